This design comes from an exercise in tuning for small area and a short achievable clock period on the open sky130 flow, not from production work. Only simulation tests tie the RTL to the original design; equivalence was not proved. The runs stand in the order in which they began. Some may have run side by side, so a run need not build on the results above it, and the first need not be the original design. The series may have gaps, and a smaller design here may also do less where the tests do not look. Power is estimated from default activity; no workload was simulated.

<file path="flow/design.v">
module ysyx_22050598_sirv_gnrl_dfflr #(
  parameter DW = 32
) (
  input               lden, 
  input      [DW-1:0] dnxt,
  output     [DW-1:0] qout,
  input               clk,
  input               rst_n
);
reg [DW-1:0] qout_r;
always @(posedge clk) begin
  if (rst_n == 1'b0)
    qout_r <= {DW{1'b0}};
  else if (lden == 1'b1)
    qout_r <= dnxt;
end
assign qout = qout_r;
endmodule
module ysyx_22050598_sirv_gnrl_dffl #(
  parameter DW = 32
) (
  input               lden,
  input      [DW-1:0] dnxt,
  output     [DW-1:0] qout,
  input               clk
);
reg [DW-1:0] qout_r;
always @(posedge clk) begin
  if (lden == 1'b1)
    qout_r <= dnxt;
end
assign qout = qout_r;
endmodule
module ysyx_22050598_sirv_gnrl_dfflr_with_resetval #(
  parameter DW = 64, 
  parameter RESET_VAL = 0
  ) (
  input               lden, 
  input      [DW-1:0] dnxt,
  output     [DW-1:0] qout,
  input               clk,
  input               rst_n
);
  reg [DW-1:0] qout_r;
  always @(posedge clk) begin:DFFLR_WITH_RESETVAL
    if (rst_n == 1'b0) 
    qout_r <= RESET_VAL;
    else if (lden == 1'b1) 
    qout_r <= dnxt;
  end
  assign qout = qout_r;
endmodule
module S011HD1P_X32Y2D128_BW #(
    parameter AW = 6
) (
    output [127:0]       Q     ,
    input                CLK   ,
    input                CEN   ,
    input                WEN   ,
    input  [127:0]       BWEN  ,
    input  [AW-1:0]      A     ,
    input  [127:0]       D     
);
wire cen  = ~CEN;
wire wen  = ~WEN;
wire [127:0] bwen = ~BWEN;
reg [127:0] ram [(1<<AW)-1:0];
always @(posedge CLK) begin
    if(cen & wen) begin
        ram[A] <= (D & bwen) | (ram[A] & BWEN);
    end
end
   assign Q = {128{(cen & ~wen)}} & ram[A] ;
endmodule
module ysyx_22050598_EX_LS (
    input           clk                     ,
    input           rst                     ,
    input           ex_ls_stall             ,
    input   [63:0]  ex_ls_alu_rd_ls_data    ,
    input           ex_ls_alu_rd_data_en    ,
    input           ex_ls_load_en           ,
    input           ex_ls_store_en          ,
    input   [63:0]  ex_ls_store_data        ,
    input   [1:0]   ex_ls_ls_data_bus       ,
    input   [4:0]   ex_ls_write_rd_idx      ,
    input           ex_ls_load_unsigned     ,
    output [63:0]   ex_ls_alu_rd_ls_data_o  ,
    output [63:0]   ex_ls_store_data_o      ,
    output          ex_ls_alu_rd_data_en_o  ,
    output          ex_ls_load_en_o         , 
    output          ex_ls_store_en_o        ,  
    output [1:0]    ex_ls_ls_data_type_o    ,
    output [4:0]    ex_ls_rd_idx_o          ,
    output          ex_ls_load_unsigned_o   ,
    input           ex_ls_inst_is_ebreak    ,
    output          ex_ls_inst_is_ebreak_o  
);
    wire [63:0] ex_ls_alu_rd_ls_data_r  ;
    wire [63:0] ex_ls_store_data_r      ;
    wire        ex_ls_alu_rd_data_en_r  ;
    wire        ex_ls_load_en_r         ;
    wire        ex_ls_store_en_r        ;
    wire [1:0]  ex_ls_ls_data_bus_r     ;
    wire [4:0]  ex_ls_write_rd_idx_r    ;
    wire        ex_ls_inst_is_ebreak_r  ;
    wire        ex_ls_load_unsigned_r   ;
    wire ex_ls_en = ~ex_ls_stall;
    wire ex_ls_store_data_en = ex_ls_en & ex_ls_store_en;
    ysyx_22050598_sirv_gnrl_dffl  #(64) ex_ls_alu_rd_ls_data_dfflr(ex_ls_en           , ex_ls_alu_rd_ls_data, ex_ls_alu_rd_ls_data_r, clk);
    ysyx_22050598_sirv_gnrl_dfflr #(1)  ex_ls_rd_data_en_dfflr    (ex_ls_en           , ex_ls_alu_rd_data_en, ex_ls_alu_rd_data_en_r, clk, rst);
    ysyx_22050598_sirv_gnrl_dfflr #(1)  ex_ls_load_en_dfflr       (ex_ls_en           , ex_ls_load_en       , ex_ls_load_en_r       , clk, rst);
    ysyx_22050598_sirv_gnrl_dfflr #(1)  ex_ls_store_en_dfflr      (ex_ls_en           , ex_ls_store_en      , ex_ls_store_en_r      , clk, rst);
    ysyx_22050598_sirv_gnrl_dfflr #(2)  ex_ls_ls_data_bus_dfflr   (ex_ls_en           , ex_ls_ls_data_bus   , ex_ls_ls_data_bus_r   , clk, rst);
    ysyx_22050598_sirv_gnrl_dfflr #(5)  ex_ls_write_rd_idx_dfflr  (ex_ls_en           , ex_ls_write_rd_idx  , ex_ls_write_rd_idx_r  , clk, rst);
    ysyx_22050598_sirv_gnrl_dffl  #(64) ex_ls_store_data_dfflr    (ex_ls_store_data_en, ex_ls_store_data    , ex_ls_store_data_r    , clk);
    ysyx_22050598_sirv_gnrl_dfflr #(1)  ex_ls_load_unsigned_dfflr (ex_ls_en           , ex_ls_load_unsigned , ex_ls_load_unsigned_r , clk, rst);
    ysyx_22050598_sirv_gnrl_dfflr #(1)  ex_ls_inst_is_ebreak_dfflr(ex_ls_en           , ex_ls_inst_is_ebreak, ex_ls_inst_is_ebreak_r, clk, rst);
    assign ex_ls_alu_rd_data_en_o  = ex_ls_alu_rd_data_en_r ;
    assign ex_ls_load_en_o         = ex_ls_load_en_r        ;
    assign ex_ls_store_en_o        = ex_ls_store_en_r       ;
    assign ex_ls_ls_data_type_o    = ex_ls_ls_data_bus_r    ;
    assign ex_ls_rd_idx_o          = ex_ls_write_rd_idx_r   ;
    assign ex_ls_alu_rd_ls_data_o  = ex_ls_alu_rd_ls_data_r ;
    assign ex_ls_store_data_o      = ex_ls_store_data_r     ;
    assign ex_ls_load_unsigned_o   = ex_ls_load_unsigned_r  ;
    assign ex_ls_inst_is_ebreak_o  = ex_ls_inst_is_ebreak_r ;
endmodule
module ysyx_22050598_ID_EX (
    input            clk                      ,   
    input            rst                      ,
    input            id_ex_flush              ,
    input            id_ex_stall              ,
    input   [9:0]    id_ex_op_type            ,
    input   [63:0]   alu_op_a                 ,
    input   [63:0]   alu_op_b                 ,
    input   [63:0]   id_ex_pc                 ,
    input   [63:0]   id_ex_bs_zimm_data       ,
    input   [4:0]    id_write_rd_idx          ,
    input            id_ex_w_reg_en           ,
    input            id_ex_inst_is_ebreak     ,
    input            id_ex_inst_is_ecall      ,
    input            id_ex_inst_is_fencei     ,
    input            id_ex_inst_is_jalr       ,
    input            id_ex_inst_is_jal        ,
    input            id_ex_inst_is_store      ,
    input            id_ex_inst_is_set        ,
    input            id_ex_inst_is_srax       ,
    input            id_ex_inst_5_shamt       ,
    input            id_ex_inst_is_mret       ,
    input            id_inst_is_csri          ,
    input   [1:0]    id_ex_ls_data_bus        ,
    input            id_ex_inst_divrem_bus    ,
    input   [4:0]    id_ex_inst_mul_bus       ,
    input   [5:0]    id_ex_csr_bus            ,
    input   [5:0]    id_ex_branch_bus         ,
    input   [1:0]    id_ex_unsigned_bus       ,
    input            id_ex_ls_req             ,
    input            id_ex_inst_is_rv64       ,
    input            id_ex_inst_is_illegal    ,
    output  [9:0]    id_ex_op_type_o          ,
    output  [63:0]   alu_op_a_o               ,
    output  [63:0]   alu_op_b_o               ,
    output  [63:0]   id_ex_pc_o               ,
    output  [63:0]   id_ex_bs_zimm_data_o     ,
    output  [4:0]    id_write_rd_idx_o        ,
    output           id_ex_w_reg_en_o         ,
    output           id_ex_inst_is_ebreak_o   ,
    output           id_ex_inst_is_ecall_o    ,
    output           id_ex_inst_is_fencei_o   ,
    output           id_ex_inst_is_jalr_o     ,
    output           id_ex_inst_is_jal_o      ,
    output           id_ex_inst_is_store_o    ,
    output           id_ex_inst_is_set_o      ,
    output           id_ex_inst_is_srax_o     ,
    output           id_ex_inst_5_shamt_o     ,
    output           id_ex_inst_is_mret_o     ,
    output  [1:0]    id_ex_ls_data_bus_o      ,
    output           id_ex_inst_divrem_bus_o  ,
    output  [4:0]    id_ex_inst_mul_bus_o     ,
    output  [5:0]    id_ex_csr_bus_o          ,
    output  [5:0]    id_ex_branch_bus_o       ,
    output  [1:0]    id_ex_unsigned_bus_o     ,
    output           id_ex_ls_req_o           ,
    output           id_ex_inst_is_rv64_o     ,
    output           id_ex_inst_is_illegal_o 
);
    wire [9:0]  id_ex_inst_bus = {
                                  id_ex_inst_is_fencei  ,
                                  id_ex_inst_is_ebreak  , 
                                  id_ex_inst_is_ecall   , 
                                  id_ex_inst_is_jalr    , 
                                  id_ex_inst_is_jal     ,     
                                  id_ex_inst_is_store   , 
                                  id_ex_inst_is_set     , 
                                  id_ex_inst_is_srax    ,
                                  id_ex_inst_5_shamt    , 
                                  id_ex_inst_is_mret
                                 };
    wire [9:0]  temp_id_ex_inst_bus         = id_ex_flush ? 10'b0          : id_ex_inst_bus         ;
    wire [9:0]  temp_id_ex_op_type          = id_ex_flush ? 10'b1000000000 : id_ex_op_type          ;
    wire [63:0] temp_alu_op_a               = alu_op_a               ;
    wire [63:0] temp_alu_op_b               = alu_op_b               ;  
    wire [63:0] temp_id_ex_pc               = id_ex_pc               ;
    wire [63:0] temp_id_ex_bs_zimm_data     = id_ex_bs_zimm_data     ;
    wire [4:0]  temp_id_write_rd_idx        = id_ex_flush ? 5'b0           : id_write_rd_idx        ;
    wire        temp_id_ex_w_reg_en         = id_ex_flush ? 1'b0           : id_ex_w_reg_en         ;
    wire [1:0]  temp_id_ex_ls_data_bus      = id_ex_flush ? 2'b0           : id_ex_ls_data_bus      ;
    wire        temp_id_ex_inst_divrem_bus  = id_ex_flush ? 1'b0           : id_ex_inst_divrem_bus  ;
    wire [4:0]  temp_id_ex_inst_mul_bus     = id_ex_flush ? 5'b0           : id_ex_inst_mul_bus     ;
    wire [5:0]  temp_id_ex_csr_bus          = id_ex_flush ? 6'b0           : id_ex_csr_bus          ;
    wire [5:0]  temp_id_ex_branch_bus       = id_ex_flush ? 6'b0           : id_ex_branch_bus       ;
    wire [1:0]  temp_id_ex_unsigned_bus     = id_ex_flush ? 2'b0           : id_ex_unsigned_bus     ;
    wire        temp_id_ex_ls_req           = id_ex_flush ? 1'b0           : id_ex_ls_req           ;
    wire        temp_id_ex_inst_is_rv64     = id_ex_flush ? 1'b0           : id_ex_inst_is_rv64     ;
    wire        temp_id_ex_inst_is_illegal  = id_ex_flush ? 1'b0           : id_ex_inst_is_illegal  ;
    wire [9:0]  id_ex_inst_bus_r        ;
    wire [9:0]  id_ex_op_type_r         ;
    wire [63:0] alu_op_a_r              ;
    wire [63:0] alu_op_b_r              ;
    wire [63:0] id_ex_pc_r              ;
    wire [63:0] id_ex_bs_zimm_data_r    ;
    wire [4:0]  id_write_rd_idx_r       ;
    wire        id_ex_w_reg_en_r        ;
    wire [1:0]  id_ex_ls_data_bus_r     ;
    wire        id_ex_inst_divrem_bus_r ;
    wire [4:0]  id_ex_inst_mul_bus_r    ;
    wire [5:0]  id_ex_csr_bus_r         ;
    wire [5:0]  id_ex_branch_bus_r      ;
    wire [1:0]  id_ex_unsigned_bus_r    ;
    wire        id_ex_ls_req_r          ;
    wire        id_ex_inst_is_rv64_r    ;
    wire        id_ex_inst_is_illegal_r ;
    wire id_ex_en                   = ~id_ex_stall;
    wire id_ex_inst_btype           = |id_ex_branch_bus;
    wire id_ex_pc_en                = id_ex_en ;
    wire id_ex_den                  = id_ex_en ;
    ysyx_22050598_sirv_gnrl_dfflr #(10)  id_ex_inst_bus_dfflr         (id_ex_en     , temp_id_ex_inst_bus         , id_ex_inst_bus_r        , clk, rst);
    ysyx_22050598_sirv_gnrl_dfflr #(10) id_ex_op_type_dfflr           (id_ex_en     , temp_id_ex_op_type          , id_ex_op_type_r         , clk, rst);
    ysyx_22050598_sirv_gnrl_dffl  #(64) alu_op_a_dfflr                (id_ex_en     , temp_alu_op_a               , alu_op_a_r              , clk);
    ysyx_22050598_sirv_gnrl_dffl  #(64) alu_op_b_dfflr                (id_ex_en     , temp_alu_op_b               , alu_op_b_r              , clk);
    ysyx_22050598_sirv_gnrl_dffl  #(64) id_ex_pc_dfflr                (id_ex_pc_en  , temp_id_ex_pc               , id_ex_pc_r              , clk);
    ysyx_22050598_sirv_gnrl_dffl  #(64) id_ex_bs_zimm_data_dfflr      (id_ex_den    , temp_id_ex_bs_zimm_data     , id_ex_bs_zimm_data_r    , clk);
    ysyx_22050598_sirv_gnrl_dfflr #(5)  id_write_rd_idx_dfflr         (id_ex_en     , temp_id_write_rd_idx        , id_write_rd_idx_r       , clk, rst);
    ysyx_22050598_sirv_gnrl_dfflr #(1)  id_ex_w_reg_en_dfflr          (id_ex_en     , temp_id_ex_w_reg_en         , id_ex_w_reg_en_r        , clk, rst);
    ysyx_22050598_sirv_gnrl_dfflr #(2)  id_ex_ls_data_bus_dfflr       (id_ex_en     , temp_id_ex_ls_data_bus      , id_ex_ls_data_bus_r     , clk, rst);
    ysyx_22050598_sirv_gnrl_dfflr #(1)  id_ex_inst_divrem_bus_dfflr   (id_ex_en     , temp_id_ex_inst_divrem_bus  , id_ex_inst_divrem_bus_r , clk, rst);
    ysyx_22050598_sirv_gnrl_dfflr #(5)  id_ex_inst_mul_bus_dfflr      (id_ex_en     , temp_id_ex_inst_mul_bus     , id_ex_inst_mul_bus_r    , clk, rst);
    ysyx_22050598_sirv_gnrl_dfflr #(6)  id_ex_csr_bus_dfflr           (id_ex_en     , temp_id_ex_csr_bus          , id_ex_csr_bus_r         , clk, rst);
    ysyx_22050598_sirv_gnrl_dfflr #(6)  id_ex_branch_bus_dfflr        (id_ex_en     , temp_id_ex_branch_bus       , id_ex_branch_bus_r      , clk, rst);
    ysyx_22050598_sirv_gnrl_dfflr #(2)  id_ex_unsigned_bus_dfflr      (id_ex_en     , temp_id_ex_unsigned_bus     , id_ex_unsigned_bus_r    , clk, rst);
    ysyx_22050598_sirv_gnrl_dfflr #(1)  id_ex_ls_req_dfflr            (id_ex_en     , temp_id_ex_ls_req           , id_ex_ls_req_r          , clk, rst);
    ysyx_22050598_sirv_gnrl_dfflr #(1)  id_ex_inst_is_rv64_dfflr      (id_ex_en     , temp_id_ex_inst_is_rv64     , id_ex_inst_is_rv64_r    , clk, rst);
    ysyx_22050598_sirv_gnrl_dfflr #(1)  id_ex_inst_is_illegal_dfflr   (id_ex_en     , temp_id_ex_inst_is_illegal  , id_ex_inst_is_illegal_r , clk, rst);
    assign id_ex_op_type_o         = id_ex_op_type_r         ;
    assign alu_op_a_o              = alu_op_a_r              ;
    assign alu_op_b_o              = alu_op_b_r              ;
    assign id_ex_pc_o              = id_ex_pc_r              ;
    assign id_ex_bs_zimm_data_o    = id_ex_bs_zimm_data_r    ;
    assign id_write_rd_idx_o       = id_write_rd_idx_r       ;
    assign id_ex_w_reg_en_o        = id_ex_w_reg_en_r        ;
    assign id_ex_inst_is_fencei_o  = id_ex_inst_bus_r[9]     ;
    assign id_ex_inst_is_ebreak_o  = id_ex_inst_bus_r[8]     ;
    assign id_ex_inst_is_ecall_o   = id_ex_inst_bus_r[7]     ;
    assign id_ex_inst_is_jalr_o    = id_ex_inst_bus_r[6]     ;
    assign id_ex_inst_is_jal_o     = id_ex_inst_bus_r[5]     ;
    assign id_ex_inst_is_store_o   = id_ex_inst_bus_r[4]     ;
    assign id_ex_inst_is_set_o     = id_ex_inst_bus_r[3]     ;
    assign id_ex_inst_is_srax_o    = id_ex_inst_bus_r[2]     ;
    assign id_ex_inst_5_shamt_o    = id_ex_inst_bus_r[1]     ;
    assign id_ex_inst_is_mret_o    = id_ex_inst_bus_r[0]     ;
    assign id_ex_ls_data_bus_o     = id_ex_ls_data_bus_r     ;
    assign id_ex_inst_divrem_bus_o = id_ex_inst_divrem_bus_r ;
    assign id_ex_inst_mul_bus_o    = id_ex_inst_mul_bus_r    ;
    assign id_ex_csr_bus_o         = id_ex_csr_bus_r         ;
    assign id_ex_branch_bus_o      = id_ex_branch_bus_r      ;
    assign id_ex_unsigned_bus_o    = id_ex_unsigned_bus_r    ;
    assign id_ex_ls_req_o          = id_ex_ls_req_r          ;
    assign id_ex_inst_is_rv64_o    = id_ex_inst_is_rv64_r    ;
    assign id_ex_inst_is_illegal_o = id_ex_inst_is_illegal_r ;
endmodule
module ysyx_22050598_IF_ID(
    input           clk             ,
    input           rst             ,
    input [31:0]    if_inst         ,
    input [63:0]    if_pc_i         ,
    input           if_flush        ,
    input           if_stall        ,
    output [63:0]   if_pc_o         ,
    output [31:0]   if_inst_o       
);
    wire [31:0] temp_inst;
    wire [63:0] temp_pc  ;
    wire temp_flush;
    wire [63:0] pc_r;
    wire [31:0] inst_r;
    assign temp_inst = if_flush ? 32'h00000013 : if_inst; 
    assign temp_pc   = if_flush ? 64'h0        : if_pc_i;
    wire if_en = ~if_stall;
    ysyx_22050598_sirv_gnrl_dffl  #(64) pc_dfflr   (if_en, temp_pc    , pc_r   , clk);
    ysyx_22050598_sirv_gnrl_dfflr #(32) inst_dfflr (if_en, temp_inst  , inst_r , clk, rst);
    assign if_pc_o    = pc_r;
    assign if_inst_o  = inst_r;
endmodule
module ysyx_22050598_LS_WB (
    input         clk                   ,
    input         rst                   ,
    input         ls_wb_stall           ,
    input  [63:0] ls_wb_rd_data         ,
    input         ls_wb_rd_en           ,
    input  [4:0]  ls_wb_rd_idx          ,
    input         ls_wb_inst_is_ebreak  ,
    output [63:0] ls_wb_rd_data_o       ,
    output        ls_wb_rd_en_o         ,
    output [4:0]  ls_wb_rd_idx_o        ,
    output        ls_wb_inst_is_ebreak_o 
);
    wire ls_wb_en = ~ls_wb_stall ;
    wire  [63:0] ls_wb_rd_data_r   ;
    wire         ls_wb_rd_en_r     ;
    wire  [4:0]  ls_wb_rd_idx_r    ;
    wire         ls_wb_inst_is_ebreak_r ;
    ysyx_22050598_sirv_gnrl_dffl  #(64) ls_wb_rd_data_dfflr (ls_wb_en ,ls_wb_rd_data ,ls_wb_rd_data_r , clk);
    ysyx_22050598_sirv_gnrl_dfflr #(1)  ls_wb_rd_en_dfflr   (ls_wb_en ,ls_wb_rd_en   ,ls_wb_rd_en_r   , clk, rst);
    ysyx_22050598_sirv_gnrl_dfflr #(5)  ls_wb_rd_idx_dfflr  (ls_wb_en ,ls_wb_rd_idx  ,ls_wb_rd_idx_r  , clk, rst);
    ysyx_22050598_sirv_gnrl_dfflr #(1)  ls_wb_ebreak_dfflr  (ls_wb_en ,ls_wb_inst_is_ebreak ,ls_wb_inst_is_ebreak_r , clk, rst);
    assign ls_wb_rd_data_o =  ls_wb_rd_data_r ;
    assign ls_wb_rd_en_o   =  ls_wb_rd_en_r   ;
    assign ls_wb_rd_idx_o  =  ls_wb_rd_idx_r  ;
    assign ls_wb_inst_is_ebreak_o  =  ls_wb_inst_is_ebreak_r  ;
endmodule
module ysyx_22050598_cache (
    input            clk                    ,
    input            rst                    ,
    input            cpu_read_req           ,
    input            cpu_write_req          ,
    input  [63:0]    cpu_addr_a             , 
    input  [7:0]     cpu_wmask              ,
    input  [63:0]    cpu_write_data         ,
    output           cpu_data_ok            ,
    output [63:0]    cpu_read_data          ,
    output [63:0]    mem_req_addr           ,
    output [127:0]   mem_w_data             ,
    output           mem_req_r              ,
    output           mem_req_w              ,
    input  [127:0]   mem_r_data             ,
    input            mem_req_ready          ,
    input            unalign_st             , 
    input            adv                    , 
    input  [31:0]    adv_addr                
);
    localparam TW = 26;
    reg  [4:0] state_r;
    wire s_cmp  = state_r[0];
    wire s_wmem = state_r[1];
    wire s_fill = state_r[2];
    wire s_wline= state_r[3];
    wire s_rline= state_r[4];
    wire [31:0]   cpu_addr = unalign_st ? addr_b : addr_a;
    wire [1:0]    set_i = cpu_addr[5:4];
    wire cpu_req = cpu_read_req | cpu_write_req;
    wire [TW-1:0] tag_r   [0:15];
    wire [15:0]   valid_r ;
    wire [15:0]   dirty_r ;
    wire [127:0]  data_r  [0:15];
    function [3:0] lookup(input [31:0] x);
        integer k;
        begin
            for (k = 0; k < 4; k = k + 1)
                lookup[k] = valid_r[k*4 + x[5:4]] & (tag_r[k*4 + x[5:4]] == x[31:6]);
        end
    endfunction
    wire [31:0] addr_a = {cpu_addr_a[31:3], 3'b0};
    wire [28:0] addr_b_hi;
    ysyx_22050598_pfx_add #(29) u_addr_b (.a(cpu_addr_a[31:3]), .b(29'd0), .cin(1'b1), .s(addr_b_hi), .cout());
    wire [31:0] addr_b = {addr_b_hi, 3'b0};
    reg  [3:0] hit_a_r, hit_b_r;
    always @(posedge clk) begin
        if (rst == 1'b0) begin
            hit_a_r <= 4'b0;
            hit_b_r <= 4'b0;
        end else begin
            if (adv) hit_a_r <= lookup(adv_addr);
            else if (s_fill & (~unalign_st | ~cpu_addr_a[3])) hit_a_r <= way_r;
            hit_b_r <= lookup(addr_b);
        end
    end
    wire [3:0] hit_w = unalign_st ? hit_b_r : hit_a_r;
    wire [TW-1:0] way_tag [0:3];
    wire [127:0]  way_data[0:3];
    genvar w;
    generate
        for (w = 0; w < 4; w = w + 1) begin : g_way
            assign way_tag[w]  = tag_r[w*4 + set_i];
            assign way_data[w] = data_r[w*4 + set_i];
        end
    endgenerate
    wire hit = |hit_w;
    wire [1:0] lru_way;
    wire [3:0] chose = 4'b0001 << lru_way;
    wire line_dirty  = dirty_r[{lru_way, set_i}];
    wire [3:0] way_sel = hit ? hit_w : chose;
    wire [1:0] hit_idx = {hit_w[3] | hit_w[2], hit_w[3] | hit_w[1]};
    reg  [3:0]  way_r ;
    always @(posedge clk) begin
        if (s_cmp & cpu_req) way_r <= way_sel;
    end
    wire        off_r   = cpu_addr[3];
    wire [31:0] addr_r  = cpu_addr;
    wire [63:0] wdata_r = cpu_write_data;
    always @(posedge clk) begin
        if (rst == 1'b0) state_r <= 5'b00001;
        else begin
            if (s_cmp & cpu_req)
                state_r <= hit ? (cpu_read_req ? 5'b00001 : 5'b01000) : (line_dirty ? 5'b00010 : 5'b00100);
            if (s_wmem & mem_req_ready) state_r <= 5'b00100;
            if (s_fill & mem_req_ready) state_r <= cpu_read_req ? 5'b10000 : cpu_write_req ? 5'b01000 : 5'b00100;
            if (s_wline | s_rline) state_r <= 5'b00001;
        end
    end
    ysyx_22050598_cache_lru #(4) u_cache_lru (
        .clk            (clk                        ),
        .rst            (rst                        ),
        .wen            (s_cmp & cpu_req            ),
        .set_index      (set_i                      ),
        .way_index_i    (hit ? hit_idx : lru_way    ),
        .way_index_o    (lru_way                    )
    );
    wire [15:0] wmask_line = off_r ? {cpu_wmask, 8'b0} : {8'b0, cpu_wmask};
    wire [127:0] wline_data = {2{wdata_r}};
    genvar i, b;
    generate
        for (i = 0; i < 16; i = i + 1) begin : g_line
            wire sel = way_r[i/4] & (set_i == (i % 4));
            reg          v_q, d_q;
            reg [TW-1:0] t_q;
            reg [127:0]  l_q;
            always @(posedge clk) begin
                if (rst == 1'b0) begin
                    v_q <= 1'b0;
                    d_q <= 1'b0;
                end else begin
                    if (sel & s_fill) v_q <= 1'b1;
                    if (sel & (s_fill | s_wline)) d_q <= s_wline;
                end
                if (sel & s_fill) t_q <= addr_r[31:6];
            end
            for (b = 0; b < 16; b = b + 1) begin : g_byte
                always @(posedge clk) begin
                    if (sel & ((s_fill & mem_req_ready) | (s_wline & wmask_line[b])))
                        l_q[b*8 +: 8] <= s_wline ? wline_data[b*8 +: 8] : mem_r_data[b*8 +: 8];
                end
            end
            assign valid_r[i] = v_q;
            assign dirty_r[i] = d_q;
            assign tag_r[i]   = t_q;
            assign data_r[i]  = l_q;
        end
    endgenerate
    wire [127:0] hit_line = ({128{hit_w[0]}} & way_data[0]) |
                            ({128{hit_w[1]}} & way_data[1]) |
                            ({128{hit_w[2]}} & way_data[2]) |
                            ({128{hit_w[3]}} & way_data[3]) ;
    assign cpu_read_data = cpu_addr[3] ? hit_line[127:64] : hit_line[63:0];
    assign cpu_data_ok   = (hit & cpu_read_req & s_cmp) | s_wline | s_rline;
    wire [127:0] vic_line = ({128{way_r[0]}} & way_data[0]) |
                            ({128{way_r[1]}} & way_data[1]) |
                            ({128{way_r[2]}} & way_data[2]) |
                            ({128{way_r[3]}} & way_data[3]) ;
    wire [TW-1:0] vic_tag = ({TW{way_r[0]}} & way_tag[0]) |
                            ({TW{way_r[1]}} & way_tag[1]) |
                            ({TW{way_r[2]}} & way_tag[2]) |
                            ({TW{way_r[3]}} & way_tag[3]) ;
    assign mem_w_data   = vic_line;
    assign mem_req_addr = {32'b0, s_wmem ? {vic_tag, addr_r[5:0]} : addr_r};
    assign mem_req_r    = s_fill;
    assign mem_req_w    = s_wmem;
endmodule
module ysyx_22050598_cache_lru #(
    parameter DP = 64
) (
    input           clk         ,
    input           rst         ,
    input           wen         ,
    input   [$clog2(DP)-1:0]   set_index   ,
    input   [1:0]   way_index_i ,
    output  [1:0]   way_index_o
);
    wire [1:0] cache_lru_file [DP-1:0];
    wire [DP-1:0] cache_wen;
    genvar i;
    generate 
      for (i=0; i<DP; i=i+1) begin:cache_lru_ram
            assign cache_wen[i] = wen & (set_index == i) ;
            ysyx_22050598_set_cache_lru set_cache_ram (clk, rst, cache_wen[i], way_index_i, cache_lru_file[i]);
      end
    endgenerate 
    assign way_index_o = cache_lru_file[set_index];
endmodule
module ysyx_22050598_cache_tag_vaild #(
    parameter DW = 55,
    parameter DP = 64
) (
    input               clk                 ,
    input               rst                 ,
    input               wen                 ,
    input   [$clog2(DP)-1:0]       set_index           ,
    input   [DW-1:0]    tag_vaild_data_i    ,
    output  [DW-1:0]    tag_vaild_data_o
);
    wire [DW-1:0] cache_tag_vaild_file [DP-1:0];
    wire [DP-1:0] cache_wen;
    genvar i;
    generate 
      for (i=0; i<DP; i=i+1) begin:cache_tag_vaild_ram
            assign cache_wen[i] = wen & (set_index == i) ;
            ysyx_22050598_sirv_gnrl_dfflr #(DW) tag_vaild_ram (cache_wen[i], tag_vaild_data_i, cache_tag_vaild_file[i], clk, rst);
      end
    endgenerate 
    assign tag_vaild_data_o = cache_tag_vaild_file[set_index];
endmodule
module ysyx_22050598_core(
        input           clk                 ,
        input           rst                 ,
        output [63:0]   ifu_mem_addr        ,
        output          ifu_mem_valid       ,
        input  [127:0]  ifu_mem_data        ,
        input           ifu_mem_ready       ,
        output [63:0]   lsu_mem_addr        ,
        output [127:0]  lsu_mem_wdata       ,
        output          lsu_mem_r_req       ,
        output          lsu_mem_w_req       ,
        output          lsu_is_device       ,
        output [7:0]    lsu_wmask           ,
        input  [127:0]  lsu_mem_rdata       ,
        input           lsu_mem_ready
    );
    wire [63:0] ebreak_a0              ;
    wire [63:0] if_bpu_pc_op           ;
    wire        if_prdt_taken          ;
    wire [31:0] if_id_inst             ;
    wire [63:0] if_id_pc               ;
    wire [31:0] if_inst                ;
    wire [63:0] if_pc_i                ;
    wire [63:0] id_pc                  ;
    wire [31:0] id_inst                ;
    wire [9:0]  id_ex_op_type          ;
    wire [2:0]  id_op_a_sel            ; 
    wire [1:0]  id_op_b_sel            ; 
    wire [63:0] id_imm                 ;
    wire [4:0]  id_read_rs1_idx        ;
    wire [4:0]  id_read_rs2_idx        ;
    wire        id_ex_w_reg_en         ;
    wire [4:0]  id_write_rd_idx        ;
    wire        id_ex_inst_is_ebreak   ;
    wire        id_ex_inst_is_ecall    ;
    wire        id_ex_inst_is_fencei   ;
    wire        id_ex_inst_is_jalr     ;
    wire        id_ex_inst_is_jal      ;
    wire        id_ex_inst_is_store    ; 
    wire        id_ex_inst_is_set      ; 
    wire        id_ex_inst_is_srax     ; 
    wire        id_ex_inst_5_shamt     ;
    wire        id_ex_inst_is_mret     ;
    wire        id_ex_inst_is_csri     ;
    wire [1:0]  id_ex_ls_data_bus      ; 
    wire        id_ex_inst_divrem_bus  ; 
    wire [4:0]  id_ex_inst_mul_bus     ; 
    wire [5:0]  id_ex_csr_bus          ;
    wire [5:0]  id_ex_branch_bus       ;
    wire [1:0]  id_ex_unsigned_bus     ;
    wire        id_ex_ls_req           ; 
    wire        id_ex_inst_is_rv64     ;
    wire        id_inst_is_illegal     ;
    wire [63:0] id_read_rs1_data       ;
    wire [63:0] id_read_rs2_data       ;
    wire [63:0] id_ex_alu_op_a         ;
    wire [63:0] id_ex_alu_op_b         ;
    wire [63:0] id_ex_bs_zimm_data     ;
    wire        forward_load_stall     ;
    wire [9:0]  ex_op_type             ;
    wire [63:0] ex_alu_op_a            ;
    wire [63:0] ex_alu_op_b            ;
    wire [63:0] ex_pc                  ;
    wire [63:0] ex_bs_zimm_data        ;
    wire [4:0]  ex_write_rd_idx        ;
    wire        ex_w_reg_en            ;
    wire        ex_inst_is_ebreak      ;
    wire        ex_inst_is_ecall       ;
    wire        ex_inst_is_fencei      ;
    wire        ex_inst_is_jalr        ;
    wire        ex_inst_is_jal         ;
    wire        ex_inst_is_store       ;
    wire        ex_inst_is_set         ;
    wire        ex_inst_is_srax        ;
    wire        ex_inst_5_shamt        ;
    wire        ex_inst_is_mret        ;
    wire [1:0]  ex_ls_data_bus         ;
    wire        ex_inst_divrem_bus     ;
    wire [4:0]  ex_inst_mul_bus        ;
    wire [5:0]  ex_csr_bus             ;
    wire [5:0]  ex_branch_bus          ;
    wire [1:0]  ex_unsigned_bus        ;
    wire        ex_ls_req              ;
    wire        ex_inst_is_rv64        ;
    wire        ex_inst_is_illegal     ;
    wire [63:0] ex_ls_alu_rd_ls_data ; 
    wire        ex_ls_alu_rd_data_en ;
    wire [63:0] ex_ls_alu_pc         ;
    wire        ex_ls_alu_pc_en      ;
    wire        ex_ls_load_en        ;
    wire        ex_ls_store_en       ;
    wire [63:0] ex_ls_store_data     ;
    wire        muldiv_ready         ;
    wire        muldivout_valid      ;
    wire        ex_alu_flush         ;
    wire [31:0] ex_ls_addr           ;
    wire        csr_flush            ;
    wire [63:0] ex_csr_rd_pc_data    ;
    wire [63:0] ex_rd_data           ;
    wire        ex_pc_data_ena       ;
    wire [63:0] ex_pc_data           ;
    wire [63:0]   ls_alu_rd_ls_data  ;
    wire [63:0]   ls_store_data      ;
    wire          ls_alu_rd_data_en  ;
    wire          ls_load_en         ;
    wire          ls_store_en        ;
    wire [1:0]    ls_ls_data_type    ;
    wire [4:0]    ls_rd_idx          ;
    wire          ls_inst_is_ebreak  ;
    wire          ls_load_unsigned   ;
    wire          ls_unalign_stall   ;
    wire [63:0]   ls_wb_load_data    ;
    wire [63:0]   ls_rd_data         ;
    wire [63:0]   wb_rd_data         ;
    wire          wb_rd_en           ;
    wire [4:0]    wb_rd_idx          ;
    wire          wb_inst_is_ebreak  ;
    wire [2:0]    pipeline_flush     ;
    wire [4:0]    pipeline_stall     ;
    wire          ifu_stall          ;
    ysyx_22050598_ifu_bpu ysyx_22050598_ifu_bpu(
                        .if_inst                 (if_id_inst            ),
                        .bpu_pc_add_op           (if_bpu_pc_op          ),
                        .prdt_taken              (if_prdt_taken         )
                          );
    ysyx_22050598_ifu u_ysyx_22050598_ifu(
                        .clk                     (clk                   ),
                        .rst                     (rst                   ),
                        .pc_stall                (pipeline_stall[0]     ),
                        .flush_pc_en             (pipeline_flush[0]     ),
                        .flush_pc                (ex_pc_data            ),
                        .prdt_pc_en              (if_prdt_taken         ),
                        .prdt_pc_add_op          (if_bpu_pc_op          ),
                        .ifu_stall               (ifu_stall             ),
                        .pc_now                  (if_id_pc              ),
                        .id_inst                 (if_id_inst            ),
                        .ifu_mem_addr            (ifu_mem_addr          ),
                        .ifu_mem_valid           (ifu_mem_valid         ),
                        .ifu_mem_data            (ifu_mem_data          ),
                        .ifu_mem_ready           (ifu_mem_ready         )
                      );
    ysyx_22050598_IF_ID u_ysyx_22050598_IF_ID(
                        .clk                     (clk                   ),
                        .rst                     (rst                   ),
                        .if_inst                 (if_id_inst            ),
                        .if_pc_i                 (if_id_pc              ),
                        .if_flush                (pipeline_flush[1]     ),
                        .if_stall                (pipeline_stall[1]     ),
                        .if_pc_o                 (id_pc                 ),
                        .if_inst_o               (id_inst               )
                        );
    ysyx_22050598_idu_decode u_ysyx_22050598_idu_decode (
                        .id_inst_i               (id_inst               ),
                        .id_op_type_o            (id_ex_op_type         ),
                        .id_op_a_sel_o           (id_op_a_sel           ),
                        .id_op_b_sel_o           (id_op_b_sel           ),
                        .id_imm_o                (id_imm                ),
                        .id_read_rs1_idx_o       (id_read_rs1_idx       ),
                        .id_read_rs2_idx_o       (id_read_rs2_idx       ),
                        .id_w_reg_en_o           (id_ex_w_reg_en        ),
                        .id_write_rd_idx_o       (id_write_rd_idx       ),
                        .id_inst_is_ebreak_o     (id_ex_inst_is_ebreak  ),
                        .id_inst_is_ecall_o      (id_ex_inst_is_ecall   ),
                        .id_inst_is_fencei_o     (id_ex_inst_is_fencei  ),
                        .id_inst_is_jalr_o       (id_ex_inst_is_jalr    ),
                        .id_inst_is_jal_o        (id_ex_inst_is_jal     ),
                        .id_inst_is_store_o      (id_ex_inst_is_store   ),
                        .id_inst_is_set_o        (id_ex_inst_is_set     ),
                        .id_inst_is_srax_o       (id_ex_inst_is_srax    ),
                        .id_inst_5_shamt_o       (id_ex_inst_5_shamt    ),
                        .id_inst_is_mret_o       (id_ex_inst_is_mret    ),
                        .id_inst_is_csri_o       (id_ex_inst_is_csri    ),
                        .id_ls_data_bus_o        (id_ex_ls_data_bus     ),
                        .id_inst_divrem_bus_o    (id_ex_inst_divrem_bus ),
                        .id_inst_mul_bus_o       (id_ex_inst_mul_bus    ),
                        .id_csr_bus_o            (id_ex_csr_bus         ),
                        .id_branch_bus_o         (id_ex_branch_bus      ),
                        .id_unsigned_bus_o       (id_ex_unsigned_bus    ),
                        .id_ls_req_o             (id_ex_ls_req          ),
                        .id_inst_is_rv64_o       (id_ex_inst_is_rv64    ),
                        .id_inst_is_illegal_o    (id_inst_is_illegal    )
                             );
    ysyx_22050598_regfile u_ysyx_22050598_regfile (
                        .ebreak_a0               (ebreak_a0             ),
                        .clk                     (clk                   ),
                        .rst                     (rst                   ),
                        .read_rs1_idx            (id_read_rs1_idx       ),
                        .read_rs2_idx            (id_read_rs2_idx       ),
                        .read_rs1_data           (id_read_rs1_data      ),
                        .read_rs2_data           (id_read_rs2_data      ),
                        .write_en                (wb_rd_en              ),
                        .write_rd_idx            (wb_rd_idx             ),
                        .write_rd_data           (wb_rd_data            )
                          );
    ysyx_22050598_idu_forward ysyx_22050598_idu_forward (
                        .id_rs1_idx              (id_read_rs1_idx       ),
                        .id_rs2_idx              (id_read_rs2_idx       ),
                        .alu_op_a_sel            (id_op_a_sel           ),
                        .alu_op_b_sel            (id_op_b_sel           ),
                        .id_rd_idx               (id_write_rd_idx       ),
                        .rs1_data                (id_read_rs1_data      ),
                        .rs2_data                (id_read_rs2_data      ),
                        .id_imm                  (id_imm                ),
                        .pc_data                 (id_pc                 ),
                        .id_inst_is_csri         (id_ex_inst_is_csri    ),
                        .id_branch_bus           (id_ex_branch_bus      ),
                        .id_inst_is_store        (id_ex_inst_is_store   ),
                        .ex_rd_idx               (ex_write_rd_idx       ),
                        .ex_rd_en                (ex_ls_alu_rd_data_en  ),
                        .ex_load_en              (ex_ls_load_en         ),
                        .ex_alu_data             (ex_rd_data            ),
                        .mem_rd_idx              (ls_rd_idx             ),
                        .mem_rd_en               (ls_alu_rd_data_en     ),
                        .mem_data                (ls_rd_data            ),
                        .wb_rd_idx               (wb_rd_idx             ),
                        .wb_rd_en                (wb_rd_en              ),
                        .wb_data                 (wb_rd_data            ),
                        .forward_load_stall      (forward_load_stall    ),
                        .alu_op_a                (id_ex_alu_op_a        ),
                        .alu_op_b                (id_ex_alu_op_b        ),
                        .ex_bs_zimm_data         (id_ex_bs_zimm_data    )
                              );
    ysyx_22050598_ID_EX u_ysyx_22050598_ID_EX (
                        .clk                     (clk                   ),
                        .rst                     (rst                   ),
                        .id_ex_flush             (pipeline_flush[2]     ),
                        .id_ex_stall             (pipeline_stall[2]     ),
                        .id_ex_op_type           (id_ex_op_type         ),
                        .alu_op_a                (id_ex_alu_op_a        ),
                        .alu_op_b                (id_ex_alu_op_b        ),
                        .id_ex_pc                (id_pc                 ),
                        .id_ex_bs_zimm_data      (id_ex_bs_zimm_data    ),
                        .id_write_rd_idx         (id_write_rd_idx       ),
                        .id_ex_w_reg_en          (id_ex_w_reg_en        ),
                        .id_ex_inst_is_ebreak    (id_ex_inst_is_ebreak  ),
                        .id_ex_inst_is_ecall     (id_ex_inst_is_ecall   ),
                        .id_ex_inst_is_fencei    (id_ex_inst_is_fencei  ),
                        .id_ex_inst_is_jalr      (id_ex_inst_is_jalr    ),
                        .id_ex_inst_is_jal       (id_ex_inst_is_jal     ),
                        .id_ex_inst_is_store     (id_ex_inst_is_store   ),
                        .id_ex_inst_is_set       (id_ex_inst_is_set     ),
                        .id_ex_inst_is_srax      (id_ex_inst_is_srax    ),
                        .id_ex_inst_5_shamt      (id_ex_inst_5_shamt    ),
                        .id_ex_inst_is_mret      (id_ex_inst_is_mret    ),
                        .id_inst_is_csri         (id_ex_inst_is_csri    ),
                        .id_ex_ls_data_bus       (id_ex_ls_data_bus     ),
                        .id_ex_inst_divrem_bus   (id_ex_inst_divrem_bus ),
                        .id_ex_inst_mul_bus      (id_ex_inst_mul_bus    ),
                        .id_ex_csr_bus           (id_ex_csr_bus         ),
                        .id_ex_branch_bus        (id_ex_branch_bus      ),
                        .id_ex_unsigned_bus      (id_ex_unsigned_bus    ),
                        .id_ex_ls_req            (id_ex_ls_req          ),
                        .id_ex_inst_is_rv64      (id_ex_inst_is_rv64    ),
                        .id_ex_inst_is_illegal   (id_inst_is_illegal    ),
                        .id_ex_op_type_o         (ex_op_type            ),
                        .alu_op_a_o              (ex_alu_op_a           ),
                        .alu_op_b_o              (ex_alu_op_b           ),
                        .id_ex_pc_o              (ex_pc                 ),
                        .id_ex_bs_zimm_data_o    (ex_bs_zimm_data       ),
                        .id_write_rd_idx_o       (ex_write_rd_idx       ),
                        .id_ex_w_reg_en_o        (ex_w_reg_en           ),
                        .id_ex_inst_is_ebreak_o  (ex_inst_is_ebreak     ),
                        .id_ex_inst_is_ecall_o   (ex_inst_is_ecall      ),
                        .id_ex_inst_is_fencei_o  (ex_inst_is_fencei     ),
                        .id_ex_inst_is_jalr_o    (ex_inst_is_jalr       ),
                        .id_ex_inst_is_jal_o     (ex_inst_is_jal        ),
                        .id_ex_inst_is_store_o   (ex_inst_is_store      ),
                        .id_ex_inst_is_set_o     (ex_inst_is_set        ),
                        .id_ex_inst_is_srax_o    (ex_inst_is_srax       ),
                        .id_ex_inst_5_shamt_o    (ex_inst_5_shamt       ),
                        .id_ex_inst_is_mret_o    (ex_inst_is_mret       ),
                        .id_ex_ls_data_bus_o     (ex_ls_data_bus        ),
                        .id_ex_inst_divrem_bus_o (ex_inst_divrem_bus    ),
                        .id_ex_inst_mul_bus_o    (ex_inst_mul_bus       ),
                        .id_ex_csr_bus_o         (ex_csr_bus            ),
                        .id_ex_branch_bus_o      (ex_branch_bus         ),
                        .id_ex_unsigned_bus_o    (ex_unsigned_bus       ),
                        .id_ex_ls_req_o          (ex_ls_req             ),
                        .id_ex_inst_is_rv64_o    (ex_inst_is_rv64       ),
                        .id_ex_inst_is_illegal_o (ex_inst_is_illegal    )
                        );
    ysyx_22050598_exu_alu u_ysyx_22050598_exu_alu (
                        .clk                     (clk                   ),
                        .rst                     (rst                   ),
                        .ex_muldiv_hold          (ifu_stall | ls_unalign_stall),
                        .ex_alu_op_type          (ex_op_type            ),
                        .ex_alu_op_a             (ex_alu_op_a           ),
                        .ex_alu_op_b             (ex_alu_op_b           ),
                        .ex_pc                   (ex_pc                 ),
                        .ex_bs_zimm_data         (ex_bs_zimm_data       ),
                        .ex_write_reg_en         (ex_w_reg_en           ),
                        .ex_inst_is_jalr         (ex_inst_is_jalr       ),
                        .ex_inst_is_jal          (ex_inst_is_jal        ),
                        .ex_inst_is_store        (ex_inst_is_store      ),
                        .ex_inst_is_set          (ex_inst_is_set        ),
                        .ex_inst_is_srax         (ex_inst_is_srax       ),
                        .ex_inst_5_shamt         (ex_inst_5_shamt       ),
                        .ex_inst_divrem_bus      (ex_inst_divrem_bus    ),
                        .ex_inst_mul_bus         (ex_inst_mul_bus       ),
                        .ex_branch_bus           (ex_branch_bus         ),
                        .ex_unsigned_bus         (ex_unsigned_bus[1]    ),
                        .ex_ls_req               (ex_ls_req             ),
                        .ex_inst_is_rv64         (ex_inst_is_rv64       ),
                        .id_pc                   (id_pc                 ),
                        .ex_alu_flush_o          (ex_alu_flush          ),
                        .ex_alu_rd_ls_data       (ex_ls_alu_rd_ls_data  ),
                        .ex_ls_addr_o            (ex_ls_addr            ),
                        .ex_alu_rd_data_en       (ex_ls_alu_rd_data_en  ),
                        .ex_alu_pc_o             (ex_ls_alu_pc          ),
                        .ex_alu_pc_en_o          (ex_ls_alu_pc_en       ),
                        .ex_load_en_o            (ex_ls_load_en         ),
                        .ex_store_en_o           (ex_ls_store_en        ),
                        .ex_store_data_o         (ex_ls_store_data      ),
                        .muldiv_ready            (muldiv_ready          ),
                        .muldivout_valid         (muldivout_valid       )
                          );
    ysyx_22050598_exu_csr u_ysyx_22050598_exu_csr (
                        .clk                     (clk                   ),
                        .rst                     (rst                   ),
                        .csr_commit              (~pipeline_stall[2]    ),
                        .ex_csr_bus_i            (ex_csr_bus            ),
                        .csr_imm_i               (ex_alu_op_b           ),
                        .csr_reg_i               (ex_alu_op_a           ),
                        .csr_zimm_i              (ex_bs_zimm_data       ),
                        .csr_ecall_pc            (ex_pc                 ),
                        .ex_inst_is_mret_i       (ex_inst_is_mret       ),
                        .ex_inst_is_ecall_i      (ex_inst_is_ecall      ),
                        .id_pc                   (id_pc                 ),
                        .csr_flush_o             (csr_flush             ),
                        .csr_rd_pc_data          (ex_csr_rd_pc_data     )
                          );
    ysyx_22050598_exu_rd_pc_mux u_ysyx_22050598_exu_rd_pc_mux (
                        .csr_rd_pc_data          (ex_csr_rd_pc_data     ),
                        .alu_rd_data             (ex_ls_alu_rd_ls_data  ),
                        .alu_pc_data             (ex_ls_alu_pc          ),
                        .csr_rd_en               (|ex_csr_bus           ),
                        .alu_pc_en               (ex_ls_alu_pc_en       ),
                        .csr_mret                (ex_inst_is_mret       ),
                        .csr_ecall               (ex_inst_is_ecall      ),
                        .ex_pc_data_ena_o        (ex_pc_data_ena        ),
                        .ex_rd_data_o            (ex_rd_data            ),
                        .ex_pc_data_o            (ex_pc_data            )
                                );
    ysyx_22050598_EX_LS u_ysyx_22050598_EX_LS (
                        .clk                     (clk                   ),
                        .rst                     (rst                   ),
                        .ex_ls_stall             (pipeline_stall[3]     ),
                        .ex_ls_alu_rd_ls_data    (ex_rd_data            ),
                        .ex_ls_alu_rd_data_en    (ex_ls_alu_rd_data_en  ),
                        .ex_ls_load_en           (ex_ls_load_en         ),
                        .ex_ls_store_en          (ex_ls_store_en        ),
                        .ex_ls_store_data        (ex_ls_store_data      ),
                        .ex_ls_ls_data_bus       (ex_ls_data_bus        ),
                        .ex_ls_write_rd_idx      (ex_write_rd_idx       ),
                        .ex_ls_load_unsigned     (ex_unsigned_bus[0]    ),
                        .ex_ls_alu_rd_ls_data_o  (ls_alu_rd_ls_data     ),
                        .ex_ls_store_data_o      (ls_store_data         ),
                        .ex_ls_alu_rd_data_en_o  (ls_alu_rd_data_en     ),
                        .ex_ls_load_en_o         (ls_load_en            ),
                        .ex_ls_store_en_o        (ls_store_en           ),
                        .ex_ls_ls_data_type_o    (ls_ls_data_type       ),
                        .ex_ls_rd_idx_o          (ls_rd_idx             ),
                        .ex_ls_load_unsigned_o   (ls_load_unsigned      ),
                        .ex_ls_inst_is_ebreak    (ex_inst_is_ebreak     ),
                        .ex_ls_inst_is_ebreak_o  (ls_inst_is_ebreak     )
                        );
    ysyx_22050598_lsu u_ysyx_22050598_lsu (
                        .clk                     (clk                   ),
                        .rst                     (rst                   ),
                        .ls_store_data           (ls_store_data         ),
                        .ls_loc                  (ls_alu_rd_ls_data     ),
                        .load_en                 (ls_load_en            ),
                        .store_en                (ls_store_en           ),
                        .ls_type                 (ls_ls_data_type       ),
                        .load_unsigned           (ls_load_unsigned      ),
                        .lsu_stall               (pipeline_stall[3]     ),
                        .lsu_adv                 (~pipeline_stall[3]    ),
                        .lsu_adv_addr            (ex_ls_addr            ),
                        .unalign_stall           (ls_unalign_stall      ),
                        .load_data_o             (ls_wb_load_data       ),
                        .lsu_mem_addr            (lsu_mem_addr          ),
                        .lsu_mem_wdata           (lsu_mem_wdata         ),
                        .lsu_mem_r_req           (lsu_mem_r_req         ),
                        .lsu_mem_w_req           (lsu_mem_w_req         ),
                        .lsu_wmask               (lsu_wmask             ),
                        .lsu_is_device           (lsu_is_device         ),
                        .lsu_mem_rdata           (lsu_mem_rdata         ),
                        .lsu_mem_ready           (lsu_mem_ready         )
                      );
    ysyx_22050598_lsu_rd_mux ysyx_22050598_lsu_rd_mux (
                        .ls_alu_rd_data          (ls_alu_rd_ls_data     ),
                        .ls_lsu_rd_data          (ls_wb_load_data       ),
                        .ls_load_en              (ls_load_en            ),
                        .ls_rd_data              (ls_rd_data            )
                             );
    ysyx_22050598_LS_WB ysyx_22050598_LS_WB (
                        .clk                     (clk                   ),
                        .rst                     (rst                   ),
                        .ls_wb_stall             (pipeline_stall[4]     ),
                        .ls_wb_rd_data           (ls_rd_data            ),
                        .ls_wb_rd_en             (ls_alu_rd_data_en     ),
                        .ls_wb_rd_idx            (ls_rd_idx             ),
                        .ls_wb_inst_is_ebreak    (ls_inst_is_ebreak     ),
                        .ls_wb_rd_data_o         (wb_rd_data            ),
                        .ls_wb_rd_en_o           (wb_rd_en              ),
                        .ls_wb_rd_idx_o          (wb_rd_idx             ),
                        .ls_wb_inst_is_ebreak_o  (wb_inst_is_ebreak     )
                        );
    ysyx_22050598_pipeline_ctrl ysyx_22050598_pipeline_ctrl (
                        .pc_flush_in             (ex_alu_flush | csr_flush),
                        .forward_load_stall      (forward_load_stall    ),
                        .muldiv_ready            (muldiv_ready          ),
                        .muldivout_valid         (muldivout_valid       ),
                        .exu_is_mul              (ex_op_type[7]         ),
                        .exu_is_div              (ex_op_type[6]         ),
                        .exu_is_rem              (ex_op_type[5]         ),
                        .ifu_stall               (ifu_stall             ),
                        .lsu_unalign_stall       (ls_unalign_stall      ),
                        .pipeline_flush          (pipeline_flush        ),
                        .pipeline_stall          (pipeline_stall        )
                                );
endmodule
module ysyx_22050598_cpu(
    	input            clk             ,
    	input            rst             ,
    	output           M_AXI_AWID      ,
	output [63:0]    M_AXI_AWADDR    ,
	output [7:0]     M_AXI_AWLEN     ,
	output [2:0]     M_AXI_AWSIZE    ,
	output [1:0]     M_AXI_AWBURST   ,
	output [3:0]     M_AXI_AWCACHE   ,
	output [2:0]     M_AXI_AWPROT    ,
	output [3:0]     M_AXI_AWQOS     ,
	output           M_AXI_AWVALID   ,
	input            M_AXI_AWREADY   ,
	output [63:0]    M_AXI_WDATA     ,
	output [7:0]     M_AXI_WSTRB     ,
	output           M_AXI_WLAST     ,
	output           M_AXI_WVALID    ,
	input            M_AXI_WREADY    ,
	input            M_AXI_BID       ,
	input  [1:0]     M_AXI_BRESP     ,
	input            M_AXI_BVALID    ,
	output           M_AXI_BREADY    ,
	output           M_AXI_ARID      ,
	output [63:0]    M_AXI_ARADDR    ,
	output [7:0]     M_AXI_ARLEN     ,
	output [2:0]     M_AXI_ARSIZE    ,
	output [1:0]     M_AXI_ARBURST   ,
	output [3:0]     M_AXI_ARCACHE   ,
	output [2:0]     M_AXI_ARPROT    ,
	output [3:0]     M_AXI_ARQOS     ,
	output           M_AXI_ARVALID   ,
	input            M_AXI_ARREADY   ,
	input            M_AXI_RID       ,
	input  [63:0]    M_AXI_RDATA     ,
	input  [1:0]     M_AXI_RRESP     ,
	input            M_AXI_RLAST     ,
	input            M_AXI_RVALID    ,
	output           M_AXI_RREADY
);
    wire [63:0]   ifu_mem_addr        ;
    wire          ifu_mem_valid       ;
    wire [127:0]  ifu_mem_data        ;
    wire          ifu_mem_ready       ;
    wire [63:0]   lsu_mem_addr        ;
    wire [127:0]  lsu_mem_wdata       ;
    wire          lsu_mem_r_req       ;
    wire          lsu_mem_w_req       ;
    wire [7:0]    lsu_wmask           ;
    wire [63:0]   core_ifu_mem_addr   ;
    wire          core_ifu_mem_valid  ;
    wire [127:0]  core_ifu_mem_data   ;
    wire          core_ifu_mem_ready  ;
    wire [63:0]   core_lsu_mem_addr   ;
    wire [127:0]  core_lsu_mem_wdata  ;
    wire          core_lsu_mem_r_req  ;
    wire          core_lsu_mem_w_req  ;
    wire          core_lsu_is_device  ;
    wire [7:0]    core_lsu_wmask      ;
    wire [127:0]  core_lsu_mem_rdata  ;
    wire          core_lsu_mem_ready  ;
ysyx_22050598_core u_ysyx_22050598_core(
    .clk                 (clk               ),
    .rst                 (rst               ),
    .ifu_mem_addr        (core_ifu_mem_addr ),
    .ifu_mem_valid       (core_ifu_mem_valid),
    .ifu_mem_data        (core_ifu_mem_data ),
    .ifu_mem_ready       (core_ifu_mem_ready),
    .lsu_mem_addr        (core_lsu_mem_addr ),
    .lsu_mem_wdata       (core_lsu_mem_wdata),
    .lsu_mem_r_req       (core_lsu_mem_r_req),
    .lsu_mem_w_req       (core_lsu_mem_w_req),
    .lsu_wmask           (core_lsu_wmask    ),
    .lsu_is_device       (core_lsu_is_device),
    .lsu_mem_rdata       (core_lsu_mem_rdata),
    .lsu_mem_ready       (core_lsu_mem_ready)
);
    assign ifu_mem_addr  = {core_ifu_mem_addr[63:4],4'b0000};
    assign ifu_mem_valid = core_ifu_mem_valid ;
    assign lsu_mem_addr  = ({64{~core_lsu_is_device}} & {core_lsu_mem_addr[63:4],4'b0000}) | 
                           ({64{ core_lsu_is_device}} & core_lsu_mem_addr)                 ;
    assign lsu_mem_wdata = core_lsu_mem_wdata ;
    assign lsu_mem_r_req = core_lsu_mem_r_req ;
    assign lsu_mem_w_req = core_lsu_mem_w_req ;
    assign lsu_wmask     = ({8{core_lsu_is_device}} & core_lsu_wmask) | 
                           {8{~core_lsu_is_device}}                   ;
	wire m_axi_waddr_ok = M_AXI_AWVALID & M_AXI_AWREADY	        ;
	wire m_axi_wdata_ok = M_AXI_WVALID  & M_AXI_WREADY		    ;
    wire m_axi_wresp_ok = M_AXI_BVALID  & M_AXI_BREADY          ;
	wire m_axi_raddr_ok = M_AXI_ARVALID & M_AXI_ARREADY		    ;
	wire m_axi_rdata_ok = M_AXI_RVALID  & M_AXI_RREADY		    ;
    wire lsu_mem_w_req_r                                        ;
    wire write_posedge      = ~lsu_mem_w_req_r & lsu_mem_w_req  ;
    wire m_axi_awvalid_r                                        ;
    wire m_axi_awvalid_in   =  write_posedge                    ;
    wire m_axi_awvalid_ena  =  write_posedge | m_axi_waddr_ok   ;
    ysyx_22050598_sirv_gnrl_dfflr #(1) m_axi_w_posedge_dfflr(1'b1, lsu_mem_w_req, lsu_mem_w_req_r, clk, rst);
    ysyx_22050598_sirv_gnrl_dfflr #(1) m_axi_awvalid_dfflr(m_axi_awvalid_ena, m_axi_awvalid_in, m_axi_awvalid_r, clk, rst);
    wire m_axi_cnt_r                                            ;
    wire m_axi_cnt_in  =  ~m_axi_cnt_r                          ;   
    wire m_axi_cnt_ena =  ~core_lsu_is_device & m_axi_wdata_ok  ;
    ysyx_22050598_sirv_gnrl_dfflr #(1) m_axi_cnt_dfflr(m_axi_cnt_ena, m_axi_cnt_in, m_axi_cnt_r, clk, rst);
    wire m_axi_wlast = (core_lsu_is_device & m_axi_wdata_ok) | (~core_lsu_is_device & m_axi_wdata_ok & m_axi_cnt_r);
    wire m_axi_wvalid_r                                         ;
	wire m_axi_wvalid_in  = m_axi_waddr_ok                      ;     
    wire m_axi_wvalid_ena = m_axi_waddr_ok | m_axi_wlast        ;
	ysyx_22050598_sirv_gnrl_dfflr#(1) m_axi_wvalid_dfflr(m_axi_wvalid_ena, m_axi_wvalid_in, m_axi_wvalid_r, clk, rst);
    localparam READ_IDLE    = 2'b00                                  ;
    localparam LSU_READ     = 2'b10                                  ;
    localparam IFU_READ     = 2'b11                                  ;
    wire [1:0] state_r                                               ;
    wire       sta_is_idle          = (~state_r[1])                  ;
    wire       sta_is_lsu_read      = ( state_r[1]) & (~state_r[0])  ;
    wire       sta_is_ifu_read      = ( state_r[1]) & ( state_r[0])  ;
    wire       read_done            = M_AXI_RLAST & m_axi_rdata_ok   ;
    wire       sta_is_idle_exit_ena = sta_is_idle & (lsu_mem_r_req | ifu_mem_valid) ;
    wire       sta_is_lsu_exit_ena  = sta_is_lsu_read  & read_done   ;
    wire       sta_is_ifu_exit_ena  = sta_is_ifu_read  & read_done   ;
    wire [1:0] sta_is_idle_nxt      = lsu_mem_r_req ? LSU_READ : IFU_READ ;
    wire [1:0] sta_is_lsu_read_nxt  = ifu_mem_valid ? IFU_READ : READ_IDLE ;
    wire [1:0] sta_is_ifu_read_nxt  = lsu_mem_r_req ? LSU_READ : READ_IDLE ;
    wire       state_ena = sta_is_idle_exit_ena | 
                           sta_is_lsu_exit_ena  | 
                           sta_is_ifu_exit_ena  ;
    wire [1:0] state_nxt = ({2{sta_is_idle_exit_ena}} & sta_is_idle_nxt     ) |
                           ({2{sta_is_lsu_exit_ena }} & sta_is_lsu_read_nxt ) |
                           ({2{sta_is_ifu_exit_ena }} & sta_is_ifu_read_nxt ) ;
    wire lsu_ena = sta_is_lsu_read ;
    ysyx_22050598_sirv_gnrl_dfflr #(2) m_axi_read_fsm_dfflr(state_ena, state_nxt, state_r, clk, rst);
    wire read_start         = state_ena & state_nxt[1]                          ;
    wire m_axi_arvalid_r                                                        ;
    wire m_axi_arvalid_in   =  read_start                                       ;
    wire m_axi_arvalid_ena  =  read_start | m_axi_raddr_ok                      ;
    ysyx_22050598_sirv_gnrl_dfflr #(1) m_axi_arvalid_dfflr(m_axi_arvalid_ena, m_axi_arvalid_in, m_axi_arvalid_r, clk, rst);
    wire lsu_device_read = lsu_ena & core_lsu_is_device ;
    wire [63:0] m_axi_read_data_r ;
    wire        m_axi_read_data_ena = m_axi_rdata_ok & ~lsu_device_read & ~M_AXI_RLAST;
    ysyx_22050598_sirv_gnrl_dffl  #(64) m_axi_read_data_dfflr(m_axi_read_data_ena, M_AXI_RDATA, m_axi_read_data_r, clk);
    reg  [63:0] araddr_r ;
    reg         arlen0_r ;
    reg  [63:0] awaddr_r ;
    reg         awlen0_r ;
    reg  [63:0] wdata_r  ;
    reg  [7:0]  wstrb_r  ;
    wire        w_cnt_nxt = m_axi_cnt_r ^ m_axi_cnt_ena ;
    always @(posedge clk) begin
        if (read_start) begin
            araddr_r <= state_nxt[0] ? ifu_mem_addr : lsu_mem_addr;
            arlen0_r <= state_nxt[0] | ~core_lsu_is_device;
        end
        if (write_posedge) begin
            awaddr_r <= lsu_mem_addr;
            awlen0_r <= ~core_lsu_is_device;
        end
        wdata_r <= w_cnt_nxt ? lsu_mem_wdata[127:64] : lsu_mem_wdata[63:0];
        wstrb_r <= lsu_wmask;
    end
    assign M_AXI_AWID    = 1'b1             				 	                            ;
    assign M_AXI_AWLEN   = {7'b0,awlen0_r}                                                  ; 
    assign M_AXI_AWSIZE  = 3'b011 				 	                ;
    assign M_AXI_AWBURST = 2'b01                               ;
    assign M_AXI_AWCACHE = 4'b0010   ;
    assign M_AXI_AWPROT  = 3'b000                      |
						   3'b000                            |
		   				   3'b000             	                ;
    assign M_AXI_AWQOS   = 4'b0                            				 	                ;
    assign M_AXI_AWADDR  = awaddr_r                                                         ;
    assign M_AXI_AWVALID = m_axi_awvalid_r                     				                ;
    assign M_AXI_WSTRB   = wstrb_r                                                          ;
    assign M_AXI_WDATA   = wdata_r                                                          ;
    assign M_AXI_WLAST   = core_lsu_is_device | m_axi_cnt_r                                 ;
    assign M_AXI_WVALID  = m_axi_wvalid_r                   				                ;
    assign M_AXI_BREADY  = 1'b1                             				                ; 
    assign M_AXI_ARID    = lsu_ena ? 1'b1 : 1'b0                              		        ;
    assign M_AXI_ARADDR  = araddr_r                                                         ;
    assign M_AXI_ARLEN   = {7'b0,arlen0_r}                                                  ;
    assign M_AXI_ARSIZE  = 3'b011                      				;
    assign M_AXI_ARBURST = 2'b01                               ;
    assign M_AXI_ARCACHE = 4'b0010   ;
    assign M_AXI_ARPROT  = 3'b000                      |
						   3'b000                            |
		   				   3'b000                              ;                             			
    assign M_AXI_ARQOS   = 4'b0                              				                ;
    assign M_AXI_ARVALID = m_axi_arvalid_r                  				                ;
    assign M_AXI_RREADY  = 1'b1                                                             ;     
    assign core_ifu_mem_data  = {M_AXI_RDATA, m_axi_read_data_r} ;
    assign core_ifu_mem_ready = sta_is_ifu_exit_ena              ;
    assign core_lsu_mem_rdata = ({128{~core_lsu_is_device}} & {M_AXI_RDATA, m_axi_read_data_r}) |
                                ({128{ core_lsu_is_device}} & {2{M_AXI_RDATA}})                 ;
    assign core_lsu_mem_ready = sta_is_lsu_exit_ena | m_axi_wresp_ok;             				
endmodule
module ysyx_22050598_exu_alu (
    input         clk                 ,
    input         rst                 ,
    input         ex_muldiv_hold      , 
    input [9:0]   ex_alu_op_type      , 
    input [63:0]  ex_alu_op_a         , 
    input [63:0]  ex_alu_op_b         , 
    input [63:0]  ex_pc               , 
    input [63:0]  ex_bs_zimm_data     , 
    input         ex_write_reg_en     , 
    input         ex_inst_is_jalr     , 
    input         ex_inst_is_jal      , 
    input         ex_inst_is_store    , 
    input         ex_inst_is_set      , 
    input         ex_inst_is_srax     , 
    input         ex_inst_5_shamt     , 
    input         ex_inst_divrem_bus  , 
    input [4:0]   ex_inst_mul_bus     , 
    input [5:0]   ex_branch_bus       , 
    input         ex_unsigned_bus     , 
    input         ex_ls_req           , 
    input         ex_inst_is_rv64     , 
    input [63:0]  id_pc               , 
    output [63:0] ex_alu_rd_ls_data   , 
    output [31:0] ex_ls_addr_o        , 
    output        ex_alu_rd_data_en   ,
    output [63:0] ex_alu_pc_o         ,
    output        ex_alu_pc_en_o      ,
    output        ex_alu_flush_o      , 
    output        ex_load_en_o        ,
    output        ex_store_en_o       ,
    output [63:0] ex_store_data_o     ,
    output        muldiv_ready        ,
    output        muldivout_valid
);
    wire [63:0] a = ex_alu_op_a;
    wire [63:0] b = ex_alu_op_b;
    wire is_sub  = ex_alu_op_type[8];
    wire [63:0] sum;
    wire        sum_cout;
    ysyx_22050598_pfx_add #(64) u_add (.a(a), .b(is_sub ? ~b : b), .cin(is_sub), .s(sum), .cout(sum_cout));
    assign ex_ls_addr_o = sum[31:0];
    wire [63:0] sum_result = ex_inst_is_rv64 ? {{32{sum[31]}}, sum[31:0]} : sum;
    wire lt = (ex_unsigned_bus | ~(a[63] ^ b[63])) ? ~sum_cout : a[63];
    wire eq = (a == b);
    wire mul_valid = ex_alu_op_type[7];
    wire div_valid = ex_alu_op_type[6] | ex_alu_op_type[5];
    wire muldivw = ex_inst_is_rv64;
    wire [1:0] mul_signed = ({2{ex_inst_mul_bus[4] | ex_inst_mul_bus[3] | ex_inst_mul_bus[0]}} & 2'b11) |
                            ({2{ex_inst_mul_bus[2]}} & 2'b10)                                           ;
    wire div_signed = ex_inst_divrem_bus;
    wire [63:0] result_hi ;
    wire [63:0] result_lo ;
    wire [63:0] quotient  ;
    wire [63:0] remainder ;
    ysyx_22050598_muldiv u_ysyx_22050598__muldiv(
    .clk             (clk             ),
    .rst             (rst             ),
    .mul_valid       (mul_valid       ),
    .div_valid       (div_valid       ),
    .muldiv_flush    (1'b0            ),
    .muldiv_hold     (ex_muldiv_hold  ),
    .muldivw         (muldivw         ),
    .mul_signed      (mul_signed      ),
    .div_signed      (div_signed      ),
    .muldiv_rs1      (a               ),
    .muldiv_rs2      (b               ),
    .muldiv_ready    (muldiv_ready    ),
    .out_valid       (muldivout_valid ),
    .result_hi       (result_hi       ),
    .result_lo       (result_lo       ),
    .quotient        (quotient        ),
    .remainder       (remainder       )
    );
    wire [63:0] mul_result = ({64{ex_inst_mul_bus[4]}} & result_lo) |
                             ({64{ex_inst_mul_bus[3] | ex_inst_mul_bus[2] | ex_inst_mul_bus[1]}} & result_hi) |
                             ({64{ex_inst_mul_bus[0]}} & {{32{result_lo[31]}},result_lo[31:0]})  ;
    wire [63:0] div_result = ex_inst_is_rv64 ? {{32{quotient[31] }},quotient[31:0] } : quotient  ;
    wire [63:0] mod_result = ex_inst_is_rv64 ? {{32{remainder[31]}},remainder[31:0]} : remainder ;
    wire        shl               = ex_alu_op_type[4];
    wire [63:0] sh_in_64          = shl ? reverse64(a)        : a       ;
    wire [31:0] sh_in_32          = shl ? reverse32(a[31:0])  : a[31:0] ;
    wire [64:0] shift_op_a_32     = {{33{(ex_inst_is_srax & sh_in_32[31])}}, sh_in_32} ;
    wire [64:0] shift_op_a_64     = {(ex_inst_is_srax & sh_in_64[63]), sh_in_64} ;
    wire [64:0] shift_op_a        = ex_inst_is_rv64 ? shift_op_a_32 : shift_op_a_64 ;
    wire [5:0]  shift_op_b        = ex_inst_5_shamt ? {1'b0, b[4:0]} : b[5:0] ;
    wire [64:0] sh_res            = ($signed(shift_op_a)) >>> shift_op_b ;
    wire [31:0] sh_res_32_rev     = reverse32(sh_res[31:0]);
    wire [63:0] sh_res_64_rev     = reverse64(sh_res[63:0]);
    wire [63:0] shift_result      = ex_inst_is_rv64 ? (shl ? {{32{sh_res_32_rev[31]}}, sh_res_32_rev} : {{32{sh_res[31]}}, sh_res[31:0]})
                                                    : (shl ? sh_res_64_rev : sh_res[63:0]);
    function [63:0] reverse64(input [63:0] in);
     integer i;
       for(i=0; i< 64; i=i+1) begin
        reverse64[i] = in[63-i];
       end
    endfunction
    function [31:0] reverse32(input [31:0] in);
     integer i;
       for(i=0; i< 32; i=i+1) begin
        reverse32[i] = in[31-i];
       end
    endfunction
    wire ex_inst_brach_en = |ex_branch_bus ;
    wire branch_en = (ex_branch_bus[5] &  eq) | (ex_branch_bus[4] & ~eq) |
                     (ex_branch_bus[3] &  lt) | (ex_branch_bus[2] & ~lt) |
                     (ex_branch_bus[1] &  lt) | (ex_branch_bus[0] & ~lt) ;
    wire [63:0] pc4;
    wire [63:0] br_tgt;
    ysyx_22050598_pfx_add #(64) u_pc4 (.a(ex_pc), .b(64'd4), .cin(1'b0), .s(pc4), .cout());
    ysyx_22050598_pfx_add #(64) u_tgt (.a(ex_pc), .b(ex_bs_zimm_data), .cin(1'b0), .s(br_tgt), .cout());
    function eq_sum(input [63:0] x, input [63:0] y, input [63:0] z, input cin);
        reg [63:0] need, gen;
        begin
            need = x ^ y ^ z;
            gen  = (x & y) | ((x ^ y) & ~z);
            eq_sum = (need == {gen[62:0], cin});
        end
    endfunction
    wire eq_tgt  = eq_sum(ex_pc, ex_bs_zimm_data, id_pc, 1'b0);
    wire eq_pc4  = eq_sum(ex_pc, 64'd4, id_pc, 1'b0);
    wire eq_jalr = eq_sum(a, b, {id_pc[63:1], a[0] ^ b[0]}, 1'b0) & ~id_pc[0];
    assign ex_alu_flush_o = (ex_inst_brach_en & (branch_en ? ~eq_tgt : ~eq_pc4)) |
                            (ex_inst_is_jalr & ~eq_jalr);
    assign ex_alu_pc_o    = ex_inst_brach_en ? (branch_en ? br_tgt : pc4) : {sum[63:1], 1'b0};
    assign ex_alu_pc_en_o = ex_inst_brach_en | ex_inst_is_jalr ;
    wire add_or_sub = ex_alu_op_type[8] | ex_alu_op_type[9];
    wire ex_inst_jump_en = ex_inst_is_jal | ex_inst_is_jalr;
    assign ex_alu_rd_ls_data = ({64{add_or_sub & ~ex_inst_is_set & ~ex_inst_jump_en}} & sum_result)
                             | ({64{ex_inst_is_set & ~ex_inst_jump_en}} & {63'b0, lt})
                             | ({64{ex_inst_jump_en  }} & pc4)
                             | ({64{ex_alu_op_type[7]}} & mul_result)
                             | ({64{ex_alu_op_type[6]}} & div_result)
                             | ({64{ex_alu_op_type[5]}} & mod_result)
                             | ({64{ex_alu_op_type[4] | ex_alu_op_type[3]}} & shift_result)
                             | ({64{ex_alu_op_type[2]}} & (a | b))
                             | ({64{ex_alu_op_type[1]}} & (a & b))
                             | ({64{ex_alu_op_type[0]}} & (a ^ b));
    assign ex_load_en_o       = ex_ls_req & (~ex_inst_is_store);
    assign ex_store_en_o      = ex_inst_is_store;
    assign ex_store_data_o    = ex_bs_zimm_data;
    assign ex_alu_rd_data_en  = ex_write_reg_en;
endmodule
module ysyx_22050598_exu_csr (
    input         clk                ,
    input         rst                ,
    input         csr_commit         , 
    input [5:0]   ex_csr_bus_i       ,
    input [63:0]  csr_imm_i          ,
    input [63:0]  csr_reg_i          ,
    input [63:0]  csr_zimm_i         ,
    input [63:0]  csr_ecall_pc       ,
    input         ex_inst_is_mret_i  ,
    input         ex_inst_is_ecall_i ,
    input  [63:0] id_pc              ,
    output        csr_flush_o        ,
    output [63:0] csr_rd_pc_data 
);
    wire [64-1:0] csr_mstatus_data ;
    wire [64-1:0] csr_mtvec_data   ;
    wire [64-1:0] csr_mepc_data    ;
    wire [64-1:0] csr_mcause_data  ;
    wire [64-1:0] csr_mstatus_data_r ;
    wire [64-1:0] csr_mtvec_data_r   ;
    wire [64-1:0] csr_mepc_data_r    ;
    wire [64-1:0] csr_mcause_data_r  ;
    wire mstatus_r_ena ;
    wire mtvec_r_ena   ;
    wire mepc_r_ena    ;
    wire mcause_r_ena  ;
    wire csr_ena = |ex_csr_bus_i; 
    wire [64-1:0] read_csr_data  ;
    wire [64-1:0] write_csr_data ;
    wire csr_imm_is_0x300 = ~(|(csr_imm_i[11:0] ^ 12'h300));
    wire csr_imm_is_0x305 = ~(|(csr_imm_i[11:0] ^ 12'h305));
    wire csr_imm_is_0x341 = ~(|(csr_imm_i[11:0] ^ 12'h341));
    wire csr_imm_is_0x342 = ~(|(csr_imm_i[11:0] ^ 12'h342));
    wire csr_mstatus_ena = (csr_imm_is_0x300 & csr_ena) ;
    wire csr_mtvec_ena   = (csr_imm_is_0x305 & csr_ena) ;
    wire csr_mepc_ena    = (csr_imm_is_0x341 & csr_ena) ;
    wire csr_mcause_ena  = (csr_imm_is_0x342 & csr_ena) ;
    wire write_csr_or = (ex_csr_bus_i[4] | ex_csr_bus_i[1]);
    wire [63:0] write_csr_or_data1 = read_csr_data & {64{write_csr_or}};
    wire [63:0] write_csr_or_data2 = ({64{ex_csr_bus_i[4]}} & csr_reg_i)  | 
                                     ({64{ex_csr_bus_i[1]}} & csr_zimm_i) ; 
    wire [63:0] write_csr_or_data = write_csr_or_data1 | write_csr_or_data2;
    wire write_csr_self = (ex_csr_bus_i[5] | ex_csr_bus_i[2]);
    wire [63:0] write_csr_self_data = ({64{ex_csr_bus_i[5]}} & csr_reg_i)  | 
                                      ({64{ex_csr_bus_i[2]}} & csr_zimm_i) ; 
    wire write_csr_and = (ex_csr_bus_i[3] | ex_csr_bus_i[0]);
    wire [63:0] write_csr_and_data1 = read_csr_data & {64{write_csr_and}};
    wire [63:0] write_csr_and_data2 = ({64{ex_csr_bus_i[3]}} & csr_reg_i)  | 
                                      ({64{ex_csr_bus_i[0]}} & csr_zimm_i) ; 
    wire [63:0] write_csr_and_data = write_csr_and_data1 & (~write_csr_and_data2);
    assign read_csr_data = ({64{csr_mstatus_ena}} & csr_mstatus_data_r) |
                           ({64{csr_mtvec_ena}}   & csr_mtvec_data_r  ) | 
                           ({64{csr_mepc_ena}}    & csr_mepc_data_r   ) |
                           ({64{csr_mcause_ena}}  & csr_mcause_data_r ) ;
    assign write_csr_data = ({64{write_csr_self}} & write_csr_self_data) | 
                            ({64{write_csr_or}}   & write_csr_or_data  ) | 
                            ({64{write_csr_and}}  & write_csr_and_data ) ;
    assign mstatus_r_ena    = csr_commit & csr_mstatus_ena  ; 
    assign mtvec_r_ena      = csr_commit & csr_mtvec_ena    ;
    assign mepc_r_ena       = csr_commit & (csr_mepc_ena    | ex_inst_is_ecall_i);
    assign mcause_r_ena     = csr_commit & (csr_mcause_ena  | ex_inst_is_ecall_i);
    assign csr_mstatus_data = (write_csr_data & {64{csr_mstatus_ena   }}) ; 
    assign csr_mtvec_data   = (write_csr_data & {64{csr_mtvec_ena     }}) ;
    assign csr_mepc_data    = (write_csr_data & {64{csr_mepc_ena      }}) | 
                              (csr_ecall_pc   & {64{ex_inst_is_ecall_i}}) ;
    assign csr_mcause_data  = (write_csr_data & {64{csr_mcause_ena }})    |  
                              (64'h0b         & {64{ex_inst_is_ecall_i }});
    wire [64-1:0] mstatus_q, mtvec_q, mepc_q, mcause_q;
    reg  [3:0] csr_valid_r;
    always @(posedge clk) begin
        if (rst == 1'b0) csr_valid_r <= 4'b0;
        else csr_valid_r <= csr_valid_r | {mcause_r_ena, mepc_r_ena, mtvec_r_ena, mstatus_r_ena};
    end
    ysyx_22050598_sirv_gnrl_dffl #(64) mstatus_dfflr(mstatus_r_ena, csr_mstatus_data, mstatus_q, clk);
    ysyx_22050598_sirv_gnrl_dffl #(64) mtvec_dfflr  (mtvec_r_ena  , csr_mtvec_data  , mtvec_q  , clk);
    ysyx_22050598_sirv_gnrl_dffl #(64) mepc_dfflr   (mepc_r_ena   , csr_mepc_data   , mepc_q   , clk);
    ysyx_22050598_sirv_gnrl_dffl #(64) mcause_dfflr (mcause_r_ena , csr_mcause_data , mcause_q , clk);
    assign csr_mstatus_data_r = csr_valid_r[0] ? mstatus_q : 64'h0000000a00001800;
    assign csr_mtvec_data_r   = mtvec_q  & {64{csr_valid_r[1]}};
    assign csr_mepc_data_r    = mepc_q   & {64{csr_valid_r[2]}};
    assign csr_mcause_data_r  = mcause_q & {64{csr_valid_r[3]}};
    assign csr_rd_pc_data = (read_csr_data    & {64{csr_ena}})            |
                            (csr_mtvec_data_r & {64{ex_inst_is_ecall_i}}) |
                            (csr_mepc_data_r  & {64{ex_inst_is_mret_i}})  ;
    assign csr_flush_o = (ex_inst_is_ecall_i & (csr_mtvec_data_r != id_pc)) |
                         (ex_inst_is_mret_i  & (csr_mepc_data_r  != id_pc)) ;
endmodule
module ysyx_22050598_exu_rd_pc_mux (
    input [63:0]   csr_rd_pc_data   ,
    input [63:0]   alu_rd_data      ,
    input [63:0]   alu_pc_data      ,
    input          csr_rd_en        ,
    input          alu_pc_en        ,
    input          csr_mret         ,
    input          csr_ecall        ,
    output         ex_pc_data_ena_o ,
    output [63:0]  ex_rd_data_o     ,
    output [63:0]  ex_pc_data_o 
);
    wire csr_pc_en = csr_ecall | csr_mret;
    assign ex_pc_data_ena_o = alu_pc_en | csr_pc_en ;
    assign ex_rd_data_o = csr_rd_en ? csr_rd_pc_data : alu_rd_data;
    assign ex_pc_data_o = csr_pc_en ? csr_rd_pc_data : alu_pc_data;
endmodule
module ysyx_22050598_pfx_add #(
    parameter W = 64
) (
    input  [W-1:0] a   ,
    input  [W-1:0] b   ,
    input          cin ,
    output [W-1:0] s   ,
    output         cout
);
    localparam L = $clog2(W);
    wire [W-1:0] p0 = a ^ b;
    wire [W-1:0] g0 = a & b;
    wire [W-1:0] gl [0:L];
    wire [W-1:0] pl [0:L];
    assign gl[0] = {g0[W-1:1], g0[0] | (p0[0] & cin)};
    assign pl[0] = p0;
    genvar l, i;
    generate
        for (l = 0; l < L; l = l + 1) begin : g_lvl
            for (i = 0; i < W; i = i + 1) begin : g_bit
                if (i >= (1 << l)) begin : g_op
                    assign gl[l+1][i] = gl[l][i] | (pl[l][i] & gl[l][i-(1<<l)]);
                    assign pl[l+1][i] = pl[l][i] & pl[l][i-(1<<l)];
                end else begin : g_pass
                    assign gl[l+1][i] = gl[l][i];
                    assign pl[l+1][i] = pl[l][i];
                end
            end
        end
    endgenerate
    assign s    = p0 ^ {gl[L][W-2:0], cin};
    assign cout = gl[L][W-1];
endmodule
module ysyx_22050598_idu_decode (
    input [31:0]  id_inst_i             ,
    output [9:0]  id_op_type_o          ,
    output [2:0]  id_op_a_sel_o         , 
    output [1:0]  id_op_b_sel_o         , 
    output [63:0] id_imm_o              ,
    output [4:0]  id_read_rs1_idx_o     ,
    output [4:0]  id_read_rs2_idx_o     ,
    output        id_w_reg_en_o         ,
    output [4:0]  id_write_rd_idx_o     ,
    output        id_inst_is_ebreak_o   ,
    output        id_inst_is_ecall_o    ,
    output        id_inst_is_fencei_o   ,
    output        id_inst_is_jalr_o     ,
    output        id_inst_is_jal_o      ,
    output        id_inst_is_store_o    , 
    output        id_inst_is_set_o      , 
    output        id_inst_is_srax_o     , 
    output        id_inst_5_shamt_o     ,
    output        id_inst_is_mret_o     ,
    output        id_inst_is_csri_o     ,
    output [1:0]  id_ls_data_bus_o      , 
    output        id_inst_divrem_bus_o  , 
    output [4:0]  id_inst_mul_bus_o     , 
    output [5:0]  id_csr_bus_o          ,
    output [5:0]  id_branch_bus_o       ,
    output [1:0]  id_unsigned_bus_o     ,
    output        id_ls_req_o           , 
    output        id_inst_is_rv64_o     ,
    output        id_inst_is_illegal_o 
);
    wire [2:0] func3  = id_inst_i[14:12];
    wire func3_000     = ~func3[2] & ~func3[1] & ~func3[0] ;
    wire func3_001     = ~func3[2] & ~func3[1] &  func3[0] ;
    wire func3_010     = ~func3[2] &  func3[1] & ~func3[0] ;
    wire func3_011     = ~func3[2] &  func3[1] &  func3[0] ;
    wire func3_100     =  func3[2] & ~func3[1] & ~func3[0] ;
    wire func3_101     =  func3[2] & ~func3[1] &  func3[0] ;
    wire func3_110     =  func3[2] &  func3[1] & ~func3[0] ;
    wire func3_111     =  func3[2] &  func3[1] &  func3[0] ;
    wire [6:0] func7  = id_inst_i[31:25];
    wire func7_0000000 = ~(|func7) ;
    wire func7_0100000 = ~func7[6] &  func7[5] & ~func7[4] & ~func7[3] & ~func7[2] & ~func7[1] & ~func7[0] ;
    wire func7_0000001 = ~func7[6] & ~func7[5] & ~func7[4] & ~func7[3] & ~func7[2] & ~func7[1] &  func7[0] ;
    wire func7_0000100 = ~func7[6] & ~func7[5] & ~func7[4] & ~func7[3] &  func7[2] & ~func7[1] & ~func7[0] ;
    wire func7_0001000 = ~func7[6] & ~func7[5] & ~func7[4] &  func7[3] & ~func7[2] & ~func7[1] & ~func7[0] ;
    wire func7_0010000 = ~func7[6] & ~func7[5] &  func7[4] & ~func7[3] & ~func7[2] & ~func7[1] & ~func7[0] ;
    wire func7_0011000 = ~func7[6] & ~func7[5] &  func7[4] &  func7[3] & ~func7[2] & ~func7[1] & ~func7[0] ;   
    wire func6_010000  = ~func7[6] &  func7[5] & ~func7[4] & ~func7[3] & ~func7[2] & ~func7[1] ;
    wire func6_000000  = ~(|func7[6:1]);
    wire [4:0] rs1_idx = id_inst_i[19:15];
    wire [4:0] rs2_idx = id_inst_i[24:20];
    wire [4:0] rd_idx  = id_inst_i[11:7];
    wire rs1_00000     = ~(|rs1_idx);
    wire rs2_00000     = ~(|rs2_idx);
    wire rs2_00001     = ~rs2_idx[4] & ~rs2_idx[3] & ~rs2_idx[2] & ~rs2_idx[1] &  rs2_idx[0] ;
    wire rs2_00010     = ~rs2_idx[4] & ~rs2_idx[3] & ~rs2_idx[2] &  rs2_idx[1] & ~rs2_idx[0] ;
    wire rd_00000      = ~(|rd_idx);
    wire [6:0] opcode  = id_inst_i[6:0];
    wire opcode_alui   = ~(|(opcode ^ 7'b00_100_11   ));
    wire opcode_alur   = ~(|(opcode ^ 7'b01_100_11   ));
    wire opcode_aluiw  = ~(|(opcode ^ 7'b00_110_11  ));
    wire opcode_alurw  = ~(|(opcode ^ 7'b01_110_11  ));
    wire opcode_auipc  = ~(|(opcode ^ 7'b00_101_11  ));
    wire opcode_branch = ~(|(opcode ^ 7'b11_000_11 ));
    wire opcode_jal    = ~(|(opcode ^ 7'b11_011_11    ));
    wire opcode_jalr   = ~(|(opcode ^ 7'b11_001_11   ));
    wire opcode_load   = ~(|(opcode ^ 7'b00_000_11   ));
    wire opcode_store  = ~(|(opcode ^ 7'b01_000_11  ));
    wire opcode_lui    = ~(|(opcode ^ 7'b01_101_11    ));
    wire opcode_system = ~(|(opcode ^ 7'b11_100_11 ));
    wire opcode_fence  = ~(|(opcode ^ 7'b00_011_11  ));
    wire inst_addi     = (opcode_alui & func3_000);
    wire inst_slti     = (opcode_alui & func3_010);
    wire inst_sltiu    = (opcode_alui & func3_011); 
    wire inst_xori     = (opcode_alui & func3_100);
    wire inst_ori      = (opcode_alui & func3_110);
    wire inst_andi     = (opcode_alui & func3_111);
    wire inst_slli     = (opcode_alui & func3_001 & func6_000000);
    wire inst_srli     = (opcode_alui & func3_101 & func6_000000);
    wire inst_srai     = (opcode_alui & func3_101 & func6_010000);
    wire inst_addiw    = (opcode_aluiw & func3_000);
    wire inst_slliw    = (opcode_aluiw & func3_001 & func6_000000);
    wire inst_srliw    = (opcode_aluiw & func3_101 & func6_000000);
    wire inst_sraiw    = (opcode_aluiw & func3_101 & func6_010000);
    wire inst_add      = (opcode_alur & func3_000 & func7_0000000);
    wire inst_sub      = (opcode_alur & func3_000 & func7_0100000);
    wire inst_sll      = (opcode_alur & func3_001 & func7_0000000);
    wire inst_slt      = (opcode_alur & func3_010 & func7_0000000);
    wire inst_sltu     = (opcode_alur & func3_011 & func7_0000000); 
    wire inst_xor      = (opcode_alur & func3_100 & func7_0000000);
    wire inst_srl      = (opcode_alur & func3_101 & func7_0000000);
    wire inst_sra      = (opcode_alur & func3_101 & func7_0100000);
    wire inst_or       = (opcode_alur & func3_110 & func7_0000000);
    wire inst_and      = (opcode_alur & func3_111 & func7_0000000);
    wire inst_div      = (opcode_alur & func3_100 & func7_0000001);
    wire inst_divu     = (opcode_alur & func3_101 & func7_0000001); 
    wire inst_mul      = (opcode_alur & func3_000 & func7_0000001);
    wire inst_mulh     = (opcode_alur & func3_001 & func7_0000001);
    wire inst_mulhsu   = (opcode_alur & func3_010 & func7_0000001); 
    wire inst_mulhu    = (opcode_alur & func3_011 & func7_0000001); 
    wire inst_rem      = (opcode_alur & func3_110 & func7_0000001);
    wire inst_remu     = (opcode_alur & func3_111 & func7_0000001); 
    wire inst_addw     = (opcode_alurw & func3_000 & func7_0000000);
    wire inst_subw     = (opcode_alurw & func3_000 & func7_0100000);
    wire inst_sllw     = (opcode_alurw & func3_001 & func7_0000000);
    wire inst_srlw     = (opcode_alurw & func3_101 & func7_0000000);
    wire inst_sraw     = (opcode_alurw & func3_101 & func7_0100000);
    wire inst_mulw     = (opcode_alurw & func3_000 & func7_0000001);
    wire inst_divw     = (opcode_alurw & func3_100 & func7_0000001);
    wire inst_divuw    = (opcode_alurw & func3_101 & func7_0000001); 
    wire inst_remw     = (opcode_alurw & func3_110 & func7_0000001);
    wire inst_remuw    = (opcode_alurw & func3_111 & func7_0000001); 
    wire inst_beq      = (opcode_branch & func3_000);
    wire inst_bne      = (opcode_branch & func3_001);
    wire inst_blt      = (opcode_branch & func3_100);
    wire inst_bge      = (opcode_branch & func3_101);
    wire inst_bltu     = (opcode_branch & func3_110); 
    wire inst_bgeu     = (opcode_branch & func3_111); 
    wire inst_jal      = opcode_jal ;
    wire inst_jalr     = opcode_jalr & func3_000; 
    wire inst_lui      = opcode_lui  ;
    wire inst_auipc    = opcode_auipc;
    wire inst_lb       = (opcode_load & func3_000);
    wire inst_lbu      = (opcode_load & func3_100); 
    wire inst_ld       = (opcode_load & func3_011);
    wire inst_lh       = (opcode_load & func3_001);
    wire inst_lhu      = (opcode_load & func3_101); 
    wire inst_lw       = (opcode_load & func3_010);
    wire inst_lwu      = (opcode_load & func3_110); 
    wire inst_sb       = (opcode_store & func3_000);
    wire inst_sh       = (opcode_store & func3_001);
    wire inst_sw       = (opcode_store & func3_010);
    wire inst_sd       = (opcode_store & func3_011);
    wire inst_ebreak   = (opcode_system & func3_000 & func7_0000000 & rs1_00000 & rs2_00001 & rd_00000);
    wire inst_ecall    = (opcode_system & func3_000 & func7_0000000 & rs1_00000 & rs2_00000 & rd_00000);
    wire inst_mret     = (opcode_system & func3_000 & func7_0011000 & rs1_00000 & rs2_00010 & rd_00000);
    wire inst_fencei   = (opcode_fence  & func3_001 & func7_0000000 & rs1_00000 & rs2_00000 & rd_00000);
    wire inst_csrrw    = (opcode_system & func3_001);
    wire inst_csrrs    = (opcode_system & func3_010);
    wire inst_csrrc    = (opcode_system & func3_011);
    wire inst_csrrwi   = (opcode_system & func3_101);
    wire inst_csrrsi   = (opcode_system & func3_110);
    wire inst_csrrci   = (opcode_system & func3_111);
    wire csr_need_rs1 = inst_csrrw  | inst_csrrs  | inst_csrrc ;
    wire inst_is_csri = inst_csrrwi | inst_csrrsi | inst_csrrci;
    wire inst_is_csr  = csr_need_rs1 | inst_is_csri;
    wire [9:0] inst_opcode; 
    wire inst_set_en = inst_slt | inst_slti | inst_sltiu | inst_sltu;
    assign inst_opcode[9] = inst_add    | inst_addi | inst_addiw | inst_addw  
                          | inst_auipc  | inst_jalr | inst_jal   | opcode_store
                          | opcode_load | inst_lui  ;
    assign inst_opcode[8] = inst_sub | inst_subw | inst_set_en | opcode_branch;
    assign inst_opcode[7] = inst_mul | inst_mulh | inst_mulhsu | inst_mulhu | inst_mulw ;
    assign inst_opcode[6] = inst_div | inst_divu | inst_divuw | inst_divw ;
    assign inst_opcode[5] = inst_rem | inst_remu | inst_remuw | inst_remw ;
    assign inst_opcode[4] = inst_sll | inst_slli | inst_slliw | inst_sllw ;
    assign inst_opcode[3] = inst_sra | inst_srai | inst_sraiw | inst_sraw 
                          | inst_srl | inst_srli | inst_srliw | inst_srlw ; 
    assign inst_opcode[2] = inst_or  | inst_ori  ;
    assign inst_opcode[1] = inst_and | inst_andi ; 
    assign inst_opcode[0] = inst_xor | inst_xori ;
    wire cmp_unsigned     = inst_sltu | inst_sltiu | inst_bltu | inst_bgeu  ;
    wire load_unsigned    =  inst_lbu | inst_lhu   | inst_lwu               ; 
    wire [5:0] inst_type; 
    assign inst_type[5] = opcode_alur | opcode_alurw;
    assign inst_type[4] = opcode_alui | opcode_aluiw | opcode_jalr | opcode_load | inst_is_csr;
    assign inst_type[3] = opcode_store ;
    assign inst_type[2] = opcode_branch ;
    assign inst_type[1] = opcode_lui | opcode_auipc;
    assign inst_type[0] = opcode_jal ;
    wire [63:0] Iimm = {{53{id_inst_i[31]}}, id_inst_i[30:20]};
    wire [63:0] Simm = {{53{id_inst_i[31]}}, id_inst_i[30:25], id_inst_i[11:7]};
    wire [63:0] Bimm = {{52{id_inst_i[31]}}, id_inst_i[7], id_inst_i[30:25], id_inst_i[11:8], 1'b0};
    wire [63:0] Uimm = {{32{id_inst_i[31]}}, id_inst_i[31:12], 12'b0};
    wire [63:0] Jimm = {{44{id_inst_i[31]}}, id_inst_i[19:12], id_inst_i[20], id_inst_i[30:21], 1'b0};   
    wire [63:0] imm = ({64{inst_type[4]}} & Iimm)
                    | ({64{inst_type[3]}} & Simm)
                    | ({64{inst_type[2]}} & Bimm)
                    | ({64{inst_type[1]}} & Uimm)
                    | ({64{inst_type[0]}} & Jimm);
    wire [2:0] alu_operand_sel_a; 
    wire [1:0] alu_operand_sel_b; 
    assign alu_operand_sel_a[2] = inst_type[5]  | inst_type[4]  | inst_type[3] | inst_type[2];  
    assign alu_operand_sel_a[1] = opcode_jal | opcode_auipc  ;  
    assign alu_operand_sel_a[0] = opcode_lui ;  
    assign alu_operand_sel_b[1] = inst_type[5] | inst_type[2] ; 
    assign alu_operand_sel_b[0] = inst_type[4] | inst_type[3] | inst_type[1] | inst_type[0];
    wire [1:0] ls_type =  
                         ({2{(inst_lh | inst_lhu | inst_sh)}} & 2'b01)
                       | ({2{(inst_lw | inst_lwu | inst_sw)}} & 2'b10)
                       | ({2{(inst_ld | inst_sd)}} & 2'b11);
    assign id_op_type_o    = inst_opcode;
    assign id_op_a_sel_o   = alu_operand_sel_a;
    assign id_op_b_sel_o   = alu_operand_sel_b;
    assign id_imm_o = imm;
    assign id_read_rs1_idx_o = rs1_idx;
    assign id_read_rs2_idx_o = rs2_idx;
    assign id_w_reg_en_o     = inst_type[5] | inst_type[4] | inst_type[1] | inst_type[0] ; 
    assign id_write_rd_idx_o = rd_idx;
    assign id_inst_is_ebreak_o = inst_ebreak;
    assign id_inst_is_ecall_o  = inst_ecall;
    assign id_inst_is_fencei_o = inst_fencei;
    assign id_inst_is_mret_o   = inst_mret;
    assign id_inst_is_jalr_o   = inst_jalr ;
    assign id_inst_is_jal_o    = opcode_jal;
    assign id_inst_is_store_o  = opcode_store;
    assign id_inst_is_srax_o   = inst_sra | inst_srai | inst_sraiw | inst_sraw;
    assign id_inst_5_shamt_o   = inst_sraw| inst_srlw | inst_sllw  ;
    assign id_inst_is_set_o    = inst_set_en;
    assign id_inst_is_csri_o   = inst_is_csri;
    assign id_csr_bus_o         = {inst_csrrw , inst_csrrs , inst_csrrc  , inst_csrrwi ,inst_csrrsi , inst_csrrci};
    assign id_branch_bus_o      = {inst_beq   , inst_bne   , inst_blt    , inst_bge    , inst_bltu  , inst_bgeu};
    assign id_inst_mul_bus_o    = {inst_mul   , inst_mulh  , inst_mulhsu , inst_mulhu  , inst_mulw};
    assign id_inst_divrem_bus_o = inst_rem  | inst_remw | inst_div | inst_divw;
    assign id_ls_data_bus_o     = ls_type ;
    assign id_unsigned_bus_o    = {cmp_unsigned, load_unsigned};
    assign id_ls_req_o          = opcode_load | opcode_store ;
    wire rv64_inst           = opcode_alurw | opcode_aluiw ; 
    assign id_inst_is_rv64_o = rv64_inst;
    wire sxxiw_shamt_legl = ~id_inst_i[25];  
    wire sxxiw_shamt_ilgl = (inst_slliw | inst_srliw | inst_sraiw) & (~sxxiw_shamt_legl);
    assign id_inst_is_illegal_o = sxxiw_shamt_ilgl;
 endmodule
module ysyx_22050598_idu_forward (
    input [4:0]      id_rs1_idx        ,
    input [4:0]      id_rs2_idx        ,
    input [2:0]      alu_op_a_sel      , 
    input [1:0]      alu_op_b_sel      , 
    input [4:0]      id_rd_idx         ,
    input [63:0]     rs1_data          ,
    input [63:0]     rs2_data          ,
    input [63:0]     id_imm            ,
    input [63:0]     pc_data           ,
    input [5:0]      id_branch_bus     ,
    input            id_inst_is_csri   ,
    input            id_inst_is_store  ,
    input [4:0]      ex_rd_idx         ,
    input            ex_rd_en          , 
    input            ex_load_en        ,
    input [63:0]     ex_alu_data       ,
    input [4:0]      mem_rd_idx        ,
    input            mem_rd_en         , 
    input [63:0]     mem_data          ,
    input [4:0]      wb_rd_idx         ,
    input            wb_rd_en          ,
    input [63:0]     wb_data           ,
    output           forward_load_stall,
    output [63:0]    alu_op_a          ,
    output [63:0]    alu_op_b          ,
    output [63:0]    ex_bs_zimm_data
   );
    wire rs1_used = alu_op_a_sel[2];
    wire rs2_used = alu_op_b_sel[1] | id_inst_is_store;
    wire ex_ok  = ex_rd_en & ~ex_load_en & (|ex_rd_idx);
    wire mem_ok = mem_rd_en & (|mem_rd_idx);
    wire wb_ok  = wb_rd_en  & (|wb_rd_idx);
    wire ex_hit1  = ex_ok  & (ex_rd_idx  == id_rs1_idx) & rs1_used;
    wire mem_hit1 = mem_ok & (mem_rd_idx == id_rs1_idx) & rs1_used;
    wire wb_hit1  = wb_ok  & (wb_rd_idx  == id_rs1_idx) & rs1_used;
    wire ex_hit2  = ex_ok  & (ex_rd_idx  == id_rs2_idx) & rs2_used;
    wire mem_hit2 = mem_ok & (mem_rd_idx == id_rs2_idx) & rs2_used;
    wire wb_hit2  = wb_ok  & (wb_rd_idx  == id_rs2_idx) & rs2_used;
    wire s1_ex  = ex_hit1;
    wire s1_mem = ~ex_hit1 & mem_hit1;
    wire s1_wb  = ~ex_hit1 & ~mem_hit1 & wb_hit1;
    wire s1_rf  = ~ex_hit1 & ~mem_hit1 & ~wb_hit1;
    wire s2_ex  = ex_hit2;
    wire s2_mem = ~ex_hit2 & mem_hit2;
    wire s2_wb  = ~ex_hit2 & ~mem_hit2 & wb_hit2;
    wire s2_rf  = ~ex_hit2 & ~mem_hit2 & ~wb_hit2;
    wire a_ex  = rs1_used & s1_ex;
    wire a_mem = rs1_used & s1_mem;
    wire a_wb  = rs1_used & s1_wb;
    wire a_rf  = rs1_used & s1_rf;
    wire a_pc  = alu_op_a_sel[1];
    assign alu_op_a = ({64{a_ex }} & ex_alu_data) |
                      ({64{a_mem}} & mem_data   ) |
                      ({64{a_wb }} & wb_data    ) |
                      ({64{a_rf }} & rs1_data   ) |
                      ({64{a_pc }} & pc_data    ) ;
    wire b_rs  = alu_op_b_sel[1];
    wire b_imm = alu_op_b_sel[0];
    assign alu_op_b = ({64{b_rs & s2_ex }} & ex_alu_data) |
                      ({64{b_rs & s2_mem}} & mem_data   ) |
                      ({64{b_rs & s2_wb }} & wb_data    ) |
                      ({64{b_rs & s2_rf }} & rs2_data   ) |
                      ({64{b_imm      }} & id_imm     ) ;
    wire z_br  = |id_branch_bus;
    wire z_st  = id_inst_is_store;
    assign ex_bs_zimm_data = ({64{z_br}} & id_imm) |
                             ({64{z_st & s2_ex }} & ex_alu_data) |
                             ({64{z_st & s2_mem}} & mem_data   ) |
                             ({64{z_st & s2_wb }} & wb_data    ) |
                             ({64{z_st & s2_rf }} & rs2_data   ) |
                             ({64{id_inst_is_csri}} & {59'd0, id_rs1_idx});
    wire ex_load_stall_rs1    = ex_load_en & (ex_rd_idx == (id_rs1_idx & {5{rs1_used}})) & (|ex_rd_idx);
    wire ex_load_stall_rs2    = ex_load_en & (ex_rd_idx == (id_rs2_idx & {5{rs2_used}})) & (|ex_rd_idx);
    assign forward_load_stall = ex_load_stall_rs1 | ex_load_stall_rs2 ;
endmodule
module ysyx_22050598_ifu(
input           clk               ,
input           rst               ,
input           pc_stall          ,
input           flush_pc_en       ,
input  [63:0]   flush_pc          ,
input           prdt_pc_en        ,
input  [63:0]   prdt_pc_add_op    ,
output          ifu_stall         ,
output [63:0]   pc_now            ,
output [31:0]   id_inst           ,
output [63:0]   ifu_mem_addr      ,
output          ifu_mem_valid     ,
input  [127:0]  ifu_mem_data      ,
input           ifu_mem_ready
);
    localparam TW = 26;
    reg  [31:0] pc_r;
    reg  [2:0] state_r;
    wire s_cmp  = state_r[0];
    wire s_fill = state_r[1];
    wire s_rline= state_r[2];
    wire [TW-1:0] tag_r   [0:15];
    wire [15:0]   valid_r ;
    wire [127:0]  data_r  [0:15];
    wire [3:0]  set_oh  = 4'b0001 << pc_r[5:4];
    wire [15:0] word_oh = 16'h0001 << pc_r[5:2];
    wire [15:0] tag_eq;
    wire [3:0]  hit_w;
    wire [31:0] inst_w [0:3];
    genvar i, w;
    generate
        for (i = 0; i < 16; i = i + 1) begin : g_cmp
            assign tag_eq[i] = valid_r[i] & (tag_r[i] == pc_r[31:6]);
        end
        for (w = 0; w < 4; w = w + 1) begin : g_way
            assign hit_w[w] = |(set_oh & tag_eq[w*4 +: 4]);
            wire [31:0] wd [0:15];
            wire [31:0] acc [0:16];
            assign acc[0] = 32'd0;
            for (i = 0; i < 16; i = i + 1) begin : g_word
                assign acc[i+1] = acc[i] | ({32{word_oh[i]}} & data_r[w*4 + i/4][(i%4)*32 +: 32]);
            end
            assign inst_w[w] = acc[16];
        end
    endgenerate
    wire hit = |hit_w;
    wire [31:0] inst = ({32{hit_w[0]}} & inst_w[0]) | ({32{hit_w[1]}} & inst_w[1]) |
                       ({32{hit_w[2]}} & inst_w[2]) | ({32{hit_w[3]}} & inst_w[3]) ;
    wire is_jal = (inst[6:0] == 7'b11_011_11);
    wire is_bxx = (inst[6:0] == 7'b11_000_11);
    wire [20:0] jimm = {inst[31], inst[19:12], inst[20], inst[30:21], 1'b0};
    wire [12:0] bimm = {inst[31], inst[7], inst[30:25], inst[11:8], 1'b0};
    wire [20:0] j_lo; wire j_c;
    wire [12:0] b_lo; wire b_c;
    ysyx_22050598_pfx_add #(21) u_jadd (.a(pc_r[20:0]), .b(jimm), .cin(1'b0), .s(j_lo), .cout(j_c));
    ysyx_22050598_pfx_add #(13) u_badd (.a(pc_r[12:0]), .b(bimm), .cin(1'b0), .s(b_lo), .cout(b_c));
    wire [10:0] j_hi_p, j_hi_m;
    wire [18:0] b_hi_p, b_hi_m;
    ysyx_22050598_pfx_add #(11) u_jhp (.a(pc_r[31:21]), .b(11'd0),    .cin(1'b1), .s(j_hi_p), .cout());
    ysyx_22050598_pfx_add #(11) u_jhm (.a(pc_r[31:21]), .b({11{1'b1}}), .cin(1'b0), .s(j_hi_m), .cout());
    ysyx_22050598_pfx_add #(19) u_bhp (.a(pc_r[31:13]), .b(19'd0),    .cin(1'b1), .s(b_hi_p), .cout());
    ysyx_22050598_pfx_add #(19) u_bhm (.a(pc_r[31:13]), .b({19{1'b1}}), .cin(1'b0), .s(b_hi_m), .cout());
    wire [10:0] j_hi = (j_c == jimm[20]) ? pc_r[31:21] : j_c ? j_hi_p : j_hi_m;
    wire [18:0] b_hi = (b_c == bimm[12]) ? pc_r[31:13] : b_c ? b_hi_p : b_hi_m;
    wire [31:0] pc_j = {j_hi, j_lo};
    wire [31:0] pc_b = {b_hi, b_lo};
    wire [29:0] pc_4_hi;
    ysyx_22050598_pfx_add #(30) u_pc4 (.a(pc_r[31:2]), .b(30'd0), .cin(1'b1), .s(pc_4_hi), .cout());
    wire [31:0] pc_4 = {pc_4_hi, pc_r[1:0]};
    wire [31:0] pc_pred = is_jal ? pc_j : (is_bxx & inst[31]) ? pc_b : pc_4;
    wire [31:0] pc_in   = flush_pc_en ? flush_pc[31:0] : pc_pred;
    always @(posedge clk) begin
        if (rst == 1'b0) pc_r <= 32'h80000000;
        else if (~pc_stall) pc_r <= pc_in;
    end
    wire [1:0] lru_way;
    wire [3:0] chose = 4'b0001 << lru_way;
    wire [1:0] hit_idx = {hit_w[3] | hit_w[2], hit_w[3] | hit_w[1]};
    reg  [3:0]  way_r ;
    always @(posedge clk) begin
        if (s_cmp) way_r <= hit ? hit_w : chose;
    end
    wire [31:0] addr_r = pc_r;
    always @(posedge clk) begin
        if (rst == 1'b0) state_r <= 3'b001;
        else begin
            if (s_cmp & ~hit) state_r <= 3'b010;
            if (s_fill & ifu_mem_ready) state_r <= 3'b100;
            if (s_rline) state_r <= 3'b001;
        end
    end
    ysyx_22050598_cache_lru #(4) u_cache_lru (
        .clk            (clk                        ),
        .rst            (rst                        ),
        .wen            (s_cmp                      ),
        .set_index      (pc_r[5:4]                  ),
        .way_index_i    (hit ? hit_idx : lru_way    ),
        .way_index_o    (lru_way                    )
    );
    generate
        for (i = 0; i < 16; i = i + 1) begin : g_line
            wire sel = way_r[i/4] & (addr_r[5:4] == (i % 4));
            reg          v_q;
            reg [TW-1:0] t_q;
            reg [127:0]  l_q;
            always @(posedge clk) begin
                if (rst == 1'b0) v_q <= 1'b0;
                else if (sel & s_fill) v_q <= 1'b1;
                if (sel & s_fill) t_q <= addr_r[31:6];
                if (sel & s_fill & ifu_mem_ready) l_q <= ifu_mem_data;
            end
            assign valid_r[i] = v_q;
            assign tag_r[i]   = t_q;
            assign data_r[i]  = l_q;
        end
    endgenerate
    assign ifu_mem_addr  = {32'b0, addr_r};
    assign ifu_mem_valid = s_fill;
    assign pc_now        = {32'b0, pc_r};
    assign ifu_stall     = ~((hit & s_cmp) | s_rline);
    assign id_inst       = inst;
endmodule
module ysyx_22050598_ifu_bpu(
    input  [31:0] if_inst           ,
    output [63:0] bpu_pc_add_op     ,
    output        prdt_taken                  
);
    wire inst_is_jal  = (if_inst[6:0] == 7'b11_011_11   );
    wire inst_is_bxx  = (if_inst[6:0] == 7'b11_000_11);
    wire [63:0] Bimm = {{52{if_inst[31]}}, if_inst[7]    , if_inst[30:25], if_inst[11:8] , 1'b0};
    wire [63:0] Jimm = {{44{if_inst[31]}}, if_inst[19:12], if_inst[20]   , if_inst[30:21], 1'b0};  
    assign bpu_pc_add_op  = ({64{inst_is_jal }} & Jimm) |
                            ({64{inst_is_bxx }} & Bimm) ; 
    assign prdt_taken   = inst_is_jal | (inst_is_bxx & Bimm[63]) ; 
endmodule
module ysyx_22050598_lsu (
    input           clk             ,
    input           rst             ,
    input [63:0]    ls_store_data   ,
    input [63:0]    ls_loc          ,
    input           load_en         ,
    input           store_en        ,
    input [1:0]     ls_type         ,
    input           load_unsigned   ,
    input           lsu_stall       ,
    input           lsu_adv         , 
    input  [31:0]   lsu_adv_addr    , 
    output          unalign_stall   ,
    output [63:0]   load_data_o     ,
    output [63:0]   lsu_mem_addr    ,
    output [127:0]  lsu_mem_wdata   ,
    output          lsu_mem_r_req   ,
    output          lsu_mem_w_req   ,
    output          lsu_is_device   ,
    output [7:0]    lsu_wmask       ,
    input  [127:0]  lsu_mem_rdata   ,
    input           lsu_mem_ready   
);
    wire addr_is_device = (ls_loc[31] & ~ls_loc[30] & ls_loc[29] & ~ls_loc[28]) ;
    wire cpu_data_ok ;
    wire unalign_state_r                               ; 
    wire state_is_lsu_idle         = ~unalign_state_r  ;
    wire state_is_lsu_unalign      =  unalign_state_r  ;
    wire lsu_unalign ;
    wire device_sta_is_done ;
    wire lsu_ena = (load_en | store_en) ;
    wire device_exit_ena = ( addr_is_device & lsu_mem_ready) | device_sta_is_done;
    wire normal_exit_ena = (~addr_is_device & cpu_data_ok  );
    wire exit_ena = (device_exit_ena | normal_exit_ena);
    wire state_is_idle_exit_ena    =  state_is_lsu_idle & lsu_unalign & lsu_ena & exit_ena ; 
    wire state_is_unalign_exit_ena =  state_is_lsu_unalign & exit_ena; 
    wire unalign_state_ena = state_is_idle_exit_ena | state_is_unalign_exit_ena ;
    wire unalign_state_nxt = state_is_lsu_idle;
    ysyx_22050598_sirv_gnrl_dfflr #(1) lsu_fsm_dfflr(unalign_state_ena, unalign_state_nxt, unalign_state_r, clk, rst);
    wire size_b  = (~ls_type[1]) & (~ls_type[0]) ;
    wire size_h  = (~ls_type[1]) & ( ls_type[0]) ;
    wire size_w  = ( ls_type[1]) & (~ls_type[0]) ;
    wire size_d  = ( ls_type[1]) & ( ls_type[0]) ;
    wire loc_000 = (~ls_loc[2]) & (~ls_loc[1]) & (~ls_loc[0]) ;
    wire loc_001 = (~ls_loc[2]) & (~ls_loc[1]) & ( ls_loc[0]) ;
    wire loc_010 = (~ls_loc[2]) & ( ls_loc[1]) & (~ls_loc[0]) ;
    wire loc_011 = (~ls_loc[2]) & ( ls_loc[1]) & ( ls_loc[0]) ;
    wire loc_100 = ( ls_loc[2]) & (~ls_loc[1]) & (~ls_loc[0]) ;
    wire loc_101 = ( ls_loc[2]) & (~ls_loc[1]) & ( ls_loc[0]) ;
    wire loc_110 = ( ls_loc[2]) & ( ls_loc[1]) & (~ls_loc[0]) ;
    wire loc_111 = ( ls_loc[2]) & ( ls_loc[1]) & ( ls_loc[0]) ;
    wire unalign_h_111 = (size_h & loc_111);
    wire unalign_w_101 = (size_w & loc_101);
    wire unalign_w_110 = (size_w & loc_110);
    wire unalign_w_111 = (size_w & loc_111);
    wire unalign_d_001 = (size_d & loc_001);
    wire unalign_d_010 = (size_d & loc_010);
    wire unalign_d_011 = (size_d & loc_011);
    wire unalign_d_100 = (size_d & loc_100);
    wire unalign_d_101 = (size_d & loc_101);
    wire unalign_d_110 = (size_d & loc_110);
    wire unalign_d_111 = (size_d & loc_111);
    assign lsu_unalign = unalign_h_111      |
                         unalign_w_101      |
                         unalign_w_110      |
                         unalign_w_111      |
                         (size_d & ~loc_000);
    wire [63:0] rdata;
    wire [63:0] device_load_data  = ({64{device_sta_is_done}} & device_load_data_r) | ({64{~device_sta_is_done}} & lsu_mem_rdata[63:0]);
    wire [63:0] align_rdata       = ({64{~lsu_unalign & ~addr_is_device}} & rdata) | ({64{addr_is_device}} & device_load_data);
    wire unalign_load_data_ena    = (lsu_unalign & state_is_lsu_idle & load_en);
    wire [63:0] unalign_rdata     = ({64{~addr_is_device}} & rdata) | ({64{addr_is_device}} & device_load_data);
    wire [7:0] align_load_data_b  = ({8{loc_000}} & align_rdata[7:0])    |
                                    ({8{loc_001}} & align_rdata[15:8])   |
                                    ({8{loc_010}} & align_rdata[23:16])  |
                                    ({8{loc_011}} & align_rdata[31:24])  |
                                    ({8{loc_100}} & align_rdata[39:32])  |
                                    ({8{loc_101}} & align_rdata[47:40])  |
                                    ({8{loc_110}} & align_rdata[55:48])  |
                                    ({8{loc_111}} & align_rdata[63:56])  ;
    wire [15:0] align_load_data_h = ({16{loc_000}} & align_rdata[15:0])  |
                                    ({16{loc_001}} & align_rdata[23:8])  |
                                    ({16{loc_010}} & align_rdata[31:16]) |
                                    ({16{loc_011}} & align_rdata[39:24]) |
                                    ({16{loc_100}} & align_rdata[47:32]) |
                                    ({16{loc_101}} & align_rdata[55:40]) |
                                    ({16{loc_110}} & align_rdata[63:48]) ;
    wire [31:0] align_load_data_w = ({32{loc_000}} & align_rdata[31:0])  |
                                    ({32{loc_001}} & align_rdata[39:8])  |
                                    ({32{loc_010}} & align_rdata[47:16]) |
                                    ({32{loc_011}} & align_rdata[55:24]) |
                                    ({32{loc_100}} & align_rdata[63:32]) ; 
    wire [63:0] align_load_data   = ({64{size_b}}  & {{56{align_load_data_b[7]  & ~load_unsigned}},align_load_data_b }) |
                                    ({64{size_h}}  & {{48{align_load_data_h[15] & ~load_unsigned}},align_load_data_h }) | 
                                    ({64{size_w}}  & {{32{align_load_data_w[31] & ~load_unsigned}},align_load_data_w }) |
                                    ({64{size_d}}  & align_rdata ) ;
    wire [55:0] idle_unalign_load_data_r ;
    wire [55:0] idle_unalign_load_data  = ({56{unalign_d_010}} & {8'b0 ,unalign_rdata[63:16]}) |
                                          ({56{unalign_d_011}} & {16'b0,unalign_rdata[63:24]}) |
                                          ({56{unalign_d_100}} & {24'b0,unalign_rdata[63:32]}) |
                                          ({56{unalign_w_101}} & {32'b0,unalign_rdata[63:40]}) |
                                          ({56{unalign_d_101}} & {32'b0,unalign_rdata[63:40]}) |
                                          ({56{unalign_w_110}} & {40'b0,unalign_rdata[63:48]}) |
                                          ({56{unalign_d_110}} & {40'b0,unalign_rdata[63:48]}) |
                                          ({56{unalign_h_111}} & {48'b0,unalign_rdata[63:56]}) |
                                          ({56{unalign_w_111}} & {48'b0,unalign_rdata[63:56]}) |
                                          ({56{unalign_d_111}} & {48'b0,unalign_rdata[63:56]}) |
                                          ({56{unalign_d_001}} & unalign_rdata[63:8]         ) ;
    wire [63:0] temp_unalign_load_data = ({64{unalign_h_111 & state_is_lsu_unalign}} & {48'b0,unalign_rdata[7:0] ,idle_unalign_load_data_r[7:0] }) |
                                         ({64{unalign_w_101 & state_is_lsu_unalign}} & {32'b0,unalign_rdata[7:0] ,idle_unalign_load_data_r[23:0]}) |
                                         ({64{unalign_w_110 & state_is_lsu_unalign}} & {32'b0,unalign_rdata[15:0],idle_unalign_load_data_r[15:0]}) |
                                         ({64{unalign_w_111 & state_is_lsu_unalign}} & {32'b0,unalign_rdata[23:0],idle_unalign_load_data_r[7:0] }) |
                                         ({64{unalign_d_001 & state_is_lsu_unalign}} & {unalign_rdata[7:0] ,idle_unalign_load_data_r[55:0]})       |
                                         ({64{unalign_d_010 & state_is_lsu_unalign}} & {unalign_rdata[15:0],idle_unalign_load_data_r[47:0]})       |
                                         ({64{unalign_d_011 & state_is_lsu_unalign}} & {unalign_rdata[23:0],idle_unalign_load_data_r[39:0]})       |
                                         ({64{unalign_d_100 & state_is_lsu_unalign}} & {unalign_rdata[31:0],idle_unalign_load_data_r[31:0]})       |
                                         ({64{unalign_d_101 & state_is_lsu_unalign}} & {unalign_rdata[39:0],idle_unalign_load_data_r[23:0]})       |
                                         ({64{unalign_d_110 & state_is_lsu_unalign}} & {unalign_rdata[47:0],idle_unalign_load_data_r[15:0]})       |
                                         ({64{unalign_d_111 & state_is_lsu_unalign}} & {unalign_rdata[55:0],idle_unalign_load_data_r[7:0]})        ;
    wire [63:0] unalign_load_data = ({64{size_h}}  & {{48{temp_unalign_load_data[15] & ~load_unsigned}},temp_unalign_load_data[15:0]}) | 
                                    ({64{size_w}}  & {{32{temp_unalign_load_data[31] & ~load_unsigned}},temp_unalign_load_data[31:0]}) |
                                    ({64{size_d}}  & temp_unalign_load_data ) ;                                 
    wire [63:0] load_data  = ({64{state_is_lsu_idle}} & align_load_data) | ({64{state_is_lsu_unalign}} & unalign_load_data );
    ysyx_22050598_sirv_gnrl_dffl  #(56) unalign_load_data_dfflr(unalign_load_data_ena, idle_unalign_load_data, idle_unalign_load_data_r, clk);
    wire [7:0]  wmask;
    wire [7:0] idle_wmask_b = ({8{loc_000}} & 8'b00000001)  |
                              ({8{loc_001}} & 8'b00000010)  |
                              ({8{loc_010}} & 8'b00000100)  |
                              ({8{loc_011}} & 8'b00001000)  |
                              ({8{loc_100}} & 8'b00010000)  |
                              ({8{loc_101}} & 8'b00100000)  |
                              ({8{loc_110}} & 8'b01000000)  |
                              ({8{loc_111}} & 8'b10000000)  ;
    wire [7:0] idle_wmask_h = ({8{loc_000}} & 8'b00000011) |
                              ({8{loc_001}} & 8'b00000110) |
                              ({8{loc_010}} & 8'b00001100) |
                              ({8{loc_011}} & 8'b00011000) |
                              ({8{loc_100}} & 8'b00110000) |
                              ({8{loc_101}} & 8'b01100000) |
                              ({8{loc_110}} & 8'b11000000) |
                              ({8{loc_111}} & 8'b10000000) ;  
    wire [7:0] idle_wmask_w = ({8{loc_000}} & 8'b00001111) |
                              ({8{loc_001}} & 8'b00011110) |
                              ({8{loc_010}} & 8'b00111100) |
                              ({8{loc_011}} & 8'b01111000) |
                              ({8{loc_100}} & 8'b11110000) |
                              ({8{loc_101}} & 8'b11100000) |
                              ({8{loc_110}} & 8'b11000000) |
                              ({8{loc_111}} & 8'b10000000) ;
    wire [7:0] idle_wmask_d = ({8{loc_000}} & 8'b11111111) |
                              ({8{loc_001}} & 8'b11111110) |
                              ({8{loc_010}} & 8'b11111100) |
                              ({8{loc_011}} & 8'b11111000) |
                              ({8{loc_100}} & 8'b11110000) |
                              ({8{loc_101}} & 8'b11100000) |
                              ({8{loc_110}} & 8'b11000000) |
                              ({8{loc_111}} & 8'b10000000) ;
    wire [7:0] idle_wmask = ({8{size_b}} & idle_wmask_b ) |
                            ({8{size_h}} & idle_wmask_h ) |
                            ({8{size_w}} & idle_wmask_w ) |
                            ({8{size_d}} & idle_wmask_d ) ;
    wire [7:0] unalign_wmask_h = ({8{unalign_h_111}} & 8'b00000001) ;  
    wire [7:0] unalign_wmask_w = ({8{unalign_w_101}} & 8'b00000001) |
                                 ({8{unalign_w_110}} & 8'b00000011) |
                                 ({8{unalign_w_111}} & 8'b00000111) ;
    wire [7:0] unalign_wmask_d = ({8{unalign_d_001}} & 8'b00000001) |
                                 ({8{unalign_d_010}} & 8'b00000011) |
                                 ({8{unalign_d_011}} & 8'b00000111) |
                                 ({8{unalign_d_100}} & 8'b00001111) |
                                 ({8{unalign_d_101}} & 8'b00011111) |
                                 ({8{unalign_d_110}} & 8'b00111111) |
                                 ({8{unalign_d_111}} & 8'b01111111) ;
    wire [7:0] unalign_wmask   = ({8{size_h}} & unalign_wmask_h ) |
                                 ({8{size_w}} & unalign_wmask_w ) |
                                 ({8{size_d}} & unalign_wmask_d ) ;
    assign wmask = ({8{state_is_lsu_idle}} & idle_wmask) | ({8{state_is_lsu_unalign}} & unalign_wmask) ;
    wire [63:0] normal_store_data = ls_store_data ; 
    wire [63:0] idle_data_b  = {8{normal_store_data[7:0]}} ;
    wire [63:0] idle_data_h  = ({64{loc_000}} & {4{normal_store_data[15:0]}})             | 
                               ({64{loc_010}} & {4{normal_store_data[15:0]}})             |
                               ({64{loc_100}} & {4{normal_store_data[15:0]}})             |
                               ({64{loc_110}} & {4{normal_store_data[15:0]}})             |
                               ({64{loc_001}} & {8'b0,{3{normal_store_data[15:0]}},8'b0}) |
                               ({64{loc_011}} & {8'b0,{3{normal_store_data[15:0]}},8'b0}) |
                               ({64{loc_101}} & {8'b0,{3{normal_store_data[15:0]}},8'b0}) |
                               ({64{loc_111}} & {normal_store_data[7:0],56'b0})           ;
    wire [63:0] idle_data_w  = ({64{loc_000}} & {2{normal_store_data[31:0]}})           |
                               ({64{loc_100}} & {2{normal_store_data[31:0]}})           |
                               ({64{loc_001}} & {24'b0,normal_store_data[31:0],8'b0 })  |
                               ({64{loc_010}} & {16'b0,normal_store_data[31:0],16'b0})  |
                               ({64{loc_011}} & {8'b0,normal_store_data[31:0],24'b0})   |
                               ({64{loc_101}} & {normal_store_data[23:0],40'b0})        |
                               ({64{loc_110}} & {normal_store_data[15:0],48'b0})        |
                               ({64{loc_111}} & {normal_store_data[7:0],56'b0})         ;
    wire [63:0] idle_data_d  = ({64{loc_000}} & normal_store_data)                |
                               ({64{loc_001}} & {normal_store_data[55:0],8'b0 })  |
                               ({64{loc_010}} & {normal_store_data[47:0],16'b0})  |
                               ({64{loc_011}} & {normal_store_data[39:0],24'b0})  |
                               ({64{loc_100}} & {normal_store_data[31:0],32'b0})  |
                               ({64{loc_101}} & {normal_store_data[23:0],40'b0})  |
                               ({64{loc_110}} & {normal_store_data[15:0],48'b0})  |
                               ({64{loc_111}} & {normal_store_data[7:0] ,56'b0})  ;
    wire [63:0] idle_data = ({64{size_b}} & idle_data_b ) |
                            ({64{size_h}} & idle_data_h ) |
                            ({64{size_w}} & idle_data_w ) |
                            ({64{size_d}} & idle_data_d ) ;
    wire [63:0] unalign_data_h  = {8{normal_store_data[15:8]}} ;  
    wire [63:0] unalign_data_w  = ({64{unalign_w_101}} & {56'b0,normal_store_data[31:24]}) |
                                  ({64{unalign_w_110}} & {48'b0,normal_store_data[31:16]}) |
                                  ({64{unalign_w_111}} & {40'b0,normal_store_data[31:8]})  ;
    wire [63:0] unalign_data_d  = ({64{unalign_d_001}} & {56'b0,normal_store_data[63:56]})  |
                                  ({64{unalign_d_010}} & {48'b0,normal_store_data[63:48]})  |
                                  ({64{unalign_d_011}} & {40'b0,normal_store_data[63:40]})  |
                                  ({64{unalign_d_100}} & {32'b0,normal_store_data[63:32]})  |
                                  ({64{unalign_d_101}} & {24'b0,normal_store_data[63:24]})  |
                                  ({64{unalign_d_110}} & {16'b0,normal_store_data[63:16]})  |
                                  ({64{unalign_d_111}} & {8'b0 ,normal_store_data[63:8] })  ;
    wire [63:0] unalign_data =  ({64{size_h}} & unalign_data_h ) |
                                ({64{size_w}} & unalign_data_w ) |
                                ({64{size_d}} & unalign_data_d ) ;
    wire [63:0] normal_wdata = ({64{state_is_lsu_idle}} & idle_data) | ({64{state_is_lsu_unalign}} & unalign_data);
    wire         cpu_read_req  = load_en  & ~addr_is_device ;
    wire         cpu_write_req = store_en & ~addr_is_device ; 
    wire [63:0]  cache_mem_addr                             ;
    wire [127:0] cache_mem_wdata                            ;
    wire         cache_mem_r                                ;
    wire         cache_mem_w                                ;
    ysyx_22050598_cache u_ysyx_22050598_dcache (
        .clk                    (clk            ),
        .rst                    (rst            ),
        .cpu_read_req           (cpu_read_req   ),
        .cpu_write_req          (cpu_write_req  ),
        .cpu_addr_a             (ls_loc         ),
        .unalign_st             (state_is_lsu_unalign),
        .adv                    (lsu_adv        ),
        .adv_addr               (lsu_adv_addr   ),
        .cpu_wmask              (wmask          ),
        .cpu_write_data         (normal_wdata   ),
        .cpu_data_ok            (cpu_data_ok    ),
        .cpu_read_data          (rdata          ),
        .mem_req_addr           (cache_mem_addr ),
        .mem_w_data             (cache_mem_wdata),
        .mem_req_r              (cache_mem_r    ), 
        .mem_req_w              (cache_mem_w    ),   
        .mem_r_data             (lsu_mem_rdata  ),
        .mem_req_ready          (lsu_mem_ready  )
    );
    localparam DEVICE_IDLE  = 2'b00 ;
    localparam DEVICE_WRITE = 2'b01 ;
    localparam DEVICE_READ  = 2'b10 ;
    localparam DEVICE_DONE  = 2'b11 ;
    wire [1:0] device_state_r ;
    wire       device_sta_is_idle  = ~device_state_r[1] & ~device_state_r[0];
    wire       device_sta_is_write = ~device_state_r[1] &  device_state_r[0];
    wire       device_sta_is_read  =  device_state_r[1] & ~device_state_r[0];
    assign     device_sta_is_done  =  device_state_r[1] &  device_state_r[0];
    wire   device_sta_is_idle_exit_ena   = device_sta_is_idle  & lsu_ena & addr_is_device  ; 
    wire   device_sta_is_write_exit_ena  = device_sta_is_write & lsu_mem_ready             ;
    wire   device_sta_is_read_exit_ena   = device_sta_is_read  & lsu_mem_ready             ;
    wire   device_sta_is_done_exit_ena   = device_sta_is_done  & ~lsu_stall                ;
    wire [1:0] device_sta_is_idle_nxt  = load_en    ? DEVICE_READ : DEVICE_WRITE           ; 
    wire [1:0] device_sta_is_write_nxt = lsu_stall  ? DEVICE_DONE : DEVICE_IDLE            ;
    wire [1:0] device_sta_is_read_nxt  = lsu_stall  ? DEVICE_DONE : DEVICE_IDLE            ;
    wire [1:0] device_sta_is_done_nxt  = DEVICE_IDLE                                       ;
    wire       device_ena = device_sta_is_idle_exit_ena  | 
                            device_sta_is_write_exit_ena | 
                            device_sta_is_read_exit_ena  |
                            device_sta_is_done_exit_ena  ;
    wire [1:0] device_nxt = ({2{device_sta_is_idle_exit_ena }} & device_sta_is_idle_nxt ) |
                            ({2{device_sta_is_write_exit_ena}} & device_sta_is_write_nxt) |
                            ({2{device_sta_is_read_exit_ena }} & device_sta_is_read_nxt ) |
                            ({2{device_sta_is_done_exit_ena }} & device_sta_is_done_nxt ) ;
    ysyx_22050598_sirv_gnrl_dfflr #(2) device_dfflr(device_ena, device_nxt, device_state_r, clk, rst); 
    wire        device_load_data_ena = device_sta_is_read_exit_ena ;
    wire [63:0] device_load_data_r ;
    ysyx_22050598_sirv_gnrl_dffl  #(64) device_load_data_dfflr(device_load_data_ena, lsu_mem_rdata[63:0], device_load_data_r, clk);               
    wire [63:0] device_wdata = ({64{size_b}} & {8{ls_store_data[7:0]}})  |
                               ({64{size_h}} & {4{ls_store_data[15:0]}}) |
                               ({64{size_w}} & {2{ls_store_data[31:0]}}) |
                               ({64{size_d}} & ls_store_data)            ;
    assign lsu_mem_addr     = ({64{~addr_is_device}}  & cache_mem_addr ) | ({64{addr_is_device & state_is_lsu_idle}} & {ls_loc[63:3],3'b0}) ;
    assign lsu_mem_wdata    = ({128{~addr_is_device}} & cache_mem_wdata) | ({128{addr_is_device}} & {2{device_wdata}}); 
    assign lsu_mem_r_req    = (cache_mem_r | device_sta_is_read );
    assign lsu_mem_w_req    = (cache_mem_w | device_sta_is_write); 
    assign lsu_is_device    = device_sta_is_read | device_sta_is_write ;
    assign lsu_wmask        = wmask ;
    assign unalign_stall = ( lsu_unalign & state_is_lsu_idle & lsu_ena            ) | 
                           (~lsu_unalign & state_is_lsu_idle & ~exit_ena & lsu_ena) | 
                           ( state_is_lsu_unalign & ~exit_ena                     ) ; 
    assign load_data_o   = load_data ;
    wire device_unalign = addr_is_device & lsu_unalign ;
endmodule
module ysyx_22050598_lsu_rd_mux (
    input  [63:0]  ls_alu_rd_data ,
    input  [63:0]  ls_lsu_rd_data ,
    input          ls_load_en     ,
    output [63:0]  ls_rd_data    
);
  assign ls_rd_data = ls_load_en ? ls_lsu_rd_data : ls_alu_rd_data ;
endmodule
module ysyx_22050598_muldiv(
    input           clk             ,
    input           rst             ,
    input           mul_valid       ,
    input           div_valid       ,
    input           muldiv_flush    ,
    input           muldiv_hold     ,
    input           muldivw         ,
    input  [1:0]    mul_signed      ,
    input           div_signed      ,
    input  [63:0]   muldiv_rs1      ,
    input  [63:0]   muldiv_rs2      ,
    output          muldiv_ready    ,
    output          out_valid       ,
    output [63:0]   result_hi       ,
    output [63:0]   result_lo       ,
    output [63:0]   quotient        ,
    output [63:0]   remainder
    );
    reg  [1:0] st_r ;
    reg  [5:0] cnt_r;
    wire st_idle = (st_r == 2'b00);
    wire st_mul  = (st_r == 2'b01);
    wire st_div  = (st_r == 2'b10);
    wire st_done = (st_r == 2'b11);
    wire mul_last = muldivw ? (cnt_r == 6'd16) : (cnt_r == 6'd32);
    wire div_last = muldivw ? (cnt_r == 6'd31) : (cnt_r == 6'd63);
    wire start_mul = st_idle & mul_valid;
    wire start_div = st_idle & div_valid;
    always @(posedge clk) begin
        if (rst == 1'b0) st_r <= 2'b00;
        else if (st_idle) st_r <= {div_valid, mul_valid};
        else if ((st_mul & mul_last) | (st_div & div_last)) st_r <= 2'b11;
        else if (st_done & ~muldiv_hold) st_r <= 2'b00;
    end
    always @(posedge clk) begin
        if (rst == 1'b0) cnt_r <= 6'd0;
        else if (st_idle) cnt_r <= 6'd0;
        else if (st_mul | st_div) cnt_r <= cnt_r + 6'd1;
    end
    reg  [67:0] acc_r ;    
    reg  [65:0] lo_r  ;    
    reg  [65:0] op_r  ;    
    reg         bprev_r;
    reg         q_neg_r;
    reg         r_neg_r;
    wire m1_sign = (mul_signed != 2'b00) & (muldivw ? muldiv_rs1[31] : muldiv_rs1[63]);
    wire m2_sign = (mul_signed == 2'b11) & (muldivw ? muldiv_rs2[31] : muldiv_rs2[63]);
    wire [65:0] m_init  = muldivw ? {{34{m1_sign}}, muldiv_rs1[31:0]} : {{2{m1_sign}}, muldiv_rs1};
    wire [65:0] l_init  = muldivw ? {{34{m2_sign}}, muldiv_rs2[31:0]} : {{2{m2_sign}}, muldiv_rs2};
    wire d1_sign = div_signed & (muldivw ? muldiv_rs1[31] : muldiv_rs1[63]);
    wire d2_sign = div_signed & (muldivw ? muldiv_rs2[31] : muldiv_rs2[63]);
    wire [63:0] d_a  = muldivw ? {{32{d1_sign}}, muldiv_rs1[31:0]} : muldiv_rs1;
    wire [63:0] d_b  = muldivw ? {{32{d2_sign}}, muldiv_rs2[31:0]} : muldiv_rs2;
    wire [63:0] abs_a;
    wire [63:0] abs_b;
    ysyx_22050598_pfx_add #(64) u_aneg (.a(d1_sign ? ~d_a : d_a), .b(64'd0), .cin(d1_sign), .s(abs_a), .cout());
    ysyx_22050598_pfx_add #(64) u_bneg (.a(d2_sign ? ~d_b : d_b), .b(64'd0), .cin(d2_sign), .s(abs_b), .cout());
    wire div_by_zero = muldivw ? ~(|muldiv_rs2[31:0]) : ~(|muldiv_rs2);
    wire [2:0]  bcode = {lo_r[1:0], bprev_r};
    wire        b_neg  = lo_r[1] & ~(lo_r[0] & bprev_r);
    wire        b_two  = (bcode == 3'b011) | (bcode == 3'b100);
    wire        b_zero = (bcode == 3'b000) | (bcode == 3'b111);
    wire [67:0] pp     = b_zero ? 68'd0 : b_two ? {op_r[65], op_r, 1'b0} : {{2{op_r[65]}}, op_r};
    wire [64:0] r_sh   = {acc_r[63:0], lo_r[63]};
    wire [67:0] add_a  = st_mul ? acc_r : {3'b0, r_sh};
    wire [67:0] add_b  = st_mul ? (b_neg ? ~pp : pp) : ~{4'b0, op_r[63:0]};
    wire        add_c  = st_mul ? b_neg : 1'b1;
    wire [67:0] sum;
    ysyx_22050598_pfx_add #(68) u_add (.a(add_a), .b(add_b), .cin(add_c), .s(sum), .cout());
    wire        d_ok   = ~sum[65];
    always @(posedge clk) begin
        if (start_mul) begin
            acc_r   <= 68'd0;
            lo_r    <= l_init;
            op_r    <= m_init;
            bprev_r <= 1'b0;
        end else if (start_div) begin
            acc_r   <= 68'd0;
            lo_r    <= {2'b0, muldivw ? {abs_a[31:0], 32'd0} : abs_a};
            op_r    <= {2'b0, abs_b};
            q_neg_r <= (d1_sign ^ d2_sign) & ~div_by_zero;
            r_neg_r <= d1_sign;
        end else if (st_mul) begin
            acc_r   <= {{2{sum[67]}}, sum[67:2]};
            lo_r    <= {sum[1:0], lo_r[65:2]};
            bprev_r <= lo_r[1];
        end else if (st_div) begin
            acc_r   <= {4'b0, d_ok ? sum[63:0] : r_sh[63:0]};
            lo_r    <= {2'b0, lo_r[62:0], d_ok};
        end
    end
    assign result_hi = {acc_r[61:0], lo_r[65:64]};
    assign result_lo = {lo_r[63:32], muldivw ? lo_r[63:32] : lo_r[31:0]};
    wire [63:0] q_abs = lo_r[63:0];
    wire [63:0] r_abs = acc_r[63:0];
    wire [63:0] q_sig;
    wire [63:0] r_sig;
    ysyx_22050598_pfx_add #(64) u_qneg (.a(q_neg_r ? ~q_abs : q_abs), .b(64'd0), .cin(q_neg_r), .s(q_sig), .cout());
    ysyx_22050598_pfx_add #(64) u_rneg (.a(r_neg_r ? ~r_abs : r_abs), .b(64'd0), .cin(r_neg_r), .s(r_sig), .cout());
    assign quotient  = q_sig;
    assign remainder = r_sig;
    assign muldiv_ready = st_idle;
    assign out_valid    = st_done;
endmodule
module ysyx_22050598_pipeline_ctrl (
    input         pc_flush_in       ,
    output [2:0]  pipeline_flush    ,
    input         muldiv_ready      ,
    input         muldivout_valid   ,
    input         exu_is_mul        ,
    input         exu_is_div        ,
    input         exu_is_rem        ,
    input         ifu_stall         ,
    input         lsu_unalign_stall ,
    input         forward_load_stall,
    output [4:0]  pipeline_stall    
);
    wire pc_flush_ena           = pc_flush_in ;
    wire inst_is_muldiv         = exu_is_mul | exu_is_div | exu_is_rem ;
    wire muldiv_stall           = (~muldivout_valid) & inst_is_muldiv;
    assign pipeline_flush   = ({3{forward_load_stall}} & 3'b100) |
                              ({3{pc_flush_ena      }} & 3'b111) ;
    assign pipeline_stall   = ({5{forward_load_stall}} & 5'b00011) |
                              ({5{muldiv_stall | lsu_unalign_stall | ifu_stall}} & 5'b11111) ;
endmodule
module ysyx_22050598_regfile (
    input                                     clk             ,
    input                                     rst             ,
    input  [5-1:0] read_rs1_idx    ,
    input  [5-1:0] read_rs2_idx    ,
    output [64-1:0]   read_rs1_data   ,
    output [64-1:0]   read_rs2_data   ,  
    input                                     write_en        ,
    input  [5-1:0] write_rd_idx    ,
    input  [64-1:0]   write_rd_data   ,
    output [63:0]                             ebreak_a0
);
    wire [64-1:0] rf_r [31:0];
    wire [31:0] rf_wen;
    genvar i;
    generate 
      for (i=0; i<32; i=i+1) begin:regfile
        if(i==0) begin  
            assign rf_wen[i] = 1'b0;
            assign rf_r[i] = 64'b0;
        end
        else begin
            assign rf_wen[i] = write_en & (write_rd_idx == i) ;
            ysyx_22050598_sirv_gnrl_dffl #(64) regfile_dfflr(rf_wen[i], write_rd_data, rf_r[i], clk);
        end
      end
    endgenerate
  reg [31:0] rf_valid_r;
  always @(posedge clk) begin
    if (rst == 1'b0) rf_valid_r <= 32'b0;
    else rf_valid_r <= rf_valid_r | rf_wen;
  end
  assign read_rs1_data = rf_r[read_rs1_idx] & {64{rf_valid_r[read_rs1_idx]}};
  assign read_rs2_data = rf_r[read_rs2_idx] & {64{rf_valid_r[read_rs2_idx]}};
  assign ebreak_a0     = rf_r[10];
endmodule
module ysyx_22050598_set_cache_lru (
    input           clk             ,
    input           rst             ,
    input           wen             ,
    input  [1:0]    way_index_i     ,
    output [1:0]    way_index_o
);
    wire [1:0] way0_way1_data;
    wire [1:0] way1_way2_data;
    wire [1:0] way2_way3_data;
    wire [1:0] way3_out_data ;
    wire not_way_0 = (|(way_index_i ^ way0_way1_data)) & wen       ;
    wire not_way_1 = (|(way_index_i ^ way1_way2_data)) & not_way_0 ;
    wire not_way_2 = (|(way_index_i ^ way2_way3_data)) & not_way_1 ;
    ysyx_22050598_sirv_gnrl_dfflr_with_resetval #(2,2'b00) u_cache_lru_reg_way0 (
    .lden         (wen            ), 
    .dnxt         (way_index_i    ),
    .qout         (way0_way1_data ),
    .clk          (clk            ),
    .rst_n        (rst            )
    );
    ysyx_22050598_sirv_gnrl_dfflr_with_resetval #(2,2'b01) u_cache_lru_reg_way1 (
    .lden         (not_way_0      ), 
    .dnxt         (way0_way1_data ),
    .qout         (way1_way2_data ),
    .clk          (clk            ),
    .rst_n        (rst            )
    );
    ysyx_22050598_sirv_gnrl_dfflr_with_resetval #(2,2'b10) u_cache_lru_reg_way2 (
    .lden         (not_way_1      ), 
    .dnxt         (way1_way2_data ),
    .qout         (way2_way3_data ),
    .clk          (clk            ),
    .rst_n        (rst            )
    );
    ysyx_22050598_sirv_gnrl_dfflr_with_resetval #(2,2'b11) u_cache_lru_reg_way3 (
    .lden         (not_way_2      ), 
    .dnxt         (way2_way3_data ),
    .qout         (way3_out_data  ),
    .clk          (clk            ),
    .rst_n        (rst            )
    );
    assign way_index_o = way3_out_data;
endmodule
</file>
<file path="flow/flow/run.sh">
#!/bin/bash
set -uo pipefail
here=$(pwd)
margin=$(tr -d ' \n' < flow/setup_margin.txt)
bash standard.sh synth > "$here/make_synth.log" 2>&1 || { echo "synthesis failed, see make_synth.log"; exit 1; }
bash standard.sh SETUP_SLACK_MARGIN="$margin" finish > "$here/make_layout.log" 2>&1 || { echo "layout failed, see make_layout.log"; exit 1; }
test -s out/final.def || { echo "no out/final.def"; exit 1; }
echo "flow done (setup slack margin $margin)"
</file>
<file path="flow/flow/setup_margin.txt">
10.5
</file>
<file path="flow/standard.sh">
#!/bin/bash
# synth_recipe.tcl (not shown) runs the flow's synth.tcl, then flattens the netlist and writes it again
# the make line also repeats each setting of config.mk as NAME=value (left out here)
make -C /OpenROAD-flow-scripts/flow DESIGN_CONFIG=/design/flow/config.mk WORK_HOME=/design/flow/orfs CLKGATE_MAP_FILE= SYNTH_SCRIPT=/design/flow/synth_recipe.tcl "${@:-finish}"
</file>
<file path="flow/config.mk">
export PLATFORM = sky130hd
export DESIGN_NAME = ysyx_22050598_cpu
export DESIGN_NICKNAME = ysyx_22050598_cpu
export VERILOG_FILES = /design/flow/design.v
export SDC_FILE = /design/flow/constraint.sdc
export NUM_CORES = 8
export LEC_CHECK = 0
export CAP_MARGIN = 40
export CORE_MARGIN = 2
export CORE_UTILIZATION = 35
export CTS_CLUSTER_DIAMETER = 100
export CTS_CLUSTER_SIZE = 20
export SETUP_SLACK_MARGIN = 0.5
export SLEW_MARGIN = 30
</file>
<file path="flow/constraint.sdc">
create_clock -name core_clock -period 16.0 [get_ports {clk}]
set_input_delay 3.2000 -clock core_clock [delete_from_list [all_inputs] [get_ports {clk}]]
set_output_delay 3.2000 -clock core_clock [all_outputs]
set_load 0.01 [all_outputs]
</file>
==> flow_summary.json, run 1 <==
{
  "cts_tree": "yes",
  "busiest_layer": "met2",
  "hold_class": "reg2reg",
  "drt_iter0_markers": 71809,
  "first_global_vias": 307546,
  "rrSetupSlack_ps": 9580,
  "crit_type": "reg2reg",
  "cts_buffers": 533,
  "area_growth_syn_to_layout_pct": 17.5,
  "worst_pin_slew_ps": 1180,
  "num_rows": 397,
  "core_area_sq_um": 1170000,
  "yosys_warnings": 28,
  "met1_usage_pct": 43.2,
  "clock_latency_ps": 1240,
  "crit_arrival_ps": 7460,
  "min_period_ps": 6420,
  "p_leak_nw": 155,
  "cts_root_buf": "clkbuf_16",
  "io_pins": 334,
  "synth_top_area_share_pct": 59.0,
  "use_met3_pct": 15.2,
  "relSlewSlack_pct": 20.8,
  "globalRoute.totalOverflow": 0,
  "syn_inst": 31133,
  "track_usage_pct": 36.1,
  "drv_cap": 0,
  "ys_types": 108,
  "r2r_cells": 25,
  "ctsHoldBuffers": 0,
  "drtAntennaViolNets": 0,
  "hold_viol": 0,
  "synthTopCellsByArea": "edfxtp_1, mux4_2, a22oi_1",
  "crit_required_ps": 17040,
  "fp.dieW_mm": 1.09,
  "cts_max_path_buffers": 5,
  "yosys.area.top_type": "edfxtp_1",
  "synth_seq_cells": 8514,
  "endpoint_kind": "flip-flop",
  "grt_first_pass_wirelength_mm": 2900,
  "ys_seq_area_share_pct": 61.2,
  "clock_skew_ps": 151,
  "vias": 340260,
  "firstDrtPassIters": 13,
  "min_period_over_period_pct": 40.1,
  "async_flop_share_pct": 0,
  "hpwl_mm": 1450,
  "drt_wl_total_mm": 2240,
  "antenna_found_initial": 318,
  "dieArea_sq_um": 1180000,
  "netlist_area_sq_um": 410000,
  "gp_congestion": 1.09,
  "wl_per_cell_um": 46.2,
  "fillers": 107228,
  "utilization_pct": 41.3,
  "rsz0062_at_grt": "true",
  "synth_edf_count": 8065,
  "clk_pin_slew_worst_paths_ps": 90,
  "final_layout_size_suffix_gt1_share_pct": 20.6,
  "start_util_pct": 35.1,
  "clock-sinks": 8514,
  "vdd_ir_drop_max_uv": 110,
  "p_per_area_nw_per_um2": 91.1,
  "grt_max_degree": 145,
  "ys.flop_type": "edfxtp_1",
  "setup_viol": 0,
  "cp_max_fo": 28,
  "status": "no timing/DRC/antenna violations",
  "vias_per_cell": 7.01,
  "syn_avg_cell_area_sq_um": 13.2,
  "max_freq_ghz": 0.156,
  "finalMaxSlewViolations": 0,
  "port_buffers": 272,
  "drcViolationCount": 0,
  "min_path_cells": 2,
  "final.setup.tns_ps": 0,
  "finalNetCount": 32886,
  "htree_levels": 6,
  "power.total_mw": 43.9,
  "met2_usage_pct": 49.7,
  "die_height_mm": 1.09,
  "start_kind": "flip-flop"
}
metal layers:
metal  part of all wire [%]  vias to the layer above
li1                       -                   127211
met1                     34                   171583
met2                     40                    33238
met3                     15                     8092
met4                     11                      136
met5                   0.11                        -
worst max-delay path, stage by stage, from the launching register on:
cell and delay (ps):
dfxtp_4 420, clkinvlp_4 130, ha_4 230, buf_4 150, clkinvlp_4 200, nor2_4 70
buf_12 160, bufbuf_16 450, a221o_1 390, a221oi_2 170, nand4_1 120, a221o_2 460
buf_16 200, ha_4 190, or3_4 340, o2111a_1 290, o21ai_2 170, a21oi_2 80
o211ai_1 430, nand2_4 140, buf_8 190, buf_4 150, mux2i_1 110, mux2_4 300
o2111a_1 240, a211o_1 260
cells in the mapped netlist (all sizes together), types with 56 or more instances:
cell / count
a211oi: 174
a21o: 184
a21oi: 1173
a221o: 253
a221oi: 757
a222oi: 366
a22o: 703
a22oi: 2033
a31oi: 198
and2: 84
and3: 193
and4: 75
buf: 643
clkbuf: 2000
dfxtp: 449
edfxtp: 8065
fa: 69
ha: 382
inv: 441
mux2: 488
mux2i: 582
mux4: 917
nand2: 1875
nand2b: 121
nand3: 914
nand4: 471
nor2: 2017
nor2b: 101
nor3: 296
nor4: 289
o2111ai: 85
o211ai: 288
o21a: 165
o21ai: 1330
o21bai: 56
o221ai: 240
o22a: 59
o22ai: 340
o31ai: 72
or3: 63
or4: 76
xnor2: 648
xor2: 834
area by class of cell:
type,instances,area (sq um),area share [%]
repair buffers,3266,36400,7.54
repair inverters,4,50.0,0.0104
clock buffers,675,14200,2.94
inverters,449,1840,0.382
well taps,15561,19500,4.04
flip-flops and latches,8514,251000,52.1
clock inverters,90,1310,0.271
diodes,370,926,0.192
multi-input cells,19589,157000,32.5
power by group:
part	switching, mW	internal [mW]
clock network	8.00	6.43
registers	0.395	24.4
logic	2.82	1.85
worst max path at each step:
stage / startpoint / endpoint / slack, ps / cells past startpoint
2_1_floorplan: M_AXI_RVALID / flip-flop / 8270 / 3
3_3_place_gp: flip-flop / flip-flop / 6860 / 27
6_report: flip-flop / flip-flop / 9580 / 25
3_5_place_dp: flip-flop / flip-flop / 6900 / 28
4_1_cts: flip-flop / flip-flop / 9720 / 31
5_1_grt: flip-flop / flip-flop / 9500 / 35
layout by cell type, fill, tap and decap left out, drive strengths merged, types with 340 or more instances in the layout:
cell type	Yosys	final
edfxtp	8065	8065
buf	643	2853
a22oi	2033	2033
nor2	2017	2019
nand2	1875	1877
o21ai	1330	1330
a21oi	1173	1173
mux4	917	917
nand3	914	914
xor2	834	834
a221oi	757	757
clkbuf	2000	742
a22o	703	703
xnor2	648	648
mux2i	582	582
mux2	488	491
inv	441	477
nand4	471	471
dfxtp	449	449
ha	382	382
diode	0	370
a222oi	366	366
o22ai	340	340
per-stage QoR:
stage	std cells	hold WS [ps]	area (sq um)	setup WS [ps]
after global placement	45891	435	438000	6860
after floorplan	31186	415	412000	8270
after detailed placement	46256	445	443000	6900
after global routing	48304	491	482000	9500
after CTS	47787	464	475000	9720
final	48518	464	482000	9580
cells by family after synthesis:
kind of cell / share of synthesized area, %
DFF: 61.2
adders and majority gates: 1.50
AOI/OAI and AO/OA: 15.6
buffers and inverters: 3.01
xor gates and xnor gates: 3.17
other: 0.00183
muxes: 7.80
and+or+nand+nor: 7.72
timing repair:
item | CTS | global route
pin swaps | 332 | 272
setup endpoints to repair | 4353 | 1437
gates resized for setup | 1522 | 575
cloned | 129 | 27
buffers inserted | 637 | 211
==> run 2, diff against run 1 <==
--- a/flow/design.v
+++ b/flow/design.v
@@ -1762,10 +1762,2 @@
                        ({32{hit_w[2]}} & inst_w[2]) | ({32{hit_w[3]}} & inst_w[3]) ;
-    wire is_jal = (inst[6:0] == 7'b11_011_11);
-    wire is_bxx = (inst[6:0] == 7'b11_000_11);
-    wire [20:0] jimm = {inst[31], inst[19:12], inst[20], inst[30:21], 1'b0};
-    wire [12:0] bimm = {inst[31], inst[7], inst[30:25], inst[11:8], 1'b0};
-    wire [20:0] j_lo; wire j_c;
-    wire [12:0] b_lo; wire b_c;
-    ysyx_22050598_pfx_add #(21) u_jadd (.a(pc_r[20:0]), .b(jimm), .cin(1'b0), .s(j_lo), .cout(j_c));
-    ysyx_22050598_pfx_add #(13) u_badd (.a(pc_r[12:0]), .b(bimm), .cin(1'b0), .s(b_lo), .cout(b_c));
     wire [10:0] j_hi_p, j_hi_m;
@@ -1776,6 +1768,2 @@
     ysyx_22050598_pfx_add #(19) u_bhm (.a(pc_r[31:13]), .b({19{1'b1}}), .cin(1'b0), .s(b_hi_m), .cout());
-    wire [10:0] j_hi = (j_c == jimm[20]) ? pc_r[31:21] : j_c ? j_hi_p : j_hi_m;
-    wire [18:0] b_hi = (b_c == bimm[12]) ? pc_r[31:13] : b_c ? b_hi_p : b_hi_m;
-    wire [31:0] pc_j = {j_hi, j_lo};
-    wire [31:0] pc_b = {b_hi, b_lo};
     wire [29:0] pc_4_hi;
@@ -1783,3 +1771,21 @@
     wire [31:0] pc_4 = {pc_4_hi, pc_r[1:0]};
-    wire [31:0] pc_pred = is_jal ? pc_j : (is_bxx & inst[31]) ? pc_b : pc_4;
+    wire [31:0] pred_w [0:3];
+    generate
+        for (w = 0; w < 4; w = w + 1) begin : g_pred
+            wire [31:0] iw = inst_w[w];
+            wire is_jal = (iw[6:0] == 7'b11_011_11);
+            wire is_bxx = (iw[6:0] == 7'b11_000_11);
+            wire [20:0] jimm = {iw[31], iw[19:12], iw[20], iw[30:21], 1'b0};
+            wire [12:0] bimm = {iw[31], iw[7], iw[30:25], iw[11:8], 1'b0};
+            wire [20:0] j_lo; wire j_c;
+            wire [12:0] b_lo; wire b_c;
+            ysyx_22050598_pfx_add #(21) u_jadd (.a(pc_r[20:0]), .b(jimm), .cin(1'b0), .s(j_lo), .cout(j_c));
+            ysyx_22050598_pfx_add #(13) u_badd (.a(pc_r[12:0]), .b(bimm), .cin(1'b0), .s(b_lo), .cout(b_c));
+            wire [10:0] j_hi = (j_c == jimm[20]) ? pc_r[31:21] : j_c ? j_hi_p : j_hi_m;
+            wire [18:0] b_hi = (b_c == bimm[12]) ? pc_r[31:13] : b_c ? b_hi_p : b_hi_m;
+            assign pred_w[w] = is_jal ? {j_hi, j_lo} : (is_bxx & iw[31]) ? {b_hi, b_lo} : pc_4;
+        end
+    endgenerate
+    wire [31:0] pc_pred = ({32{hit_w[0]}} & pred_w[0]) | ({32{hit_w[1]}} & pred_w[1]) |
+                          ({32{hit_w[2]}} & pred_w[2]) | ({32{hit_w[3]}} & pred_w[3]) ;
     wire [31:0] pc_in   = flush_pc_en ? flush_pc[31:0] : pc_pred;
@@ -1918,29 +1924,26 @@
     wire [63:0] device_load_data  = ({64{device_sta_is_done}} & device_load_data_r) | ({64{~device_sta_is_done}} & lsu_mem_rdata[63:0]);
-    wire [63:0] align_rdata       = ({64{~lsu_unalign & ~addr_is_device}} & rdata) | ({64{addr_is_device}} & device_load_data);
     wire unalign_load_data_ena    = (lsu_unalign & state_is_lsu_idle & load_en);
     wire [63:0] unalign_rdata     = ({64{~addr_is_device}} & rdata) | ({64{addr_is_device}} & device_load_data);
-    wire [7:0] align_load_data_b  = ({8{loc_000}} & align_rdata[7:0])    |
-                                    ({8{loc_001}} & align_rdata[15:8])   |
-                                    ({8{loc_010}} & align_rdata[23:16])  |
-                                    ({8{loc_011}} & align_rdata[31:24])  |
-                                    ({8{loc_100}} & align_rdata[39:32])  |
-                                    ({8{loc_101}} & align_rdata[47:40])  |
-                                    ({8{loc_110}} & align_rdata[55:48])  |
-                                    ({8{loc_111}} & align_rdata[63:56])  ;
-    wire [15:0] align_load_data_h = ({16{loc_000}} & align_rdata[15:0])  |
-                                    ({16{loc_001}} & align_rdata[23:8])  |
-                                    ({16{loc_010}} & align_rdata[31:16]) |
-                                    ({16{loc_011}} & align_rdata[39:24]) |
-                                    ({16{loc_100}} & align_rdata[47:32]) |
-                                    ({16{loc_101}} & align_rdata[55:40]) |
-                                    ({16{loc_110}} & align_rdata[63:48]) ;
-    wire [31:0] align_load_data_w = ({32{loc_000}} & align_rdata[31:0])  |
-                                    ({32{loc_001}} & align_rdata[39:8])  |
-                                    ({32{loc_010}} & align_rdata[47:16]) |
-                                    ({32{loc_011}} & align_rdata[55:24]) |
-                                    ({32{loc_100}} & align_rdata[63:32]) ; 
-    wire [63:0] align_load_data   = ({64{size_b}}  & {{56{align_load_data_b[7]  & ~load_unsigned}},align_load_data_b }) |
-                                    ({64{size_h}}  & {{48{align_load_data_h[15] & ~load_unsigned}},align_load_data_h }) | 
-                                    ({64{size_w}}  & {{32{align_load_data_w[31] & ~load_unsigned}},align_load_data_w }) |
-                                    ({64{size_d}}  & align_rdata ) ;
+    wire [7:0]  ld_loc  = {loc_111, loc_110, loc_101, loc_100, loc_011, loc_010, loc_001, loc_000};
+    wire [3:0]  ld_size = {size_d, size_w, size_h, size_b};
+    function [63:0] align_ld(input [63:0] x, input [7:0] lc, input [3:0] sz, input uns);
+        reg [7:0]  b;
+        reg [15:0] h;
+        reg [31:0] w;
+        begin
+            b = ({8{lc[0]}} & x[7:0])   | ({8{lc[1]}} & x[15:8])  | ({8{lc[2]}} & x[23:16]) | ({8{lc[3]}} & x[31:24]) |
+                ({8{lc[4]}} & x[39:32]) | ({8{lc[5]}} & x[47:40]) | ({8{lc[6]}} & x[55:48]) | ({8{lc[7]}} & x[63:56]);
+            h = ({16{lc[0]}} & x[15:0])  | ({16{lc[1]}} & x[23:8])  | ({16{lc[2]}} & x[31:16]) | ({16{lc[3]}} & x[39:24]) |
+                ({16{lc[4]}} & x[47:32]) | ({16{lc[5]}} & x[55:40]) | ({16{lc[6]}} & x[63:48]);
+            w = ({32{lc[0]}} & x[31:0])  | ({32{lc[1]}} & x[39:8])  | ({32{lc[2]}} & x[47:16]) | ({32{lc[3]}} & x[55:24]) |
+                ({32{lc[4]}} & x[63:32]);
+            align_ld = ({64{sz[0]}} & {{56{b[7]  & ~uns}}, b}) |
+                       ({64{sz[1]}} & {{48{h[15] & ~uns}}, h}) |
+                       ({64{sz[2]}} & {{32{w[31] & ~uns}}, w}) |
+                       ({64{sz[3]}} & x);
+        end
+    endfunction
+    wire [63:0] align_load_data = align_ld(rdata & {64{~lsu_unalign & ~addr_is_device}}, ld_loc, ld_size, load_unsigned) |
+                                  align_ld(lsu_mem_rdata[63:0] & {64{addr_is_device & ~device_sta_is_done}}, ld_loc, ld_size, load_unsigned) |
+                                  align_ld(device_load_data_r & {64{addr_is_device & device_sta_is_done}}, ld_loc, ld_size, load_unsigned);
     wire [55:0] idle_unalign_load_data_r ;
@@ -2192,3 +2195,2 @@
     reg  [65:0] op_r  ;    
-    reg         bprev_r;
     reg         q_neg_r;
@@ -2208,6 +2210,9 @@
     wire div_by_zero = muldivw ? ~(|muldiv_rs2[31:0]) : ~(|muldiv_rs2);
-    wire [2:0]  bcode = {lo_r[1:0], bprev_r};
-    wire        b_neg  = lo_r[1] & ~(lo_r[0] & bprev_r);
-    wire        b_two  = (bcode == 3'b011) | (bcode == 3'b100);
-    wire        b_zero = (bcode == 3'b000) | (bcode == 3'b111);
+    function [2:0] booth(input [2:0] c);    
+        booth = {c[2] & ~(c[1] & c[0]), (c == 3'b011) | (c == 3'b100), (c == 3'b000) | (c == 3'b111)};
+    endfunction
+    reg  [2:0]  bd_r;
+    wire        b_neg  = bd_r[2];
+    wire        b_two  = bd_r[1];
+    wire        b_zero = bd_r[0];
     wire [67:0] pp     = b_zero ? 68'd0 : b_two ? {op_r[65], op_r, 1'b0} : {{2{op_r[65]}}, op_r};
@@ -2222,2 +2227,3 @@
         if (start_mul) begin
+            bd_r    <= booth({l_init[1:0], 1'b0});
             acc_r   <= 68'd0;
@@ -2225,3 +2231,2 @@
             op_r    <= m_init;
-            bprev_r <= 1'b0;
         end else if (start_div) begin
@@ -2233,5 +2238,5 @@
         end else if (st_mul) begin
+            bd_r    <= booth(lo_r[3:1]);
             acc_r   <= {{2{sum[67]}}, sum[67:2]};
             lo_r    <= {sum[1:0], lo_r[65:2]};
-            bprev_r <= lo_r[1];
         end else if (st_div) begin
==> run 2 against run 1 <==
  * Cell count up 9.5%
  * Fmax rose by 6.7%
  * Synthesized area rose by 4.9%
  * First-iteration DRC count up 3.2%
  * Worst setup slack better by 400 ps
  * Utilization decreased by 0.35 points
  * Global-route usage rose by 2.3 points
  * Synthesized cell count grew 13%
  * Wire length grew 11%
  * Still clean
  * Clock-buffer cell count up 7
  * Non-clock buffer count grew 69
  * Clock skew grew 39 ps
==> flow_summary.json, run 2 <==
{
  "status": "no timing/DRC/antenna violations",
  "endpoint_kind": "flip-flop",
  "globalRoute.totalOverflow": 0,
  "start_kind": "flip-flop",
  "layout_common_cells": "edfxtp_1, nand2_1, buf_4",
  "clk_pin_slew_worst_paths_ps": 90,
  "die_height_mm": 1.11,
  "mostFrequentLayoutCell": "edfxtp_1",
  "ys_types": 126,
  "crit_chain": "inv_4 -> ha_4 -> buf_12 -> and2_4 -> buf_16 -> a22o_4 -> a2111oi_4 -> nand4_1 -> ha_4 -> nand4_1 -> buf_6 -> a211oi_4 -> o41ai_4 -> buf_12 -> and2_4 -> or2_1 -> buf_6 -> o2111a_1 -> a2111oi_4 -> o2111ai_1 -> or4_4 -> o211a_1 -> o21a_1",
  "antenna_found_initial": 319,
  "path_delay_family": "compound AO/OA/AOI/OAI gates",
  "area.sequential_sq_um": 251000,
  "grt_first_pass_wirelength_mm": 3220,
  "multi_input_area_sq_um": 175000,
  "yosys.area.top_type": "edfxtp_1",
  "crit_path_top_delay_cell": "or4_4",
  "vias": 369989,
  "gp_congestion": 1.04,
  "synth_edf_count": 8068,
  "final.setup.tns_ps": 0,
  "busiest_layer": "met2",
  "grt_max_degree": 103,
  "synth_seq_cells": 8516,
  "layout_setup_ws_ps": 9980,
  "cts_root_buf": "clkbuf_16",
  "syn_avg_cell_area_sq_um": 12.3,
  "port_buffers": 272,
  "setup_viol": 0,
  "worst_pin_slew_ps": 1270,
  "clock_skew_ps": 190,
  "synth_top_area_share_pct": 56.3,
  "crit_required_ps": 17040,
  "final_layout_size_suffix_gt1_share_pct": 18.3,
  "drtAntennaViolNets": 0,
  "wl_per_cell_um": 46.9,
  "io_pins": 334,
  "finalNetCount": 36718,
  "vdd_ir_drop_max_uv": 149,
  "drv_cap": 0,
  "cts_buffers": 548,
  "slowest_delay_ps": 540,
  "ys.flop_type": "edfxtp_1",
  "core_area_sq_um": 1230000,
  "relSlewSlack_pct": 15.5,
  "netlist_area_sq_um": 430000,
  "pre_cts_slack_ps": 6830,
  "min_period_over_period_pct": 37.6,
  "track_usage_pct": 38.4,
  "dieArea_sq_um": 1240000,
  "cp_max_fo": 7,
  "min_period_ps": 6020,
  "use_met3_pct": 14.4,
  "first_global_vias": 333184,
  "finalMaxSlewViolations": 0,
  "met1_usage_pct": 48.1,
  "start_util_pct": 35.1,
  "p_leak_nw": 166,
  "cts_max_path_buffers": 5,
  "critPathBufInv": 6,
  "hpwl_mm": 1690,
  "crit_type": "reg2reg",
  "rsz0062_at_grt": "true",
  "ys_seq_area_share_pct": 58.4,
  "clock-sinks": 8516,
  "drt_iter0_markers": 74103,
  "num_rows": 407,
  "p_per_area_nw_per_um2": 86.8,
  "drt_wl_total_mm": 2490,
  "crit_arrival_ps": 7050,
  "cts_tree": "yes",
  "fp.dieW_mm": 1.11,
  "yosysMostFrequentCell": "edfxtp_1",
  "htree_levels": 6,
  "async_flop_share_pct": 0,
  "synthTopCellsByArea": "edfxtp_1, a22oi_1, mux4_2",
  "fillers": 114214,
  "drcViolationCount": 0,
  "met2_usage_pct": 52.4,
  "synth_commonest_cells": "edfxtp_1, nand2_1, nor2_1",
  "hold_class": "reg2reg",
  "clock_latency_ps": 1290,
  "max_freq_ghz": 0.166,
  "area_growth_syn_to_layout_pct": 16.7,
  "yosys_warnings": 29,
  "hold_viol": 0,
  "vias_per_cell": 6.96,
  "syn_inst": 35040,
  "firstDrtPassIters": 13
}
==> run 2: changes by cell type in the layout (fill, tap and decap cells not counted), moves of 162 or more <==
cell	before	now
nor3_1	221	411
nor2_1	1770	1945
o21ai_0	1138	1513
a21oi_1	1057	1338
nand2_1	1786	2637
a22o_1	698	536
and2_1	71	269
mux2i_1	538	1104
mux4_2	917	639
==> run 2: cells by family after synthesis <==
| family | synth area share, % |
|---|---|
| AOI/OAI and AO/OA | 16.8 |
| xor gates and xnor gates | 3.26 |
| adders and majority gates | 1.68 |
| buffers and inverters | 3.22 |
| DFF | 58.4 |
| muxes | 7.30 |
| other | 0.00174 |
| and+or+nand+nor | 9.35 |
==> run 2: where the power goes <==
part / switching, mW / leakage, nW / internal, mW
registers: 0.437 / 76.8 / 24.5
clock network: 8.26 / 7.96 / 6.74
logic: 2.41 / 81.0 / 1.26
total: 11.1 / 166 / 32.5
==> run 2: per-stage QoR <==
step | std cells | util [%] | total power, mW | cell area (sq um) | hold WS [ps]
detailed placement | 51026 | 38.0 | 28.7 | 466000 | 450
global placement | 50597 | 37.4 | 28.6 | 459000 | 438
global route | 52872 | 40.9 | 44.4 | 502000 | 496
CTS | 52395 | 40.4 | 43.4 | 495000 | 471
finish | 53137 | 40.9 | 43.6 | 502000 | 468
floorplan | 35093 | - | 27.1 | 432000 | 418
==> run 2: metal layers <==
metal  wire length [um]  part of all wire (%)
met1             885000                    36
met2             985000                    40
met3             364000                    15
met4             257000                    10
met5                775                 0.031
==> run 2: area by class of cell <==
type	count	area share (%)
well taps	16360	4.08
repair inverters	2	0.00349
inverters	504	0.408
repair buffers	3335	7.03
diodes	410	0.204
clock buffers	682	2.88
flip-flops and latches	8516	50.1
multi-input cells	23199	34.9
clock inverters	129	0.400
==> run 2: final timing paths <==
path / from / endpoint / slack [ps] / cells after the start
max: flip-flop / flip-flop / 9980 / 23
min: flip-flop / flip-flop / 470 / 2
max reg2reg: flip-flop / flip-flop / 9980 / 23
min reg2reg: flip-flop / flip-flop / 470 / 2
==> run 2: repair_timing <==
item                                    in CTS  in global routing
gates resized for setup                   1464                564
endpoints found under the setup margin    3788                968
setup buffers                              480                175
gates cloned                                78                 20
endpoints found under the hold margin        0                  0
hold buffers                                 0                  0
pin swaps                                  258                225
==> run 2: tightest hold or removal path, stage by stage, from the launching register on <==
cell     delay [ps]
dfxtp_1         330
nor2_1           40
nor2_1           70
==> run 3, diff against run 2 <==
--- a/flow/design.v
+++ b/flow/design.v
@@ -1739,3 +1739,3 @@
     wire [3:0]  set_oh  = 4'b0001 << pc_r[5:4];
-    wire [15:0] word_oh = 16'h0001 << pc_r[5:2];
+    reg  [15:0] word_oh;
     wire [15:0] tag_eq;
@@ -1792,4 +1792,9 @@
     always @(posedge clk) begin
-        if (rst == 1'b0) pc_r <= 32'h80000000;
-        else if (~pc_stall) pc_r <= pc_in;
+        if (rst == 1'b0) begin
+            pc_r    <= 32'h80000000;
+            word_oh <= 16'h0001;
+        end else if (~pc_stall) begin
+            pc_r    <= pc_in;
+            word_oh <= 16'h0001 << pc_in[5:2];
+        end
     end
@@ -1923,3 +1928,3 @@
     wire [63:0] rdata;
-    wire [63:0] device_load_data  = ({64{device_sta_is_done}} & device_load_data_r) | ({64{~device_sta_is_done}} & lsu_mem_rdata[63:0]);
+    wire [63:0] device_load_data  = ({64{device_sta_is_done}} & device_load_data_r) | ({64{~device_sta_is_done}} & lsu_mem_rdata[127:64]);
     wire unalign_load_data_ena    = (lsu_unalign & state_is_lsu_idle & load_en);
@@ -1946,3 +1951,3 @@
     wire [63:0] align_load_data = align_ld(rdata & {64{~lsu_unalign & ~addr_is_device}}, ld_loc, ld_size, load_unsigned) |
-                                  align_ld(lsu_mem_rdata[63:0] & {64{addr_is_device & ~device_sta_is_done}}, ld_loc, ld_size, load_unsigned) |
+                                  align_ld(lsu_mem_rdata[127:64] & {64{addr_is_device & ~device_sta_is_done}}, ld_loc, ld_size, load_unsigned) |
                                   align_ld(device_load_data_r & {64{addr_is_device & device_sta_is_done}}, ld_loc, ld_size, load_unsigned);
@@ -2127,3 +2132,3 @@
     wire [63:0] device_load_data_r ;
-    ysyx_22050598_sirv_gnrl_dffl  #(64) device_load_data_dfflr(device_load_data_ena, lsu_mem_rdata[63:0], device_load_data_r, clk);               
+    ysyx_22050598_sirv_gnrl_dffl  #(64) device_load_data_dfflr(device_load_data_ena, lsu_mem_rdata[127:64], device_load_data_r, clk);               
     wire [63:0] device_wdata = ({64{size_b}} & {8{ls_store_data[7:0]}})  |
==> run 3 against run 2 <==
  * Clock power about the same
  * Worst setup slack better by 170 ps
  * Worst hold slack got worse by 1.1 ps
  * Clock skew is 8.2 ps higher
  * Critical path type unchanged
  * Largest cell class unchanged
  * Still clean
  * Die area is 0.92% lower
  * Sequential power is essentially flat
==> flow_summary.json, run 3 <==
{
  "antenna_found_initial": 345,
  "cts_max_path_buffers": 5,
  "p_sw_mw": 11.0,
  "rsz0062_at_grt": "true",
  "clock_skew_ps": 199,
  "crit_type": "reg2reg",
  "io_pins": 334,
  "syn_avg_cell_area_sq_um": 12.3,
  "cts_root_buf": "clkbuf_16",
  "p_per_area_nw_per_um2": 87.8,
  "syn_inst": 34607,
  "grt_max_degree": 134,
  "yosys_warnings": 29,
  "first_global_vias": 332300,
  "hp-start": "m_axi_read_data_dfflr.qout_r[46]",
  "gp_congestion": 1.11,
  "ys.flop_type": "edfxtp_1",
  "dieArea_sq_um": 1230000,
  "globalRoute.totalOverflow": 0,
  "clock-sinks": 8532,
  "crit_required_ps": 16920,
  "hold_viol": 0,
  "ys_types": 110,
  "core_area_sq_um": 1220000,
  "vias_per_cell": 7.11,
  "crit_arrival_ps": 6780,
  "internal_power_mw": 32.3,
  "grt_first_pass_wirelength_mm": 3200,
  "drv_cap": 0,
  "cts_buffers": 544,
  "track_usage_pct": 38.6,
  "area_growth_syn_to_layout_pct": 15.9,
  "netSwitchingFraction_pct": 25.5,
  "combPwrFrac_pct": 8.3,
  "async_flop_share_pct": 0,
  "drt_iter0_markers": 80607,
  "synthTopCellsByArea": "edfxtp_1, a22oi_1, mux4_2",
  "cp_max_fo": 37,
  "finalMaxSlewViolations": 0,
  "vias": 372580,
  "synth_commonest_cells": "edfxtp_1, nand2_1, nor2_1",
  "min_period_ps": 5850,
  "status": "no timing/DRC/antenna violations",
  "max_freq_ghz": 0.171,
  "synth_edf_count": 8068,
  "firstDrtPassIters": 22,
  "clk_pin_slew_worst_paths_ps": 100,
  "clkPwrFrac_pct": 34.3,
  "drcViolationCount": 0,
  "timing.hold.ws_ps": 467,
  "yosys.area.top_type": "edfxtp_1",
  "ys_seq_area_share_pct": 59.0,
  "yosysMostFrequentCell": "edfxtp_1",
  "clock_latency_ps": 1270,
  "netlist_area_sq_um": 426000,
  "mostFrequentLayoutCell": "edfxtp_1",
  "final_layout_size_suffix_gt1_share_pct": 17.3,
  "setup_viol": 0,
  "endpoint_kind": "flip-flop",
  "hpwl_mm": 1670,
  "cts_tree": "yes",
  "die_height_mm": 1.11,
  "relSlewSlack_pct": 21.9,
  "wl_per_cell_um": 47.5,
  "pwr-share-seq_pct": 57.4,
  "htree_levels": 6,
  "fp.dieW_mm": 1.11,
  "vdd_ir_drop_max_uv": 123,
  "start_kind": "flip-flop",
  "finalNetCount": 36061,
  "num_rows": 405,
  "synth_seq_cells": 8532,
  "hold_class": "reg2reg",
  "port_buffers": 272,
  "start_util_pct": 35.1,
  "layout_common_cells": "edfxtp_1, nand2_1, a22oi_1",
  "drtAntennaViolNets": 0,
  "drt_wl_total_mm": 2490,
  "min_period_over_period_pct": 36.6,
  "p_leak_nw": 162,
  "worst_pin_slew_ps": 1170,
  "synth_top_area_share_pct": 56.8,
  "final.setup.tns_ps": 0
}
==> run 3: cell count changes after synthesis, sizes merged, moves of 114 or more <==
cell	delta
clkbuf	+114
nor2	+185
xor2	-143
xnor2	+133
and2	-181
mux2i	-371
a22oi	+301
==> run 3: logic make-up (layout without fill, tap and decap cells) <==
kind of cell | Yosys count | in the layout | share of synthesized area (%)
mux | 1857 | 1859 | 6.47
simple gates | 8483 | 8485 | 9.33
other cells | 2 | 650 | 0.00176
xor+xnor | 1593 | 1593 | 3.27
compound gates | 10150 | 10150 | 17.0
fa+ha+maj | 529 | 529 | 1.68
flops | 8532 | 8532 | 59.0
buf+inv | 3461 | 4537 | 3.25
==> run 3: critical path: stages (launching register included) <==
cell	delay [ps]
edfxtp_1	340
buf_4	330
clkbuf_8	470
buf_4	500
nor2b_4	230
buf_4	310
nand2_1	150
buf_4	380
nor2_2	120
buf_4	270
or3_1	700
a22oi_1	290
o21ai_0	380
a2111oi_4	580
or2_4	290
inv_1	60
==> run 3: worst paths after layout <==
| kind | endpoint | slack, ps | depth (start not counted) |
|---|---|---|---|
| hold reg to reg | flip-flop | 470 | 0 |
| setup / recovery | flip-flop | 10150 | 15 |
| hold / removal | flip-flop | 470 | 0 |
| setup reg to reg | flip-flop | 10150 | 15 |
==> run 3: repair_timing <==
| action | CTS | global route |
|---|---|---|
| buffers inserted | 307 | 123 |
| hold buffers | 0 | 0 |
| resized for setup | 926 | 506 |
| endpoints found under the setup margin | 3423 | 794 |
| gates cloned | 73 | 25 |
| pin swaps | 115 | 120 |
==> run 3: cell type report <==
cell class	instances	area [sq um]
Inverter	550	2180
Timing Repair Buffer	3154	32900
Multi-Input combinational cell	22671	169000
Antenna cell	595	1490
Tap cell	16076	20100
Timing Repair inverter	1	8.76
Clock inverter	124	1930
Fill cell	113137	721000
Sequential cell	8532	252000
Clock buffer	708	14400
==> run 3: per-layer routing <==
layer / share of wire [%] / track usage, %
met5: 0.037 / 0.255
met4: 11 / 33.1
met1: 34 / 47.2
met2: 39 / 52.5
met3: 15 / 15.8
==> run 3: power by group through the flow <==
stage / clock [mW] / combinational [mW] / sequential (mW)
6_report: 14.9 / 3.60 / 24.9
5_1_grt: 15.5 / 3.69 / 24.9
4_1_cts: 14.8 / 3.38 / 24.9
3_5_place_dp: 0 / 3.27 / 25.4
3_3_place_gp: 0 / 3.18 / 25.4
2_1_floorplan: 0 / 1.89 / 25.1
==> run 3: stage by stage <==
| stage | cell area (sq um) | total power [mW] | instances | setup WS (ps) | util, % |
|---|---|---|---|---|---|
| floorplan | 427000 | 27.0 | 34660 | 8300 | - |
| global placement | 456000 | 28.6 | 49862 | 6840 | 37.5 |
| detailed placement | 462000 | 28.7 | 50320 | 7080 | 38.0 |
| CTS | 487000 | 43.1 | 51532 | 10260 | 40.1 |
| global route | 493000 | 44.1 | 52096 | 10270 | 40.6 |
| finish | 494000 | 43.4 | 52411 | 10150 | 40.7 |
==> run 4, diff against run 3 <==
--- a/flow/config.mk
+++ b/flow/config.mk
@@ -7,3 +7,3 @@
 export LEC_CHECK = 0
-export CAP_MARGIN = 40
+export CAP_MARGIN = 20
 export CORE_MARGIN = 2
@@ -13,2 +13,2 @@
 export SETUP_SLACK_MARGIN = 0.5
-export SLEW_MARGIN = 30
+export SLEW_MARGIN = 20
==> run 4 against run 3 <==
  * Fmax is 1.4% lower
  * Wire length hardly changed
  * Power hardly changed
  * First-iteration DRC count is 3.5% lower
  * Largest cell class unchanged
  * Largest power group unchanged
==> flow_summary.json, run 4 <==
{
  "clock-sinks": 8532,
  "fp.dieW_mm": 1.11,
  "synthXorXnorAreaFrac_pct": 3.27,
  "cp_max_fo": 23,
  "mostFrequentLayoutCell": "edfxtp_1",
  "cp.depth": 14,
  "hold_viol": 0,
  "cts_root_buf": "clkbuf_16",
  "crit_arrival_ps": 7040,
  "crit_type": "reg2reg",
  "synth_top_family_by_area": "compound AO/OA/AOI/OAI gates",
  "rrSetupSlack_ps": 10070,
  "path_delay_family": "buffers and inverters",
  "yosys.area_share.simple_pct": 9.33,
  "final.setup.tns_ps": 0,
  "area_growth_syn_to_layout_pct": 15.0,
  "status": "no timing/DRC/antenna violations",
  "globalRoute.totalOverflow": 0,
  "drt_iter0_markers": 77824,
  "vdd_ir_drop_max_uv": 101,
  "ys.flop_type": "edfxtp_1",
  "track_usage_pct": 38.6,
  "p_per_area_nw_per_um2": 88.5,
  "cts_max_path_buffers": 5,
  "die_height_mm": 1.11,
  "synthAdderAreaFrac_pct": 1.68,
  "synth_mux_area_share_pct": 6.47,
  "finalMaxSlewViolations": 0,
  "yosys_warnings": 29,
  "yosysMostFrequentCell": "edfxtp_1",
  "grt_first_pass_wirelength_mm": 3190,
  "drtAntennaViolNets": 0,
  "drv_cap": 0,
  "ys_types": 110,
  "clock_latency_ps": 1270,
  "vias_per_cell": 7.12,
  "clk_pin_slew_worst_paths_ps": 100,
  "finalNetCount": 35616,
  "cts_tree": "yes",
  "drt_wl_total_mm": 2490,
  "ctsHoldBuffers": 0,
  "crit_required_ps": 17100,
  "min_path_cells": 0,
  "synth_edf_count": 8068,
  "syn_avg_cell_area_sq_um": 12.3,
  "dpl_cell_area_sq_um": 456000,
  "start_util_pct": 35.1,
  "io_pins": 334,
  "area.sequential_sq_um": 252000,
  "wl_per_cell_um": 47.9,
  "crit_chain": "buf_4 -> or2_2 -> nor2_4 -> buf_4 -> buf_4 -> buf_4 -> a22oi_1 -> nand3_1 -> nor3_1 -> a211oi_2 -> a21oi_1 -> o21ai_0 -> mux2_2 -> a221o_1",
  "ys_seq_area_share_pct": 59.0,
  "synth_commonest_cells": "edfxtp_1, nand2_1, nor2_1",
  "min_period_ps": 5930,
  "netlist_area_sq_um": 426000,
  "p_leak_nw": 159,
  "critPathBufInv": 4,
  "hold_class": "reg2reg",
  "layout_common_cells": "edfxtp_1, nand2_1, a22oi_1",
  "worst_pin_slew_ps": 1380,
  "hpwl_mm": 1650,
  "yosys.area.top_type": "edfxtp_1",
  "first_global_vias": 330690,
  "fillers": 113218,
  "drcViolationCount": 0,
  "relSlewSlack_pct": 6.43,
  "final_layout_size_suffix_gt1_share_pct": 16.4,
  "synth_compound_area_share_pct": 17.0,
  "htree_levels": 6,
  "rsz0062_at_grt": "true",
  "vias": 370267,
  "synthTopCellsByArea": "edfxtp_1, a22oi_1, mux4_2",
  "crit_top_cell": "buf_4",
  "syn_inst": 34607,
  "fin_area_sq_um": 490000,
  "clock_skew_ps": 192,
  "start_kind": "flip-flop",
  "multi_input_area_sq_um": 170000,
  "synth_seq_cells": 8532,
  "hp-start": "m_axi_read_data_dfflr.qout_r[46]",
  "max_freq_ghz": 0.169,
  "cts_buffers": 543,
  "min_period_over_period_pct": 37.1,
  "antenna_found_initial": 367,
  "firstDrtPassIters": 17,
  "grt_max_degree": 134,
  "synth_top_area_share_pct": 56.8,
  "timing.hold.ws_ps": 464,
  "setup_viol": 0,
  "port_buffers": 272,
  "core_area_sq_um": 1220000,
  "async_flop_share_pct": 0,
  "num_rows": 405,
  "crit_path_top_delay_cell": "a211oi_2",
  "slowest_delay_ps": 1070,
  "endpoint_kind": "flip-flop",
  "dieArea_sq_um": 1230000,
  "r2r_cells": 14,
  "gp_congestion": 1.11
}
## run 4: what timing repair did
| item | 4_1_cts | 5_1_grt |
|---|---|---|
| setup endpoints to repair | 3974 | 1001 |
| pin swaps | 137 | 181 |
| gates cloned | 69 | 36 |
| gates resized for setup | 1171 | 576 |
| setup buffers | 339 | 189 |
## run 4: cell type report
class | instances | area share (%)
flip-flops and latches | 8532 | 51.4
multi-input cells | 22672 | 34.7
repair inverters | 1 | 0.00179
repair buffers | 2709 | 5.75
clock buffers | 688 | 2.90
inverters | 550 | 0.447
well taps | 16076 | 4.10
clock inverters | 123 | 0.385
diodes | 661 | 0.337
## run 4: routing by layer
layer | up-vias | wire length [um] | global-route usage, %
li1 | 138152 | - | -
met1 | 186323 | 852000 | 46.5
met2 | 36877 | 980000 | 52.1
met3 | 8769 | 387000 | 16.6
met4 | 146 | 272000 | 33.7
met5 | - | 2930 | 1.35
## run 4: worst max-delay path by stage
| stage | end | slack (ps) |
|---|---|---|
| floorplan | flip-flop | 8300 |
| global placement | flip-flop | 6840 |
| detailed placement | flip-flop | 6810 |
| CTS | M_AXI_WLAST | 10250 |
| global route | flip-flop | 10230 |
| finish | flip-flop | 10070 |
## run 4: cell families (layout without fill, tap and decap cells)
logic type | count (synthesis) | after routing
AOI/OAI and AO/OA | 10150 | 10151
DFF | 8532 | 8532
and+or+nand+nor | 8483 | 8485
buffers and inverters | 3461 | 4071
muxes | 1857 | 1859
xor gates and xnor gates | 1593 | 1593
adders and majority gates | 529 | 529
other | 2 | 716
## run 4: power breakdown
part           switching [mW]  total [mW]  internal [mW]  leakage, nW
logic                    2.43        3.64           1.21         74.7
clock network            8.27        14.8           6.56         7.73
registers               0.389        24.9           24.5         77.1
total                    11.1        43.4           32.3          159
## run 4: through the flow
| step | instances | setup slack (ps) | power, mW | utilization [%] |
|---|---|---|---|---|
| after floorplan | 34660 | 8300 | 27.0 | - |
| after global placement | 49862 | 6840 | 28.6 | 37.5 |
| after detailed placement | 49883 | 6810 | 28.6 | 37.5 |
| after CTS | 51102 | 10250 | 42.9 | 39.7 |
| after global routing | 51686 | 10230 | 44.1 | 40.3 |
| final | 52012 | 10070 | 43.4 | 40.3 |
## run 4: worst register-to-register path, stage by stage (launching register included)
cell,delay (ps)
dfxtp_1,300
buf_4,260
or2_2,690
nor2_4,300
buf_4,500
buf_4,620
buf_4,690
a22oi_1,220
nand3_1,120
nor3_1,60
a211oi_2,1070
a21oi_1,240
o21ai_0,370
mux2_2,220
a221o_1,150
==> run 5, diff against run 4 <==
--- a/flow/design.v
+++ b/flow/design.v
@@ -347,2 +347,3 @@
     input            unalign_st             , 
+    input            unalign_nxt            , 
     input            adv                    , 
@@ -358,3 +359,3 @@
     wire [31:0]   cpu_addr = unalign_st ? addr_b : addr_a;
-    wire [1:0]    set_i = cpu_addr[5:4];
+    wire [1:0]    set_i = set_r;    
     wire cpu_req = cpu_read_req | cpu_write_req;
@@ -375,3 +376,6 @@
     wire [31:0] addr_b = {addr_b_hi, 3'b0};
-    reg  [3:0] hit_a_r, hit_b_r;
+    reg  [3:0] hit_a_r, hit_w_r;
+    reg  [1:0] set_r;
+    wire [3:0] hit_a_nxt = adv ? lookup(adv_addr) :
+                           (s_fill & (~unalign_st | ~cpu_addr_a[3])) ? way_r : hit_a_r;
     always @(posedge clk) begin
@@ -379,10 +383,10 @@
             hit_a_r <= 4'b0;
-            hit_b_r <= 4'b0;
+            hit_w_r <= 4'b0;
         end else begin
-            if (adv) hit_a_r <= lookup(adv_addr);
-            else if (s_fill & (~unalign_st | ~cpu_addr_a[3])) hit_a_r <= way_r;
-            hit_b_r <= lookup(addr_b);
+            hit_a_r <= hit_a_nxt;
+            hit_w_r <= unalign_nxt ? lookup(addr_b) : hit_a_nxt;
         end
+        set_r <= adv ? adv_addr[5:4] : unalign_nxt ? addr_b[5:4] : addr_a[5:4];
     end
-    wire [3:0] hit_w = unalign_st ? hit_b_r : hit_a_r;
+    wire [3:0] hit_w = hit_w_r;
     wire [TW-1:0] way_tag [0:3];
@@ -1085,2 +1089,3 @@
     reg  [7:0]  wstrb_r  ;
+    reg         wlast_r  ;
     wire        w_cnt_nxt = m_axi_cnt_r ^ m_axi_cnt_ena ;
@@ -1097,2 +1102,3 @@
         wstrb_r <= lsu_wmask;
+        wlast_r <= core_lsu_is_device | w_cnt_nxt;
     end
@@ -1111,3 +1117,3 @@
     assign M_AXI_WDATA   = wdata_r                                                          ;
-    assign M_AXI_WLAST   = core_lsu_is_device | m_axi_cnt_r                                 ;
+    assign M_AXI_WLAST   = wlast_r                                                          ;
     assign M_AXI_WVALID  = m_axi_wvalid_r                   				                ;
@@ -2091,2 +2097,3 @@
         .unalign_st             (state_is_lsu_unalign),
+        .unalign_nxt            (unalign_state_ena ? unalign_state_nxt : unalign_state_r),
         .adv                    (lsu_adv        ),
--- a/flow/config.mk
+++ b/flow/config.mk
@@ -7,3 +7,3 @@
 export LEC_CHECK = 0
-export CAP_MARGIN = 20
+export CAP_MARGIN = 40
 export CORE_MARGIN = 2
@@ -13,2 +13,2 @@
 export SETUP_SLACK_MARGIN = 0.5
-export SLEW_MARGIN = 20
+export SLEW_MARGIN = 30
==> run 5 against run 4 <==
  * Highest routed layer unchanged
  * Sequential cell count rose by 3
  * Worst hold slack gained 7.4 ps
  * Still clean
  * Fmax is 2.5% higher
  * Largest cell class unchanged
  * Synthesized cell count decreased by 6.0%
  * Clock skew shrank 34 ps
  * Largest power group unchanged
  * First-iteration DRC count decreased by 8.4%
  * Worst setup slack better by 140 ps
==> flow_summary.json, run 5 <==
{
  "syn_inst": 32531,
  "setup_viol": 0,
  "max_freq_ghz": 0.173,
  "p_leak_nw": 155,
  "dpl_cell_area_sq_um": 454000,
  "num_rows": 402,
  "first_global_vias": 316110,
  "syn_avg_cell_area_sq_um": 12.9,
  "placed_cells": 48152,
  "ys_seq_area_share_pct": 60.0,
  "antenna_found_initial": 346,
  "vias_per_cell": 7.02,
  "port_buffers": 272,
  "start_util_pct": 35.0,
  "cp_max_fo": 8,
  "fin_area_sq_um": 484000,
  "finalMaxSlewViolations": 0,
  "drcViolationCount": 0,
  "clock_latency_ps": 1270,
  "synth_seq_cells": 8535,
  "layout_common_cells": "edfxtp_1, a22oi_1, nor2_1",
  "drv_cap": 0,
  "yosysMostFrequentCell": "edfxtp_1",
  "drt_wl_total_mm": 2390,
  "drtAntennaViolNets": 0,
  "layout.cells.non_filler": 49968,
  "final.setup.tns_ps": 0,
  "crit_type": "reg2reg",
  "ys.flop_type": "edfxtp_1",
  "globalRoute.totalOverflow": 0,
  "hold_viol": 0,
  "vdd_ir_drop_max_uv": 101,
  "start_kind": "flip-flop",
  "track_usage_pct": 37.7,
  "die_height_mm": 1.10,
  "htree_levels": 6,
  "layout_setup_ws_ps": 10210,
  "ys_types": 110,
  "core_area_sq_um": 1200000,
  "fp.dieW_mm": 1.10,
  "hold_class": "reg2reg",
  "r2r_cells": 17,
  "synth_commonest_cells": "edfxtp_1, nor2_1, clkbuf_1",
  "clock_skew_ps": 158,
  "status": "no timing/DRC/antenna violations",
  "crit_arrival_ps": 6800,
  "finalNetCount": 33967,
  "firstDrtPassIters": 12,
  "min_period_ps": 5790,
  "cts_buffers": 539,
  "netlist_area_sq_um": 419000,
  "p_per_area_nw_per_um2": 83.7,
  "synth_edf_count": 8068,
  "rrSetupSlack_ps": 10210,
  "gp_congestion": 1.07,
  "area_growth_syn_to_layout_pct": 15.4,
  "hpwl_mm": 1610,
  "cts_tree": "yes",
  "final_layout_size_suffix_gt1_share_pct": 17.6,
  "endpoint_kind": "flip-flop",
  "worst_pin_slew_ps": 1180,
  "yosys_warnings": 29,
  "min_path_cells": 2,
  "wl_per_cell_um": 47.9,
  "async_flop_share_pct": 0,
  "crit_required_ps": 17010,
  "clk_pin_slew_worst_paths_ps": 100,
  "cts_root_buf": "clkbuf_16",
  "io_pins": 334,
  "power.total_mw": 40.5,
  "relSlewSlack_pct": 19.7,
  "cts_max_path_buffers": 5,
  "grt_max_degree": 124,
  "drt_iter0_markers": 71257,
  "clock-sinks": 8535,
  "mostFrequentLayoutCell": "edfxtp_1",
  "yosys.area.top_type": "edfxtp_1",
  "synthTopCellsByArea": "edfxtp_1, mux4_2, a22oi_1",
  "ctsHoldBuffers": 0,
  "min_period_over_period_pct": 36.2,
  "rsz0062_at_grt": "true",
  "dieArea_sq_um": 1210000,
  "synth_top_area_share_pct": 57.8,
  "timing.hold.ws_ps": 471,
  "grt_first_pass_wirelength_mm": 3080,
  "utilization_pct": 40.4,
  "pre_cts_slack_ps": 6820,
  "vias": 350771
}
run 5: cell types whose count changed in the layout (fill, tap and decap cells not counted), sizes merged, moves of 165 or more:
cell / previous run / this run
mux4: 683 / 923
mux2: 381 / 204
and2: 112 / 277
a22o: 629 / 1046
a221oi: 730 / 1043
mux2i: 795 / 558
diode: 661 / 403
a222oi: 387 / 191
a22oi: 2283 / 2011
nor2: 2416 / 2105
buf: 2412 / 2675
nand2: 2608 / 1638
run 5: layout make-up:
class | count | area [sq um]
fillers | 111693 | 712000
flip-flops and latches | 8535 | 252000
multi-input cells | 20803 | 162000
repair buffers | 3005 | 31100
well taps | 15958 | 20000
clock buffers | 669 | 14100
inverters | 472 | 1850
clock inverters | 121 | 1790
diodes | 403 | 1010
repair inverters | 2 | 17.5
run 5: worst max-delay path by stage:
| stage | from | end | slack [ps] | cells past startpoint |
|---|---|---|---|---|
| after global routing | flip-flop | flip-flop | 10410 | 22 |
| after detailed placement | M_AXI_RVALID | flip-flop | 6820 | 19 |
| final | flip-flop | flip-flop | 10210 | 17 |
| after global placement | M_AXI_RVALID | flip-flop | 6630 | 18 |
| after floorplan | M_AXI_RVALID | flip-flop | 8300 | 3 |
| after CTS | m_axi_read_fsm_dfflr.qout_r[1] | M_AXI_ARID | 10490 | 2 |
run 5: worst max-delay path, stage by stage (launching register included):
cell and delay (ps):
edfxtp_1 360, buf_6 380, inv_1 230, ha_1 470
nor4_4 380, nand4_1 380, nor4_4 600, mux2i_2 390
buf_4 170, o31ai_2 70, buf_6 190, or4_1 510
a31oi_2 410, buf_6 260, mux2i_4 140, and2_1 250
a32oi_1 210, nor2_1 50
run 5: routing by layer:
metal,track usage [%],up-vias,wire length (um)
met5,0.445,-,2050
met4,33.0,148,263000
met3,14.7,7452,351000
met2,51.1,32332,943000
met1,46.5,178842,835000
li1,-,131997,-
run 5: cells by family (layout without fill, tap and decap cells):
family	count (synthesis)	after routing	share of synthesized area, %
and+or+nand+nor	7159	7161	8.17
AOI/OAI and AO/OA	9768	9769	16.8
DFF	8535	8535	60.0
adders and majority gates	533	533	1.72
other	2	458	0.00179
xor gates and xnor gates	1599	1600	3.34
buffers and inverters	3250	4269	3.07
muxes	1685	1685	6.84
run 5: what timing repair did:
| item | 4_1_cts | 5_1_grt |
|---|---|---|
| buffers inserted | 242 | 150 |
| pin swaps | 75 | 111 |
| resized for setup | 849 | 434 |
| gates cloned | 48 | 26 |
| endpoints found under the setup margin | 2027 | 643 |
run 5: report_power, final:
| part | switching (mW) | internal [mW] | total [mW] |
|---|---|---|---|
| registers | 0.109 | 24.3 | 24.5 |
| logic | 1.01 | 0.338 | 1.35 |
| clock network | 8.15 | 6.53 | 14.7 |
| total | 9.27 | 31.2 | 40.5 |
==> run 6, diff against run 5 <==
--- a/flow/design.v
+++ b/flow/design.v
@@ -805,2 +805,8 @@
                         );
+    wire [11:0] id_csr_num = id_inst[31:20];
+    wire [3:0]  id_csr_sel = {id_csr_num == 12'h342, id_csr_num == 12'h341, id_csr_num == 12'h305, id_csr_num == 12'h300};
+    reg  [3:0]  ex_csr_sel_r;
+    always @(posedge clk) begin
+        if (~pipeline_stall[2]) ex_csr_sel_r <= id_csr_sel;
+    end
     ysyx_22050598_exu_alu u_ysyx_22050598_exu_alu (
@@ -846,2 +852,3 @@
                         .csr_imm_i               (ex_alu_op_b           ),
+                        .csr_sel_i               (ex_csr_sel_r          ),
                         .csr_reg_i               (ex_alu_op_a           ),
@@ -1287,2 +1294,3 @@
     input [63:0]  csr_imm_i          ,
+    input [3:0]   csr_sel_i          , 
     input [63:0]  csr_reg_i          ,
@@ -1311,6 +1319,6 @@
     wire [64-1:0] write_csr_data ;
-    wire csr_imm_is_0x300 = ~(|(csr_imm_i[11:0] ^ 12'h300));
-    wire csr_imm_is_0x305 = ~(|(csr_imm_i[11:0] ^ 12'h305));
-    wire csr_imm_is_0x341 = ~(|(csr_imm_i[11:0] ^ 12'h341));
-    wire csr_imm_is_0x342 = ~(|(csr_imm_i[11:0] ^ 12'h342));
+    wire csr_imm_is_0x300 = csr_sel_i[0];
+    wire csr_imm_is_0x305 = csr_sel_i[1];
+    wire csr_imm_is_0x341 = csr_sel_i[2];
+    wire csr_imm_is_0x342 = csr_sel_i[3];
     wire csr_mstatus_ena = (csr_imm_is_0x300 & csr_ena) ;
==> run 6 against run 5 <==
  * Still clean on timing, DRC and antenna
  * Via count about the same
  * Clock power decreased by 7%
  * Worst hold slack improved by 4.7 ps
  * Synthesized cell count increased by 1.4%
  * Worst setup slack got worse by 130 ps
  * Sequential power about the same
  * Global-route usage decreased by 3.6 points
  * First-iteration DRC count increased by 5.9%
  * Power increased by 2.2%
  * Combinational power increased by 130%
  * Clock-buffer cell count increased by 31
  * Critical path type unchanged
  * Highest routed layer unchanged
==> flow_summary.json, run 6 <==
{
  "rsz0062_at_grt": "true",
  "dieArea_sq_um": 1210000,
  "p_leak_nw": 153,
  "synth_edf_count": 8072,
  "drtAntennaViolNets": 0,
  "combPwrFrac_pct": 7.3,
  "crit_type": "reg2reg",
  "cts_max_path_buffers": 5,
  "antenna_found_initial": 301,
  "yosys.area.top_type": "edfxtp_1",
  "ctsHoldBuffers": 0,
  "area_growth_syn_to_layout_pct": 13.7,
  "rrSetupSlack_ps": 10080,
  "worst_pin_slew_ps": 1210,
  "crit_required_ps": 16970,
  "max_freq_ghz": 0.169,
  "syn_inst": 33001,
  "track_usage_pct": 34.1,
  "fin_area_sq_um": 478000,
  "fp.dieW_mm": 1.10,
  "fillers": 111464,
  "endpoint_kind": "flip-flop",
  "netlist_area_sq_um": 420000,
  "dpl_cell_area_sq_um": 452000,
  "first_global_vias": 315948,
  "final_layout_size_suffix_gt1_share_pct": 15.4,
  "cts_buffers": 493,
  "crit_top_cell": "buf_4",
  "synth_top_area_share_pct": 57.7,
  "synthTopCellsByArea": "edfxtp_1, mux4_2, a22oi_1",
  "start_util_pct": 35.1,
  "wl_per_cell_um": 43.8,
  "ys_seq_area_share_pct": 59.9,
  "pre_cts_slack_ps": 7840,
  "min_period_ps": 5920,
  "drcViolationCount": 0,
  "mostFrequentLayoutCell": "edfxtp_1",
  "ys_types": 122,
  "netSwitchingFraction_pct": 24.3,
  "htree_levels": 5,
  "drt_wl_total_mm": 2180,
  "drv_cap": 0,
  "vias_per_cell": 7.04,
  "firstDrtPassIters": 14,
  "finalNetCount": 33967,
  "syn_avg_cell_area_sq_um": 12.7,
  "finalMaxSlewViolations": 0,
  "relSlewSlack_pct": 19.1,
  "slowest_delay_ps": 930,
  "vdd_ir_drop_max_uv": 110,
  "async_flop_share_pct": 0,
  "internal_power_mw": 31.3,
  "crit_arrival_ps": 6880,
  "yosysMostFrequentCell": "edfxtp_1",
  "num_rows": 402,
  "cts_root_buf": "clkbuf_16",
  "hpwl_mm": 1420,
  "power.total_mw": 41.4,
  "pwr-share-seq_pct": 59.9,
  "grt_first_pass_wirelength_mm": 2850,
  "drt_iter0_markers": 75488,
  "clkPwrFrac_pct": 32.8,
  "clock_skew_ps": 169,
  "grt_max_degree": 158,
  "p_sw_mw": 10.0,
  "vias": 350673,
  "hold_viol": 0,
  "hold_class": "reg2reg",
  "crit_chain": "buf_4 -> nand3b_1 -> nor2_4 -> buf_4 -> buf_4 -> a22oi_1 -> nand3_1 -> nor3_1 -> buf_2 -> nor2_1 -> a222oi_1 -> o221ai_1",
  "cp_max_fo": 31,
  "cts_tree": "yes",
  "min_period_over_period_pct": 37.0,
  "clock-sinks": 8539,
  "ys.flop_type": "edfxtp_1",
  "timing.hold.ws_ps": 476,
  "crit_path_top_delay_cell": "buf_4",
  "synth_commonest_cells": "edfxtp_1, nand2_1, nor2_1",
  "io_pins": 334,
  "globalRoute.totalOverflow": 0,
  "setup_viol": 0,
  "core_area_sq_um": 1200000,
  "layout_common_cells": "edfxtp_1, nand2_1, nor2_1",
  "gp_congestion": 1.06,
  "port_buffers": 272,
  "die_height_mm": 1.10,
  "yosys_warnings": 30,
  "clk_pin_slew_worst_paths_ps": 100,
  "start_kind": "flip-flop",
  "layout_setup_ws_ps": 10080,
  "final.setup.tns_ps": 0,
  "p_per_area_nw_per_um2": 86.6,
  "synth_seq_cells": 8539,
  "status": "no timing/DRC/antenna violations",
  "clock_latency_ps": 1280
}
[run 6: repair_timing]
item	in CTS	in global routing
pin swaps	74	70
setup buffers	226	134
setup endpoints to repair	1819	1135
gates cloned	40	21
resized for setup	747	376
[run 6: power groups by stage]
| stage | clock network [mW] | registers [mW] | logic (mW) |
|---|---|---|---|
| global route | 14.2 | 24.8 | 3.20 |
| CTS | 13.5 | 24.8 | 2.83 |
| finish | 13.6 | 24.8 | 3.04 |
| global placement | 0 | 25.3 | 2.59 |
| floorplan | 0 | 25.0 | 1.84 |
| detailed placement | 0 | 25.3 | 2.65 |
[run 6: stage by stage]
stage	utilization (%)	cells
3_3_place_gp	37.3	47914
2_1_floorplan	-	33054
6_report	39.9	49813
3_5_place_dp	37.7	48268
4_1_cts	39.4	49295
5_1_grt	39.9	49669
[run 6: path summary, 6_finish.rpt]
path,end,cells past startpoint
worst max-delay path,flip-flop,12
worst max register to register,flip-flop,12
worst min-delay path,flip-flop,2
worst min register to register,flip-flop,2
[run 6: area by class of cell]
class | count | area (sq um) | share of cell area [%]
Inverter | 469 | 1900 | 0.398
Antenna cell | 231 | 578 | 0.121
Clock inverter | 61 | 898 | 0.188
Tap cell | 15958 | 20000 | 4.18
Sequential cell | 8539 | 252000 | 52.7
Clock buffer | 700 | 13200 | 2.76
Timing Repair inverter | 2 | 25.0 | 0.00524
Timing Repair Buffer | 2646 | 27500 | 5.75
Multi-Input combinational cell | 21207 | 162000 | 33.9
[run 6: logic make-up (layout without fill, tap and decap cells)]
logic type | Yosys count | count (layout) | share of synthesized area, %
AOI/OAI and AO/OA | 9852 | 9853 | 17.2
xor gates and xnor gates | 1582 | 1582 | 3.31
adders and majority gates | 532 | 532 | 1.72
buffers and inverters | 3311 | 3878 | 3.21
DFF | 8539 | 8539 | 59.9
muxes | 1486 | 1486 | 6.08
other | 2 | 286 | 0.00179
and+or+nand+nor | 7697 | 7699 | 8.65
[run 6: worst max-delay path, delay by kind of cell (launching register included)]
| family | cells | cell delay [ps] |
|---|---|---|
| DFF | 1 | 570 |
| and+or+nand+nor | 5 | 1790 |
| AOI/OAI and AO/OA | 3 | 630 |
| buffers and inverters | 4 | 2340 |
[run 6: routing by layer]
metal | track usage [%] | vias to the layer above | share of wire (%)
met5 | 0.695 | - | 0.16
met3 | 15.3 | 7820 | 17
met1 | 42.8 | 176279 | 35
met2 | 46.5 | 33887 | 39
li1 | - | 132496 | -
met4 | 24.3 | 191 | 9.0
==> run 7, diff against run 6 <==
==> flow/flow/setup_margin.txt (replaced) <==
10
==> run 7 against run 6 <==
  * Die area did not move
  * Register-to-register slack got worse by 440 ps
  * Critical path depth did not move
  * Synthesized area did not move
  * Clock-buffer cell count fell by 66
  * Utilization fell by 0.33 points
  * Worst hold slack got worse by 1.0 ps
  * First-iteration DRC count fell by 4.5%
  * Via count fell by 0.99%
  * Sequential power barely moved
  * Cell area fell by 0.82%
  * Global-route usage fell by 0.26 points
  * Critical path type unchanged
  * Highest routed layer unchanged
==> flow_summary.json, run 7 <==
{
  "grt_max_degree": 125,
  "start_util_pct": 35.1,
  "synth_seq_cells": 8539,
  "clk_pin_slew_worst_paths_ps": 100,
  "cp_max_fo": 41,
  "antenna_found_initial": 258,
  "gp_congestion": 1.09,
  "ys.flop_type": "edfxtp_1",
  "synthTopCellsByArea": "edfxtp_1, mux4_2, a22oi_1",
  "io_pins": 334,
  "p_leak_nw": 151,
  "synth_commonest_cells": "edfxtp_1, nand2_1, nor2_1",
  "drt_wl_total_mm": 2150,
  "yosys_warnings": 30,
  "clock-sinks": 8539,
  "vias": 347201,
  "layout_common_cells": "edfxtp_1, nand2_1, nor2_1",
  "min_period_ps": 6350,
  "ys_types": 122,
  "clock_skew_ps": 170,
  "drcViolationCount": 0,
  "yosys.area.top_type": "edfxtp_1",
  "hold_viol": 0,
  "finalMaxSlewViolations": 0,
  "cts_max_path_buffers": 5,
  "worst_pin_slew_ps": 1310,
  "drtAntennaViolNets": 0,
  "finalNetCount": 33822,
  "met1_usage_pct": 42.5,
  "timing.hold.ws_ps": 475,
  "hold_class": "reg2reg",
  "final_layout_size_suffix_gt1_share_pct": 14.3,
  "slowest_delay_ps": 1020,
  "rsz0062_at_grt": "true",
  "crit_arrival_ps": 7370,
  "cts_buffers": 530,
  "async_flop_share_pct": 0,
  "syn_avg_cell_area_sq_um": 12.7,
  "synth_edf_count": 8072,
  "max_freq_ghz": 0.157,
  "vdd_ir_drop_max_uv": 94.6,
  "crit_required_ps": 17010,
  "crit_chain": "nand2_1 -> nor4_1 -> or4_1 -> nor2_1 -> nor2_1 -> nand2_1 -> nor3_2 -> buf_4 -> buf_4 -> o21ai_0 -> nand2_1 -> a221o_1",
  "port_buffers": 272,
  "hpwl_mm": 1420,
  "first_global_vias": 314992,
  "fp.dieW_mm": 1.10,
  "netlist_area_sq_um": 420000,
  "syn_inst": 33001,
  "min_period_over_period_pct": 39.7,
  "yosysMostFrequentCell": "edfxtp_1",
  "grt_first_pass_wirelength_mm": 2830,
  "endpoint_kind": "flip-flop",
  "crit_top_cell": "nand2_1",
  "setup_viol": 0,
  "wl_per_cell_um": 43.5,
  "crit_path_top_delay_cell": "dfxtp_1",
  "placed_cells": 48297,
  "area_growth_syn_to_layout_pct": 12.8,
  "final.setup.tns_ps": 0,
  "clock_latency_ps": 1240,
  "htree_levels": 6,
  "num_rows": 402,
  "status": "no timing/DRC/antenna violations",
  "drt_iter0_markers": 72109,
  "use_met3_pct": 15.2,
  "die_height_mm": 1.10,
  "met2_usage_pct": 46.6,
  "core_area_sq_um": 1200000,
  "utilization_pct": 39.6,
  "relSlewSlack_pct": 13.0,
  "mostFrequentLayoutCell": "edfxtp_1",
  "start_kind": "flip-flop",
  "fillers": 111440,
  "busiest_layer": "met2",
  "vias_per_cell": 7.00,
  "synth_top_area_share_pct": 57.7,
  "power.total_mw": 41.9,
  "track_usage_pct": 33.9,
  "cts_tree": "yes",
  "firstDrtPassIters": 15,
  "p_per_area_nw_per_um2": 88.4,
  "ys_seq_area_share_pct": 59.9,
  "dieArea_sq_um": 1210000,
  "crit_type": "reg2reg",
  "layout.cells.non_filler": 49572,
  "globalRoute.totalOverflow": 0,
  "drv_cap": 0,
  "cts_root_buf": "clkbuf_16"
}
## run 7: cell types whose count changed in the layout (fill, tap and decap cells not counted), moves of 30 or more
cell,previous run,this run
clkbuf_1,202,97
buf_4,1646,1567
nor2_2,80,50
nor2_1,1907,1941
buf_12,198,163
buf_6,163,122
diode_2,231,198
o21ai_0,1282,1327
## run 7: worst paths after layout
check	startpoint	end	slack [ps]	cells past startpoint
setup reg to reg	flip-flop	flip-flop	9650	12
setup / recovery	flip-flop	flip-flop	9650	12
hold reg to reg	flip-flop	flip-flop	470	1
hold / removal	flip-flop	flip-flop	470	1
## run 7: cells by family after synthesis
kind of cell,after synthesis,synth area share [%]
flops,8539,59.9
mux,1486,6.08
simple gates,7697,8.65
compound gates,9852,17.2
buf+inv,3311,3.21
fa+ha+maj,532,1.72
xor+xnor,1582,3.31
other cells,2,0.00179
## run 7: layer usage
metal	part of all wire, %	vias up
met5	0.13	-
met4	8.6	145
met3	16	7241
met2	40	33269
met1	35	174481
li1	-	132065
## run 7: area by class of cell
type                            instances  area, sq um  share of cell area (%)
Sequential cell                      8539       252000                    53.2
Multi-Input combinational cell      21205       160000                    33.7
Timing Repair Buffer                 2466        24600                    5.20
Tap cell                            15958        20000                    4.21
Clock buffer                          634        13800                    2.91
Inverter                              469         1880                   0.396
Clock inverter                        101         1420                   0.299
Antenna cell                          198          495                   0.105
Timing Repair inverter                  2         17.5                 0.00370
## run 7: timing repair
| item | CTS | global route |
|---|---|---|
| hold buffers | 0 | 0 |
| setup endpoints to repair | 1266 | 450 |
| gates resized for setup | 279 | 192 |
| gates cloned | 14 | 7 |
| pin swaps | 20 | 26 |
| buffers inserted | 100 | 59 |
## run 7: metrics by stage
| stage | setup WS [ps] | cell area [sq um] |
|---|---|---|
| floorplan | 8300 | 421000 |
| global placement | 7300 | 446000 |
| detailed placement | 7440 | 452000 |
| CTS | 10000 | 470000 |
| global route | 9800 | 474000 |
| finish | 9650 | 474000 |
## run 7: worst max-delay path: cells and delay by family (launching register included)
kind,cells,cell delay [ps]
AOI/OAI and AO/OA,2,730
buffers and inverters,2,1420
DFF,1,1020
and+or+nand+nor,8,2670
## run 7: power by group
group	leakage, nW	internal, mW	total (mW)	switching (mW)
Combinational	67.8	1.03	2.83	1.80
Sequential	76.0	24.4	24.8	0.384
Clock	7.37	6.29	14.3	7.98
==> run 8, diff against run 7 <==
==> flow/flow/setup_margin.txt (replaced) <==
10.5
--- a/flow/config.mk
+++ b/flow/config.mk
@@ -9,3 +9,3 @@
 export CORE_MARGIN = 2
-export CORE_UTILIZATION = 35
+export CORE_UTILIZATION = 45
 export CTS_CLUSTER_DIAMETER = 100
==> run 8 against run 7 <==
  * Still clean
  * Cell area is essentially flat
  * Worst hold slack lost 3.9 ps
  * Power grew 0.86%
  * Sequential cell count is the same
  * Utilization grew 11 points
  * Synthesized cell count is the same
  * Wire length grew 0.85%
  * Combinational power grew 9.5%
  * Synthesized area is the same
  * First-iteration DRC count grew 3.4%
  * Register-to-register slack gained 450 ps
  * Sequential share of layout area is essentially flat
  * Largest power group unchanged
==> flow_summary.json, run 8 <==
{
  "crit_path_top_delay_cell": "nand4_1",
  "p_leak_nw": 153,
  "crit_top_cell": "buf_6",
  "endpoint_kind": "flip-flop",
  "yosys.area.top_type": "edfxtp_1",
  "hold_viol": 0,
  "area_growth_syn_to_layout_pct": 12.8,
  "syn_inst": 33001,
  "power.total_mw": 42.2,
  "pwr-share-seq_pct": 58.7,
  "hold_class": "reg2reg",
  "gp_congestion": 1.09,
  "synth_seq_cells": 8539,
  "crit_type": "reg2reg",
  "cp_max_fo": 41,
  "start_kind": "flip-flop",
  "internal_power_mw": 32.0,
  "clkPwrFrac_pct": 34.0,
  "met1_usage_pct": 55.5,
  "grt_first_pass_wirelength_mm": 2840,
  "ys_types": 122,
  "synth_edf_count": 8072,
  "max_freq_ghz": 0.170,
  "combPwrFrac_pct": 7.3,
  "clock_skew_ps": 140,
  "async_flop_share_pct": 0,
  "synth_commonest_cells": "edfxtp_1, nand2_1, nor2_1",
  "firstDrtPassIters": 15,
  "clock_latency_ps": 1150,
  "p_per_area_nw_per_um2": 89.1,
  "cts_buffers": 542,
  "setup_viol": 0,
  "min_period_ps": 5900,
  "drtAntennaViolNets": 0,
  "cts_tree": "yes",
  "p_sw_mw": 10.3,
  "vdd_ir_drop_max_uv": 98.7,
  "ys.flop_type": "edfxtp_1",
  "slowest_delay_ps": 520,
  "finalNetCount": 34027,
  "met2_usage_pct": 59.5,
  "first_global_vias": 316439,
  "ys_seq_area_share_pct": 59.9,
  "crit_required_ps": 16810,
  "yosysMostFrequentCell": "edfxtp_1",
  "worst_pin_slew_ps": 1310,
  "cts_root_buf": "clkbuf_16",
  "synth_top_area_share_pct": 57.7,
  "antenna_found_initial": 306,
  "min_period_over_period_pct": 36.9,
  "drt_iter0_markers": 74587,
  "synthTopCellsByArea": "edfxtp_1, mux4_2, a22oi_1",
  "vias_per_cell": 7.61,
  "crit_arrival_ps": 6710,
  "io_pins": 334,
  "finalMaxSlewViolations": 0,
  "hpwl_mm": 1410,
  "yosys_warnings": 30,
  "wl_per_cell_um": 46.9,
  "crit_chain": "or2_2 -> buf_4 -> buf_6 -> nor4_2 -> buf_6 -> buf_4 -> buf_6 -> o211ai_1 -> a21oi_1 -> nand4_1 -> a21oi_2 -> a21oi_1 -> a21o_1",
  "dieArea_sq_um": 942000,
  "rsz0062_at_grt": "true",
  "htree_levels": 6,
  "fp.dieW_um": 970,
  "track_usage_pct": 44.0,
  "start_util_pct": 45.1,
  "netlist_area_sq_um": 420000,
  "layout_setup_ws_ps": 10100,
  "layout_common_cells": "edfxtp_1, nand2_1, nor2_1",
  "final_layout_size_suffix_gt1_share_pct": 15.8,
  "syn_avg_cell_area_sq_um": 12.7,
  "grt_max_degree": 129,
  "core_area_sq_um": 933000,
  "die_height_um": 970,
  "relSlewSlack_pct": 12.7,
  "clk_pin_slew_worst_paths_ps": 90,
  "busiest_layer": "met2",
  "vias": 352412,
  "mostFrequentLayoutCell": "edfxtp_1",
  "status": "no timing/DRC/antenna violations",
  "clock-sinks": 8539,
  "use_met3_pct": 21.1,
  "globalRoute.totalOverflow": 0,
  "netSwitchingFraction_pct": 24.3,
  "path_delay_family": "buffers and inverters",
  "drt_wl_total_mm": 2170,
  "drcViolationCount": 0,
  "port_buffers": 272,
  "num_rows": 355,
  "pre_cts_slack_ps": 7700,
  "cts_max_path_buffers": 5,
  "final.setup.tns_ps": 0,
  "critPathBufInv": 5,
  "ctsHoldBuffers": 0,
  "drv_cap": 0
}
[run 8: cell counts after synthesis]
No cell type changed its count.
[run 8: path summary, 6_finish.rpt]
| kind | startpoint | cells past startpoint | slack (ps) | endpoint |
|---|---|---|---|---|
| worst max-delay path | flip-flop | 13 | 10100 | flip-flop |
| worst min-delay path | flip-flop | 1 | 470 | flip-flop |
| worst max register to register | flip-flop | 13 | 10100 | flip-flop |
| worst min register to register | flip-flop | 1 | 470 | flip-flop |
[run 8: cell type report]
cell class / instances / area, sq um
diodes: 403 / 1010
clock buffers: 649 / 14100
clock inverters: 90 / 1160
fillers: 79825 / 458000
inverters: 469 / 1850
multi-input cells: 21209 / 162000
flip-flops and latches: 8539 / 252000
well taps: 12316 / 15400
repair buffers: 2655 / 26900
repair inverters: 2 / 17.5
[run 8: what timing repair did]
item | 4_1_cts | 5_1_grt
endpoints found under the setup margin | 2177 | 1003
pin swaps | 63 | 84
gates cloned | 42 | 30
buffers inserted | 222 | 151
gates resized for setup | 633 | 389
[run 8: logic make-up after synthesis]
family          Yosys count  share of synthesized area, %
compound gates         9852                          17.2
flops                  8539                          59.9
simple gates           7697                          8.65
buf+inv                3311                          3.21
xor+xnor               1582                          3.31
mux                    1486                          6.08
fa+ha+maj               532                          1.72
other cells               2                       0.00179
[run 8: power by group through the flow]
stage | sequential [mW] | clock, mW | combinational, mW
finish | 24.8 | 14.4 | 3.10
global route | 24.8 | 15.0 | 3.25
CTS | 24.8 | 14.3 | 2.84
detailed placement | 25.3 | 0 | 2.66
global placement | 25.3 | 0 | 2.60
floorplan | 25.0 | 0 | 1.84
[run 8: routing by layer]
metal | vias to the layer above | routed length, um
li1 | 132729 | -
met1 | 176171 | 750000
met2 | 35326 | 852000
met3 | 8057 | 377000
met4 | 129 | 191000
met5 | - | 3270
[run 8: through the flow]
| step | area (sq um) | utilization (%) | std cells | hold WS [ps] |
|---|---|---|---|---|
| after detailed placement | 446000 | 47.9 | 44592 | 451 |
| after global placement | 442000 | 47.4 | 44290 | 439 |
| final | 474000 | 50.8 | 46332 | 471 |
| after floorplan | 421000 | - | 33054 | 424 |
| after global routing | 474000 | 50.8 | 46051 | 483 |
| after CTS | 468000 | 50.2 | 45595 | 472 |

[what the ideal ports hide]
In the flow no input, the clock included, has a driving cell. The finished layouts below were timed again as built, in two steps. Step 1 (the two cells are an assumption about what drives the block):
set clk [get_ports {clk}]
set_driving_cell -lib_cell sky130_fd_sc_hd__clkbuf_16 $clk
set_driving_cell -lib_cell sky130_fd_sc_hd__buf_2 [delete_from_list [all_inputs] $clk]
Step 2 also shifts input and output timing later by t, the mid clock arrival at the registers, as if the neighbouring blocks saw the same clock. a / b / c = ideal ports / drivers / drivers and shift; a / b = the first two.
| run | t (ns) | slack for setup (ns) | hold WS [ns] | worst setup path after step 2 | pins driven straight from the clock port |
|---|---|---|---|---|---|
| run 1 | 1.321 | 9.579 / 9.579 / 8.786 | 0.464 / 0.464 / 0.464 | input to register | 1 |
| run 2 | 1.382 | 9.982 / 9.982 / 8.944 | 0.468 / 0.468 / 0.468 | input to register | 1 |
| run 3 | 1.361 | 10.148 / 10.105 / 9.156 | 0.467 / 0.467 / 0.467 | input to register | 1 |
| run 4 | 1.361 | 10.066 / 10.066 / 9.082 | 0.464 / 0.464 / 0.464 | input to register | 1 |
| run 5 | 1.357 | 10.211 / 10.211 / 8.858 | 0.471 / 0.471 / 0.471 | input to register | 1 |
| run 6 | 1.363 | 10.082 / 10.082 / 8.932 | 0.476 / 0.476 / 0.476 | input to register | 1 |
| run 7 | 1.348 | 9.647 / 9.647 / 8.660 | 0.475 / 0.475 / 0.475 | input to register | 1 |
| run 8 | 1.249 | 10.101 / 10.101 / 9.244 | 0.471 / 0.471 / 0.471 | input to register | 1 |
After both steps setup and hold are still met in every run listed. For run 5, which loses most, drivers alone change the setup slack by 0.000 ns; drivers and shift together by -1.353 ns.
